Context: an optimization exercise on an open-source flow, tuned for small area. The choices shown serve that exercise and are no tape-out recipe.
Where RTL was checked, it was by simulation tests only, not by an equivalence proof against the original.
Order is by start time. A run may have started before the one above it ended, and the first run may already hold edits.
Some runs may be left out. An edit can pass the tests and still lose a function that they never use.
Only the layout flow was run in runs 1 and 2; the RTL was not checked for function there.
Power is estimated from default activity; no workload was simulated.

<file path="flow/run.sh">
#!/bin/bash
# synth_recipe.tcl (not shown) runs the flow's synth.tcl, then flattens the netlist and writes it again
# the make line also repeats each setting of config.mk as NAME=value (left out here)
make -C /OpenROAD-flow-scripts/flow DESIGN_CONFIG=/design/flow/config.mk WORK_HOME=/design/flow/orfs CLKGATE_MAP_FILE= SYNTH_SCRIPT=/design/flow/synth_recipe.tcl finish
</file>
<file path="flow/config.mk">
export PLATFORM = sky130hd
export DESIGN_NAME = processor
export DESIGN_NICKNAME = processor
export VERILOG_FILES = /design/flow/design.v
export SDC_FILE = /design/flow/constraint.sdc
export NUM_CORES = 8
export LEC_CHECK = 0
export CAP_MARGIN = 20
export CORE_MARGIN = 2
export CORE_UTILIZATION = 30
export PLACE_DENSITY = 0.45
export SLEW_MARGIN = 20
</file>
<file path="flow/constraint.sdc">
create_clock -name core_clock -period 15.0 [get_ports {clk}]
set_input_delay 3.0000 -clock core_clock [delete_from_list [all_inputs] [get_ports {clk}]]
set_output_delay 3.0000 -clock core_clock [all_outputs]
set_load 0.01 [all_outputs]
</file>
<file path="flow/design.v">
module mux2(in0,in1,select,out);
input[31:0] in0,in1;
input select;
output[31:0] out;
reg[31:0] out;
always @(*)
		begin
case(select)
		0:out<=in0;
1:out<=in1;
endcase
end
endmodule
module mux4(in0,in1,in2,in3,select,out);
input[31:0] in0,in1,in2,in3;   
input[1:0] select;   
output[31:0] out;  
reg[31:0] out;
always@(*)
		begin
			case(select)
				0:out<=in0;
				1:out<=in1;
				2:out<=in2;
				3:out<=in3;
			endcase
		end
endmodule
module dff(in,clk,out,reset);
input reset;   
input[31:0] in;       
input clk;
output[31:0] out;   
reg[31:0] out;
	always @(posedge clk)
		begin
			if(reset==1'b1)           
				begin
					out<=0;
				end
			else
				begin
					out<=in;
				end
		end
endmodule
module dff2(in,clk,out,reset);
input reset;
input[5:0] in;
input clk;
output[5:0] out;
reg[5:0] out;
always @(posedge clk)
		begin
if(reset==1)
		begin
		out<=0;
		end
		else
		begin
		out<=in;
		end
		end
		endmodule
module dff3(in,clk,out,reset);
input reset;   
input in;       
input clk;
output out;   
reg out;
	always @(posedge clk)
		begin
			if(reset==1)           
				begin
					out<=0;
				end
			else
				begin
					out<=in;
				end
		end
endmodule
module adder(pc2,sext,branchaddress);
input[31:0] pc2,sext;   
output[31:0] branchaddress;  
reg[31:0] branchaddress;
always @(*)
		begin
		branchaddress <= pc2 + sext; 
		end
endmodule
module incby1(in,out,clear);
input clear;  
input[31:0] in;  
output[31:0] out;  
reg[31:0] out;
always @(in or clear)
	begin
		if(clear==1)
			begin
				out<=0;
			end
		else
			begin
				out<= in + 1;
			end
	end
endmodule
module sext(ir2,sext_select,sextended_value);
input[31:0] ir2;  
input[2:0] sext_select;  
output[31:0] sextended_value;  
reg[31:0] sextended_value; 	
always @(*)
		begin
			sextended_value<= {{21{ir2[31]}},ir2[30:25],ir2[24:21],ir2[20]};  
			case(sext_select)
				0: sextended_value<= {{21{ir2[31]}},ir2[30:25],ir2[24:21],ir2[20]};  
				1: sextended_value<= {{20{ir2[31]}},ir2[7],ir2[30:25],ir2[11:8],1'b0}; 
				2: sextended_value<= {ir2[31],ir2[30:20],ir2[19:12],{12{1'b0}}}; 
				3: sextended_value<= {{21{ir2[31]}},ir2[30:25],ir2[11:8],ir2[7]}; 
				4: sextended_value<= {{12{ir2[31]}},ir2[19:12],ir2[20],ir2[30:25],ir2[24:21],1'b0}; 
			endcase
		end
endmodule
module decoder(in,sext_select);
		input[6:0] in;
		output[2:0] sext_select;
		reg[2:0] sext_select;
always @(*)
		begin
sext_select<=0;  
case(in)
		19:sext_select<=0; 
		3:sext_select<=0; 
		99:sext_select<=1; 
		55:sext_select<=2; 
		23:sext_select<=2; 
		3:sext_select<=3;  
		111:sext_select<=4; 
endcase
end
endmodule
module alu_decode(ir2_output,alu_select);
input[31:0] ir2_output;
output[5:0] alu_select;
reg[5:0] alu_select;
always @(*)
		begin
		alu_select = 6'b000000;  
		if(ir2_output[6:0]==7'b0110011)
		begin
		if(ir2_output[31:25]==7'b0100000&&ir2_output[14:12]==3'b000)
		alu_select = 6'b000000; 
		if(ir2_output[31:25]==7'b0000000&&ir2_output[14:12]==3'b000)
		alu_select = 6'b000001; 
		if(ir2_output[31:25]==7'b0000000&&ir2_output[14:12]==3'b111)
		alu_select = 6'b000010; 
		if(ir2_output[31:25]==7'b0000000&&ir2_output[14:12]==3'b110)
		alu_select = 6'b000011; 
		if(ir2_output[31:25]==7'b0000000&&ir2_output[14:12]==3'b100)
		alu_select = 6'b000100; 
		if(ir2_output[31:25]==7'b0000000&&ir2_output[14:12]==3'b010)
		alu_select = 6'b000101; 
		if(ir2_output[31:25]==7'b0000000&&ir2_output[14:12]==3'b011)
		alu_select = 6'b000110; 
		if(ir2_output[31:25]==7'b0100000&&ir2_output[14:12]==3'b101)
		alu_select = 6'b000111; 
		if(ir2_output[31:25]==7'b0000000&&ir2_output[14:12]==3'b101)
		alu_select = 6'b001000; 
		if(ir2_output[31:25]==7'b0000000&&ir2_output[14:12]==3'b001)
		alu_select = 6'b001001; 
		if(ir2_output[31:25]==7'b0000001&&ir2_output[14:12]==3'b000)
		alu_select = 6'b001010; 
		end
		else if(ir2_output[6:0]==7'b0010011)
		begin
		if(ir2_output[14:12] == 3'b000)
		alu_select = 6'b001011; 
		if(ir2_output[14:12] == 3'b001)
		alu_select = 6'b001100; 
		if(ir2_output[14:12] == 3'b111)
		alu_select = 6'b001101; 
		if(ir2_output[14:12] == 3'b110)
		alu_select = 6'b001110; 
		if(ir2_output[14:12] == 3'b100)
		alu_select = 6'b001111; 
		if(ir2_output[14:12] == 3'b010)
		alu_select = 6'b010000; 
		if(ir2_output[14:12] == 3'b011)
		alu_select = 6'b010001; 
		if(ir2_output[14:12] == 3'b101&&ir2_output[31:25]==7'b0100000)
		alu_select = 6'b010010; 
		if(ir2_output[14:12] == 3'b101&&ir2_output[31:25]==7'b0000000)
		alu_select = 6'b010011; 
		if(ir2_output[14:12] == 3'b101&&ir2_output[31:25]==7'b0000001)
		alu_select = 6'b010100; 
		end
		else if(ir2_output[6:0]==7'b0110111)
		alu_select = 6'b010101; 
		else if(ir2_output[6:0]==7'b0010111)
		alu_select = 6'b010110; 
		else if(ir2_output[6:0]==7'b0000011&&ir2_output[14:12]==3'b010)
		alu_select = 6'b010111; 
		else if(ir2_output[6:0]==7'b0100011&&ir2_output[14:12]==3'b010)
		alu_select = 6'b011000; 
		else if(ir2_output[6:0]==7'b1101111)
		alu_select = 6'b011001; 
		else if(ir2_output[6:0]==7'b1100111)
		begin
		if (ir2_output[11:7]==5'b00000) 
		alu_select = 6'b011011;
		else
		alu_select = 6'b011010; 
		end
		else if(ir2_output[6:0]==7'b1100011)
		begin
		if(ir2_output[14:12]==3'b000)
		alu_select = 6'b011100; 
		if(ir2_output[14:12]==3'b001)
		alu_select = 6'b011101; 
		if(ir2_output[14:12]==3'b100)
		alu_select = 6'b011110; 
		if(ir2_output[14:12]==3'b101)
		alu_select = 6'b011111; 
		if(ir2_output[14:12]==3'b110)
		alu_select = 6'b100000; 
		if(ir2_output[14:12]==3'b111)
		alu_select = 6'b100001; 
		end
		else 
		alu_select = 6'b000000;  
		end
		endmodule
module alu(operand1,operand2,alu_select,z4_input);
input[31:0] operand1,operand2;
input[5:0] alu_select;
output[31:0] z4_input;
reg signed [31:0] z4_input;
always @(*)
				begin
				case(alu_select)
				0:	z4_input = operand1 + operand2;	 
1:	z4_input = operand1 - operand2;	 
2:	z4_input = operand1 & operand2;	 
3:	z4_input = operand1|operand2;  
4:	z4_input = operand1^operand2;	 
5:	begin 
if($signed(operand1)<$signed(operand2))
				z4_input = 1;
						else 
								z4_input = 0;
										end
												6:	begin
												if(operand1<operand2)
				z4_input =	1;
						else
								z4_input = 0; 
										end
												7:	z4_input = operand1>>>operand2[4:0]; 
8:	z4_input = operand1>>operand2[4:0];	 
9:	z4_input = operand1<<operand2[4:0]; 
10:	z4_input = operand1 * operand2 ;	 
11:	z4_input = operand1 + operand2 ;	 
12:	z4_input = operand1 - operand2 ;	 
13:	z4_input = operand1 & operand2 ;	 
14:	z4_input = operand1 | operand2 ;	 
15:	z4_input = operand1 ^ operand2 ;	 
16:	z4_input = 	operand1 << operand2 ; 
17:	begin
if(operand1<operand2)
				z4_input =	1;
						else
								z4_input = 0; 
										end
												18:	z4_input = 	operand1>>>operand2; 
19:	z4_input = 	operand1>>operand2;  
20:	z4_input = 	operand1<<operand2; 
21:	z4_input = 	operand2; 
22:	z4_input = 	operand1 + operand2; 
23:	z4_input = 	operand1 + operand2 ; 
24:	z4_input = 	operand1 + operand2; 
25:	z4_input = operand1 + operand2;	 
26:	z4_input = 	operand1 + operand2; 
27:	z4_input = 	operand1 + operand2; 
28:	z4_input = operand1 - operand2 ; 
29:	z4_input = 	operand1 - operand2 ; 
30:	z4_input = 	operand1 - operand2 ; 
31:	z4_input = 	operand1 - operand2 ; 
32:	z4_input = 	operand1 - operand2 ; 
33:	z4_input = 	operand1 - operand2 ; 
default:z4_input<=operand1 + operand2;
endcase
end
endmodule
module regfile(r1_add,r2_add,write_add,z5_output,write_enable,clk,reset,r1_value,r2_value);
reg[5:0] i;   
reg[31:0] registers[31:0];  
input[4:0] r1_add;
input [4:0] r2_add;
input[4:0] write_add;  
input[31:0] z5_output;   
input write_enable,reset,clk;
output[31:0] r1_value,r2_value;  
reg[31:0] r1_value,r2_value;
	always @(posedge clk)
		begin
			if(reset==1)
				begin
					for(i=0;i<32;i=i+1)
						begin
							registers[i] = 0;   
						end
				end
			else
				begin
					if(write_enable==1)    
						begin
							registers[write_add] <= z5_output;
						end
					r1_value <= registers[r1_add];   
					r2_value <= registers[r2_add];
				end
		end
endmodule
module fetch_stage(z4,clk,reset,select_pc,select_ir2,select_pc2,instruction,pc,branchaddress,ir2_input,pc2_input,ir2_output,pc2_output);
input clk,reset;
input[31:0] z4;  
input[1:0] select_pc,select_ir2;   
input select_pc2;  
input[31:0] instruction,branchaddress,ir2_output,pc2_output;   
output[31:0] pc;    
output[31:0] ir2_input,pc2_input;
wire[31:0] pcout,incrementedpc;
wire[31:0] nop = 32'b0;  
mux4 pcmux(.in0(z4),.in1(incrementedpc),.in2(pcout),.in3(branchaddress),.select(select_pc),.out(pc)); 
dff pcd(.in(pc),.clk(clk),.out(pcout),.reset(reset));   
incby1 inc(.in(pcout),.out(incrementedpc),.clear(reset));   
mux2 pc2mux(.in0(incrementedpc),.in1(pc2_output),.select(select_pc2),.out(pc2_input));  
mux4 ir2mux(.in0(instruction),.in1(nop),.in2(ir2_output),.in3(ir2_output),.select(select_ir2),.out(ir2_input));  
endmodule
module decode_stage(ir2_output,pc2_output,clk,r1_value,r2_value,z5_output,reset,ir3_output,pc3_output,x3_output,y3_output,md3_output,ir3_input,pc3_input,x3_input,y3_input,md3_input,branchaddress_input,select_ir3,select_pc3,select_x3,select_y3,select_md3,alu_select_input);
input[31:0] ir3_output,pc3_output,x3_output,y3_output,md3_output;  
input[31:0] ir2_output,pc2_output,r1_value,r2_value,z5_output;   
input reset,clk;     
input[1:0] select_ir3,select_x3,select_y3,select_md3; 
input select_pc3;
output[31:0] ir3_input,pc3_input,x3_input,y3_input,md3_input,branchaddress_input; 
output[5:0] alu_select_input;   
wire[31:0] ir2_output,pc2_output,r1_value,r2_value,z5_output,sextended_value;  
wire reset,clk;	
wire[5:0] alu_select_input;  
wire[1:0] select_ir3,select_x3,select_y3,select_md3;  
wire select_pc3;   
wire[31:0] nop = 32'b0;  
wire[2:0] sext_select;    
alu_decode decode(.ir2_output(ir2_output),.alu_select(alu_select_input));  
mux4 ir3mux(.in0(ir2_output),.in1(nop),.in2(ir3_output),.in3(ir3_output),.select(select_ir3),.out(ir3_input)); 
mux2 pc3mux(.in0(pc2_output),.in1(pc3_output),.select(select_pc3),.out(pc3_input));  
mux4 x3mux(.in0(r1_value),.in1(pc2_output),.in2(x3_output),.in3(z5_output),.select(select_x3),.out(x3_input));
mux4 y3mux(.in0(r2_value),.in1(sextended_value),.in2(y3_output),.in3(z5_output),.select(select_y3),.out(y3_input));
mux4 md3mux(.in0(r2_value),.in1(z5_output),.in2(md3_output),.in3(md3_output),.select(select_md3),.out(md3_input));  
decoder de(ir2_output[6:0],sext_select);   
sext ext(ir2_output,sext_select,sextended_value);  
adder branchadd(pc2_output,sextended_value,branchaddress_input);  
endmodule
module execute_stage(ir3_output,pc3_output,x3_output,y3_output,md3_output,pc4_output,z4_output,z5_output,select_ir4,select_pc4z4,select_operand1,select_operand2,select_md4,clk,reset,ir4_input,pc4_input,z4_input,md4_input,alu_select_output,branch_control_input,ir4_output,md4_output);
input[31:0] md4_output;
input [31:0] ir4_output;
input[5:0] alu_select_output;         
input[1:0] select_operand1,select_operand2,select_md4;   
input[1:0] select_ir4;
input select_pc4z4;    
input[31:0] ir3_output,pc3_output,x3_output,y3_output,md3_output,z4_output,z5_output,pc4_output;  
input clk,reset;     
output[31:0] ir4_input,pc4_input,z4_input,md4_input;  
wire[31:0] nop = 32'b0;  
wire[31:0] ir4_input,pc4_input,z4_input,md4_input;  
wire[31:0] operand1,operand2,mux_operand_in;  
wire[5:0] alu_select_output;     
output branch_control_input;
reg branch_control_input;
wire[31:0] md4_output;
		assign pc4_input = pc3_output;
		mux2 pc4z4mux(.in0(pc4_output),.in1(z4_output),.select(select_pc4z4),.out(mux_operand_in));
		mux4 operand1mux(.in0(x3_output),.in1(z5_output),.in2(z4_output),.in3(z4_output),.select(select_operand1),.out(operand1));
		mux4 operand2mux(.in0(y3_output),.in1(z5_output),.in2(z4_output),.in3(z4_output),.select(select_operand2),.out(operand2));
		mux4 ir4mux(.in0(ir3_output),.in1(nop),.in2(ir4_output),.in3(ir4_output),.select(select_ir4),.out(ir4_input));
		mux4 md4mux(.in0(md3_output),.in1(z5_output),.in2(z4_output),.in3(md4_output),.select(select_md4),.out(md4_input));
		alu al(.operand1(operand1),.operand2(operand2),.alu_select(alu_select_output),.z4_input(z4_input));
always @(*)
		begin
			if(ir3_output[6:0]==7'b1100011)
				begin
					if(ir3_output[14:12]==3'b000&&z4_input[31:0]==32'b0)
						branch_control_input = 1;
					else if(ir3_output[14:12]==3'b001&&z4_input[31:0]!=32'b0)
						branch_control_input = 1;
					else if(ir3_output[14:12]==3'b100&&z4_input[31]==1'b1)
						branch_control_input = 1;
					else if(ir3_output[14:12]==3'b101&&z4_input[31]==1'b0)
						branch_control_input = 1;
					else if(ir3_output[14:12]==3'b110&&z4_input[31]==1'b1)
						branch_control_input = 1;
					else if(ir3_output[14:12]==3'b111&&z4_input[31]==1'b0)
						branch_control_input = 1;
					else 
						branch_control_input = 0;
				end
			else
				begin
					branch_control_input = 0;
				end
		 end
endmodule
module memory_stage(clk,reset,ir4_output,pc4_output,z4_output,md4_output,z5_output,read_data,write_data,select_z5,select_writedata,ir5_input,z5_input,select_ir5);
input clk,reset,select_ir5;
input[31:0] ir4_output,pc4_output,z4_output,md4_output,z5_output,read_data;  
output[31:0] write_data,ir5_input,z5_input;   
input[1:0] select_z5;  
input select_writedata;          
wire[31:0] ir5_input;
wire[31:0] nop = 32'b0;  
mux2 writedatamux(.in0(z5_output),.in1(md4_output),.select(select_writedata),.out(write_data));
mux4 z5mux(.in0(read_data),.in1(z4_output),.in2(pc4_output),.in3(pc4_output),.select(select_z5),.out(z5_input));
mux2 ir5_mux(.in0(ir4_output),.in1(nop),.select(select_ir5),.out(ir5_input));
endmodule
module control(reset,ir2_output,ir3_output,ir4_output,ir5_output,branch_control_output,select_pc,select_pc2,select_ir2,select_ir3,select_ir4,select_pc3,select_x3,select_y3,select_md3,select_operand1,select_operand2,select_md4,select_datawrite,select_z5,reg_write_enable,data_write_signal,select_ir5,backpressureslave,a_ready,ir4_input);
input[31:0] ir4_input;
input a_ready;
input backpressureslave;
input branch_control_output;
input[31:0] ir2_output,ir3_output,ir4_output,ir5_output;  
output[1:0] select_pc,select_ir2,select_ir3,select_x3,select_y3,select_md3,select_operand1,select_operand2,select_md4,select_z5;
output select_pc2,select_pc3,select_datawrite,reg_write_enable,data_write_signal;
output[1:0] select_ir4;
output select_ir5;
reg[1:0] select_pc,select_ir2,select_ir3,select_x3,select_y3,select_md3,select_operand1,select_operand2,select_md4,select_z5;
reg select_pc2,select_pc3,select_datawrite,output_reg_enable,reg_write_enable,data_write_signal;
reg select_ir5;
reg[1:0] select_ir4;
reg backpressure;
input reset;
always @(*)
		begin
select_pc = 1; select_pc2 = 0; select_ir2 = 0; select_ir3 = 0; select_ir4 = 0;
select_pc3 = 0; select_x3 = 0; select_y3 = 0; select_md3 = 0;
select_operand1 = 0; select_operand2 = 0; select_md4 = 0; select_z5 = 1;
select_datawrite = 1; reg_write_enable = 0; data_write_signal = 0; select_ir5 = 0;
backpressure = 0;
if(reset==1)
		begin
		select_pc = 2;
		select_ir2 = 0;
		select_pc2 = 0;
		backpressure = 0;
		end
else
		begin
backpressure = 0;
if(backpressureslave==1||backpressure==1)
		begin
			select_pc = 2;
			select_pc2 = 1;
			select_ir2 = 2;
			select_ir3 = 2;
		end
else if((ir4_output[6:0]==7'b1100111)||(ir4_output[6:0]==7'b1101111))  
	begin
		select_pc = 0;   
		select_ir2 = 1;  
		select_ir3 = 1;  
		select_ir4 = 1;  
	end
else if(ir4_output[6:0] == 7'b1100011 && branch_control_output == 1 ) 
	begin
		select_pc = 3;   
		select_ir2 = 1;  
		select_ir3 = 1;  
		select_ir4 = 1;  
	end
else if(ir2_output[19:15] == ir3_output[11:7]&&(ir3_output[14:12] == 3'b010) && (ir3_output[6:0] == 7'b0000011) && (ir2_output[6:0] == 7'b1100111) && (ir2_output[14:12] == 3'b000))
	begin                                            
		select_pc = 2;  
		select_pc2 = 1;  
		select_ir2 = 2;  
		select_ir3 = 1;  
	end
else if((ir2_output[19:15] == ir3_output[11:7])&&(ir3_output[6:0] == 7'b0000011) && (ir2_output[6:0] == 7'b1100111) && (ir3_output[14:12] == 3'b010) && (ir3_output[14:12] == 3'b000))    
	begin
		select_pc = 2;  
		select_pc2 = 1;  
		select_ir2 = 2;  
		select_ir3 = 1;  
	end
else if(((ir3_output[11:7]== ir2_output[24:20])||(ir3_output[11:7]==ir2_output[19:15]))&&(ir2_output[6:0]==7'b0110011)&&(ir3_output[6:0]==7'b0000011)&&(ir3_output[14:12] == 3'b010))  
	begin
		select_pc = 2;  
		select_pc2 = 1;  
		select_ir2 = 2;  
		select_ir3 = 1;  
	end
else if((ir3_output[11:7]==ir2_output[19:15])&&(ir2_output[6:0]==7'b0010011)&&(ir3_output[6:0]==7'b0000011)&&(ir3_output[14:12] == 3'b010))  
	begin
		select_pc = 2;
		select_pc2 = 1;
		select_ir2 = 2;
		select_ir3 = 1;
	end
else if((ir3_output[14:12]==3'b010)&&(ir3_output[6:0]==7'b0000011)&&(ir2_output[6:0]==7'b1100011)&&((ir3_output[11:7]==ir2_output[24:20])||(ir3_output[11:7]==ir2_output[19:15])))  
	begin
		select_pc = 2;   
		select_pc2 = 1;	 
		select_ir2 = 2;  
		select_ir3 = 1;  
	end
else if((ir3_output[6:0]==7'b0000011)&&(ir2_output[6:0]==7'b0100011)&&(ir3_output[14:12]==3'b010)&&(ir2_output[14:12]==3'b010)&&(ir3_output[11:7]==ir2_output[19:15]))  
	begin
		select_pc = 2; 
		select_pc2 = 1;
		select_ir2 = 2;
		select_ir3 = 1;
	end 
else        
	begin
		select_pc = 1;
		select_pc2 = 0;
		select_ir2 = 0;
		select_ir3 = 0;
	end	
if(backpressureslave==1||backpressure==1)
		begin	
			select_x3 = 2;
		end
else if((ir2_output[6:0]==7'b0010111)||(ir2_output[6:0]==7'b1101111))  
	begin
		select_x3 = 1;
	end
else if((ir5_output[6:0] == 7'b0000011||ir5_output[6:0]==7'b0110011||ir5_output[6:0]==7'b0010011) && (ir2_output[6:0]==7'b1100011||ir2_output[6:0]==7'b0010011||ir2_output[6:0]==7'b0110011) && (ir5_output[11:7] == ir2_output[19:15])) 
	begin                     
		select_x3 = 3;																  
	end							 
else if(ir5_output[6:0]==7'b0000011&&ir5_output[14:12]==3'b010&&ir2_output[6:0]==7'b0100011&&ir2_output[14:12]==3'b010&&ir5_output[11:7]==ir2_output[19:15])
	begin  
		select_x3 = 3;
	end
else
	begin
		select_x3 = 0;
	end
if(backpressureslave==1||backpressure==1)			 
	begin
		select_y3 = 2;
	end
else if((ir2_output[6:0]==7'b0010011)||ir2_output[6:0]==7'b1100111||ir2_output[6:0]==7'b0110111||ir2_output[6:0]==7'b0010111||ir2_output[6:0]==7'b0000011)	 
	begin
		select_y3 = 1;
	end
else if((ir5_output[6:0]==7'b0000011||ir5_output[6:0]==7'b0110011||ir5_output[6:0]==7'b0010011)&&(ir2_output[6:0]==7'b0110011||ir2_output[6:0]==7'b0100011||ir2_output==7'b1100011)&&(ir2_output[24:20]==ir5_output[11:7])) 
	begin					 
		select_y3 = 3;       
	end
else
	begin
		select_y3 = 0;
	end
if(backpressureslave==0&&backpressure==0)
	begin
	select_pc3 = 0;
	end
else
	begin
	select_pc3 = 1;
	end
if(backpressureslave==1||backpressure==1)        
	begin
		select_md3 = 2;
	end
else if(ir2_output[24:20]==ir5_output[11:7]&&ir2_output[6:0]==7'b0100011&&ir5_output[6:0]==7'b0000011)
	begin	
		select_md3 = 1;
	end
else
	begin
		select_md3 = 0;
	end
if((ir5_output[6:0]==7'b0000011)&&(ir5_output[14:12]==3'b010)&&((ir3_output==7'b1100011)||(ir3_output[6:0]==7'b1100111)||(ir3_output[6:0]==7'b0110011)||(ir3_output[6:0]==7'b0010011))&&(ir5_output[11:7]==ir3_output[19:15]))  
	begin
		select_operand1 = 1;  
	end
else if((ir5_output[6:0]==7'b0000011)&&(ir5_output[14:12]==3'b010)&&(ir3_output[6:0]==7'b0100011)&&(ir3_output[14:12]==3'b010)&&(ir5_output[11:7]==ir3_output[19:15]))
	begin
		select_operand1 = 1;  
	end
else if((ir5_output[6:0]==7'b0110011||ir5_output==7'b0010011)&&(ir3_output[6:0]==7'b0110011||ir3_output==7'b0010011)&&(ir5_output[11:7]==ir3_output[19:15]));
else if((ir4_output[6:0]==7'b0110011||ir4_output[6:0]==7'b0010011||ir4_output[6:0]==7'b0110111||ir4_output[6:0]==7'b0010111)&&((ir3_output[6:0]==7'b0100011)||(ir3_output[6:0]==7'b1100111)||(ir3_output[6:0]==7'b0000011)&&(ir3_output[6:0]==7'b1100011)||(ir3_output[6:0]==7'b0010011)||(ir3_output[6:0]==7'b0010011)||(ir3_output[6:0]==7'b0110011))&&ir4_output[11:7]==ir3_output[19:15])  
	begin         
		select_operand1 = 2;
	end
else
	begin
		select_operand1 = 0;
	end
if((ir5_output[6:0]==7'b0000011||ir5_output[6:0]==7'b0110011||ir5_output[6:0]==7'b0010011)&&((ir3_output[6:0]==7'b1100011||ir3_output[6:0]==7'b0110011))&&(ir5_output[11:7]==ir3_output[24:20]))  
	begin  
		select_operand2 = 1;
	end
else if((ir4_output[6:0]==7'b0110011)&&((ir3_output[6:0]==7'b1100011))&&(ir4_output[11:7]==ir3_output[24:20]))
	begin  
		select_operand2 = 2;
	end
else if((ir4_output[6:0]==7'b0110011||ir4_output[6:0]==7'b0110111)&&(ir3_output[6:0]==7'b0110011)&&(ir4_output[11:7]==ir3_output[24:20]))  
	begin  
		select_operand2 = 2;
	end
else
	begin
		select_operand2 = 0;
	end
if(backpressureslave==1||backpressure==1)
		begin
		select_md4 = 3;
		end
else if((ir5_output[6:0]==7'b0000011)||(ir5_output[6:0]==7'b0110011)||(ir5_output[6:0]==7'b0010011)&&(ir3_output[6:0]==7'b0100011)&&(ir5_output[11:7]==ir3_output[24:20]))  
	begin
		select_md4 = 1;
	end
else if(((ir4_output[6:0]==7'b0110011)||(ir4_output[6:0]==7'b0010011))&&(ir3_output[6:0]==7'b0100011)&&(ir4_output[11:7]==ir3_output[24:20])) 
	begin
		select_md4 = 2;
	end
else 
	begin
		select_md4 = 0;
	end
	if(ir4_output[6:0] == 7'b1100011 && branch_control_output == 1)  
	begin
	select_ir4 = 1;
	end
	else if(backpressureslave==1||backpressure==1)
		begin
			select_ir4 = 2;
		end
	else
	begin
	select_ir4 = 0;
	end
if(ir4_output[6:0]==7'b0000011)   
	begin
		select_z5 = 0;
	end
else if(ir4_output[6:0]==7'b0110011||ir4_output[6:0]==7'b0010011||ir4_output[6:0]==7'b0110111||ir4_output[6:0]==7'b0010111)  
	begin
		select_z5 = 1;
	end
else if(((ir4_output[6:0]==7'b1101111)||(ir4_output[6:0]==7'b1100111))&&(ir4_output[11:7]!=5'b00000))  
	begin
		select_z5 = 2;
	end
if((ir5_output[6:0]==7'b0000011)&&(ir4_output[6:0]==7'b0100011)&&(ir5_output[11:7]==ir4_output[24:20])) 
	begin			
		select_datawrite = 0;     
	end
else
	begin
		select_datawrite = 1;
	end
if(ir4_output[6:0]==7'b0100011)  
	begin
		data_write_signal = 1;
	end
else
	begin
		data_write_signal = 0;
	end	
if(ir5_output[6:0]==7'b0110011||ir5_output[6:0]==7'b0010011||ir5_output[6:0]==7'b1101111||ir5_output[6:0]==7'b0000011||ir5_output[6:0]==7'b0110111||ir5_output[6:0]==7'b0010111)  
	begin	
		reg_write_enable = 1;
	end
else 
	begin
		reg_write_enable = 0;
	end
if(backpressureslave==0&&backpressure==0)
		begin
			select_ir5 = 0;
		end
else							 
	begin
			select_ir5 = 1;
	end
end
end
endmodule
module master(clk,reset,ir34,a_ready,a_valid,a_channel,d_channel,d_ready,backpressureslave,z4_input,md4_input,d_valid,d_error);
parameter a_channel_size = 53;
parameter d_channel_size = 43;
input[31:0] z4_input;
input[31:0] md4_input;
input clk,reset;
input[31:0] ir34;
input[d_channel_size-1:0] d_channel;
input backpressureslave;
input a_ready;
input d_ready;
input d_valid;
input d_error;
output[a_channel_size-1:0] a_channel;
output a_valid;
reg a_valid;
reg[a_channel_size-1:0] a_channel;
reg state;
always@(posedge clk)
		begin
			if(reset==1)
				begin
					a_valid <= 0;
					a_channel <= 0;
					state <= 0;
				end
			else
				begin
					case(state)
						0: 	begin
									if(ir34[6:0]==7'b0000011&&backpressureslave==0&&a_ready==1)            
										begin
											a_valid <= 1;
											state <=1;
											a_channel[52:50] <=   4;          
											a_channel[49:47] <=   0;          
											a_channel[46:44] <=   5;             
											a_channel[43:42] <=   0;             
											a_channel[41:32] <=   z4_input[9:0];            
											a_channel[31:0] <=    md4_input;            
										end
									else if(ir34[6:0]==7'b0100011&&backpressureslave==0&&a_ready==1)            
										begin
											a_valid <= 1;
											state <= 1;
											a_channel[52:50] <=  0;					 
											a_channel[49:47] <=	 0;			    
											a_channel[46:44] <=	 5;			    
											a_channel[43:42] <=	 0;			    
											a_channel[41:32] <=	 z4_input[9:0]; 				    
											a_channel[31:0] <=   md4_input;               
										end
							end
						1: begin
								if((d_valid!=1)&&backpressureslave==1)
									begin
											a_valid<=0;
									end
								else if(d_error==1&&d_valid==1)
									begin
											a_valid<=1;
									end
	 	 						else if((d_valid==1&&d_error!=1)&&(ir34[6:0]==7'b0000011||ir34[6:0]==7'b0100011)&&a_ready==1&&backpressureslave==0)
									begin
											a_valid <= 1;
											if(ir34[6:0]==7'b0000011)					 
												begin
													a_channel[52:50] <= 4;				 
													a_channel[49:47] <= 0;				 
													a_channel[46:44] <= 5;				 
													a_channel[43:42] <= 0;				 
													a_channel[41:32] <= z4_input[9:0];	 
													a_channel[31:0] <= md4_input;		 
												end
											else if(ir34[6:0]==7'b0100011)              	 
												begin
													a_channel[52:50] <= 0;					 
													a_channel[49:47] <= 0;					 
													a_channel[46:44] <= 5;					 
													a_channel[43:42] <= 0;					 
													a_channel[41:32] <= z4_input[9:0];		 
													a_channel[31:0] <= md4_input;			 
												end
									end
								else if(d_valid==1)
									begin
											a_valid <= 0;
											state <= 0;
									end
						   end
					endcase
				end
		end
endmodule
module processor(clk,reset,pc,instruction,backpressureslave,d_valid,d_data,a_valid,a_channel);
input[31:0] instruction;
output[31:0] pc;
input backpressureslave;  
input d_valid;            
input[31:0] d_data;       
output a_valid;           
output[52:0] a_channel;   
wire data_write_signal;  
input clk,reset;
wire clk,reset;
wire[31:0] z4_input,instruction,pc,branchaddress,z4_output;  
wire[1:0] select_pc,select_ir2;  
wire select_pc2;   
wire[31:0] ir2_input,pc2_input,ir2_output,pc2_output; 
wire[31:0] r1_value,r2_value;  
wire[31:0] ir3_output,pc3_output,x3_output,y3_output,md3_output,ir3_input,pc3_input,x3_input,y3_input,md3_input,branchaddress_input; 
wire[1:0] select_ir3,select_x3,select_y3,select_md3;  
wire select_pc3;   
wire[31:0] ir4_output,pc4_output,md4_output;
wire[31:0] ir4_input,pc4_input,md4_input;
wire[1:0] select_ir4;
wire select_pc4z4;  
wire[1:0] select_operand1,select_operand2,select_md4; 
wire[31:0] ir5_input,z5_input,z5_output,ir5_output;  
wire[31:0] read_data,write_data;  
wire[1:0] select_z5;	
wire select_writedata;
wire reg_write_enable;  
wire branch_control_output;  
wire[31:0] branchaddress3_input,branchaddress3_output;  
wire[5:0] alu_select_input,alu_select_output;  
wire branch_control_input;
wire backpressureslave;
wire a_ready = 1'b1;
wire d_ready = 1'b1;
wire select_ir5;
wire select_datawrite;
wire[42:0] d_channel = {11'b0,d_data};
fetch_stage fetch(.z4(z4_output),.clk(clk),.reset(reset),.select_pc(select_pc),.select_ir2(select_ir2),.select_pc2(select_pc2),.instruction(instruction),.pc(pc),.branchaddress(branchaddress),.ir2_input(ir2_input),.pc2_input(pc2_input),.ir2_output(ir2_output),.pc2_output(pc2_output));
dff ir2(.in(ir2_input),.clk(clk),.out(ir2_output),.reset(reset));
dff pc2(.in(pc2_input),.clk(clk),.out(pc2_output),.reset(reset));
decode_stage decode(.ir2_output(ir2_output),.pc2_output(pc2_output),.clk(clk),.r1_value(r1_value),.r2_value(r2_value),.z5_output(z5_output),.reset(reset),.ir3_output(ir3_output),.pc3_output(pc3_output),.x3_output(x3_output),.y3_output(y3_output),.md3_output(md3_output),.ir3_input(ir3_input),.pc3_input(pc3_input),.x3_input(x3_input),.y3_input(y3_input),.md3_input(md3_input),.branchaddress_input(branchaddress3_input),.select_ir3(select_ir3),.select_pc3(select_pc3),.select_x3(select_x3),.select_y3(select_y3),.select_md3(select_md3),.alu_select_input(alu_select_input));
dff ir3(.in(ir3_input),.clk(clk),.out(ir3_output),.reset(reset));
dff pc3(.in(pc3_input),.clk(clk),.out(pc3_output),.reset(reset));
dff x3(.in(x3_input),.clk(clk),.out(x3_output),.reset(reset));
dff y3(.in(y3_input),.clk(clk),.out(y3_output),.reset(reset));
dff branchadd(.in(branchaddress3_input),.clk(clk),.out(branchaddress3_output),.reset(reset));
dff md3(.in(md3_input),.clk(clk),.out(md3_output),.reset(reset));
dff2 aluselect(.in(alu_select_input),.clk(clk),.out(alu_select_output),.reset(reset));
execute_stage execute(.ir3_output(ir3_output),.pc3_output(pc3_output),.x3_output(x3_output),.y3_output(y3_output),.md3_output(md3_output),.pc4_output(pc4_output),.z4_output(z4_output),.z5_output(z5_output),.select_ir4(select_ir4),.select_pc4z4(select_pc4z4),.select_operand1(select_operand1),.select_operand2(select_operand2),.select_md4(select_md4),.clk(clk),.reset(reset),.ir4_input(ir4_input),.pc4_input(pc4_input),.z4_input(z4_input),.md4_input(md4_input),.alu_select_output(alu_select_output),.branch_control_input(branch_control_input),.ir4_output(ir4_output),.md4_output(md4_output));
dff ir4(.in(ir4_input),.clk(clk),.out(ir4_output),.reset(reset));
dff pc4(.in(pc4_input),.clk(clk),.out(pc4_output),.reset(reset));
dff z4(.in(z4_input),.clk(clk),.out(z4_output),.reset(reset));
dff md4(.in(md4_input),.clk(clk),.out(md4_output),.reset(reset));
dff branch4(.in(branchaddress3_output),.clk(clk),.out(branchaddress),.reset(reset));
dff3 controlbranch(.in(branch_control_input),.clk(clk),.out(branch_control_output),.reset(reset));
memory_stage mem(.clk(clk),.reset(reset),.ir4_output(ir4_output),.pc4_output(pc4_output),.z4_output(z4_output),.md4_output(md4_output),.z5_output(z5_output),.read_data(read_data),.write_data(write_data),.select_z5(select_z5),.select_writedata(select_writedata),.ir5_input(ir5_input),.z5_input(z5_input),.select_ir5(select_ir5));
dff ir5(.in(ir5_input),.clk(clk),.out(ir5_output),.reset(reset));
dff z5(.in(z5_input),.clk(clk),.out(z5_output),.reset(reset));
regfile registers(.r1_add(ir2_input[19:15]),.r2_add(ir2_input[24:20]),.write_add(ir5_output[11:7]),.z5_output(z5_output),.write_enable(reg_write_enable),.clk(clk),.reset(reset),.r1_value(r1_value),.r2_value(r2_value));
control control_part(.reset(reset),.ir2_output(ir2_output),.ir3_output(ir3_output),.ir4_output(ir4_output),.ir5_output(ir5_output),.select_pc(select_pc),.select_pc2(select_pc2),.select_ir2(select_ir2),.select_ir3(select_ir3),.select_ir4(select_ir4),.select_pc3(select_pc3),.select_x3(select_x3),.select_y3(select_y3),.select_md3(select_md3),.select_operand1(select_operand1),.select_operand2(select_operand2),.select_md4(select_md4),.select_datawrite(select_datawrite),.select_z5(select_z5),.reg_write_enable(reg_write_enable),.data_write_signal(data_write_signal),.branch_control_output(branch_control_output),.select_ir5(select_ir5),.backpressureslave(backpressureslave),.a_ready(a_ready),.ir4_input(ir4_input));
assign read_data = d_channel[31:0];
master m(.clk(clk),.reset(reset),.ir34(ir4_input),.a_ready(a_ready),.a_valid(a_valid),.a_channel(a_channel),.d_ready(d_ready),.d_channel(d_channel),.backpressureslave(backpressureslave),.z4_input(z4_input),.md4_input(md4_input),.d_valid(d_valid),.d_error(1'b0));
endmodule
</file>
==> metrics.md, run 1 <==
| Metric | Value |
|---|---|
| Outcome | no timing/DRC/antenna violations |
| Depth of the worst register-to-register path | 39 |
| Data arrival time of the critical path | 14.47 ns |
| RSZ-0062 raised after global routing | no |
| Average instance area after synthesis | 7.79 um2 |
| CP startpoint | reset |
| Worst slew margin | 13.7% |
| Synth unique cells | 110 |
| Worst path required time | 15.75 ns |
| Max-cap check violation count | 0 |
| Startpoint type of the worst setup path | primary input |
| Post-synthesis async set-or-reset flop share | 0% |
| Global-route total usage across every layer | 35.5% |
| Number of DRC markers in iteration 0 | 18.5k |
| Post-synthesis to final-layout area growth | 13.8% |
| Min cycle time layout | 13.72 ns |
| Die outline area | 0.333 mm2 |
| Total of fill cells in the finished design | 34.3k |
| Count of flip-flops with a built-in enable after synthesis | 64 |
| Count of buffers inserted at the top-level ports | 145 |
| Max clock buf depth | 4 |
| Critical path peak fanout | 32 |
| Worst vdd rail ir drop | 0.0855 mV |
| Worst setup slack after layout | 1.28 ns |
| Final hold slack | 0.427 ns |
| Sort of element at the end of the critical path | register |
| Pin slew with the least headroom to its limit | 1.29 ns |
| Number of nets still failing antenna checks after routing | 0 |
| Floorplan core area | 0.327 mm2 |
| Cts repair resizes | 0 |
| Largest register FFs | 1024 |
| Final-layout setup total negative slack | 0 ns |
| Total setup violations reported at the end of the flow | 0 |
| Most frequently used flop master after synthesis | sky130_fd_sc_hd__dfxtp_1 |
| Global-route wire length before repair | 833000 um |
| Later-pin clock latency in the skew report | 0.93 ns |
| Power per cell area | 99.4 mW/mm2 |
| Synthesized instance count | 12.7k |
| FMAX | 72.9 MHz |
| Cell row count | 210 |
| Slew Limit Fails | 0 |
| Final hold violations | 0 |
| Number of clock sinks seen by CTS | 1653 |
| Period utilization | 91.4% |
| Pin count of the biggest net entering global routing | 193 |
| Destination of the critical timing path | controlbranch.out |
| Tightest Hold Check Type | reg2reg |
| DRC errors left | 0 |
| Number of synthesis warnings | 16 |
| Detailed-route vias per instance | 6.33 |
| Via count of the routed design | 107k |
| Critical R2R Capture | controlbranch.out |
| Initial DRT Pass Iterations | 13 |
| R2r setup slk | 2.21 ns |
| Number of setup buffers added after CTS | 0 |
| Number of primary I/O pins | 154 |
| Die X | 577 um |
| Half-perimeter wire length of the detailed placement result | 395000 um |
| Share of final-layout standard cells stronger than drive strength 1 | 8.23% |
| Starting density of the core | 30.1% |
| Detailed Route WL | 613000 um |
| Register bank with the most flops | registers.registers |
| Average detailed-routed wire length per instance | 36.3 um |
| Type of the setup path with the least slack | in2reg |
| Clk slew on worst S/H paths | 0.06 ns |
| DIE HEIGHT | 577 um |
| Number of buffers created by CTS | 184 |
| Sequential element share of the synthesized area | 34.2% |
| Startpoint of the lowest-slack register-to-register path | ir5.out[10] |
| Post-synth design cell area | 0.0986 mm2 |
| #FFs+latches synth | 1653 |
| Global-route congestion overflow total | 0 |
| CTS root buffer | sky130_fd_sc_hd__clkbuf_16 |
| CTS Hold Bufs | 0 |
| Static Leakage | 40.6 nW |
| Final Net Count | 13.1k |
| CTS HTree Levels | 4 |
| Via count of the first global-routing pass | 99.1k |
| Antenna violations before repair | 45 |
| Standard cell with the maximum stage delay on the critical path | sky130_fd_sc_hd__or4_1 |
| Worst slack after detailed placement | 0.556 ns |
| Max incr delay on CP | 0.59 ns |
| Routability Congestion | 1.01 |
| Registers with the most flip-flops | registers.registers: 1024 flops, m.a_channel: 44 flops |
| Skew final | 0.0935 ns |
| Clock tree from TritonCTS | done |
logic make-up (layout without fill, tap and decap cells):
family	after synthesis	after routing	synth area share, %
and+or+nand+nor	4943	4943	21.1
AOI/OAI and AO/OA	3384	3384	23.2
DFF	1653	1653	34.2
buffers and inverters	1652	1491	6.44
adders and majority gates	665	665	11.6
xor gates and xnor gates	192	192	1.80
muxes	160	160	1.64
other	1	43	0.00380
cell type report:
cell class | instances | area, um2 | area share, %
tap | 4346 | 5440 | 4.84
multi-input combinational | 9352 | 59700 | 53.2
sequential | 1653 | 33800 | 30.1
antenna | 35 | 87.6 | 0.0780
inverter | 558 | 2100 | 1.87
clock inverter | 68 | 833 | 0.742
timing repair buffer | 608 | 5060 | 4.51
clock buffer | 257 | 5250 | 4.68
power by group:
part / total, mW / switching [mW] / internal (mW)
Sequential: 4.58 / 0.0944 / 4.48
Clock: 4.79 / 2.05 / 2.73
Combinational: 1.79 / 1.29 / 0.506
Total: 11.2 / 3.44 / 7.72
synthesized netlist by cell type (all sizes together), types with 20 or more instances:
| master | count | area share (%) |
|---|---|---|
| nand2 | 2724 | 10 |
| dfxtp | 1589 | 32 |
| a21oi | 1333 | 6.8 |
| nor2 | 1136 | 4.3 |
| clkbuf | 965 | 3.7 |
| a22oi | 577 | 4.4 |
| inv | 546 | 2.1 |
| fa | 411 | 8.3 |
| a221oi | 350 | 3.1 |
| nand3 | 323 | 1.6 |
| ha | 254 | 3.2 |
| o21ai | 189 | 0.98 |
| nor3 | 174 | 0.90 |
| a211oi | 166 | 1.3 |
| a22o | 161 | 1.4 |
| mux2i | 151 | 1.5 |
| nand4 | 133 | 0.84 |
| buf | 129 | 0.65 |
| xnor2 | 110 | 0.98 |
| nor2b | 92 | 0.58 |
| and2 | 91 | 0.58 |
| a222oi | 81 | 0.82 |
| and3 | 81 | 0.51 |
| a31oi | 78 | 0.50 |
| xor2 | 75 | 0.67 |
| edfxtp | 64 | 1.9 |
| nor4 | 64 | 0.42 |
| o211ai | 56 | 0.44 |
| o221ai | 40 | 0.36 |
| o22ai | 40 | 0.25 |
| o32ai | 40 | 0.39 |
| a21o | 36 | 0.27 |
| or3 | 29 | 0.19 |
| nand2b | 27 | 0.17 |
| o21bai | 24 | 0.18 |
| o31ai | 24 | 0.22 |
| o21a | 20 | 0.15 |
per-stage QoR:
stage	util (%)	total power, mW	cell area (um2)	instances
2_1_floorplan	-	5.56	98600	12700
3_3_place_gp	32.4	6.39	106000	16500
3_5_place_dp	32.4	6.39	106000	16500
4_1_cts	34.2	11.1	112000	16800
5_1_grt	34.3	11.4	112000	16800
6_report	34.3	11.2	112000	16900
critical path: cells and delay by family:
family | cells | cell delay [ns]
AO/OA/AOI/OAI | 9 | 2.62
buffers and inverters | 9 | 1.98
adder cells (fa/ha/maj) | 9 | 3.43
AND/OR/NAND/NOR | 12 | 2.94
XOR/XNOR | 1 | 0.44
placed cells by master, fill, tap and decap left out, types with 254 or more instances in the layout:
cell type,n
sky130_fd_sc_hd__buf_4,454
sky130_fd_sc_hd__inv_1,529
sky130_fd_sc_hd__nand2_1,2698
sky130_fd_sc_hd__a22oi_1,577
sky130_fd_sc_hd__ha_1,254
sky130_fd_sc_hd__nand3_1,307
sky130_fd_sc_hd__nor2_1,1040
sky130_fd_sc_hd__fa_1,411
sky130_fd_sc_hd__dfxtp_1,1574
sky130_fd_sc_hd__a221oi_1,350
sky130_fd_sc_hd__a21oi_1,1324
worst min-delay path by stage:
stage	depth (start not counted)	end	start
3_3_place_gp	1	branch4.out[22]	branchadd.out[22]
4_1_cts	1	branch4.out[1]	branchadd.out[1]
6_report	1	branch4.out[17]	branchadd.out[17]
5_1_grt	1	branch4.out[29]	branchadd.out[29]
3_5_place_dp	1	branch4.out[1]	branchadd.out[1]
2_1_floorplan	2	y3.out[12]	y3.out[12]
per-layer routing:
metal / up-vias / wire [um] / global-route usage, %
li1: 43600 / - / -
met1: 52200 / 234000 / 44.3
met5: - / 371 / 0.142
met4: 37 / 49900 / 23.9
met3: 2430 / 74300 / 11.1
met2: 8420 / 254000 / 52.1
==> run 2: too many edits to list; what changed since run 1 <==
flow/design.v: 853 -> 1068 lines; modules unchanged: 0
  lc_fa: new, 6 lines
  lc_ha: new, 6 lines
  lc_xor2: new, 5 lines
  lc_xnor2: new, 5 lines
  lc_xor3: new, 5 lines
  lc_o22ai: new, 5 lines
  lc_o21ai: new, 5 lines
  lc_a222oi: new, 5 lines
  lc_nand4: new, 5 lines
  lc_nand3: new, 5 lines
  lc_nand2: new, 5 lines
  lc_or3: new, 5 lines
  lc_mux2i: new, 5 lines
  lc_mux4: new, 6 lines
  lc_nor2: new, 5 lines
  lc_a22o: new, 5 lines
  lc_inv: new, 5 lines
  mul32: new, 597 lines, shown in part
  alu_unit: new, 46 lines
  rf_unit: new, 36 lines
  rdmux: new, 16 lines
  processor: edited, 65 -> 285 lines
  removed: mux2, mux4, dff, dff2, dff3, adder, incby1, sext, decoder, alu_decode, alu, regfile, fetch_stage, decode_stage, execute_stage, memory_stage, control, master
==> module lc_fa as of run 2 <==
module lc_fa(a, b, ci, s, co);
input a, b, ci;
output s, co;
assign s = a ^ b ^ ci;
assign co = (a & b) | (a & ci) | (b & ci);
endmodule
==> module lc_ha as of run 2 <==
module lc_ha(a, b, s, co);
input a, b;
output s, co;
assign s = a ^ b;
assign co = a & b;
endmodule
==> module lc_xor2 as of run 2 <==
module lc_xor2(a, b, y);
input a, b;
output y;
assign y = a ^ b;
endmodule
==> module lc_xnor2 as of run 2 <==
module lc_xnor2(a, b, y);
input a, b;
output y;
assign y = ~(a ^ b);
endmodule
==> module lc_xor3 as of run 2 <==
module lc_xor3(a, b, c, y);
input a, b, c;
output y;
assign y = a ^ b ^ c;
endmodule
==> module lc_o22ai as of run 2 <==
module lc_o22ai(a1, a2, b1, b2, y);
input a1, a2, b1, b2;
output y;
assign y = ~((a1 | a2) & (b1 | b2));
endmodule
==> module lc_o21ai as of run 2 <==
module lc_o21ai(a1, a2, b1, y);
input a1, a2, b1;
output y;
assign y = ~((a1 | a2) & b1);
endmodule
==> module lc_a222oi as of run 2 <==
module lc_a222oi(a1, a2, b1, b2, c1, c2, y);
input a1, a2, b1, b2, c1, c2;
output y;
assign y = ~((a1 & a2) | (b1 & b2) | (c1 & c2));
endmodule
==> module lc_nand4 as of run 2 <==
module lc_nand4(a, b, c, d, y);
input a, b, c, d;
output y;
assign y = ~(a & b & c & d);
endmodule
==> module lc_nand3 as of run 2 <==
module lc_nand3(a, b, c, y);
input a, b, c;
output y;
assign y = ~(a & b & c);
endmodule
==> module lc_nand2 as of run 2 <==
module lc_nand2(a, b, y);
input a, b;
output y;
assign y = ~(a & b);
endmodule
==> module lc_or3 as of run 2 <==
module lc_or3(a, b, c, y);
input a, b, c;
output y;
assign y = a | b | c;
endmodule
==> module lc_mux2i as of run 2 <==
module lc_mux2i(s, a, b, y);
input s, a, b;
output y;
assign y = ~(s ? b : a);
endmodule
==> module lc_mux4 as of run 2 <==
module lc_mux4(s1, s0, d, y);
input s1, s0;
input [3:0] d;
output y;
assign y = d[{s1, s0}];
endmodule
==> module lc_nor2 as of run 2 <==
module lc_nor2(a, b, y);
input a, b;
output y;
assign y = ~(a | b);
endmodule
==> module lc_a22o as of run 2 <==
module lc_a22o(a1, a2, b1, b2, y);
input a1, a2, b1, b2;
output y;
assign y = (a1 & a2) | (b1 & b2);
endmodule
==> module lc_inv as of run 2 <==
module lc_inv(a, y);
input a;
output y;
assign y = ~a;
endmodule
==> module mul32 as of run 2, first 18 of 597 lines <==
module mul32(an, bn, p);
input [31:0] an, bn;
output [31:0] p;
wire [31:0] b = ~bn;
wire neg0 = b[1];
wire none0 = ~(b[0] ^ 1'b0);
wire ntwo0 = ~((b[1] & ~b[0] & ~1'b0) | (~b[1] & b[0] & 1'b0));
wire pp0_0, pp0_0t; lc_nor2 upp0_0t(.a(none0), .b(an[0]), .y(pp0_0t)); lc_xor2 upp0_0(.a(pp0_0t), .b(neg0), .y(pp0_0));
wire pp0_1, pp0_1t; lc_o22ai upp0_1t(.a1(none0), .a2(an[1]), .b1(ntwo0), .b2(an[0]), .y(pp0_1t)); lc_xor2 upp0_1(.a(pp0_1t), .b(neg0), .y(pp0_1));
wire pp0_2, pp0_2t; lc_o22ai upp0_2t(.a1(none0), .a2(an[2]), .b1(ntwo0), .b2(an[1]), .y(pp0_2t)); lc_xor2 upp0_2(.a(pp0_2t), .b(neg0), .y(pp0_2));
wire pp0_3, pp0_3t; lc_o22ai upp0_3t(.a1(none0), .a2(an[3]), .b1(ntwo0), .b2(an[2]), .y(pp0_3t)); lc_xor2 upp0_3(.a(pp0_3t), .b(neg0), .y(pp0_3));
wire pp0_4, pp0_4t; lc_o22ai upp0_4t(.a1(none0), .a2(an[4]), .b1(ntwo0), .b2(an[3]), .y(pp0_4t)); lc_xor2 upp0_4(.a(pp0_4t), .b(neg0), .y(pp0_4));
wire pp0_5, pp0_5t; lc_o22ai upp0_5t(.a1(none0), .a2(an[5]), .b1(ntwo0), .b2(an[4]), .y(pp0_5t)); lc_xor2 upp0_5(.a(pp0_5t), .b(neg0), .y(pp0_5));
wire pp0_6, pp0_6t; lc_o22ai upp0_6t(.a1(none0), .a2(an[6]), .b1(ntwo0), .b2(an[5]), .y(pp0_6t)); lc_xor2 upp0_6(.a(pp0_6t), .b(neg0), .y(pp0_6));
wire pp0_7, pp0_7t; lc_o22ai upp0_7t(.a1(none0), .a2(an[7]), .b1(ntwo0), .b2(an[6]), .y(pp0_7t)); lc_xor2 upp0_7(.a(pp0_7t), .b(neg0), .y(pp0_7));
wire pp0_8, pp0_8t; lc_o22ai upp0_8t(.a1(none0), .a2(an[8]), .b1(ntwo0), .b2(an[7]), .y(pp0_8t)); lc_xor2 upp0_8(.a(pp0_8t), .b(neg0), .y(pp0_8));
wire pp0_9, pp0_9t; lc_o22ai upp0_9t(.a1(none0), .a2(an[9]), .b1(ntwo0), .b2(an[8]), .y(pp0_9t)); lc_xor2 upp0_9(.a(pp0_9t), .b(neg0), .y(pp0_9));
wire pp0_10, pp0_10t; lc_o22ai upp0_10t(.a1(none0), .a2(an[10]), .b1(ntwo0), .b2(an[9]), .y(pp0_10t)); lc_xor2 upp0_10(.a(pp0_10t), .b(neg0), .y(pp0_10));
==> module alu_unit as of run 2 <==
module alu_unit(a, b, op, z);
input [31:0] a, b;
input [3:0] op;
output [31:0] z;
wire sub   = (op == 4'd1) || (op == 4'd5) || (op == 4'd6);
wire rs    = (op == 4'd0) || (op == 4'd1) || (op >= 4'd13);
wire rm    = (op == 4'd8) || (op == 4'd9) || (op == 4'd10);
wire rr    = (op == 4'd7) || (op == 4'd11);
wire shift = (op == 4'd7) || (op == 4'd8) || (op == 4'd10) || (op == 4'd11);
wire full  = (op == 4'd10) || (op == 4'd11);
reg [3:0] nlut;
always @(*) begin
  case (op)
    4'd2: nlut = ~4'b1000;    
    4'd3: nlut = ~4'b1110;    
    4'd4: nlut = ~4'b0110;    
    4'd12: nlut = ~4'b1010;   
    default: nlut = 4'b1111;
  endcase
end
wire [31:0] bx, sum;
wire [32:0] c;
assign c[0] = sub;
genvar j;
generate for (j = 0; j < 32; j = j + 1) begin : add
  lc_xor2 ux(.a(b[j]), .b(sub), .y(bx[j]));
  lc_fa   ua(.a(a[j]), .b(bx[j]), .ci(c[j]), .s(sum[j]), .co(c[j+1]));
end endgenerate
wire slt  = (a[31] ^ b[31]) ? a[31] : sum[31];
wire sltu = !c[32];
wire [31:0] oh = (32'b1 << b[4:0]) & {32{!(full && (b[31:5] != 27'b0))}};
wire [31:0] an, bn, p;
generate for (j = 0; j < 32; j = j + 1) begin : mop
  lc_mux2i ua(.s(rr), .a(a[j]), .b(a[31-j]), .y(an[j]));
  lc_mux2i ub(.s(shift), .a(b[j]), .b(oh[j]), .y(bn[j]));
end endgenerate
mul32 mul(.an(an), .bn(bn), .p(p));
wire [31:0] nl, y;
generate for (j = 1; j < 32; j = j + 1) begin : res
  lc_mux4    ul(.s1(a[j]), .s0(b[j]), .d(nlut), .y(nl[j]));
  lc_a222oi  uy(.a1(sum[j]), .a2(rs), .b1(p[j]), .b2(rm), .c1(p[31-j]), .c2(rr), .y(y[j]));
  lc_nand2   uz(.a(y[j]), .b(nl[j]), .y(z[j]));
end endgenerate
assign z[0] = (sum[0] & rs) | (p[0] & rm) | (p[31] & rr) | !nlut[{a[0], b[0]}] |
              (slt & (op == 4'd5)) | (sltu & (op == 4'd6));
endmodule
==> module rf_unit as of run 2 <==
module rf_unit(clk, reset, ra1, ra2, wa, wd, we, r1, r2);
input clk, reset;
input [4:0] ra1, ra2, wa;
input [31:0] wd;
input we;
output reg [31:0] r1, r2;
wire [31:0] dec = we ? (32'b1 << wa) : 32'b0;
wire [31:0] ld = dec | {32{reset}};
wire [31:0] hd = ~ld;
wire [31:0] wdr = reset ? 32'b0 : wd;
wire [31:0] s1 = 32'b1 << ra1;
wire [31:0] s2 = 32'b1 << ra2;
wire [31:0] o1, o2;
wire [31:0] col [0:31];
genvar g, h;
generate for (h = 0; h < 32; h = h + 1) begin : w
  reg [31:0] q;
  wire [31:0] d;
  for (g = 0; g < 32; g = g + 1) begin : b
    lc_a22o u(.a1(q[g]), .a2(hd[h]), .b1(wdr[g]), .b2(ld[h]), .y(d[g]));
  end
  always @(posedge clk) q <= d;
end endgenerate
generate for (g = 0; g < 32; g = g + 1) begin : rd
  wire [31:0] c;
  for (h = 0; h < 32; h = h + 1) begin : r
    assign c[h] = w[h].q[g];
  end
  rdmux m1(.s(s1), .d(c), .y(o1[g]));
  rdmux m2(.s(s2), .d(c), .y(o2[g]));
end endgenerate
always @(posedge clk) begin
  r1 <= o1;
  r2 <= o2;
end
endmodule
==> module rdmux as of run 2 <==
module rdmux(s, d, y);
input [31:0] s, d;
output y;
wire [11:0] t;
genvar g;
generate for (g = 0; g < 10; g = g + 1) begin : l1
  lc_a222oi u(.a1(s[3*g]), .a2(d[3*g]), .b1(s[3*g+1]), .b2(d[3*g+1]), .c1(s[3*g+2]), .c2(d[3*g+2]), .y(t[g]));
end endgenerate
lc_nand2 u30(.a(s[30]), .b(d[30]), .y(t[10]));
lc_nand2 u31(.a(s[31]), .b(d[31]), .y(t[11]));
wire z0, z1, z2;
lc_nand4 n0(.a(t[0]), .b(t[1]), .c(t[2]), .d(t[3]), .y(z0));
lc_nand4 n1(.a(t[4]), .b(t[5]), .c(t[6]), .d(t[7]), .y(z1));
lc_nand4 n2(.a(t[8]), .b(t[9]), .c(t[10]), .d(t[11]), .y(z2));
lc_or3 o(.a(z0), .b(z1), .c(z2), .y(y));
endmodule
==> module processor as of run 2 <==
module processor(clk,reset,pc,instruction,backpressureslave,d_valid,d_data,a_valid,a_channel);
input clk, reset;
input [31:0] instruction;
output [31:0] pc;
input backpressureslave;
input d_valid;
input [31:0] d_data;
output a_valid;
output [52:0] a_channel;
localparam OP_R = 7'b0110011, OP_I = 7'b0010011, OP_L = 7'b0000011, OP_S = 7'b0100011,
           OP_B = 7'b1100011, OP_JALR = 7'b1100111, OP_JAL = 7'b1101111,
           OP_LUI = 7'b0110111, OP_AUIPC = 7'b0010111;
wire bp = backpressureslave;
reg [31:0] pcd;                  
reg [31:0] ir2, pc2;             
wire [31:0] r1_value, r2_value;  
reg [24:0] ir3;                  
reg        hi3;
reg [31:0] pc3, x3, y3, md3, bra3;
reg [3:0]  aluc3;                
reg [14:0] ir4;                  
reg        hi4;
reg [31:0] pc4, z4, md4, bra4;
reg        bco;                  
reg [14:0] ir5;
reg        hi5;
reg [31:0] z5;
reg        a_valid_r, mstate;
reg        ach_load, ach_size;
reg [9:0]  ach_addr;
reg [31:0] ach_data;
wire [6:0] op2 = ir2[6:0], op3 = ir3[6:0], op4 = ir4[6:0], op5 = ir5[6:0];
wire [2:0] f3_2 = ir2[14:12], f3_3 = ir3[14:12], f3_5 = ir5[14:12];
wire [4:0] rs1_2 = ir2[19:15], rs2_2 = ir2[24:20];
wire [4:0] rd3 = ir3[11:7], rs1_3 = ir3[19:15], rs2_3 = ir3[24:20];
wire [4:0] rd4 = ir4[11:7];
wire [4:0] rd5 = ir5[11:7];
wire lw3 = (op3 == OP_L) && (f3_3 == 3'b010);
wire lw5 = (op5 == OP_L) && (f3_5 == 3'b010);
wire jump4  = (op4 == OP_JALR) || (op4 == OP_JAL);
wire takebr = (op4 == OP_B) && bco;
wire c1 = (rs1_2 == rd3) && lw3 && (op2 == OP_JALR) && (f3_2 == 3'b000);
wire c3 = ((rd3 == rs2_2) || (rd3 == rs1_2)) && (op2 == OP_R) && lw3;
wire c4 = (rd3 == rs1_2) && (op2 == OP_I) && lw3;
wire c5 = lw3 && (op2 == OP_B) && ((rd3 == rs2_2) || (rd3 == rs1_2));
wire c6 = lw3 && (op2 == OP_S) && (f3_2 == 3'b010) && (rd3 == rs1_2);
wire stall = c1 | c3 | c4 | c5 | c6;
wire spc_z4  = !reset && !bp && jump4;
wire spc_br  = !reset && !bp && !jump4 && takebr;
wire spc_hld = reset || bp || (!jump4 && !takebr && stall);
wire spc_inc = !spc_z4 && !spc_br && !spc_hld;
wire hold2  = !reset && (bp || (!jump4 && !takebr && stall));    
wire nop2   = !reset && !bp && (jump4 || takebr);                
wire hold3  = !reset && bp;                                      
wire nop3   = !reset && !bp && (jump4 || takebr || stall);       
wire ld2    = !reset && !hold2 && !nop2;
wire ld3    = !reset && !hold3 && !nop3;
wire ir5_fwd = (op5 == OP_L) || (op5 == OP_R) || (op5 == OP_I);
reg [1:0] select_x3;
always @(*) begin
  if (bp) select_x3 = 2'd2;
  else if ((op2 == OP_AUIPC) || (op2 == OP_JAL)) select_x3 = 2'd1;
  else if (ir5_fwd && ((op2 == OP_B) || (op2 == OP_I) || (op2 == OP_R)) && (rd5 == rs1_2)) select_x3 = 2'd3;
  else if (lw5 && (op2 == OP_S) && (f3_2 == 3'b010) && (rd5 == rs1_2)) select_x3 = 2'd3;
  else select_x3 = 2'd0;
end
reg [1:0] select_y3;
always @(*) begin
  if (bp) select_y3 = 2'd2;
  else if ((op2 == OP_I) || (op2 == OP_JALR) || (op2 == OP_LUI) || (op2 == OP_AUIPC) || (op2 == OP_L)) select_y3 = 2'd1;
  else if (ir5_fwd && ((op2 == OP_R) || (op2 == OP_S) || (ir2 == 32'h63)) && (rs2_2 == rd5)) select_y3 = 2'd3;
  else select_y3 = 2'd0;
end
reg [1:0] select_md3;
always @(*) begin
  if (bp) select_md3 = 2'd2;
  else if ((rs2_2 == rd5) && (op2 == OP_S) && (op5 == OP_L)) select_md3 = 2'd1;
  else select_md3 = 2'd0;
end
wire ir3_63 = hi3 && (ir3[24:7] == 18'b0) && (op3 == 7'h63);
wire ir3_13 = hi3 && (ir3[24:7] == 18'b0) && (op3 == 7'h13);
wire ir5_13 = hi5 && (ir5[14:7] == 8'b0) && (op5 == 7'h13);
reg [1:0] select_op1;
always @(*) begin
  if (lw5 && (ir3_63 || (op3 == OP_JALR) || (op3 == OP_R) || (op3 == OP_I)) && (rd5 == rs1_3)) select_op1 = 2'd1;
  else if (lw5 && (op3 == OP_S) && (f3_3 == 3'b010) && (rd5 == rs1_3)) select_op1 = 2'd1;
  else if (((op5 == OP_R) || ir5_13) && ((op3 == OP_R) || ir3_13) && (rd5 == rs1_3)) select_op1 = 2'd0;
  else if (((op4 == OP_R) || (op4 == OP_I) || (op4 == OP_LUI) || (op4 == OP_AUIPC)) &&
           ((op3 == OP_S) || (op3 == OP_JALR) || (op3 == OP_I) || (op3 == OP_R)) && (rd4 == rs1_3)) select_op1 = 2'd2;
  else select_op1 = 2'd0;
end
reg [1:0] select_op2;
always @(*) begin
  if (ir5_fwd && ((op3 == OP_B) || (op3 == OP_R)) && (rd5 == rs2_3)) select_op2 = 2'd1;
  else if ((op4 == OP_R) && (op3 == OP_B) && (rd4 == rs2_3)) select_op2 = 2'd2;
  else if (((op4 == OP_R) || (op4 == OP_LUI)) && (op3 == OP_R) && (rd4 == rs2_3)) select_op2 = 2'd2;
  else select_op2 = 2'd0;
end
reg [1:0] select_md4;
always @(*) begin
  if (bp) select_md4 = 2'd3;
  else if ((op5 == OP_L) || (op5 == OP_R) || ((op5 == OP_I) && (op3 == OP_S) && (rd5 == rs2_3))) select_md4 = 2'd1;
  else if (((op4 == OP_R) || (op4 == OP_I)) && (op3 == OP_S) && (rd4 == rs2_3)) select_md4 = 2'd2;
  else select_md4 = 2'd0;
end
reg [1:0] select_z5;
always @(*) begin
  if (op4 == OP_L) select_z5 = 2'd0;
  else if ((op4 == OP_R) || (op4 == OP_I) || (op4 == OP_LUI) || (op4 == OP_AUIPC)) select_z5 = 2'd1;
  else if (jump4 && (rd4 != 5'd0)) select_z5 = 2'd2;
  else select_z5 = 2'd1;
end
wire reg_we = (op5 == OP_R) || (op5 == OP_I) || (op5 == OP_JAL) || (op5 == OP_L) || (op5 == OP_LUI) || (op5 == OP_AUIPC);
wire nop4  = !reset && takebr;
wire hold4 = !reset && !takebr && bp;
wire [14:0] ir4_in = nop4 ? 15'b0 : (hold4 ? ir4 : ir3[14:0]);
wire        hi4_in = nop4 ? 1'b1 : (hold4 ? hi4 : (hi3 && ir3[24:15] == 10'b0));
wire memop = (ir4_in[6:0] == OP_L) || (ir4_in[6:0] == OP_S);
wire req = memop && !bp && (!mstate || d_valid);
wire ach_ld = req && !reset;
wire ach_hd = !req && !reset;
reg [31:0] imm2;
always @(*) begin
  case (op2)
    OP_B: imm2 = {{20{ir2[31]}}, ir2[7], ir2[30:25], ir2[11:8], 1'b0};
    OP_LUI, OP_AUIPC: imm2 = {ir2[31:12], 12'b0};
    OP_JAL: imm2 = {{12{ir2[31]}}, ir2[19:12], ir2[20], ir2[30:21], 1'b0};
    default: imm2 = {{21{ir2[31]}}, ir2[30:20]};
  endcase
end
localparam A_ADD = 4'd0, A_SUB = 4'd1, A_AND = 4'd2, A_OR = 4'd3, A_XOR = 4'd4, A_SLT = 4'd5,
           A_SLTU = 4'd6, A_SRL = 4'd7, A_SLL = 4'd8, A_MUL = 4'd9, A_SLLW = 4'd10,
           A_SRLW = 4'd11, A_LUI = 4'd12;
reg [3:0] aluc2;
wire [6:0] f7_2 = ir2[31:25];
always @(*) begin
  aluc2 = A_ADD;
  if (op2 == OP_R) begin
    case ({f7_2, f3_2})
      {7'b0100000, 3'b000}: aluc2 = A_ADD;
      {7'b0000000, 3'b000}: aluc2 = A_SUB;
      {7'b0000000, 3'b111}: aluc2 = A_AND;
      {7'b0000000, 3'b110}: aluc2 = A_OR;
      {7'b0000000, 3'b100}: aluc2 = A_XOR;
      {7'b0000000, 3'b010}: aluc2 = A_SLT;
      {7'b0000000, 3'b011}: aluc2 = A_SLTU;
      {7'b0100000, 3'b101}: aluc2 = A_SRL;
      {7'b0000000, 3'b101}: aluc2 = A_SRL;
      {7'b0000000, 3'b001}: aluc2 = A_SLL;
      {7'b0000001, 3'b000}: aluc2 = A_MUL;
      default: aluc2 = A_ADD;
    endcase
  end else if (op2 == OP_I) begin
    case (f3_2)
      3'b000: aluc2 = A_ADD;
      3'b001: aluc2 = A_SUB;
      3'b111: aluc2 = A_AND;
      3'b110: aluc2 = A_OR;
      3'b100: aluc2 = A_XOR;
      3'b010: aluc2 = A_SLLW;
      3'b011: aluc2 = A_SLTU;
      3'b101: aluc2 = (f7_2 == 7'b0100000 || f7_2 == 7'b0000000) ? A_SRLW :
                      (f7_2 == 7'b0000001) ? A_SLLW : A_ADD;
      default: aluc2 = A_ADD;
    endcase
  end else if (op2 == OP_LUI) aluc2 = A_LUI;
  else if (op2 == OP_B) aluc2 = (f3_2 == 3'b010 || f3_2 == 3'b011) ? A_ADD : A_SUB;
  else aluc2 = A_ADD;
end
wire sx_r = (select_x3 == 2'd0), sx_p = (select_x3 == 2'd1), sx_h = (select_x3 == 2'd2), sx_z = (select_x3 == 2'd3);
wire sy_r = (select_y3 == 2'd0), sy_i = (select_y3 == 2'd1), sy_h = (select_y3 == 2'd2), sy_z = (select_y3 == 2'd3);
wire sm_r = (select_md3 == 2'd0), sm_z = (select_md3 == 2'd1), sm_h = (select_md3 == 2'd2);
wire s1_x = (select_op1 == 2'd0), s1_5 = (select_op1 == 2'd1), s1_4 = select_op1[1];
wire s2_y = (select_op2 == 2'd0), s2_5 = (select_op2 == 2'd1), s2_4 = select_op2[1];
wire s4_m = (select_md4 == 2'd0), s4_5 = (select_md4 == 2'd1), s4_4 = (select_md4 == 2'd2), s4_h = (select_md4 == 2'd3);
wire s5_d = (select_z5 == 2'd0), s5_4 = (select_z5 == 2'd1), s5_p = select_z5[1];
wire nhold2 = !hold2, nhold3 = !hold3, nrst = !reset;
wire [31:0] pc_n, pcinc, ir2_d, pc2_d, x3_d, y3_d, md3_d, bra3_d, ir3_d, pc3_d;
wire [31:0] operand1, operand2, md4_d, z5_d, ach_data_d;
wire [9:0]  ach_addr_d;
wire [31:0] z4_in;
wire [32:0] bc;
assign bc[0] = 1'b0;
lc_inv inc0(.a(pcd[0]), .y(pcinc[0]));
wire [31:0] ic;
assign ic[1] = pcd[0];
genvar j;
generate for (j = 1; j < 31; j = j + 1) begin : inc
  lc_ha u(.a(pcd[j]), .b(ic[j]), .s(pcinc[j]), .co(ic[j+1]));
end endgenerate
lc_xor2 inc31(.a(pcd[31]), .b(ic[31]), .y(pcinc[31]));
generate for (j = 0; j < 32; j = j + 1) begin : dp
  wire t1, t2, t3, t4, t5, t6, t7, t8, t9, t10, t11, t12;
  lc_a222oi upc(.a1(z4[j]), .a2(spc_z4), .b1(pcinc[j]), .b2(spc_inc), .c1(pcd[j]), .c2(spc_hld), .y(t1));
  lc_nand2 upb(.a(bra4[j]), .b(spc_br), .y(t2));
  lc_nand2 upo(.a(t1), .b(t2), .y(pc_n[j]));
  lc_a22o uir2(.a1(ir2[j]), .a2(hold2), .b1(instruction[j]), .b2(ld2), .y(ir2_d[j]));
  lc_a22o upc2(.a1(pc2[j]), .a2(hold2), .b1(pcinc[j]), .b2(nhold2), .y(pc2_d[j]));
  lc_a222oi ux3(.a1(r1_value[j]), .a2(sx_r), .b1(pc2[j]), .b2(sx_p), .c1(x3[j]), .c2(sx_h), .y(t3));
  lc_nand2 ux3z(.a(z5[j]), .b(sx_z), .y(t4));
  lc_nand2 ux3o(.a(t3), .b(t4), .y(x3_d[j]));
  lc_a222oi uy3(.a1(r2_value[j]), .a2(sy_r), .b1(imm2[j]), .b2(sy_i), .c1(y3[j]), .c2(sy_h), .y(t5));
  lc_nand2 uy3z(.a(z5[j]), .b(sy_z), .y(t6));
  lc_nand2 uy3o(.a(t5), .b(t6), .y(y3_d[j]));
  lc_a222oi umd3(.a1(r2_value[j]), .a2(sm_r), .b1(z5[j]), .b2(sm_z), .c1(md3[j]), .c2(sm_h), .y(t7));
  lc_inv umd3o(.a(t7), .y(md3_d[j]));
  lc_fa uba(.a(pc2[j]), .b(imm2[j]), .ci(bc[j]), .s(bra3_d[j]), .co(bc[j+1]));
  lc_a22o upc3(.a1(pc3[j]), .a2(hold3), .b1(pc2[j]), .b2(nhold3), .y(pc3_d[j]));
  lc_a222oi uo1(.a1(x3[j]), .a2(s1_x), .b1(z5[j]), .b2(s1_5), .c1(z4[j]), .c2(s1_4), .y(t8));
  lc_inv uo1o(.a(t8), .y(operand1[j]));
  lc_a222oi uo2(.a1(y3[j]), .a2(s2_y), .b1(z5[j]), .b2(s2_5), .c1(z4[j]), .c2(s2_4), .y(t9));
  lc_inv uo2o(.a(t9), .y(operand2[j]));
  lc_a222oi um4(.a1(md3[j]), .a2(s4_m), .b1(z5[j]), .b2(s4_5), .c1(z4[j]), .c2(s4_4), .y(t10));
  lc_nand2 um4h(.a(md4[j]), .b(s4_h), .y(t11));
  lc_nand2 um4o(.a(t10), .b(t11), .y(md4_d[j]));
  lc_a222oi uz5(.a1(d_data[j]), .a2(s5_d), .b1(z4[j]), .b2(s5_4), .c1(pc4[j]), .c2(s5_p), .y(t12));
  lc_inv uz5o(.a(t12), .y(z5_d[j]));
  lc_a22o uad(.a1(ach_data[j]), .a2(ach_hd), .b1(md4_d[j]), .b2(ach_ld), .y(ach_data_d[j]));
end endgenerate
generate for (j = 0; j < 25; j = j + 1) begin : dp3
  lc_a22o uir3(.a1(ir3[j]), .a2(hold3), .b1(ir2[j]), .b2(ld3), .y(ir3_d[j]));
end endgenerate
generate for (j = 0; j < 10; j = j + 1) begin : dpa
  lc_a22o uaa(.a1(ach_addr[j]), .a2(ach_hd), .b1(z4_in[j]), .b2(ach_ld), .y(ach_addr_d[j]));
end endgenerate
assign pc = pc_n;
rf_unit rf(.clk(clk), .reset(reset), .ra1(ir2_d[19:15]), .ra2(ir2_d[24:20]), .wa(rd5), .wd(z5), .we(reg_we),
           .r1(r1_value), .r2(r2_value));
alu_unit alu(.a(operand1), .b(operand2), .op(aluc3), .z(z4_in));
reg bci;
always @(*) begin
  bci = 1'b0;
  if (op3 == OP_B) begin
    case (f3_3)
      3'b000: bci = (z4_in == 32'b0);
      3'b001: bci = (z4_in != 32'b0);
      3'b100, 3'b110: bci = z4_in[31];
      3'b101, 3'b111: bci = !z4_in[31];
      default: bci = 1'b0;
    endcase
  end
end
assign a_valid = a_valid_r;
assign a_channel = {ach_load, 2'b00, 3'b000, ach_size, 1'b0, ach_size, 2'b00, ach_addr, ach_data};
always @(posedge clk) begin
  pcd <= pc_n & {32{nrst}};
  ir2 <= ir2_d;
  ir3 <= ir3_d;
  ach_data <= ach_data_d;
  ach_addr <= ach_addr_d;
  if (reset) begin
    hi3 <= 1'b1;
    ir4 <= 15'b0; hi4 <= 1'b1;
    ir5 <= 15'b0; hi5 <= 1'b1;
    a_valid_r <= 1'b0; mstate <= 1'b0;
    ach_load <= 1'b0; ach_size <= 1'b0;
  end else begin
    if (!hold3) hi3 <= nop3 ? 1'b1 : (ir2[31:25] == 7'b0);
    ir4 <= ir4_in; hi4 <= hi4_in;
    ir5 <= bp ? 15'b0 : ir4;
    hi5 <= bp ? 1'b1 : hi4;
    a_valid_r <= req | (a_valid_r & !d_valid & !bp);
    mstate <= req | (mstate & !d_valid);
    if (req) begin
      ach_load <= (ir4_in[6:0] == OP_L);
      ach_size <= 1'b1;
    end
  end
end
always @(posedge clk) begin
  pc2 <= pc2_d;
  pc3 <= pc3_d;
  x3 <= x3_d;
  y3 <= y3_d;
  md3 <= md3_d;
  bra3 <= bra3_d;
  aluc3 <= aluc2;
  pc4 <= pc3;
  z4 <= z4_in;
  md4 <= md4_d;
  bra4 <= bra3;
  bco <= bci;
  z5 <= z5_d;
end
endmodule
--- a/flow/config.mk
+++ b/flow/config.mk
@@ -12 +12,2 @@
 export SLEW_MARGIN = 20
+export SYNTH_HIERARCHICAL = 1
==> metrics.md, run 2 <==
| Metric | Value |
|---|---|
| Outcome | failed layout checks |
| Layout check fault list | setup timing |
| Data arrival time of the critical path | 17.57 ns (+3.10 ns) |
| Later-pin clock latency in the skew report | 0.86 ns (-0.07 ns) |
| Die X | 499 um (-14%) |
| Via count of the routed design | 70.0k (-34%) |
| Standard cell with the maximum stage delay on the critical path | sky130_fd_sc_hd__or4_4 |
| Die outline area | 0.249 mm2 (-25%) |
| Total of fill cells in the finished design | 23.9k (-30%) |
| Number of primary I/O pins | 154 (unchanged) |
| Global-route congestion overflow total | 0 (unchanged) |
| Number of nets still failing antenna checks after routing | 0 (unchanged) |
| Placed standard-cell area | 0.0849 mm2 (-20%) |
| Global-route wire length before repair | 535000 um (-36%) |
| Post-synth design cell area | 0.0734 mm2 (-26%) |
| Family of cells with the greatest summed delay on the critical path | adder cells |
| Clock tree from TritonCTS | done |
| Clk slew on worst S/H paths | 0.08 ns (+0.02 ns) |
| Final-layout setup total negative slack | -6.61 ns (-6.61 ns) |
| Max clock buf depth | 3 (-1) |
| Via count of the first global-routing pass | 66.4k (-33%) |
| DIE HEIGHT | 499 um (-14%) |
| Skew final | 0.0468 ns (-0.0467 ns) |
| Area of combinational cells with multiple inputs | 0.0419 mm2 (-30%) |
| Cell row count | 181 (-14%) |
| Commonest non-fill, non-tap cell in the layout | sky130_fd_sc_hd__dfxtp_1 |
| Number of buffers created by CTS | 168 (-8.7%) |
| Leading post-synthesis cells by instance count | 1613 x sky130_fd_sc_hd__dfxtp_1, 1191 x sky130_fd_sc_hd__a22o_1, 927 x sky130_fd_sc_hd__a222oi_1 |
| Sort of element at the end of the critical path | register |
| Most frequently used flop master after synthesis | sky130_fd_sc_hd__dfxtp_1 |
| Final hold violations | 0 (unchanged) |
| Sequential element share of the synthesized area | 44.0% (+9.8 points) |
| #FFs+latches synth | 1613 (-2.4%) |
| Final Cell Area | 0.0910 mm2 (-19%) |
| Critical path peak fanout | 19 (-41%) |
| Register bank with the most flops | rf.w.q |
| Share of final-layout standard cells stronger than drive strength 1 | 16.4% (+8.1 points) |
| Slew Limit Fails | 0 (unchanged) |
| Top-count cell post-synth | sky130_fd_sc_hd__dfxtp_1 |
| Average detailed-routed wire length per instance | 36.2 um (-0.38%) |
| Number of DRC markers in iteration 0 | 14.8k (-20%) |
| Synthesized instance count | 6424 (-49%) |
| Startpoint type of the worst setup path | register |
| DRC errors left | 0 (unchanged) |
| Commonest non-fill, non-tap cells in the layout | 1612 x sky130_fd_sc_hd__dfxtp_1, 1191 x sky130_fd_sc_hd__a22o_1, 927 x sky130_fd_sc_hd__a222oi_1 |
| Number of synthesis warnings | 9 (-7) |
| Routability Congestion | 0.964 (-4.4%) |
| Worst slew margin | 19.9% (+6.1 points) |
| Post-synthesis to final-layout area growth | 24.0% |
| Cell taking the most area after synthesis | sky130_fd_sc_hd__dfxtp_1 |
| Core utilization of the finished layout | 37.4% (+3.1 points) |
| CTS HTree Levels | 4 (unchanged) |
| Number of clock sinks seen by CTS | 1613 (-2.4%) |
| Detailed Route WL | 387000 um (-37%) |
| Count of buffer and inverter cells on the critical path | 7 (-2) |
| Cell repeated most along the worst path | sky130_fd_sc_hd__fa_2 |
| Average instance area after synthesis | 11.4 um2 (+47%) |
| Starting density of the core | 30.2% (about the same) |
| Max incr delay on CP | 0.53 ns (-0.06 ns) |
| Half-perimeter wire length of the detailed placement result | 250000 um (-37%) |
| Worst setup slack after layout | -1.77 ns (-3.05 ns) |
| Period utilization | 112% (+20 points) |
| Max-cap check violation count | 0 (unchanged) |
| Count of buffers inserted at the top-level ports | 145 (unchanged) |
| Ranking of synthesized cells by area | sky130_fd_sc_hd__dfxtp_1 44%, sky130_fd_sc_hd__a22o_1 14%, sky130_fd_sc_hd__a222oi_1 13% |
| Detailed-route vias per instance | 6.55 (+3.6%) |
| Pin count of the biggest net entering global routing | 81 (-58%) |
| FMAX | 59.6 MHz (-18%) |
| Floorplan core area | 0.243 mm2 (-26%) |
| Footprint of the flip-flops and latches | 0.0323 mm2 (-4.3%) |
| Share of the synthesized area in the top cell type | 44.0% (+12 points) |
| Antenna violations before repair | 34 (-24%) |
| Final Net Count | 7772 (-41%) |
| Final hold slack | 0.309 ns (-0.118 ns) |
| RSZ-0062 raised after global routing | yes |
| Post-synthesis async set-or-reset flop share | 0% (unchanged) |
| Tightest Hold Check Type | reg2reg |
| Largest register FFs | 1024 (unchanged) |
| Type of the setup path with the least slack | reg2reg |
| Initial DRT Pass Iterations | 13 (unchanged) |
| Pin slew with the least headroom to its limit | 1.20 ns (-0.0916 ns) |
| Global-route total usage across every layer | 29.7% (-5.8 points) |
| CTS root buffer | sky130_fd_sc_hd__clkbuf_16 |
| Count of flip-flops with a built-in enable after synthesis | 0 (-100%) |
| Synth unique cells | 91 (-17%) |
| Worst path required time | 15.80 ns (+0.05 ns) |
| Total setup violations reported at the end of the flow | 10 (+10) |
| Min cycle time layout | 16.77 ns (+3.05 ns) |
[run 2: per-layer routing]
layer | routed length (um) | global-route usage [%]
met1 | 157000 | 40.0
met2 | 170000 | 45.5
met3 | 40400 | 6.61
met4 | 19100 | 12.8
met5 | 122 | 0
[run 2: metrics by stage]
| step | worst slack, ns | cells |
|---|---|---|
| 6_report | -1.77 | 10700 |
| 3_3_place_gp | -2.30 | 10300 |
| 3_5_place_dp | -2.37 | 10400 |
| 2_1_floorplan | -2.71 | 6462 |
| 5_1_grt | -2.24 | 10700 |
| 4_1_cts | -1.88 | 10700 |
[run 2: cell type report]
cell class | instances | area share (%)
antenna | 12 | 0.0330
multi-input combinational | 4614 | 46.1
sequential | 1613 | 35.5
tap | 3202 | 4.40
clock inverter | 53 | 0.737
timing repair buffer | 789 | 7.10
inverter | 153 | 0.636
clock buffer | 251 | 5.50
[run 2: per-module statistics from Yosys, one instance, submodules excluded, excerpt]
| module | cells | area (um2) |
|---|---|---|
| alu_unit | 108 | 679 |
| lc_a22o | 1 | 8.76 |
| lc_fa | 1 | 20.0 |
| lc_ha | 1 | 12.5 |
| lc_inv | 1 | 3.75 |
| lc_mux2i | 1 | 10.0 |
| lc_mux4 | 1 | 22.5 |
| lc_nand4 | 1 | 6.26 |
| lc_o22ai | 1 | 6.26 |
| processor | 972 | 13300 |
[run 2: worst paths after layout]
path,startpoint,to,slack (ns),depth (start not counted)
worst max-delay path,ir5[6],bco,-1.77,58
worst min-delay path,bra3[18],bra4[18],0.31,0
worst max register to register,ir5[6],bco,-1.77,58
worst min register to register,bra3[18],bra4[18],0.31,0
[run 2: logic make-up after synthesis]
family	after synthesis	share of synthesized area, %
AOI/OAI and AO/OA	2563	30.8
xor gates and xnor gates	365	4.36
adders and majority gates	365	9.33
buffers and inverters	235	1.32
DFF	1613	44.0
muxes	98	1.87
other	2	0.0102
and+or+nand+nor	1183	8.29
[run 2: repair_timing]
| item | CTS | global route |
|---|---|---|
| buffers inserted | 12 | 10 |
| pin swaps | 26 | 23 |
| endpoints found under the setup margin | 13 | 15 |
| resized for setup | 34 | 26 |
| cloned | 0 | 1 |
| hold buffers | 0 | 0 |
Power of run 2 is not shown: the default activity estimate is doubtful for this run.
==> inputs of run 3 (changes only) <==
--- a/flow/design.v
+++ b/flow/design.v
@@ -88,2 +88,7 @@
 endmodule
+module lc_or2(a, b, y);
+input a, b;
+output y;
+assign y = a | b;
+endmodule
 module mul32(an, bn, p);
@@ -672,14 +677,39 @@
 wire t520; lc_fa ut519(.a(t455), .b(t454), .ci(t518), .s(p[19]), .co(t520));
-wire t522; lc_fa ut521(.a(t457), .b(t456), .ci(t520), .s(p[20]), .co(t522));
-wire t524; lc_fa ut523(.a(t459), .b(t458), .ci(t522), .s(p[21]), .co(t524));
-wire t526; lc_fa ut525(.a(t461), .b(t460), .ci(t524), .s(p[22]), .co(t526));
-wire t528; lc_fa ut527(.a(t463), .b(t462), .ci(t526), .s(p[23]), .co(t528));
-wire t530; lc_fa ut529(.a(t465), .b(t464), .ci(t528), .s(p[24]), .co(t530));
-wire t532; lc_fa ut531(.a(t467), .b(t466), .ci(t530), .s(p[25]), .co(t532));
-wire t534; lc_fa ut533(.a(t469), .b(t468), .ci(t532), .s(p[26]), .co(t534));
-wire t536; lc_fa ut535(.a(t471), .b(t470), .ci(t534), .s(p[27]), .co(t536));
-wire t538; lc_fa ut537(.a(t473), .b(t472), .ci(t536), .s(p[28]), .co(t538));
-wire t540; lc_fa ut539(.a(t475), .b(t474), .ci(t538), .s(p[29]), .co(t540));
-wire t542; lc_fa ut541(.a(t477), .b(t476), .ci(t540), .s(p[30]), .co(t542));
-wire t544; lc_fa ut543(.a(t479), .b(t478), .ci(t542), .s(p[31]), .co(t544));
+wire nsel; lc_inv usel(.a(t520), .y(nsel));
+wire t521, t523; lc_ha ut521(.a(t457), .b(t456), .s(t521), .co(t523));
+wire t522, t524; lc_xnor2 ut522(.a(t457), .b(t456), .y(t522)); lc_or2 ut524(.a(t457), .b(t456), .y(t524));
+lc_a22o um20(.a1(t522), .a2(t520), .b1(t521), .b2(nsel), .y(p[20]));
+wire t525, t527; lc_fa ut525(.a(t459), .b(t458), .ci(t523), .s(t525), .co(t527));
+wire t526, t528; lc_fa ut526(.a(t459), .b(t458), .ci(t524), .s(t526), .co(t528));
+lc_a22o um21(.a1(t526), .a2(t520), .b1(t525), .b2(nsel), .y(p[21]));
+wire t529, t531; lc_fa ut529(.a(t461), .b(t460), .ci(t527), .s(t529), .co(t531));
+wire t530, t532; lc_fa ut530(.a(t461), .b(t460), .ci(t528), .s(t530), .co(t532));
+lc_a22o um22(.a1(t530), .a2(t520), .b1(t529), .b2(nsel), .y(p[22]));
+wire t533, t535; lc_fa ut533(.a(t463), .b(t462), .ci(t531), .s(t533), .co(t535));
+wire t534, t536; lc_fa ut534(.a(t463), .b(t462), .ci(t532), .s(t534), .co(t536));
+lc_a22o um23(.a1(t534), .a2(t520), .b1(t533), .b2(nsel), .y(p[23]));
+wire t537, t539; lc_fa ut537(.a(t465), .b(t464), .ci(t535), .s(t537), .co(t539));
+wire t538, t540; lc_fa ut538(.a(t465), .b(t464), .ci(t536), .s(t538), .co(t540));
+lc_a22o um24(.a1(t538), .a2(t520), .b1(t537), .b2(nsel), .y(p[24]));
+wire t541, t543; lc_fa ut541(.a(t467), .b(t466), .ci(t539), .s(t541), .co(t543));
+wire t542, t544; lc_fa ut542(.a(t467), .b(t466), .ci(t540), .s(t542), .co(t544));
+lc_a22o um25(.a1(t542), .a2(t520), .b1(t541), .b2(nsel), .y(p[25]));
+wire t545, t547; lc_fa ut545(.a(t469), .b(t468), .ci(t543), .s(t545), .co(t547));
+wire t546, t548; lc_fa ut546(.a(t469), .b(t468), .ci(t544), .s(t546), .co(t548));
+lc_a22o um26(.a1(t546), .a2(t520), .b1(t545), .b2(nsel), .y(p[26]));
+wire t549, t551; lc_fa ut549(.a(t471), .b(t470), .ci(t547), .s(t549), .co(t551));
+wire t550, t552; lc_fa ut550(.a(t471), .b(t470), .ci(t548), .s(t550), .co(t552));
+lc_a22o um27(.a1(t550), .a2(t520), .b1(t549), .b2(nsel), .y(p[27]));
+wire t553, t555; lc_fa ut553(.a(t473), .b(t472), .ci(t551), .s(t553), .co(t555));
+wire t554, t556; lc_fa ut554(.a(t473), .b(t472), .ci(t552), .s(t554), .co(t556));
+lc_a22o um28(.a1(t554), .a2(t520), .b1(t553), .b2(nsel), .y(p[28]));
+wire t557, t559; lc_fa ut557(.a(t475), .b(t474), .ci(t555), .s(t557), .co(t559));
+wire t558, t560; lc_fa ut558(.a(t475), .b(t474), .ci(t556), .s(t558), .co(t560));
+lc_a22o um29(.a1(t558), .a2(t520), .b1(t557), .b2(nsel), .y(p[29]));
+wire t561, t563; lc_fa ut561(.a(t477), .b(t476), .ci(t559), .s(t561), .co(t563));
+wire t562, t564; lc_fa ut562(.a(t477), .b(t476), .ci(t560), .s(t562), .co(t564));
+lc_a22o um30(.a1(t562), .a2(t520), .b1(t561), .b2(nsel), .y(p[30]));
+wire t565, t567; lc_fa ut565(.a(t479), .b(t478), .ci(t563), .s(t565), .co(t567));
+wire t566, t568; lc_fa ut566(.a(t479), .b(t478), .ci(t564), .s(t566), .co(t568));
+lc_a22o um31(.a1(t566), .a2(t520), .b1(t565), .b2(nsel), .y(p[31]));
 endmodule
@@ -691,6 +721,8 @@
 wire rs    = (op == 4'd0) || (op == 4'd1) || (op >= 4'd13);
-wire rm    = (op == 4'd8) || (op == 4'd9) || (op == 4'd10);
-wire rr    = (op == 4'd7) || (op == 4'd11);
-wire shift = (op == 4'd7) || (op == 4'd8) || (op == 4'd10) || (op == 4'd11);
 wire full  = (op == 4'd10) || (op == 4'd11);
+wire tl    = full && (b[31:5] != 27'b0);
+wire rm    = ((op == 4'd8) || (op == 4'd9) || (op == 4'd10)) && !tl;
+wire rev   = (op == 4'd7) || (op == 4'd11);
+wire rr    = rev && !tl;
+wire shift = (op == 4'd7) || (op == 4'd8) || (op == 4'd10) || (op == 4'd11);
 reg [3:0] nlut;
@@ -706,3 +738,3 @@
 wire [31:0] bx, sum;
-wire [32:0] c;
+wire [16:0] c;
 assign c[0] = sub;
@@ -711,10 +743,27 @@
   lc_xor2 ux(.a(b[j]), .b(sub), .y(bx[j]));
-  lc_fa   ua(.a(a[j]), .b(bx[j]), .ci(c[j]), .s(sum[j]), .co(c[j+1]));
 end endgenerate
+generate for (j = 0; j < 16; j = j + 1) begin : addl
+  lc_fa ua(.a(a[j]), .b(bx[j]), .ci(c[j]), .s(sum[j]), .co(c[j+1]));
+end endgenerate
+wire [32:16] c0, c1;
+wire [31:16] s0, s1;
+lc_ha  uh0(.a(a[16]), .b(bx[16]), .s(s0[16]), .co(c0[17]));
+lc_xnor2 uh1(.a(a[16]), .b(bx[16]), .y(s1[16]));
+lc_or2 uh1c(.a(a[16]), .b(bx[16]), .y(c1[17]));
+generate for (j = 17; j < 32; j = j + 1) begin : addh
+  lc_fa ua0(.a(a[j]), .b(bx[j]), .ci(c0[j]), .s(s0[j]), .co(c0[j+1]));
+  lc_fa ua1(.a(a[j]), .b(bx[j]), .ci(c1[j]), .s(s1[j]), .co(c1[j+1]));
+end endgenerate
+wire nc16;
+lc_inv uc16(.a(c[16]), .y(nc16));
+generate for (j = 16; j < 32; j = j + 1) begin : addm
+  lc_a22o um(.a1(s1[j]), .a2(c[16]), .b1(s0[j]), .b2(nc16), .y(sum[j]));
+end endgenerate
+wire cout = c[16] ? c1[32] : c0[32];
 wire slt  = (a[31] ^ b[31]) ? a[31] : sum[31];
-wire sltu = !c[32];
-wire [31:0] oh = (32'b1 << b[4:0]) & {32{!(full && (b[31:5] != 27'b0))}};
+wire sltu = !cout;
+wire [31:0] oh = 32'b1 << b[4:0];
 wire [31:0] an, bn, p;
 generate for (j = 0; j < 32; j = j + 1) begin : mop
-  lc_mux2i ua(.s(rr), .a(a[j]), .b(a[31-j]), .y(an[j]));
+  lc_mux2i ua(.s(rev), .a(a[j]), .b(a[31-j]), .y(an[j]));
   lc_mux2i ub(.s(shift), .a(b[j]), .b(oh[j]), .y(bn[j]));
@@ -862,21 +911,27 @@
 end
-wire ir3_63 = hi3 && (ir3[24:7] == 18'b0) && (op3 == 7'h63);
-wire ir3_13 = hi3 && (ir3[24:7] == 18'b0) && (op3 == 7'h13);
-wire ir5_13 = hi5 && (ir5[14:7] == 8'b0) && (op5 == 7'h13);
-reg [1:0] select_op1;
-always @(*) begin
-  if (lw5 && (ir3_63 || (op3 == OP_JALR) || (op3 == OP_R) || (op3 == OP_I)) && (rd5 == rs1_3)) select_op1 = 2'd1;
-  else if (lw5 && (op3 == OP_S) && (f3_3 == 3'b010) && (rd5 == rs1_3)) select_op1 = 2'd1;
-  else if (((op5 == OP_R) || ir5_13) && ((op3 == OP_R) || ir3_13) && (rd5 == rs1_3)) select_op1 = 2'd0;
-  else if (((op4 == OP_R) || (op4 == OP_I) || (op4 == OP_LUI) || (op4 == OP_AUIPC)) &&
-           ((op3 == OP_S) || (op3 == OP_JALR) || (op3 == OP_I) || (op3 == OP_R)) && (rd4 == rs1_3)) select_op1 = 2'd2;
-  else select_op1 = 2'd0;
-end
-reg [1:0] select_op2;
-always @(*) begin
-  if (ir5_fwd && ((op3 == OP_B) || (op3 == OP_R)) && (rd5 == rs2_3)) select_op2 = 2'd1;
-  else if ((op4 == OP_R) && (op3 == OP_B) && (rd4 == rs2_3)) select_op2 = 2'd2;
-  else if (((op4 == OP_R) || (op4 == OP_LUI)) && (op3 == OP_R) && (rd4 == rs2_3)) select_op2 = 2'd2;
-  else select_op2 = 2'd0;
-end
+function [1:0] f_sel_op1(input [24:0] i3, input h3, input [14:0] i4, input [14:0] i5, input h5);
+  reg i3_63, i3_13, i5_13, l5;
+  begin
+    i3_63 = h3 && (i3[24:7] == 18'b0) && (i3[6:0] == 7'h63);
+    i3_13 = h3 && (i3[24:7] == 18'b0) && (i3[6:0] == 7'h13);
+    i5_13 = h5 && (i5[14:7] == 8'b0) && (i5[6:0] == 7'h13);
+    l5 = (i5[6:0] == OP_L) && (i5[14:12] == 3'b010);
+    if (l5 && (i3_63 || (i3[6:0] == OP_JALR) || (i3[6:0] == OP_R) || (i3[6:0] == OP_I)) && (i5[11:7] == i3[19:15])) f_sel_op1 = 2'd1;
+    else if (l5 && (i3[6:0] == OP_S) && (i3[14:12] == 3'b010) && (i5[11:7] == i3[19:15])) f_sel_op1 = 2'd1;
+    else if (((i5[6:0] == OP_R) || i5_13) && ((i3[6:0] == OP_R) || i3_13) && (i5[11:7] == i3[19:15])) f_sel_op1 = 2'd0;
+    else if (((i4[6:0] == OP_R) || (i4[6:0] == OP_I) || (i4[6:0] == OP_LUI) || (i4[6:0] == OP_AUIPC)) &&
+             ((i3[6:0] == OP_S) || (i3[6:0] == OP_JALR) || (i3[6:0] == OP_I) || (i3[6:0] == OP_R)) && (i4[11:7] == i3[19:15])) f_sel_op1 = 2'd2;
+    else f_sel_op1 = 2'd0;
+  end
+endfunction
+function [1:0] f_sel_op2(input [24:0] i3, input [14:0] i4, input [14:0] i5);
+  reg f5;
+  begin
+    f5 = (i5[6:0] == OP_L) || (i5[6:0] == OP_R) || (i5[6:0] == OP_I);
+    if (f5 && ((i3[6:0] == OP_B) || (i3[6:0] == OP_R)) && (i5[11:7] == i3[24:20])) f_sel_op2 = 2'd1;
+    else if ((i4[6:0] == OP_R) && (i3[6:0] == OP_B) && (i4[11:7] == i3[24:20])) f_sel_op2 = 2'd2;
+    else if (((i4[6:0] == OP_R) || (i4[6:0] == OP_LUI)) && (i3[6:0] == OP_R) && (i4[11:7] == i3[24:20])) f_sel_op2 = 2'd2;
+    else f_sel_op2 = 2'd0;
+  end
+endfunction
 reg [1:0] select_md4;
@@ -900,2 +955,11 @@
 wire        hi4_in = nop4 ? 1'b1 : (hold4 ? hi4 : (hi3 && ir3[24:15] == 10'b0));
+wire [24:0] ir3n;
+wire        hi3n = reset ? 1'b1 : (hold3 ? hi3 : (nop3 ? 1'b1 : (ir2[31:25] == 7'b0)));
+wire [14:0] ir4n = reset ? 15'b0 : ir4_in;
+wire        hi4n = reset ? 1'b1 : hi4_in;
+wire [14:0] ir5n = (reset || bp) ? 15'b0 : ir4;
+wire        hi5n = (reset || bp) ? 1'b1 : hi4;
+wire [1:0]  sel_op1n = f_sel_op1(ir3n, hi3n, ir4n, ir5n, hi5n);
+wire [1:0]  sel_op2n = f_sel_op2(ir3n, ir4n, ir5n);
+reg s1_x, s1_5, s1_4, s2_y, s2_5, s2_4;
 wire memop = (ir4_in[6:0] == OP_L) || (ir4_in[6:0] == OP_S);
@@ -955,4 +1019,2 @@
 wire sm_r = (select_md3 == 2'd0), sm_z = (select_md3 == 2'd1), sm_h = (select_md3 == 2'd2);
-wire s1_x = (select_op1 == 2'd0), s1_5 = (select_op1 == 2'd1), s1_4 = select_op1[1];
-wire s2_y = (select_op2 == 2'd0), s2_5 = (select_op2 == 2'd1), s2_4 = select_op2[1];
 wire s4_m = (select_md4 == 2'd0), s4_5 = (select_md4 == 2'd1), s4_4 = (select_md4 == 2'd2), s4_h = (select_md4 == 2'd3);
@@ -960,3 +1022,3 @@
 wire nhold2 = !hold2, nhold3 = !hold3, nrst = !reset;
-wire [31:0] pc_n, pcinc, ir2_d, pc2_d, x3_d, y3_d, md3_d, bra3_d, ir3_d, pc3_d;
+wire [31:0] pc_n, pcinc, ir2_d, pc2_d, x3_d, y3_d, md3_d, bra3_d, pc3_d;
 wire [31:0] operand1, operand2, md4_d, z5_d, ach_data_d;
@@ -1003,3 +1065,3 @@
 generate for (j = 0; j < 25; j = j + 1) begin : dp3
-  lc_a22o uir3(.a1(ir3[j]), .a2(hold3), .b1(ir2[j]), .b2(ld3), .y(ir3_d[j]));
+  lc_a22o uir3(.a1(ir3[j]), .a2(hold3), .b1(ir2[j]), .b2(ld3), .y(ir3n[j]));
 end endgenerate
@@ -1030,3 +1092,7 @@
   ir2 <= ir2_d;
-  ir3 <= ir3_d;
+  ir3 <= ir3n; hi3 <= hi3n;
+  ir4 <= ir4n; hi4 <= hi4n;
+  ir5 <= ir5n; hi5 <= hi5n;
+  s1_x <= (sel_op1n == 2'd0); s1_5 <= (sel_op1n == 2'd1); s1_4 <= sel_op1n[1];
+  s2_y <= (sel_op2n == 2'd0); s2_5 <= (sel_op2n == 2'd1); s2_4 <= sel_op2n[1];
   ach_data <= ach_data_d;
@@ -1034,5 +1100,2 @@
   if (reset) begin
-    hi3 <= 1'b1;
-    ir4 <= 15'b0; hi4 <= 1'b1;
-    ir5 <= 15'b0; hi5 <= 1'b1;
     a_valid_r <= 1'b0; mstate <= 1'b0;
@@ -1040,6 +1103,2 @@
   end else begin
-    if (!hold3) hi3 <= nop3 ? 1'b1 : (ir2[31:25] == 7'b0);
-    ir4 <= ir4_in; hi4 <= hi4_in;
-    ir5 <= bp ? 15'b0 : ir4;
-    hi5 <= bp ? 1'b1 : hi4;
     a_valid_r <= req | (a_valid_r & !d_valid & !bp);
--- a/flow/config.mk
+++ b/flow/config.mk
@@ -10,2 +10,4 @@
 export CORE_UTILIZATION = 30
+export CTS_CLUSTER_DIAMETER = 150
+export CTS_CLUSTER_SIZE = 20
 export PLACE_DENSITY = 0.45
==> metrics.md, run 3 <==
| Metric | Value |
|---|---|
| Number of buffers created by CTS | 90 (-46%) |
| Floorplan core area | 0.246 mm2 (+1.2%) |
| Number of nets still failing antenna checks after routing | 0 (unchanged) |
| Met2 GRT Util | 44.5% (-1.0 points) |
| Via count of the first global-routing pass | 64.7k (-2.6%) |
| DRC errors left | 0 (unchanged) |
| Half-perimeter wire length of the detailed placement result | 240000 um (-4.0%) |
| Depth of the worst register-to-register path | 37 (-36%) |
| Data arrival time of the critical path | 15.00 ns (-2.57 ns) |
| Top-count cell post-synth | sky130_fd_sc_hd__dfxtp_1 |
| Worst slew margin | 20.1% (+0.29 points) |
| Total of fill cells in the finished design | 24.4k (+2.3%) |
| Number of instances in the placed design | 10.2k (-1.3%) |
| Number of setup buffers added after CTS | 0 (-12) |
| Cell repeated most along the worst path | sky130_fd_sc_hd__fa_1 |
| Cell taking the most area after synthesis | sky130_fd_sc_hd__dfxtp_1 |
| Via count of the routed design | 68.8k (-1.8%) |
| R2r setup slk | 0.66 ns (+2.43 ns) |
| Pin count of the biggest net entering global routing | 93 (+15%) |
| CTS Hold Bufs | 0 (unchanged) |
| Startpoint of the lowest-slack register-to-register path | ir2[4] |
| Commonest non-fill, non-tap cells in the layout | 1618 x sky130_fd_sc_hd__dfxtp_1, 1216 x sky130_fd_sc_hd__a22o_1, 927 x sky130_fd_sc_hd__a222oi_1 |
| Synthesized instance count | 6514 (+1.4%) |
| Period utilization | 95.6% (-16 points) |
| Final Net Count | 7462 (-4.0%) |
| Detailed-route vias per instance | 6.65 (+1.6%) |
| Startpoint type of the worst setup path | register |
| Worst path required time | 15.66 ns (-0.14 ns) |
| Worst slack after detailed placement | 0.758 ns (+3.13 ns) |
| Average instance area after synthesis | 11.4 um2 (about the same) |
| Total number of cells along the worst setup path | 37 (-36%) |
| Number of DRC markers in iteration 0 | 15.0k (+1.7%) |
| Starting density of the core | 30.2% (+0.042 points) |
| Post-synth design cell area | 0.0744 mm2 (+1.3%) |
| Slew Limit Fails | 0 (unchanged) |
| CP startpoint | ir2[4] |
| Clk slew on worst S/H paths | 0.10 ns (+0.02 ns) |
| Commonest non-fill, non-tap cell in the layout | sky130_fd_sc_hd__dfxtp_1 |
| Die X | 502 um (+0.67%) |
| FMAX | 69.7 MHz (+17%) |
| Share of the synthesized area in the top cell type | 43.6% (-0.45 points) |
| Final hold violations | 0 (unchanged) |
| CTS root buffer | sky130_fd_sc_hd__clkbuf_16 |
| Antenna violations before repair | 35 (+2.9%) |
| Count of buffers inserted at the top-level ports | 145 (unchanged) |
| Most frequently used flop master after synthesis | sky130_fd_sc_hd__dfxtp_1 |
| Count of buffer and inverter cells on the critical path | 1 (-6) |
| Share of final-layout standard cells stronger than drive strength 1 | 8.98% (-7.4 points) |
| Max incr delay on CP | 0.45 ns (-0.08 ns) |
| Global-route total usage across every layer | 28.9% (-0.81 points) |
| Standard cell with the maximum stage delay on the critical path | sky130_fd_sc_hd__dfxtp_1 |
| Max clock buf depth | 3 (unchanged) |
| Skew final | 0.0482 ns (+0.00137 ns) |
| Post-synthesis async set-or-reset flop share | 0% (unchanged) |
| Initial DRT Pass Iterations | 19 (+6) |
| Number of synthesis warnings | 9 (unchanged) |
| Family of cells with the greatest summed delay on the critical path | adder cells |
| Average detailed-routed wire length per instance | 36.8 um (+1.8%) |
| Global routing usage on met1 | 38.4% (-1.5 points) |
| Later-pin clock latency in the skew report | 0.79 ns (-0.07 ns) |
| Final hold slack | 0.317 ns (+0.00748 ns) |
| Max-cap check violation count | 0 (unchanged) |
| Die outline area | 0.252 mm2 (+1.3%) |
| Sequential element share of the synthesized area | 43.6% (-0.45 points) |
| Tightest Hold Check Type | reg2reg |
| Routability Congestion | 0.942 (-2.3%) |
| Global-route congestion overflow total | 0 (unchanged) |
| Critical R2R Capture | bra3[31] |
| #FFs+latches synth | 1618 (+0.31%) |
| Ranking of synthesized cells by area | sky130_fd_sc_hd__dfxtp_1 44%, sky130_fd_sc_hd__a22o_1 14%, sky130_fd_sc_hd__a222oi_1 12% |
| Count of flip-flops with a built-in enable after synthesis | 0 (unchanged) |
| Final-layout setup total negative slack | 0 ns (+6.61 ns) |
| Total setup violations reported at the end of the flow | 0 (-10) |
| Worst setup slack after layout | 0.660 ns (+2.43 ns) |
| Leading post-synthesis cells by instance count | 1618 x sky130_fd_sc_hd__dfxtp_1, 1216 x sky130_fd_sc_hd__a22o_1, 927 x sky130_fd_sc_hd__a222oi_1 |
| Number of clock sinks seen by CTS | 1618 (+0.31%) |
| Clock tree from TritonCTS | done |
| Destination of the critical timing path | bra3[31] |
| Register bank with the most flops | rf.w.q |
| Critical path peak fanout | 7 (-12) |
| Type of the setup path with the least slack | reg2reg |
| Met3 usage | 6.48% (-0.13 points) |
| Cts repair resizes | 0 (-100%) |
| Number of primary I/O pins | 154 (unchanged) |
| Pin slew with the least headroom to its limit | 1.20 ns (-0.00689 ns) |
| Cell row count | 182 (+0.55%) |
| Global-route wire length before repair | 525000 um (-1.8%) |
| Synth unique cells | 86 (-5.5%) |
| CTS HTree Levels | 3 (-1) |
| Post-synthesis to final-layout area growth | 15.5% |
| Detailed Route WL | 381000 um (-1.6%) |
| Min cycle time layout | 14.34 ns (-2.43 ns) |
| RSZ-0062 raised after global routing | no |
| Busiest layer in global routing | met2 |
| Sort of element at the end of the critical path | register |
| Number of non-filler instances in the completed layout | 10.3k (-3.3%) |
| Outcome | no timing/DRC/antenna violations |
| DIE HEIGHT | 502 um (+0.67%) |
| Largest register FFs | 1024 (unchanged) |
## run 3: cells by family after synthesis
family          count (synthesis)  share of synthesized area (%)
buf+inv                       239                           1.36
simple gates                 1193                           8.14
compound gates               2588                           30.7
other cells                     2                         0.0101
mux                           108                           1.98
xor+xnor                      375                           4.42
fa+ha+maj                     391                           9.89
flops                        1618                           43.6
## run 3: metal layers
layer  wire (um)  up-vias
li1            -    28300
met1      153000    35300
met2      167000     4449
met3       40500      695
met4       19800        8
met5          49        -
## run 3: final cells by class
type                            instances  area, um2  area share (%)
Antenna cell                           14       35.0          0.0408
Clock buffer                           92       2290            2.67
Clock inverter                          5       73.8          0.0859
Inverter                              161        604           0.703
Multi-Input combinational cell       4695      42500            49.5
Sequential cell                      1618      32400            37.7
Tap cell                             3312       4140            4.82
Timing Repair Buffer                  437       3830            4.46
## run 3: worst min path at each step
stage,start,end,slack (ns),cells after the start
after detailed placement,bra3[3],bra4[3],0.31,0
final,bra3[27],bra4[27],0.32,0
after global placement,bra3[20],bra4[20],0.31,0
after CTS,bra3[20],bra4[20],0.31,0
after floorplan,bra3[0],bra4[0],0.31,0
after global routing,bra3[27],bra4[27],0.32,0
## run 3: worst reg2reg max path, delay by kind of cell, from the launching register on
| kind | cells | cell delay, ns |
|---|---|---|
| AND/OR/NAND/NOR | 4 | 0.74 |
| flip-flops | 1 | 0.45 |
| adder cells (fa/ha/maj) | 32 | 12.84 |
| buffers and inverters | 1 | 0.19 |
## run 3: through the flow
step / area, um2 / util (%)
final: 85900 / 34.9
after global routing: 85900 / 34.9
after CTS: 85600 / 34.8
after detailed placement: 83300 / 33.8
after global placement: 83200 / 33.8
after floorplan: 74500 / -
## run 3: Yosys stat by module, one instance, submodules excluded, excerpt
module	area [um2]	flops+latches	times used	cells
lc_inv	3.75	0	131	1
mul32	474	0	1	77
lc_fa	20.0	0	328	1
processor	13700	530	1	1015
lc_mux2i	10.0	0	64	1
rf_unit	23100	1088	1	1315
lc_ha	12.5	0	63	1
alu_unit	537	0	1	95
lc_a222oi	10.0	0	927	1
lc_xnor2	8.76	0	2	1
lc_nand4	6.26	0	192	1
Power of run 3 is not shown: default switching activity piles up to over one toggle a cycle in this logic, so the estimate is an artifact.
==> inputs of run 4 (changes only) <==
--- a/flow/config.mk
+++ b/flow/config.mk
@@ -10,4 +10,2 @@
 export CORE_UTILIZATION = 30
-export CTS_CLUSTER_DIAMETER = 150
-export CTS_CLUSTER_SIZE = 20
 export PLACE_DENSITY = 0.45
==> metrics.md, run 4 <==
| Metric | Value |
|---|---|
| DRC errors left | 0 (unchanged) |
| Synthesized-area fraction occupied by ao, oa, aoi and oai cells | 30.7% (unchanged) |
| Largest register FFs | 1024 (unchanged) |
| Skew final | 0.0428 ns (-0.00542 ns) |
| DIE HEIGHT | 502 um (unchanged) |
| Share of the synthesized area in the top cell type | 43.6% (unchanged) |
| Detailed Route WL | 383000 um (+0.53%) |
| Total setup violations reported at the end of the flow | 0 (unchanged) |
| Antenna violations before repair | 34 (-2.9%) |
| Initial DRT Pass Iterations | 14 (-5) |
| #FFs+latches synth | 1618 (unchanged) |
| Share of final-layout standard cells stronger than drive strength 1 | 10.9% (+1.9 points) |
| Sort of element at the end of the critical path | register |
| Worst path required time | 15.70 ns (+0.04 ns) |
| Via count of the first global-routing pass | 65.8k (+1.6%) |
| Worst slew margin | 20.3% (+0.16 points) |
| Post-synthesis async set-or-reset flop share | 0% (unchanged) |
| Cell taking the most area after synthesis | sky130_fd_sc_hd__dfxtp_1 |
| Cell repeated most along the worst path | sky130_fd_sc_hd__fa_1 |
| Global-route congestion overflow total | 0 (unchanged) |
| Xor and xnor area share after synthesis | 4.42% (unchanged) |
| Starting density of the core | 30.2% (unchanged) |
| Via count of the routed design | 69.6k (+1.2%) |
| Number of buffers created by CTS | 169 (+88%) |
| Standard cell with the maximum stage delay on the critical path | sky130_fd_sc_hd__fa_1 |
| Die X | 502 um (unchanged) |
| RSZ-0062 raised after global routing | no |
| Count of flip-flops with a built-in enable after synthesis | 0 (unchanged) |
| Ranking of synthesized cells by area | sky130_fd_sc_hd__dfxtp_1 44%, sky130_fd_sc_hd__a22o_1 14%, sky130_fd_sc_hd__a222oi_1 12% |
| Final hold violations | 0 (unchanged) |
| Critical path peak fanout | 7 (unchanged) |
| CTS root buffer | sky130_fd_sc_hd__clkbuf_16 |
| Half-perimeter wire length of the detailed placement result | 240000 um (unchanged) |
| Synthesized instance count | 6514 (unchanged) |
| Share of cell area taken by muxes after synthesis | 1.98% (unchanged) |
| Startpoint type of the worst setup path | register |
| Post-synthesis to final-layout area growth | 19.8% |
| Number of primary I/O pins | 154 (unchanged) |
| Sequential element share of the synthesized area | 43.6% (unchanged) |
| Commonest non-fill, non-tap cell in the layout | sky130_fd_sc_hd__dfxtp_1 |
| Later-pin clock latency in the skew report | 0.83 ns (+0.04 ns) |
| Number of synthesis warnings | 9 (unchanged) |
| Total of fill cells in the finished design | 24.3k (-0.68%) |
| Leading post-synthesis cells by instance count | 1618 x sky130_fd_sc_hd__dfxtp_1, 1216 x sky130_fd_sc_hd__a22o_1, 927 x sky130_fd_sc_hd__a222oi_1 |
| Die outline area | 0.252 mm2 (unchanged) |
| CTS HTree Levels | 4 (+1) |
| Max clock buf depth | 3 (unchanged) |
| Final-layout setup total negative slack | 0 ns (unchanged) |
| Data arrival time of the critical path | 15.03 ns (+0.03 ns) |
| Clk slew on worst S/H paths | 0.07 ns (-0.03 ns) |
| Synthesized-area fraction occupied by adder cells | 9.89% (unchanged) |
| Type of the setup path with the least slack | reg2reg |
| Global-route wire length before repair | 528000 um (+0.58%) |
| Period utilization | 95.5% (about the same) |
| Count of buffers inserted at the top-level ports | 145 (unchanged) |
| Cts repair resizes | 0 (unchanged) |
| Slew Limit Fails | 0 (unchanged) |
| Cell row count | 182 (unchanged) |
| FMAX | 69.8 MHz (about the same) |
| Number of non-filler instances in the completed layout | 10.5k (+1.9%) |
| Global-route total usage across every layer | 29.1% (+0.20 points) |
| Post-Synth Simple-Gate Area | 8.14% (unchanged) |
| Min cycle time layout | 14.33 ns (-0.0121 ns) |
| Floorplan core area | 0.246 mm2 (unchanged) |
| Average instance area after synthesis | 11.4 um2 (unchanged) |
| Outcome | no timing/DRC/antenna violations |
| Number of DRC markers in iteration 0 | 15.0k (-0.040%) |
| Post-synth design cell area | 0.0744 mm2 (unchanged) |
| Top-count cell post-synth | sky130_fd_sc_hd__dfxtp_1 |
| Tightest Hold Check Type | reg2reg |
| Pin count of the biggest net entering global routing | 93 (unchanged) |
| Register bank with the most flops | rf.w.q |
| Average detailed-routed wire length per instance | 36.3 um (-1.4%) |
| Clock tree from TritonCTS | done |
| Routability Congestion | 0.942 (unchanged) |
| Main combinational cell family by area after synthesis | compound AO/OA/AOI/OAI gates |
| Number of setup buffers added after CTS | 0 (unchanged) |
| Max incr delay on CP | 0.45 ns (about the same) |
| Number of clock sinks seen by CTS | 1618 (unchanged) |
| Number of nets still failing antenna checks after routing | 0 (unchanged) |
| Most frequently used flop master after synthesis | sky130_fd_sc_hd__dfxtp_1 |
| Number of instances in the placed design | 10.2k (unchanged) |
| Detailed-route vias per instance | 6.61 (-0.71%) |
| Final Net Count | 7540 (+1.0%) |
| Max-cap check violation count | 0 (unchanged) |
| Commonest non-fill, non-tap cells in the layout | 1618 x sky130_fd_sc_hd__dfxtp_1, 1216 x sky130_fd_sc_hd__a22o_1, 927 x sky130_fd_sc_hd__a222oi_1 |
| Pin slew with the least headroom to its limit | 1.19 ns (-0.00239 ns) |
| CTS Hold Bufs | 0 (unchanged) |
| Synth unique cells | 86 (unchanged) |
-- run 4: changes by cell type in the layout (fill, tap and decap cells not counted), sizes merged --
cell | previous run | this run
clkbuf | 92 | 252
inv | 161 | 166
bufinv | 0 | 9
buf | 294 | 293
diode | 14 | 17
clkinv | 5 | 26
clkinvlp | 0 | 3
-- run 4: per-module statistics from Yosys, one instance, submodules excluded, excerpt --
| module | flip-flops and latches | times used | cells inside |
|---|---|---|---|
| lc_fa | 0 | 328 | 1 |
| lc_mux4 | 0 | 31 | 1 |
| lc_or2 | 0 | 2 | 1 |
| lc_a22o | 0 | 1215 | 1 |
| lc_o22ai | 0 | 256 | 1 |
| lc_nand4 | 0 | 192 | 1 |
| processor | 530 | 1 | 1015 |
| lc_xnor2 | 0 | 2 | 1 |
| lc_or3 | 0 | 64 | 1 |
-- run 4: metrics by stage --
step | cell area (um2) | hold WS, ns | util [%] | setup slack [ns]
2_1_floorplan | 74500 | 0.310 | - | 0.557
6_report | 89100 | 0.319 | 36.2 | 0.672
5_1_grt | 89000 | 0.322 | 36.2 | 0.245
4_1_cts | 88800 | 0.314 | 36.1 | 0.710
3_3_place_gp | 83200 | 0.310 | 33.8 | 0.806
3_5_place_dp | 83300 | 0.312 | 33.8 | 0.758
-- run 4: layout make-up --
| cell class | count | area [um2] | share of cell area (%) |
|---|---|---|---|
| antenna | 17 | 42.5 | 0.0478 |
| clock buffer | 252 | 5030 | 5.64 |
| clock inverter | 43 | 526 | 0.590 |
| inverter | 161 | 604 | 0.678 |
| multi-input combinational | 4695 | 42500 | 47.7 |
| sequential | 1618 | 32400 | 36.4 |
| tap | 3312 | 4140 | 4.65 |
| timing repair buffer | 436 | 3810 | 4.28 |
-- run 4: logic make-up after synthesis --
group | count (synthesis)
AO/OA/AOI/OAI | 2588
flip-flops | 1618
AND/OR/NAND/NOR | 1193
adder cells (fa/ha/maj) | 391
XOR/XNOR | 375
buffers and inverters | 239
multiplexers | 108
other | 2
-- run 4: routing by layer --
metal	track usage [%]	up-vias	routed length [um]
met4	13.4	12	19300
met5	0	-	87
met3	7.07	778	42200
met1	38.5	35600	154000
met2	44.5	4632	168000
li1	-	28600	-
-- run 4: critical path: cells and delay by family (launching register included) --
| kind | cells | cell delay, ns |
|---|---|---|
| buffers and inverters | 1 | 0.19 |
| DFF | 1 | 0.44 |
| adders and majority gates | 32 | 12.87 |
| and+or+nand+nor | 4 | 0.72 |
-- run 4: path summary, 6_finish.rpt --
path             from  endpoint  slack, ns  cells after the start
max            ir2[4]  bra3[31]       0.67                     37
min          bra3[24]  bra4[24]       0.32                      0
max reg2reg    ir2[4]  bra3[31]       0.67                     37
min reg2reg  bra3[24]  bra4[24]       0.32                      0
Power of run 4 is left out for the same reason.
==> inputs of run 5 (changes only) <==
--- a/flow/design.v
+++ b/flow/design.v
@@ -785,11 +785,17 @@
 input we;
-output reg [31:0] r1, r2;
-wire [31:0] dec = we ? (32'b1 << wa) : 32'b0;
+output [31:0] r1, r2;
+reg [4:0]  wb_a;
+reg [31:0] wb_d;
+reg        wb_e;
+always @(posedge clk) begin
+  wb_a <= wa;
+  wb_d <= wd;
+  wb_e <= we && !reset;
+end
+wire [31:0] dec = wb_e ? (32'b1 << wb_a) : 32'b0;
 wire [31:0] ld = dec | {32{reset}};
 wire [31:0] hd = ~ld;
-wire [31:0] wdr = reset ? 32'b0 : wd;
+wire [31:0] wdr = reset ? 32'b0 : wb_d;
 wire [31:0] s1 = 32'b1 << ra1;
 wire [31:0] s2 = 32'b1 << ra2;
-wire [31:0] o1, o2;
-wire [31:0] col [0:31];
 genvar g, h;
@@ -808,9 +814,5 @@
   end
-  rdmux m1(.s(s1), .d(c), .y(o1[g]));
-  rdmux m2(.s(s2), .d(c), .y(o2[g]));
+  rdmux m1(.s(s1), .d(c), .y(r1[g]));
+  rdmux m2(.s(s2), .d(c), .y(r2[g]));
 end endgenerate
-always @(posedge clk) begin
-  r1 <= o1;
-  r2 <= o2;
-end
 endmodule
@@ -846,3 +848,3 @@
 reg [31:0] pcd;                  
-reg [31:0] ir2, pc2;             
+reg [31:0] ir2;                  
 wire [31:0] r1_value, r2_value;  
@@ -854,3 +856,3 @@
 reg        hi4;
-reg [31:0] pc4, z4, md4, bra4;
+reg [31:0] pc4, z4, bra4;
 reg        bco;                  
@@ -938,4 +940,3 @@
 always @(*) begin
-  if (bp) select_md4 = 2'd3;
-  else if ((op5 == OP_L) || (op5 == OP_R) || ((op5 == OP_I) && (op3 == OP_S) && (rd5 == rs2_3))) select_md4 = 2'd1;
+  if ((op5 == OP_L) || (op5 == OP_R) || ((op5 == OP_I) && (op3 == OP_S) && (rd5 == rs2_3))) select_md4 = 2'd1;
   else if (((op4 == OP_R) || (op4 == OP_I)) && (op3 == OP_S) && (rd4 == rs2_3)) select_md4 = 2'd2;
@@ -1019,6 +1020,6 @@
 wire sm_r = (select_md3 == 2'd0), sm_z = (select_md3 == 2'd1), sm_h = (select_md3 == 2'd2);
-wire s4_m = (select_md4 == 2'd0), s4_5 = (select_md4 == 2'd1), s4_4 = (select_md4 == 2'd2), s4_h = (select_md4 == 2'd3);
+wire s4_m = (select_md4 == 2'd0), s4_5 = (select_md4 == 2'd1), s4_4 = (select_md4 == 2'd2);
 wire s5_d = (select_z5 == 2'd0), s5_4 = (select_z5 == 2'd1), s5_p = select_z5[1];
 wire nhold2 = !hold2, nhold3 = !hold3, nrst = !reset;
-wire [31:0] pc_n, pcinc, ir2_d, pc2_d, x3_d, y3_d, md3_d, bra3_d, pc3_d;
+wire [31:0] pc_n, pcinc, ir2_d, x3_d, y3_d, md3_d, bra3_d, pc3_d;
 wire [31:0] operand1, operand2, md4_d, z5_d, ach_data_d;
@@ -1042,4 +1043,3 @@
   lc_a22o uir2(.a1(ir2[j]), .a2(hold2), .b1(instruction[j]), .b2(ld2), .y(ir2_d[j]));
-  lc_a22o upc2(.a1(pc2[j]), .a2(hold2), .b1(pcinc[j]), .b2(nhold2), .y(pc2_d[j]));
-  lc_a222oi ux3(.a1(r1_value[j]), .a2(sx_r), .b1(pc2[j]), .b2(sx_p), .c1(x3[j]), .c2(sx_h), .y(t3));
+  lc_a222oi ux3(.a1(r1_value[j]), .a2(sx_r), .b1(pcd[j]), .b2(sx_p), .c1(x3[j]), .c2(sx_h), .y(t3));
   lc_nand2 ux3z(.a(z5[j]), .b(sx_z), .y(t4));
@@ -1051,4 +1051,4 @@
   lc_inv umd3o(.a(t7), .y(md3_d[j]));
-  lc_fa uba(.a(pc2[j]), .b(imm2[j]), .ci(bc[j]), .s(bra3_d[j]), .co(bc[j+1]));
-  lc_a22o upc3(.a1(pc3[j]), .a2(hold3), .b1(pc2[j]), .b2(nhold3), .y(pc3_d[j]));
+  lc_fa uba(.a(pcd[j]), .b(imm2[j]), .ci(bc[j]), .s(bra3_d[j]), .co(bc[j+1]));
+  lc_a22o upc3(.a1(pc3[j]), .a2(hold3), .b1(pcd[j]), .b2(nhold3), .y(pc3_d[j]));
   lc_a222oi uo1(.a1(x3[j]), .a2(s1_x), .b1(z5[j]), .b2(s1_5), .c1(z4[j]), .c2(s1_4), .y(t8));
@@ -1058,4 +1058,3 @@
   lc_a222oi um4(.a1(md3[j]), .a2(s4_m), .b1(z5[j]), .b2(s4_5), .c1(z4[j]), .c2(s4_4), .y(t10));
-  lc_nand2 um4h(.a(md4[j]), .b(s4_h), .y(t11));
-  lc_nand2 um4o(.a(t10), .b(t11), .y(md4_d[j]));
+  lc_inv um4o(.a(t10), .y(md4_d[j]));
   lc_a222oi uz5(.a1(d_data[j]), .a2(s5_d), .b1(z4[j]), .b2(s5_4), .c1(pc4[j]), .c2(s5_p), .y(t12));
@@ -1071,3 +1070,3 @@
 assign pc = pc_n;
-rf_unit rf(.clk(clk), .reset(reset), .ra1(ir2_d[19:15]), .ra2(ir2_d[24:20]), .wa(rd5), .wd(z5), .we(reg_we),
+rf_unit rf(.clk(clk), .reset(reset), .ra1(ir2[19:15]), .ra2(ir2[24:20]), .wa(rd5), .wd(z5), .we(reg_we),
            .r1(r1_value), .r2(r2_value));
@@ -1112,3 +1111,2 @@
 always @(posedge clk) begin
-  pc2 <= pc2_d;
   pc3 <= pc3_d;
@@ -1121,3 +1119,2 @@
   z4 <= z4_in;
-  md4 <= md4_d;
   bra4 <= bra3;
--- a/flow/config.mk
+++ b/flow/config.mk
@@ -10,2 +10,4 @@
 export CORE_UTILIZATION = 30
+export CTS_CLUSTER_DIAMETER = 150
+export CTS_CLUSTER_SIZE = 20
 export PLACE_DENSITY = 0.45
==> metrics.md, run 5 <==
| Metric | Value |
|---|---|
| Outcome | no timing/DRC/antenna violations |
| Sort of element at the end of the critical path | register |
| CTS HTree Levels | 3 (-1) |
| Total setup violations reported at the end of the flow | 0 (unchanged) |
| Global-route wire length before repair | 514000 um (-2.8%) |
| Post-synthesis async set-or-reset flop share | 0% (unchanged) |
| Number of buffers created by CTS | 86 (-49%) |
| Clock tree from TritonCTS | done |
| Half-perimeter wire length of the detailed placement result | 236000 um (-1.7%) |
| Count of buffers inserted at the top-level ports | 145 (unchanged) |
| Commonest non-fill, non-tap cell in the layout | sky130_fd_sc_hd__dfxtp_1 |
| Max-cap check violation count | 0 (unchanged) |
| Most frequently used flop master after synthesis | sky130_fd_sc_hd__dfxtp_1 |
| Via count of the first global-routing pass | 64.0k (-2.7%) |
| Startpoint type of the worst setup path | register |
| Depth of the worst register-to-register path | 35 (-5.4%) |
| Average detailed-routed wire length per instance | 37.1 um (+2.2%) |
| Total of fill cells in the finished design | 23.8k (-1.7%) |
| Count of flip-flops with a built-in enable after synthesis | 0 (unchanged) |
| Synthesized instance count | 6361 (-2.3%) |
| Routability Congestion | 0.955 (+1.4%) |
| Cell repeated most along the worst path | sky130_fd_sc_hd__fa_1 |
| Max clock buf depth | 3 (unchanged) |
| Number of nets still failing antenna checks after routing | 0 (unchanged) |
| Number of clock sinks seen by CTS | 1528 (-5.6%) |
| Min cycle time layout | 14.27 ns (-0.0630 ns) |
| Largest register FFs | 1024 (unchanged) |
| Final hold violations | 0 (unchanged) |
| CTS Hold Bufs | 0 (unchanged) |
| Data arrival time of the critical path | 14.93 ns (-0.10 ns) |
| Pin slew with the least headroom to its limit | 1.21 ns (+0.0150 ns) |
| DRC errors left | 0 (unchanged) |
| Final Net Count | 7308 (-3.1%) |
| Placed standard-cell area | 0.0809 mm2 (-2.8%) |
| Number of non-filler instances in the completed layout | 10.1k (-4.5%) |
| Worst slew margin | 19.5% (-0.83 points) |
| RSZ-0062 raised after global routing | no |
| Pin count of the biggest net entering global routing | 87 (-6.5%) |
| R2r setup slk | 0.73 ns (+0.06 ns) |
| Die outline area | 0.245 mm2 (-2.9%) |
| Cell row count | 180 (-1.1%) |
| Global-route total usage across every layer | 29.2% (+0.093 points) |
| Initial DRT Pass Iterations | 19 (+5) |
| #FFs+latches synth | 1528 (-5.6%) |
| Synth unique cells | 84 (-2.3%) |
| Average instance area after synthesis | 11.3 um2 (-0.60%) |
| Final-layout setup total negative slack | 0 ns (unchanged) |
| CTS root buffer | sky130_fd_sc_hd__clkbuf_16 |
| Period utilization | 95.1% (-0.42 points) |
| DIE HEIGHT | 495 um (-1.5%) |
| Standard cell with the maximum stage delay on the critical path | sky130_fd_sc_hd__dfxtp_1 |
| Footprint of the flip-flops and latches | 0.0306 mm2 (-5.6%) |
| Max incr delay on CP | 0.48 ns (+0.03 ns) |
| Number of instances in the placed design | 9943 (-2.6%) |
| Later-pin clock latency in the skew report | 0.79 ns (-0.04 ns) |
| Cell taking the most area after synthesis | sky130_fd_sc_hd__dfxtp_1 |
| Leading post-synthesis cells by instance count | 1528 x sky130_fd_sc_hd__dfxtp_1, 1188 x sky130_fd_sc_hd__a22o_1, 927 x sky130_fd_sc_hd__a222oi_1 |
| Number of synthesis warnings | 9 (unchanged) |
| Critical path peak fanout | 8 (+1) |
| Commonest non-fill, non-tap cells in the layout | 1528 x sky130_fd_sc_hd__dfxtp_1, 1188 x sky130_fd_sc_hd__a22o_1, 927 x sky130_fd_sc_hd__a222oi_1 |
| Sequential element share of the synthesized area | 42.4% (-1.2 points) |
| FMAX | 70.1 MHz (+0.44%) |
| Slew Limit Fails | 0 (unchanged) |
| Skew final | 0.0866 ns (+0.0439 ns) |
| Clk slew on worst S/H paths | 0.09 ns (+0.02 ns) |
| Register bank with the most flops | rf.w.q |
| Post-synthesis to final-layout area growth | 15.5% |
| Number of primary I/O pins | 154 (unchanged) |
| Floorplan core area | 0.240 mm2 (-2.6%) |
| Share of final-layout standard cells stronger than drive strength 1 | 9.25% (-1.7 points) |
| Detailed Route WL | 374000 um (-2.4%) |
| Global-route congestion overflow total | 0 (unchanged) |
| Starting density of the core | 30.1% (-0.12 points) |
| Top-count cell post-synth | sky130_fd_sc_hd__dfxtp_1 |
| Worst path required time | 15.66 ns (-0.04 ns) |
| Antenna violations before repair | 28 (-18%) |
| Tightest Hold Check Type | reg2reg |
| Cell depth of the worst min-delay path | 0 (unchanged) |
| Cts repair resizes | 0 (unchanged) |
| Final Cell Area | 0.0834 mm2 (-6.4%) |
| Type of the setup path with the least slack | reg2reg |
| Number of setup buffers added after CTS | 0 (unchanged) |
| Number of DRC markers in iteration 0 | 14.0k (-7.0%) |
| Area of combinational cells with multiple inputs | 0.0419 mm2 (-1.5%) |
| Detailed-route vias per instance | 6.69 (+1.3%) |
| Die X | 495 um (-1.5%) |
| Via count of the routed design | 67.3k (-3.3%) |
| Post-synth design cell area | 0.0722 mm2 (-2.9%) |
| Ranking of synthesized cells by area | sky130_fd_sc_hd__dfxtp_1 42%, sky130_fd_sc_hd__a22o_1 14%, sky130_fd_sc_hd__a222oi_1 13% |
| Share of the synthesized area in the top cell type | 42.4% (-1.2 points) |
[run 5: worst max-delay path: cells and delay by family (launching register included)]
family / cells / cell delay (ns)
fa+ha+maj: 32 / 13.03
flops: 1 / 0.48
simple gates: 3 / 0.62
[run 5: logic make-up after synthesis]
logic type / synth area share, %
buf+inv: 1.59
mux: 2.04
compound gates: 31.2
other cells: 0.0104
flops: 42.4
fa+ha+maj: 10.2
xor+xnor: 4.54
simple gates: 8.04
[run 5: cell type report]
class | instances | share of cell area, %
multi-input cells | 4596 | 50.3
flip-flops and latches | 1528 | 36.7
well taps | 3185 | 4.78
repair buffers | 447 | 4.53
clock buffers | 86 | 2.58
inverters | 190 | 0.856
clock inverters | 8 | 0.218
diodes | 16 | 0.0480
[run 5: final timing paths]
kind,startpoint,end
hold / removal,bra3[2],bra4[2]
hold reg to reg,bra3[2],bra4[2]
setup reg to reg,ir2[6],bra3[31]
setup / recovery,ir2[6],bra3[31]
[run 5: stage by stage]
stage | setup WS, ns | hold WS (ns) | util, %
3_5_place_dp | 0.763 | 0.312 | 33.7
4_1_cts | 0.764 | 0.326 | 34.7
6_report | 0.735 | 0.326 | 34.8
5_1_grt | 0.344 | 0.336 | 34.7
2_1_floorplan | 0.341 | 0.310 | -
3_3_place_gp | 0.935 | 0.311 | 33.7
[run 5: per-module statistics from Yosys (local to each module, per instance), excerpt]
| module | cells inside | copies in the design | cell area [um2] | flip-flops and latches |
|---|---|---|---|---|
| lc_nor2 | 1 | 16 | 3.75 | 0 |
| rf_unit | 1290 | 1 | 22500 | 1062 |
| lc_nand2 | 1 | 351 | 3.75 | 0 |
| lc_a222oi | 1 | 927 | 10.0 | 0 |
| processor | 951 | 1 | 12400 | 466 |
| lc_or3 | 1 | 64 | 6.26 | 0 |
| alu_unit | 95 | 1 | 537 | 0 |
| lc_a22o | 1 | 1183 | 8.76 | 0 |
| lc_ha | 1 | 63 | 12.5 | 0 |
[run 5: routing by layer]
metal | GRT usage (%) | up-vias | wire length (um)
li1 | - | 27700 | -
met5 | 0 | - | 69
met1 | 38.6 | 34300 | 149000
met3 | 5.94 | 758 | 37400
met4 | 16.2 | 10 | 22800
met2 | 44.3 | 4523 | 164000
Power of run 5 is left out for the same reason.
==> inputs of run 6 (changes only) <==
==> flow/flow/run.sh (new file) <==
#!/bin/bash
# The standard layout (standard.sh, unchanged synthesis and steps) with two settings
# changed through ORFS variables: the port buffers are the small sky130_fd_sc_hd__buf_2 instead of
# the delay cell buffer_ports picks by default, and clock tree synthesis clusters at most 20 sinks
# within 150 um per leaf buffer. Each make run's full output goes to its own log file here.
set -euo pipefail
export BUFFER_PORTS_ARGS="-buffer_cell sky130_fd_sc_hd__buf_2"
export CTS_ARGS="-sink_clustering_enable -repair_clock_nets -sink_clustering_size 20 -sink_clustering_max_diameter 150"
bash standard.sh synth > synth.log 2>&1
bash standard.sh > layout.log 2>&1
==> flow/standard.sh (new file) <==
#!/bin/bash
# synth_recipe.tcl (not shown) runs the flow's synth.tcl, then flattens the netlist and writes it again
# the make line also repeats each setting of config.mk as NAME=value (left out here)
make -C /OpenROAD-flow-scripts/flow DESIGN_CONFIG=/design/flow/config.mk WORK_HOME=/design/flow/orfs CLKGATE_MAP_FILE= SYNTH_SCRIPT=/design/flow/synth_recipe.tcl "${@:-finish}"
removed: flow/run.sh
==> metrics.md, run 6 <==
| Metric | Value |
|---|---|
| Post-synthesis to final-layout area growth | 14.5% |
| Floorplan core area | 0.240 mm2 (unchanged) |
| RSZ-0062 raised after global routing | no |
| Number of DRC markers in iteration 0 | 14.2k (+1.8%) |
| Average instance area after synthesis | 11.3 um2 (unchanged) |
| Number of buffers created by CTS | 86 (unchanged) |
| Skew final | 0.0622 ns (-0.0244 ns) |
| Pin count of the biggest net entering global routing | 62 (-29%) |
| Antenna violations before repair | 36 (+29%) |
| Data arrival time of the critical path | 15.07 ns (+0.14 ns) |
| Number of setup buffers added after CTS | 0 (unchanged) |
| Commonest non-fill, non-tap cells in the layout | 1528 x sky130_fd_sc_hd__dfxtp_1, 1188 x sky130_fd_sc_hd__a22o_1, 927 x sky130_fd_sc_hd__a222oi_1 |
| #FFs+latches synth | 1528 (unchanged) |
| Final-layout setup total negative slack | 0 ns (unchanged) |
| Clk slew on worst S/H paths | 0.10 ns (about the same) |
| Worst path required time | 15.66 ns (about the same) |
| Commonest non-fill, non-tap cell in the layout | sky130_fd_sc_hd__dfxtp_1 |
| Critical path peak fanout | 8 (unchanged) |
| CTS Hold Bufs | 0 (unchanged) |
| Count of buffers inserted at the top-level ports | 145 (unchanged) |
| Leading post-synthesis cells by instance count | 1528 x sky130_fd_sc_hd__dfxtp_1, 1188 x sky130_fd_sc_hd__a22o_1, 927 x sky130_fd_sc_hd__a222oi_1 |
| Max clock buf depth | 3 (unchanged) |
| Average detailed-routed wire length per instance | 37.1 um (-0.21%) |
| Worst slew margin | 15.1% (-4.4 points) |
| Pin slew with the least headroom to its limit | 1.27 ns (+0.0624 ns) |
| Share of final-layout standard cells stronger than drive strength 1 | 11.4% (+2.2 points) |
| Number of instances in the placed design | 9946 (+0.030%) |
| Register bank with the most flops | rf.w.q |
| Cell depth of the worst min-delay path | 0 (unchanged) |
| Startpoint type of the worst setup path | register |
| Starting density of the core | 30.1% (unchanged) |
| Cell row count | 180 (unchanged) |
| Max-cap check violation count | 0 (unchanged) |
| Tightest Hold Check Type | reg2reg |
| Routability Congestion | 0.912 (-4.5%) |
| Later-pin clock latency in the skew report | 0.79 ns (about the same) |
| Number of nets still failing antenna checks after routing | 0 (unchanged) |
| Post-synth design cell area | 0.0722 mm2 (unchanged) |
| Post-synthesis async set-or-reset flop share | 0% (unchanged) |
| Standard cell with the maximum stage delay on the critical path | sky130_fd_sc_hd__dfxtp_1 |
| Number of synthesis warnings | 9 (unchanged) |
| Final hold violations | 0 (unchanged) |
| Final Cell Area | 0.0826 mm2 (-0.84%) |
| Cell repeated most along the worst path | sky130_fd_sc_hd__fa_1 |
| Final Net Count | 7310 (+0.027%) |
| Most frequently used flop master after synthesis | sky130_fd_sc_hd__dfxtp_1 |
| CTS HTree Levels | 3 (unchanged) |
| Global-route wire length before repair | 515000 um (+0.19%) |
| Synth unique cells | 84 (unchanged) |
| Cts repair resizes | 0 (unchanged) |
| Global-route congestion overflow total | 0 (unchanged) |
| Largest register FFs | 1024 (unchanged) |
| Clock tree from TritonCTS | done |
| Via count of the first global-routing pass | 64.3k (+0.51%) |
| Cell taking the most area after synthesis | sky130_fd_sc_hd__dfxtp_1 |
| Number of primary I/O pins | 154 (unchanged) |
| Type of the setup path with the least slack | reg2reg |
| Count of flip-flops with a built-in enable after synthesis | 0 (unchanged) |
| Ranking of synthesized cells by area | sky130_fd_sc_hd__dfxtp_1 42%, sky130_fd_sc_hd__a22o_1 14%, sky130_fd_sc_hd__a222oi_1 13% |
| Die X | 495 um (unchanged) |
| Outcome | no timing/DRC/antenna violations |
| Placed standard-cell area | 0.0803 mm2 (-0.79%) |
| Synthesized instance count | 6361 (unchanged) |
| Total setup violations reported at the end of the flow | 0 (unchanged) |
| Depth of the worst register-to-register path | 35 (unchanged) |
| Period utilization | 96.1% (+0.97 points) |
| Number of clock sinks seen by CTS | 1528 (unchanged) |
| Initial DRT Pass Iterations | 14 (-5) |
| Top-count cell post-synth | sky130_fd_sc_hd__dfxtp_1 |
| FMAX | 69.4 MHz (-1.0%) |
| Share of the synthesized area in the top cell type | 42.4% (unchanged) |
| Sequential element share of the synthesized area | 42.4% (unchanged) |
| Die outline area | 0.245 mm2 (unchanged) |
| Final hold slack | 0.307 ns (-0.0191 ns) |
| CTS root buffer | sky130_fd_sc_hd__clkbuf_16 |
| Sort of element at the end of the critical path | register |
| Detailed Route WL | 373000 um (-0.24%) |
| Min cycle time layout | 14.41 ns (+0.145 ns) |
| Half-perimeter wire length of the detailed placement result | 234000 um (-0.93%) |
| Number of non-filler instances in the completed layout | 10.1k (-0.030%) |
| DIE HEIGHT | 495 um (unchanged) |
| Via count of the routed design | 67.4k (+0.18%) |
| DRC errors left | 0 (unchanged) |
| Detailed-route vias per instance | 6.71 (+0.21%) |
| Global-route total usage across every layer | 29.1% (-0.044 points) |
| Slew Limit Fails | 0 (unchanged) |
| Max incr delay on CP | 0.50 ns (+0.02 ns) |
[run 6: cell types whose count changed in the layout (fill, tap and decap cells not counted), sizes merged]
cell and delta:
buf +145, clkdlybuf4s50 -143, diode -6, inv +2, bufinv -1, clkbuf +1, clkinv -1
[run 6: cell type report]
type,instances,area (um2)
clock inverters,8,144
clock buffers,87,2180
inverters,190,713
well taps,3185,3990
fillers,23900,157000
flip-flops and latches,1528,30600
repair buffers,449,3090
multi-input cells,4596,41900
diodes,10,25.0
[run 6: path summary, 6_finish.rpt]
path | start | endpoint | slack (ns)
setup / recovery | ir2[6] | bra3[31] | 0.59
hold / removal | pc3[11] | pc4[11] | 0.31
setup reg to reg | ir2[6] | bra3[31] | 0.59
hold reg to reg | pc3[11] | pc4[11] | 0.31
[run 6: critical path: cells and delay by family, from the launching register on]
family	cells	cell delay, ns
flops	1	0.50
simple gates	3	0.63
fa+ha+maj	32	13.15
[run 6: cell families after synthesis]
logic type      synth area share [%]
xor+xnor                        4.54
buf+inv                         1.59
simple gates                    8.04
other cells                   0.0104
fa+ha+maj                       10.2
flops                           42.4
compound gates                  31.2
mux                             2.04
[run 6: through the flow]
step                      utilization [%]  setup slack, ns
after global placement               33.4            0.787
after CTS                            34.4            0.648
after detailed placement             33.5            0.690
final                                34.5            0.590
after global routing                 34.5            0.240
after floorplan                         -            0.341
[run 6: Yosys stat by module (local to each module, per instance), a selection]
module,cell area (um2),cells,copies in the design,flops+latches
rf_unit,22500,1290,1,1062
lc_mux4,22.5,1,31,0
lc_fa,20.0,1,328,0
lc_ha,12.5,1,63,0
lc_o22ai,6.26,1,256,0
lc_nand4,6.26,1,192,0
lc_or3,6.26,1,64,0
lc_inv,3.75,1,163,0
[run 6: layer usage]
metal	share of wire, %	track usage, %	wire length [um]
met1	40	38.2	148000
met2	44	45.2	165000
met3	10	6.06	38000
met4	5.8	15.0	21700
met5	0.026	0	97
Power of run 6 is left out for the same reason.
==> inputs of run 7 (changes only) <==
--- a/flow/design.v
+++ b/flow/design.v
@@ -93,9 +93,21 @@
 endmodule
-module mul32(an, bn, p);
-input [31:0] an, bn;
+module lc_a21o(a1, a2, b1, y);
+input a1, a2, b1;
+output y;
+assign y = (a1 & a2) | b1;
+endmodule
+module lc_and2(a, b, y);
+input a, b;
+output y;
+assign y = a & b;
+endmodule
+module mul32(an, bn, ad, ga, gb, ci, p, co);
+input [31:0] an, bn, ga, gb;
+input ad, ci;
 output [31:0] p;
+output co;
 wire [31:0] b = ~bn;
-wire neg0 = b[1];
-wire none0 = ~(b[0] ^ 1'b0);
-wire ntwo0 = ~((b[1] & ~b[0] & ~1'b0) | (~b[1] & b[0] & 1'b0));
+wire neg0 = b[1] & ~ad;
+wire none0 = ~(b[0] ^ 1'b0) | ad;
+wire ntwo0 = ~((b[1] & ~b[0] & ~1'b0) | (~b[1] & b[0] & 1'b0)) | ad;
 wire pp0_0, pp0_0t; lc_nor2 upp0_0t(.a(none0), .b(an[0]), .y(pp0_0t)); lc_xor2 upp0_0(.a(pp0_0t), .b(neg0), .y(pp0_0));
@@ -132,5 +144,5 @@
 wire pp0_31, pp0_31t; lc_o22ai upp0_31t(.a1(none0), .a2(an[31]), .b1(ntwo0), .b2(an[30]), .y(pp0_31t)); lc_xor2 upp0_31(.a(pp0_31t), .b(neg0), .y(pp0_31));
-wire neg1 = b[3];
-wire none1 = ~(b[2] ^ b[1]);
-wire ntwo1 = ~((b[3] & ~b[2] & ~b[1]) | (~b[3] & b[2] & b[1]));
+wire neg1 = b[3] & ~ad;
+wire none1 = ~(b[2] ^ b[1]) | ad;
+wire ntwo1 = ~((b[3] & ~b[2] & ~b[1]) | (~b[3] & b[2] & b[1])) | ad;
 wire pp1_0, pp1_0t; lc_nor2 upp1_0t(.a(none1), .b(an[0]), .y(pp1_0t)); lc_xor2 upp1_0(.a(pp1_0t), .b(neg1), .y(pp1_0));
@@ -165,5 +177,5 @@
 wire pp1_29, pp1_29t; lc_o22ai upp1_29t(.a1(none1), .a2(an[29]), .b1(ntwo1), .b2(an[28]), .y(pp1_29t)); lc_xor2 upp1_29(.a(pp1_29t), .b(neg1), .y(pp1_29));
-wire neg2 = b[5];
-wire none2 = ~(b[4] ^ b[3]);
-wire ntwo2 = ~((b[5] & ~b[4] & ~b[3]) | (~b[5] & b[4] & b[3]));
+wire neg2 = b[5] & ~ad;
+wire none2 = ~(b[4] ^ b[3]) | ad;
+wire ntwo2 = ~((b[5] & ~b[4] & ~b[3]) | (~b[5] & b[4] & b[3])) | ad;
 wire pp2_0, pp2_0t; lc_nor2 upp2_0t(.a(none2), .b(an[0]), .y(pp2_0t)); lc_xor2 upp2_0(.a(pp2_0t), .b(neg2), .y(pp2_0));
@@ -196,5 +208,5 @@
 wire pp2_27, pp2_27t; lc_o22ai upp2_27t(.a1(none2), .a2(an[27]), .b1(ntwo2), .b2(an[26]), .y(pp2_27t)); lc_xor2 upp2_27(.a(pp2_27t), .b(neg2), .y(pp2_27));
-wire neg3 = b[7];
-wire none3 = ~(b[6] ^ b[5]);
-wire ntwo3 = ~((b[7] & ~b[6] & ~b[5]) | (~b[7] & b[6] & b[5]));
+wire neg3 = b[7] & ~ad;
+wire none3 = ~(b[6] ^ b[5]) | ad;
+wire ntwo3 = ~((b[7] & ~b[6] & ~b[5]) | (~b[7] & b[6] & b[5])) | ad;
 wire pp3_0, pp3_0t; lc_nor2 upp3_0t(.a(none3), .b(an[0]), .y(pp3_0t)); lc_xor2 upp3_0(.a(pp3_0t), .b(neg3), .y(pp3_0));
@@ -225,5 +237,5 @@
 wire pp3_25, pp3_25t; lc_o22ai upp3_25t(.a1(none3), .a2(an[25]), .b1(ntwo3), .b2(an[24]), .y(pp3_25t)); lc_xor2 upp3_25(.a(pp3_25t), .b(neg3), .y(pp3_25));
-wire neg4 = b[9];
-wire none4 = ~(b[8] ^ b[7]);
-wire ntwo4 = ~((b[9] & ~b[8] & ~b[7]) | (~b[9] & b[8] & b[7]));
+wire neg4 = b[9] & ~ad;
+wire none4 = ~(b[8] ^ b[7]) | ad;
+wire ntwo4 = ~((b[9] & ~b[8] & ~b[7]) | (~b[9] & b[8] & b[7])) | ad;
 wire pp4_0, pp4_0t; lc_nor2 upp4_0t(.a(none4), .b(an[0]), .y(pp4_0t)); lc_xor2 upp4_0(.a(pp4_0t), .b(neg4), .y(pp4_0));
@@ -252,5 +264,5 @@
 wire pp4_23, pp4_23t; lc_o22ai upp4_23t(.a1(none4), .a2(an[23]), .b1(ntwo4), .b2(an[22]), .y(pp4_23t)); lc_xor2 upp4_23(.a(pp4_23t), .b(neg4), .y(pp4_23));
-wire neg5 = b[11];
-wire none5 = ~(b[10] ^ b[9]);
-wire ntwo5 = ~((b[11] & ~b[10] & ~b[9]) | (~b[11] & b[10] & b[9]));
+wire neg5 = b[11] & ~ad;
+wire none5 = ~(b[10] ^ b[9]) | ad;
+wire ntwo5 = ~((b[11] & ~b[10] & ~b[9]) | (~b[11] & b[10] & b[9])) | ad;
 wire pp5_0, pp5_0t; lc_nor2 upp5_0t(.a(none5), .b(an[0]), .y(pp5_0t)); lc_xor2 upp5_0(.a(pp5_0t), .b(neg5), .y(pp5_0));
@@ -277,5 +289,5 @@
 wire pp5_21, pp5_21t; lc_o22ai upp5_21t(.a1(none5), .a2(an[21]), .b1(ntwo5), .b2(an[20]), .y(pp5_21t)); lc_xor2 upp5_21(.a(pp5_21t), .b(neg5), .y(pp5_21));
-wire neg6 = b[13];
-wire none6 = ~(b[12] ^ b[11]);
-wire ntwo6 = ~((b[13] & ~b[12] & ~b[11]) | (~b[13] & b[12] & b[11]));
+wire neg6 = b[13] & ~ad;
+wire none6 = ~(b[12] ^ b[11]) | ad;
+wire ntwo6 = ~((b[13] & ~b[12] & ~b[11]) | (~b[13] & b[12] & b[11])) | ad;
 wire pp6_0, pp6_0t; lc_nor2 upp6_0t(.a(none6), .b(an[0]), .y(pp6_0t)); lc_xor2 upp6_0(.a(pp6_0t), .b(neg6), .y(pp6_0));
@@ -300,5 +312,5 @@
 wire pp6_19, pp6_19t; lc_o22ai upp6_19t(.a1(none6), .a2(an[19]), .b1(ntwo6), .b2(an[18]), .y(pp6_19t)); lc_xor2 upp6_19(.a(pp6_19t), .b(neg6), .y(pp6_19));
-wire neg7 = b[15];
-wire none7 = ~(b[14] ^ b[13]);
-wire ntwo7 = ~((b[15] & ~b[14] & ~b[13]) | (~b[15] & b[14] & b[13]));
+wire neg7 = b[15] & ~ad;
+wire none7 = ~(b[14] ^ b[13]) | ad;
+wire ntwo7 = ~((b[15] & ~b[14] & ~b[13]) | (~b[15] & b[14] & b[13])) | ad;
 wire pp7_0, pp7_0t; lc_nor2 upp7_0t(.a(none7), .b(an[0]), .y(pp7_0t)); lc_xor2 upp7_0(.a(pp7_0t), .b(neg7), .y(pp7_0));
@@ -321,5 +333,5 @@
 wire pp7_17, pp7_17t; lc_o22ai upp7_17t(.a1(none7), .a2(an[17]), .b1(ntwo7), .b2(an[16]), .y(pp7_17t)); lc_xor2 upp7_17(.a(pp7_17t), .b(neg7), .y(pp7_17));
-wire neg8 = b[17];
-wire none8 = ~(b[16] ^ b[15]);
-wire ntwo8 = ~((b[17] & ~b[16] & ~b[15]) | (~b[17] & b[16] & b[15]));
+wire neg8 = b[17] & ~ad;
+wire none8 = ~(b[16] ^ b[15]) | ad;
+wire ntwo8 = ~((b[17] & ~b[16] & ~b[15]) | (~b[17] & b[16] & b[15])) | ad;
 wire pp8_0, pp8_0t; lc_nor2 upp8_0t(.a(none8), .b(an[0]), .y(pp8_0t)); lc_xor2 upp8_0(.a(pp8_0t), .b(neg8), .y(pp8_0));
@@ -340,5 +352,5 @@
 wire pp8_15, pp8_15t; lc_o22ai upp8_15t(.a1(none8), .a2(an[15]), .b1(ntwo8), .b2(an[14]), .y(pp8_15t)); lc_xor2 upp8_15(.a(pp8_15t), .b(neg8), .y(pp8_15));
-wire neg9 = b[19];
-wire none9 = ~(b[18] ^ b[17]);
-wire ntwo9 = ~((b[19] & ~b[18] & ~b[17]) | (~b[19] & b[18] & b[17]));
+wire neg9 = b[19] & ~ad;
+wire none9 = ~(b[18] ^ b[17]) | ad;
+wire ntwo9 = ~((b[19] & ~b[18] & ~b[17]) | (~b[19] & b[18] & b[17])) | ad;
 wire pp9_0, pp9_0t; lc_nor2 upp9_0t(.a(none9), .b(an[0]), .y(pp9_0t)); lc_xor2 upp9_0(.a(pp9_0t), .b(neg9), .y(pp9_0));
@@ -357,5 +369,5 @@
 wire pp9_13, pp9_13t; lc_o22ai upp9_13t(.a1(none9), .a2(an[13]), .b1(ntwo9), .b2(an[12]), .y(pp9_13t)); lc_xor2 upp9_13(.a(pp9_13t), .b(neg9), .y(pp9_13));
-wire neg10 = b[21];
-wire none10 = ~(b[20] ^ b[19]);
-wire ntwo10 = ~((b[21] & ~b[20] & ~b[19]) | (~b[21] & b[20] & b[19]));
+wire neg10 = b[21] & ~ad;
+wire none10 = ~(b[20] ^ b[19]) | ad;
+wire ntwo10 = ~((b[21] & ~b[20] & ~b[19]) | (~b[21] & b[20] & b[19])) | ad;
 wire pp10_0, pp10_0t; lc_nor2 upp10_0t(.a(none10), .b(an[0]), .y(pp10_0t)); lc_xor2 upp10_0(.a(pp10_0t), .b(neg10), .y(pp10_0));
@@ -372,5 +384,5 @@
 wire pp10_11, pp10_11t; lc_o22ai upp10_11t(.a1(none10), .a2(an[11]), .b1(ntwo10), .b2(an[10]), .y(pp10_11t)); lc_xor2 upp10_11(.a(pp10_11t), .b(neg10), .y(pp10_11));
-wire neg11 = b[23];
-wire none11 = ~(b[22] ^ b[21]);
-wire ntwo11 = ~((b[23] & ~b[22] & ~b[21]) | (~b[23] & b[22] & b[21]));
+wire neg11 = b[23] & ~ad;
+wire none11 = ~(b[22] ^ b[21]) | ad;
+wire ntwo11 = ~((b[23] & ~b[22] & ~b[21]) | (~b[23] & b[22] & b[21])) | ad;
 wire pp11_0, pp11_0t; lc_nor2 upp11_0t(.a(none11), .b(an[0]), .y(pp11_0t)); lc_xor2 upp11_0(.a(pp11_0t), .b(neg11), .y(pp11_0));
@@ -385,5 +397,5 @@
 wire pp11_9, pp11_9t; lc_o22ai upp11_9t(.a1(none11), .a2(an[9]), .b1(ntwo11), .b2(an[8]), .y(pp11_9t)); lc_xor2 upp11_9(.a(pp11_9t), .b(neg11), .y(pp11_9));
-wire neg12 = b[25];
-wire none12 = ~(b[24] ^ b[23]);
-wire ntwo12 = ~((b[25] & ~b[24] & ~b[23]) | (~b[25] & b[24] & b[23]));
+wire neg12 = b[25] & ~ad;
+wire none12 = ~(b[24] ^ b[23]) | ad;
+wire ntwo12 = ~((b[25] & ~b[24] & ~b[23]) | (~b[25] & b[24] & b[23])) | ad;
 wire pp12_0, pp12_0t; lc_nor2 upp12_0t(.a(none12), .b(an[0]), .y(pp12_0t)); lc_xor2 upp12_0(.a(pp12_0t), .b(neg12), .y(pp12_0));
@@ -396,5 +408,5 @@
 wire pp12_7, pp12_7t; lc_o22ai upp12_7t(.a1(none12), .a2(an[7]), .b1(ntwo12), .b2(an[6]), .y(pp12_7t)); lc_xor2 upp12_7(.a(pp12_7t), .b(neg12), .y(pp12_7));
-wire neg13 = b[27];
-wire none13 = ~(b[26] ^ b[25]);
-wire ntwo13 = ~((b[27] & ~b[26] & ~b[25]) | (~b[27] & b[26] & b[25]));
+wire neg13 = b[27] & ~ad;
+wire none13 = ~(b[26] ^ b[25]) | ad;
+wire ntwo13 = ~((b[27] & ~b[26] & ~b[25]) | (~b[27] & b[26] & b[25])) | ad;
 wire pp13_0, pp13_0t; lc_nor2 upp13_0t(.a(none13), .b(an[0]), .y(pp13_0t)); lc_xor2 upp13_0(.a(pp13_0t), .b(neg13), .y(pp13_0));
@@ -405,5 +417,5 @@
 wire pp13_5, pp13_5t; lc_o22ai upp13_5t(.a1(none13), .a2(an[5]), .b1(ntwo13), .b2(an[4]), .y(pp13_5t)); lc_xor2 upp13_5(.a(pp13_5t), .b(neg13), .y(pp13_5));
-wire neg14 = b[29];
-wire none14 = ~(b[28] ^ b[27]);
-wire ntwo14 = ~((b[29] & ~b[28] & ~b[27]) | (~b[29] & b[28] & b[27]));
+wire neg14 = b[29] & ~ad;
+wire none14 = ~(b[28] ^ b[27]) | ad;
+wire ntwo14 = ~((b[29] & ~b[28] & ~b[27]) | (~b[29] & b[28] & b[27])) | ad;
 wire pp14_0, pp14_0t; lc_nor2 upp14_0t(.a(none14), .b(an[0]), .y(pp14_0t)); lc_xor2 upp14_0(.a(pp14_0t), .b(neg14), .y(pp14_0));
@@ -412,5 +424,5 @@
 wire pp14_3, pp14_3t; lc_o22ai upp14_3t(.a1(none14), .a2(an[3]), .b1(ntwo14), .b2(an[2]), .y(pp14_3t)); lc_xor2 upp14_3(.a(pp14_3t), .b(neg14), .y(pp14_3));
-wire neg15 = b[31];
-wire none15 = ~(b[30] ^ b[29]);
-wire ntwo15 = ~((b[31] & ~b[30] & ~b[29]) | (~b[31] & b[30] & b[29]));
+wire neg15 = b[31] & ~ad;
+wire none15 = ~(b[30] ^ b[29]) | ad;
+wire ntwo15 = ~((b[31] & ~b[30] & ~b[29]) | (~b[31] & b[30] & b[29])) | ad;
 wire pp15_0, pp15_0t; lc_nor2 upp15_0t(.a(none15), .b(an[0]), .y(pp15_0t)); lc_xor2 upp15_0(.a(pp15_0t), .b(neg15), .y(pp15_0));
@@ -657,59 +669,124 @@
 wire t479, t480; lc_fa ut479(.a(t360), .b(t419), .ci(t418), .s(t479), .co(t480));
-wire t482; lc_ha ut481(.a(pp0_0), .b(neg0), .s(p[0]), .co(t482));
-wire t484; lc_ha ut483(.a(pp0_1), .b(t482), .s(p[1]), .co(t484));
-wire t486; lc_fa ut485(.a(neg1), .b(t421), .ci(t484), .s(p[2]), .co(t486));
-wire t488; lc_fa ut487(.a(t423), .b(t422), .ci(t486), .s(p[3]), .co(t488));
-wire t490; lc_fa ut489(.a(t425), .b(t424), .ci(t488), .s(p[4]), .co(t490));
-wire t492; lc_fa ut491(.a(t427), .b(t426), .ci(t490), .s(p[5]), .co(t492));
-wire t494; lc_fa ut493(.a(t429), .b(t428), .ci(t492), .s(p[6]), .co(t494));
-wire t496; lc_fa ut495(.a(t431), .b(t430), .ci(t494), .s(p[7]), .co(t496));
-wire t498; lc_fa ut497(.a(t433), .b(t432), .ci(t496), .s(p[8]), .co(t498));
-wire t500; lc_fa ut499(.a(t435), .b(t434), .ci(t498), .s(p[9]), .co(t500));
-wire t502; lc_fa ut501(.a(t437), .b(t436), .ci(t500), .s(p[10]), .co(t502));
-wire t504; lc_fa ut503(.a(t439), .b(t438), .ci(t502), .s(p[11]), .co(t504));
-wire t506; lc_fa ut505(.a(t441), .b(t440), .ci(t504), .s(p[12]), .co(t506));
-wire t508; lc_fa ut507(.a(t443), .b(t442), .ci(t506), .s(p[13]), .co(t508));
-wire t510; lc_fa ut509(.a(t445), .b(t444), .ci(t508), .s(p[14]), .co(t510));
-wire t512; lc_fa ut511(.a(t447), .b(t446), .ci(t510), .s(p[15]), .co(t512));
-wire t514; lc_fa ut513(.a(t449), .b(t448), .ci(t512), .s(p[16]), .co(t514));
-wire t516; lc_fa ut515(.a(t451), .b(t450), .ci(t514), .s(p[17]), .co(t516));
-wire t518; lc_fa ut517(.a(t453), .b(t452), .ci(t516), .s(p[18]), .co(t518));
-wire t520; lc_fa ut519(.a(t455), .b(t454), .ci(t518), .s(p[19]), .co(t520));
-wire nsel; lc_inv usel(.a(t520), .y(nsel));
-wire t521, t523; lc_ha ut521(.a(t457), .b(t456), .s(t521), .co(t523));
-wire t522, t524; lc_xnor2 ut522(.a(t457), .b(t456), .y(t522)); lc_or2 ut524(.a(t457), .b(t456), .y(t524));
-lc_a22o um20(.a1(t522), .a2(t520), .b1(t521), .b2(nsel), .y(p[20]));
-wire t525, t527; lc_fa ut525(.a(t459), .b(t458), .ci(t523), .s(t525), .co(t527));
-wire t526, t528; lc_fa ut526(.a(t459), .b(t458), .ci(t524), .s(t526), .co(t528));
-lc_a22o um21(.a1(t526), .a2(t520), .b1(t525), .b2(nsel), .y(p[21]));
-wire t529, t531; lc_fa ut529(.a(t461), .b(t460), .ci(t527), .s(t529), .co(t531));
-wire t530, t532; lc_fa ut530(.a(t461), .b(t460), .ci(t528), .s(t530), .co(t532));
-lc_a22o um22(.a1(t530), .a2(t520), .b1(t529), .b2(nsel), .y(p[22]));
-wire t533, t535; lc_fa ut533(.a(t463), .b(t462), .ci(t531), .s(t533), .co(t535));
-wire t534, t536; lc_fa ut534(.a(t463), .b(t462), .ci(t532), .s(t534), .co(t536));
-lc_a22o um23(.a1(t534), .a2(t520), .b1(t533), .b2(nsel), .y(p[23]));
-wire t537, t539; lc_fa ut537(.a(t465), .b(t464), .ci(t535), .s(t537), .co(t539));
-wire t538, t540; lc_fa ut538(.a(t465), .b(t464), .ci(t536), .s(t538), .co(t540));
-lc_a22o um24(.a1(t538), .a2(t520), .b1(t537), .b2(nsel), .y(p[24]));
-wire t541, t543; lc_fa ut541(.a(t467), .b(t466), .ci(t539), .s(t541), .co(t543));
-wire t542, t544; lc_fa ut542(.a(t467), .b(t466), .ci(t540), .s(t542), .co(t544));
-lc_a22o um25(.a1(t542), .a2(t520), .b1(t541), .b2(nsel), .y(p[25]));
-wire t545, t547; lc_fa ut545(.a(t469), .b(t468), .ci(t543), .s(t545), .co(t547));
-wire t546, t548; lc_fa ut546(.a(t469), .b(t468), .ci(t544), .s(t546), .co(t548));
-lc_a22o um26(.a1(t546), .a2(t520), .b1(t545), .b2(nsel), .y(p[26]));
-wire t549, t551; lc_fa ut549(.a(t471), .b(t470), .ci(t547), .s(t549), .co(t551));
-wire t550, t552; lc_fa ut550(.a(t471), .b(t470), .ci(t548), .s(t550), .co(t552));
-lc_a22o um27(.a1(t550), .a2(t520), .b1(t549), .b2(nsel), .y(p[27]));
-wire t553, t555; lc_fa ut553(.a(t473), .b(t472), .ci(t551), .s(t553), .co(t555));
-wire t554, t556; lc_fa ut554(.a(t473), .b(t472), .ci(t552), .s(t554), .co(t556));
-lc_a22o um28(.a1(t554), .a2(t520), .b1(t553), .b2(nsel), .y(p[28]));
-wire t557, t559; lc_fa ut557(.a(t475), .b(t474), .ci(t555), .s(t557), .co(t559));
-wire t558, t560; lc_fa ut558(.a(t475), .b(t474), .ci(t556), .s(t558), .co(t560));
-lc_a22o um29(.a1(t558), .a2(t520), .b1(t557), .b2(nsel), .y(p[29]));
-wire t561, t563; lc_fa ut561(.a(t477), .b(t476), .ci(t559), .s(t561), .co(t563));
-wire t562, t564; lc_fa ut562(.a(t477), .b(t476), .ci(t560), .s(t562), .co(t564));
-lc_a22o um30(.a1(t562), .a2(t520), .b1(t561), .b2(nsel), .y(p[30]));
-wire t565, t567; lc_fa ut565(.a(t479), .b(t478), .ci(t563), .s(t565), .co(t567));
-wire t566, t568; lc_fa ut566(.a(t479), .b(t478), .ci(t564), .s(t566), .co(t568));
-lc_a22o um31(.a1(t566), .a2(t520), .b1(t565), .b2(nsel), .y(p[31]));
+wire t481; lc_a21o ut481(.a1(ga[0]), .a2(ad), .b1(pp0_0), .y(t481));
+wire t482; lc_a21o ut482(.a1(gb[0]), .a2(ad), .b1(neg0), .y(t482));
+wire t483; lc_a21o ut483(.a1(ga[1]), .a2(ad), .b1(pp0_1), .y(t483));
+wire t484; lc_and2 ut484(.a(gb[1]), .b(ad), .y(t484));
+wire t485; lc_a21o ut485(.a1(ga[2]), .a2(ad), .b1(neg1), .y(t485));
+wire t486; lc_a21o ut486(.a1(gb[2]), .a2(ad), .b1(t421), .y(t486));
+wire t487; lc_a21o ut487(.a1(ga[3]), .a2(ad), .b1(t423), .y(t487));
+wire t488; lc_a21o ut488(.a1(gb[3]), .a2(ad), .b1(t422), .y(t488));
+wire t489; lc_a21o ut489(.a1(ga[4]), .a2(ad), .b1(t425), .y(t489));
+wire t490; lc_a21o ut490(.a1(gb[4]), .a2(ad), .b1(t424), .y(t490));
+wire t491; lc_a21o ut491(.a1(ga[5]), .a2(ad), .b1(t427), .y(t491));
+wire t492; lc_a21o ut492(.a1(gb[5]), .a2(ad), .b1(t426), .y(t492));
+wire t493; lc_a21o ut493(.a1(ga[6]), .a2(ad), .b1(t429), .y(t493));
+wire t494; lc_a21o ut494(.a1(gb[6]), .a2(ad), .b1(t428), .y(t494));
+wire t495; lc_a21o ut495(.a1(ga[7]), .a2(ad), .b1(t431), .y(t495));
+wire t496; lc_a21o ut496(.a1(gb[7]), .a2(ad), .b1(t430), .y(t496));
+wire t497; lc_a21o ut497(.a1(ga[8]), .a2(ad), .b1(t433), .y(t497));
+wire t498; lc_a21o ut498(.a1(gb[8]), .a2(ad), .b1(t432), .y(t498));
+wire t499; lc_a21o ut499(.a1(ga[9]), .a2(ad), .b1(t435), .y(t499));
+wire t500; lc_a21o ut500(.a1(gb[9]), .a2(ad), .b1(t434), .y(t500));
+wire t501; lc_a21o ut501(.a1(ga[10]), .a2(ad), .b1(t437), .y(t501));
+wire t502; lc_a21o ut502(.a1(gb[10]), .a2(ad), .b1(t436), .y(t502));
+wire t503; lc_a21o ut503(.a1(ga[11]), .a2(ad), .b1(t439), .y(t503));
+wire t504; lc_a21o ut504(.a1(gb[11]), .a2(ad), .b1(t438), .y(t504));
+wire t505; lc_a21o ut505(.a1(ga[12]), .a2(ad), .b1(t441), .y(t505));
+wire t506; lc_a21o ut506(.a1(gb[12]), .a2(ad), .b1(t440), .y(t506));
+wire t507; lc_a21o ut507(.a1(ga[13]), .a2(ad), .b1(t443), .y(t507));
+wire t508; lc_a21o ut508(.a1(gb[13]), .a2(ad), .b1(t442), .y(t508));
+wire t509; lc_a21o ut509(.a1(ga[14]), .a2(ad), .b1(t445), .y(t509));
+wire t510; lc_a21o ut510(.a1(gb[14]), .a2(ad), .b1(t444), .y(t510));
+wire t511; lc_a21o ut511(.a1(ga[15]), .a2(ad), .b1(t447), .y(t511));
+wire t512; lc_a21o ut512(.a1(gb[15]), .a2(ad), .b1(t446), .y(t512));
+wire t513; lc_a21o ut513(.a1(ga[16]), .a2(ad), .b1(t449), .y(t513));
+wire t514; lc_a21o ut514(.a1(gb[16]), .a2(ad), .b1(t448), .y(t514));
+wire t515; lc_a21o ut515(.a1(ga[17]), .a2(ad), .b1(t451), .y(t515));
+wire t516; lc_a21o ut516(.a1(gb[17]), .a2(ad), .b1(t450), .y(t516));
+wire t517; lc_a21o ut517(.a1(ga[18]), .a2(ad), .b1(t453), .y(t517));
+wire t518; lc_a21o ut518(.a1(gb[18]), .a2(ad), .b1(t452), .y(t518));
+wire t519; lc_a21o ut519(.a1(ga[19]), .a2(ad), .b1(t455), .y(t519));
+wire t520; lc_a21o ut520(.a1(gb[19]), .a2(ad), .b1(t454), .y(t520));
+wire t521; lc_a21o ut521(.a1(ga[20]), .a2(ad), .b1(t457), .y(t521));
+wire t522; lc_a21o ut522(.a1(gb[20]), .a2(ad), .b1(t456), .y(t522));
+wire t523; lc_a21o ut523(.a1(ga[21]), .a2(ad), .b1(t459), .y(t523));
+wire t524; lc_a21o ut524(.a1(gb[21]), .a2(ad), .b1(t458), .y(t524));
+wire t525; lc_a21o ut525(.a1(ga[22]), .a2(ad), .b1(t461), .y(t525));
+wire t526; lc_a21o ut526(.a1(gb[22]), .a2(ad), .b1(t460), .y(t526));
+wire t527; lc_a21o ut527(.a1(ga[23]), .a2(ad), .b1(t463), .y(t527));
+wire t528; lc_a21o ut528(.a1(gb[23]), .a2(ad), .b1(t462), .y(t528));
+wire t529; lc_a21o ut529(.a1(ga[24]), .a2(ad), .b1(t465), .y(t529));
+wire t530; lc_a21o ut530(.a1(gb[24]), .a2(ad), .b1(t464), .y(t530));
+wire t531; lc_a21o ut531(.a1(ga[25]), .a2(ad), .b1(t467), .y(t531));
+wire t532; lc_a21o ut532(.a1(gb[25]), .a2(ad), .b1(t466), .y(t532));
+wire t533; lc_a21o ut533(.a1(ga[26]), .a2(ad), .b1(t469), .y(t533));
+wire t534; lc_a21o ut534(.a1(gb[26]), .a2(ad), .b1(t468), .y(t534));
+wire t535; lc_a21o ut535(.a1(ga[27]), .a2(ad), .b1(t471), .y(t535));
+wire t536; lc_a21o ut536(.a1(gb[27]), .a2(ad), .b1(t470), .y(t536));
+wire t537; lc_a21o ut537(.a1(ga[28]), .a2(ad), .b1(t473), .y(t537));
+wire t538; lc_a21o ut538(.a1(gb[28]), .a2(ad), .b1(t472), .y(t538));
+wire t539; lc_a21o ut539(.a1(ga[29]), .a2(ad), .b1(t475), .y(t539));
+wire t540; lc_a21o ut540(.a1(gb[29]), .a2(ad), .b1(t474), .y(t540));
+wire t541; lc_a21o ut541(.a1(ga[30]), .a2(ad), .b1(t477), .y(t541));
+wire t542; lc_a21o ut542(.a1(gb[30]), .a2(ad), .b1(t476), .y(t542));
+wire t543; lc_a21o ut543(.a1(ga[31]), .a2(ad), .b1(t479), .y(t543));
+wire t544; lc_a21o ut544(.a1(gb[31]), .a2(ad), .b1(t478), .y(t544));
+wire t545; lc_fa ua0(.a(t481), .b(t482), .ci(ci), .s(p[0]), .co(t545));
+wire t546; lc_fa ua1(.a(t483), .b(t484), .ci(t545), .s(p[1]), .co(t546));
+wire t547; lc_fa ua2(.a(t485), .b(t486), .ci(t546), .s(p[2]), .co(t547));
+wire t548; lc_fa ua3(.a(t487), .b(t488), .ci(t547), .s(p[3]), .co(t548));
+wire t549; lc_fa ua4(.a(t489), .b(t490), .ci(t548), .s(p[4]), .co(t549));
+wire t550; lc_fa ua5(.a(t491), .b(t492), .ci(t549), .s(p[5]), .co(t550));
+wire t551; lc_fa ua6(.a(t493), .b(t494), .ci(t550), .s(p[6]), .co(t551));
+wire t552; lc_fa ua7(.a(t495), .b(t496), .ci(t551), .s(p[7]), .co(t552));
+wire t553; lc_fa ua8(.a(t497), .b(t498), .ci(t552), .s(p[8]), .co(t553));
+wire t554; lc_fa ua9(.a(t499), .b(t500), .ci(t553), .s(p[9]), .co(t554));
+wire t555; lc_fa ua10(.a(t501), .b(t502), .ci(t554), .s(p[10]), .co(t555));
+wire t556; lc_fa ua11(.a(t503), .b(t504), .ci(t555), .s(p[11]), .co(t556));
+wire t557; lc_fa ua12(.a(t505), .b(t506), .ci(t556), .s(p[12]), .co(t557));
+wire t558; lc_fa ua13(.a(t507), .b(t508), .ci(t557), .s(p[13]), .co(t558));
+wire t559; lc_fa ua14(.a(t509), .b(t510), .ci(t558), .s(p[14]), .co(t559));
+wire t560; lc_fa ua15(.a(t511), .b(t512), .ci(t559), .s(p[15]), .co(t560));
+wire t561; lc_fa ua16(.a(t513), .b(t514), .ci(t560), .s(p[16]), .co(t561));
+wire t562; lc_fa ua17(.a(t515), .b(t516), .ci(t561), .s(p[17]), .co(t562));
+wire t563; lc_fa ua18(.a(t517), .b(t518), .ci(t562), .s(p[18]), .co(t563));
+wire t564; lc_fa ua19(.a(t519), .b(t520), .ci(t563), .s(p[19]), .co(t564));
+wire nsel; lc_inv usel(.a(t564), .y(nsel));
+wire t565, t567; lc_ha ut565(.a(t521), .b(t522), .s(t565), .co(t567));
+wire t566, t568; lc_xnor2 ut566(.a(t521), .b(t522), .y(t566)); lc_or2 ut568(.a(t521), .b(t522), .y(t568));
+lc_a22o um20(.a1(t566), .a2(t564), .b1(t565), .b2(nsel), .y(p[20]));
+wire t569, t571; lc_fa ut569(.a(t523), .b(t524), .ci(t567), .s(t569), .co(t571));
+wire t570, t572; lc_fa ut570(.a(t523), .b(t524), .ci(t568), .s(t570), .co(t572));
+lc_a22o um21(.a1(t570), .a2(t564), .b1(t569), .b2(nsel), .y(p[21]));
+wire t573, t575; lc_fa ut573(.a(t525), .b(t526), .ci(t571), .s(t573), .co(t575));
+wire t574, t576; lc_fa ut574(.a(t525), .b(t526), .ci(t572), .s(t574), .co(t576));
+lc_a22o um22(.a1(t574), .a2(t564), .b1(t573), .b2(nsel), .y(p[22]));
+wire t577, t579; lc_fa ut577(.a(t527), .b(t528), .ci(t575), .s(t577), .co(t579));
+wire t578, t580; lc_fa ut578(.a(t527), .b(t528), .ci(t576), .s(t578), .co(t580));
+lc_a22o um23(.a1(t578), .a2(t564), .b1(t577), .b2(nsel), .y(p[23]));
+wire t581, t583; lc_fa ut581(.a(t529), .b(t530), .ci(t579), .s(t581), .co(t583));
+wire t582, t584; lc_fa ut582(.a(t529), .b(t530), .ci(t580), .s(t582), .co(t584));
+lc_a22o um24(.a1(t582), .a2(t564), .b1(t581), .b2(nsel), .y(p[24]));
+wire t585, t587; lc_fa ut585(.a(t531), .b(t532), .ci(t583), .s(t585), .co(t587));
+wire t586, t588; lc_fa ut586(.a(t531), .b(t532), .ci(t584), .s(t586), .co(t588));
+lc_a22o um25(.a1(t586), .a2(t564), .b1(t585), .b2(nsel), .y(p[25]));
+wire t589, t591; lc_fa ut589(.a(t533), .b(t534), .ci(t587), .s(t589), .co(t591));
+wire t590, t592; lc_fa ut590(.a(t533), .b(t534), .ci(t588), .s(t590), .co(t592));
+lc_a22o um26(.a1(t590), .a2(t564), .b1(t589), .b2(nsel), .y(p[26]));
+wire t593, t595; lc_fa ut593(.a(t535), .b(t536), .ci(t591), .s(t593), .co(t595));
+wire t594, t596; lc_fa ut594(.a(t535), .b(t536), .ci(t592), .s(t594), .co(t596));
+lc_a22o um27(.a1(t594), .a2(t564), .b1(t593), .b2(nsel), .y(p[27]));
+wire t597, t599; lc_fa ut597(.a(t537), .b(t538), .ci(t595), .s(t597), .co(t599));
+wire t598, t600; lc_fa ut598(.a(t537), .b(t538), .ci(t596), .s(t598), .co(t600));
+lc_a22o um28(.a1(t598), .a2(t564), .b1(t597), .b2(nsel), .y(p[28]));
+wire t601, t603; lc_fa ut601(.a(t539), .b(t540), .ci(t599), .s(t601), .co(t603));
+wire t602, t604; lc_fa ut602(.a(t539), .b(t540), .ci(t600), .s(t602), .co(t604));
+lc_a22o um29(.a1(t602), .a2(t564), .b1(t601), .b2(nsel), .y(p[29]));
+wire t605, t607; lc_fa ut605(.a(t541), .b(t542), .ci(t603), .s(t605), .co(t607));
+wire t606, t608; lc_fa ut606(.a(t541), .b(t542), .ci(t604), .s(t606), .co(t608));
+lc_a22o um30(.a1(t606), .a2(t564), .b1(t605), .b2(nsel), .y(p[30]));
+wire t609, t611; lc_fa ut609(.a(t543), .b(t544), .ci(t607), .s(t609), .co(t611));
+wire t610, t612; lc_fa ut610(.a(t543), .b(t544), .ci(t608), .s(t610), .co(t612));
+lc_a22o um31(.a1(t610), .a2(t564), .b1(t609), .b2(nsel), .y(p[31]));
+lc_a22o umc(.a1(t612), .a2(t564), .b1(t611), .b2(nsel), .y(co));
 endmodule
@@ -720,2 +797,3 @@
 wire sub   = (op == 4'd1) || (op == 4'd5) || (op == 4'd6);
+wire ad    = (op == 4'd0) || sub || (op >= 4'd13);
 wire rs    = (op == 4'd0) || (op == 4'd1) || (op >= 4'd13);
@@ -723,3 +801,3 @@
 wire tl    = full && (b[31:5] != 27'b0);
-wire rm    = ((op == 4'd8) || (op == 4'd9) || (op == 4'd10)) && !tl;
+wire rm    = (((op == 4'd8) || (op == 4'd9) || (op == 4'd10)) && !tl) || rs;
 wire rev   = (op == 4'd7) || (op == 4'd11);
@@ -737,31 +815,6 @@
 end
-wire [31:0] bx, sum;
-wire [16:0] c;
-assign c[0] = sub;
-genvar j;
-generate for (j = 0; j < 32; j = j + 1) begin : add
-  lc_xor2 ux(.a(b[j]), .b(sub), .y(bx[j]));
-end endgenerate
-generate for (j = 0; j < 16; j = j + 1) begin : addl
-  lc_fa ua(.a(a[j]), .b(bx[j]), .ci(c[j]), .s(sum[j]), .co(c[j+1]));
-end endgenerate
-wire [32:16] c0, c1;
-wire [31:16] s0, s1;
-lc_ha  uh0(.a(a[16]), .b(bx[16]), .s(s0[16]), .co(c0[17]));
-lc_xnor2 uh1(.a(a[16]), .b(bx[16]), .y(s1[16]));
-lc_or2 uh1c(.a(a[16]), .b(bx[16]), .y(c1[17]));
-generate for (j = 17; j < 32; j = j + 1) begin : addh
-  lc_fa ua0(.a(a[j]), .b(bx[j]), .ci(c0[j]), .s(s0[j]), .co(c0[j+1]));
-  lc_fa ua1(.a(a[j]), .b(bx[j]), .ci(c1[j]), .s(s1[j]), .co(c1[j+1]));
-end endgenerate
-wire nc16;
-lc_inv uc16(.a(c[16]), .y(nc16));
-generate for (j = 16; j < 32; j = j + 1) begin : addm
-  lc_a22o um(.a1(s1[j]), .a2(c[16]), .b1(s0[j]), .b2(nc16), .y(sum[j]));
-end endgenerate
-wire cout = c[16] ? c1[32] : c0[32];
-wire slt  = (a[31] ^ b[31]) ? a[31] : sum[31];
-wire sltu = !cout;
 wire [31:0] oh = 32'b1 << b[4:0];
-wire [31:0] an, bn, p;
+wire [31:0] an, bn, bx, p;
+wire cout;
+genvar j;
 generate for (j = 0; j < 32; j = j + 1) begin : mop
@@ -769,4 +822,7 @@
   lc_mux2i ub(.s(shift), .a(b[j]), .b(oh[j]), .y(bn[j]));
+  lc_xor2  ux(.a(b[j]), .b(sub), .y(bx[j]));
 end endgenerate
-mul32 mul(.an(an), .bn(bn), .p(p));
+mul32 mul(.an(an), .bn(bn), .ad(ad), .ga(a), .gb(bx), .ci(sub), .p(p), .co(cout));
+wire slt  = (a[31] ^ b[31]) ? a[31] : p[31];
+wire sltu = !cout;
 wire [31:0] nl, y;
@@ -774,6 +830,6 @@
   lc_mux4    ul(.s1(a[j]), .s0(b[j]), .d(nlut), .y(nl[j]));
-  lc_a222oi  uy(.a1(sum[j]), .a2(rs), .b1(p[j]), .b2(rm), .c1(p[31-j]), .c2(rr), .y(y[j]));
+  lc_a222oi  uy(.a1(p[j]), .a2(rm), .b1(p[31-j]), .b2(rr), .c1(p[j]), .c2(rm), .y(y[j]));
   lc_nand2   uz(.a(y[j]), .b(nl[j]), .y(z[j]));
 end endgenerate
-assign z[0] = (sum[0] & rs) | (p[0] & rm) | (p[31] & rr) | !nlut[{a[0], b[0]}] |
+assign z[0] = (p[0] & rm) | (p[31] & rr) | !nlut[{a[0], b[0]}] |
               (slt & (op == 4'd5)) | (sltu & (op == 4'd6));
==> metrics.md, run 7 <==
| Metric | Value |
|---|---|
| Outcome | no timing/DRC/antenna violations |
| Final hold violations | 0 (unchanged) |
| CTS Hold Bufs | 0 (unchanged) |
| Largest register FFs | 1024 (unchanged) |
| Via count of the routed design | 67.4k (-0.064%) |
| Worst vdd rail ir drop | 0.0978 mV |
| Antenna violations before repair | 32 (-11%) |
| Total of fill cells in the finished design | 23.8k (-0.28%) |
| Most frequently used flop master after synthesis | sky130_fd_sc_hd__dfxtp_1 |
| Number of synthesis warnings | 9 (unchanged) |
| Period utilization | 95.8% (-0.28 points) |
| Number of instances in the placed design | 9948 (+0.020%) |
| Ranking of synthesized cells by area | sky130_fd_sc_hd__dfxtp_1 43%, sky130_fd_sc_hd__a22o_1 14%, sky130_fd_sc_hd__a222oi_1 13% |
| Post-synthesis async set-or-reset flop share | 0% (unchanged) |
| Final Net Count | 7284 (-0.36%) |
| Data arrival time of the critical path | 15.01 ns (-0.06 ns) |
| RSZ-0062 raised after global routing | no |
| Number of DRC markers in iteration 0 | 14.1k (-0.81%) |
| Die X | 493 um (-0.31%) |
| Count of flip-flops with a built-in enable after synthesis | 0 (unchanged) |
| Static Leakage | 35.3 nW |
| Sequential element share of the synthesized area | 42.6% (+0.27 points) |
| Min cycle time layout | 14.37 ns (-0.0414 ns) |
| Cts repair resizes | 0 (unchanged) |
| Skew final | 0.0529 ns (-0.00926 ns) |
| Max-cap check violation count | 0 (unchanged) |
| Startpoint type of the worst setup path | register |
| Detailed Route WL | 370000 um (-0.60%) |
| Number of non-filler instances in the completed layout | 10.1k (+0.070%) |
| Critical path peak fanout | 11 (+3) |
| Sequential Power Share | 50.4% |
| CTS root buffer | sky130_fd_sc_hd__clkbuf_16 |
| Switching power share of the total | 37.2% |
| Type of the setup path with the least slack | reg2reg |
| Half-perimeter wire length of the detailed placement result | 234000 um (+0.12%) |
| Total setup violations reported at the end of the flow | 0 (unchanged) |
| Share of the synthesized area in the top cell type | 42.6% (+0.27 points) |
| Pin slew with the least headroom to its limit | 1.21 ns (-0.0633 ns) |
| Cell row count | 179 (-0.56%) |
| Sort of element at the end of the critical path | register |
| #FFs+latches synth | 1528 (unchanged) |
| DRC errors left | 0 (unchanged) |
| Via count of the first global-routing pass | 63.8k (-0.76%) |
| Number of buffers created by CTS | 86 (unchanged) |
| Commonest non-fill, non-tap cells in the layout | 1528 x sky130_fd_sc_hd__dfxtp_1, 1173 x sky130_fd_sc_hd__a22o_1, 927 x sky130_fd_sc_hd__a222oi_1 |
| Pin count of the biggest net entering global routing | 111 (+79%) |
| Die outline area | 0.243 mm2 (-0.62%) |
| Floorplan core area | 0.238 mm2 (-0.84%) |
| Later-pin clock latency in the skew report | 0.80 ns (about the same) |
| Worst path required time | 15.64 ns (-0.02 ns) |
| Global-route wire length before repair | 512000 um (-0.59%) |
| Clock tree from TritonCTS | done |
| Synth unique cells | 81 (-3.6%) |
| Count of buffers inserted at the top-level ports | 145 (unchanged) |
| Routability Congestion | 0.910 (-0.23%) |
| Cell taking the most area after synthesis | sky130_fd_sc_hd__dfxtp_1 |
| Post-synth design cell area | 0.0717 mm2 (-0.63%) |
| CTS HTree Levels | 3 (unchanged) |
| Final-layout setup total negative slack | 0 ns (unchanged) |
| Commonest non-fill, non-tap cell in the layout | sky130_fd_sc_hd__dfxtp_1 |
| Starting density of the core | 30.2% (+0.064 points) |
| Average detailed-routed wire length per instance | 36.8 um (-0.67%) |
| Synthesized instance count | 6384 (+0.36%) |
| Detailed-route vias per instance | 6.70 (-0.13%) |
| Power per cell area | 138 mW/mm2 |
| Global-route total usage across every layer | 29.1% (-0.083 points) |
| Post-synthesis to final-layout area growth | 14.6% (about the same) |
| Max incr delay on CP | 0.50 ns (about the same) |
| Standard cell with the maximum stage delay on the critical path | sky130_fd_sc_hd__dfxtp_1 |
| Number of primary I/O pins | 154 (unchanged) |
| Share of final-layout standard cells stronger than drive strength 1 | 11.4% (-0.062 points) |
| Worst slew margin | 19.5% (+4.4 points) |
| Number of nets still failing antenna checks after routing | 0 (unchanged) |
| FMAX | 69.6 MHz (+0.29%) |
| Internal power contribution | 7.14 mW |
| Tightest Hold Check Type | reg2reg |
| Initial DRT Pass Iterations | 17 (+3) |
| Number of clock sinks seen by CTS | 1528 (unchanged) |
| Top-count cell post-synth | sky130_fd_sc_hd__dfxtp_1 |
| Part of the total power dissipated in the clock network | 22.5% |
| Clk slew on worst S/H paths | 0.09 ns (about the same) |
| Global-route congestion overflow total | 0 (unchanged) |
| Leading post-synthesis cells by instance count | 1528 x sky130_fd_sc_hd__dfxtp_1, 1173 x sky130_fd_sc_hd__a22o_1, 927 x sky130_fd_sc_hd__a222oi_1 |
| Slew Limit Fails | 0 (unchanged) |
| DIE HEIGHT | 493 um (-0.31%) |
| Max clock buf depth | 3 (unchanged) |
| Average instance area after synthesis | 11.2 um2 (-0.98%) |
| Number of setup buffers added after CTS | 0 (unchanged) |
| Cell repeated most along the worst path | sky130_fd_sc_hd__fa_1 |
| Part of the total power dissipated in combinational logic | 27.1% |
| Register bank with the most flops | rf.w.q |
| Switching power of the nets | 4.23 mW |
-- run 7: power groups by stage --
stage	Sequential, mW	Clock [mW]	Combinational, mW
after floorplan	5.48	0	1.77
after global placement	5.73	0	2.95
after detailed placement	5.76	0	2.99
after CTS	5.68	2.59	2.99
after global routing	5.81	2.73	3.20
final	5.74	2.55	3.09
-- run 7: worst paths after layout --
check / startpoint / endpoint / slack (ns) / depth (start not counted)
min reg2reg: bra3[14] / bra4[14] / 0.33 / 0
max reg2reg: ir2[6] / bra3[31] / 0.63 / 36
max: ir2[6] / bra3[31] / 0.63 / 36
min: bra3[14] / bra4[14] / 0.33 / 0
-- run 7: cells by family after synthesis --
kind of cell | after synthesis | share of synthesized area, %
AO/OA/AOI/OAI | 2612 | 31.9
XOR/XNOR | 373 | 4.55
adder cells (fa/ha/maj) | 344 | 8.97
buffers and inverters | 274 | 1.60
flip-flops | 1528 | 42.6
multiplexers | 106 | 2.02
other | 2 | 0.0105
AND/OR/NAND/NOR | 1145 | 8.29
-- run 7: critical path, delay by kind of cell (launching register included) --
family / cells / cell delay, ns
fa+ha+maj: 32 / 13.00
simple gates: 3 / 0.55
flops: 1 / 0.50
buf+inv: 1 / 0.18
-- run 7: through the flow --
stage	hold slack [ns]	utilization [%]	cell area (um2)	setup WS [ns]	power (mW)
6_report	0.329	34.6	82200	0.632	11.4
3_5_place_dp	0.312	33.5	79800	0.645	8.75
2_1_floorplan	0.310	-	71900	0.173	7.25
4_1_cts	0.332	34.5	82100	0.641	11.3
5_1_grt	0.337	34.5	82200	0.305	11.7
3_3_place_gp	0.311	33.5	79700	0.726	8.69
-- run 7: Yosys stat by module, one instance, submodules excluded, excerpt --
module	times used	flip-flops and latches
lc_or2	1	0
lc_a222oi	927	0
lc_nand4	192	0
lc_a21o	63	0
rf_unit	1	1062
alu_unit	1	0
lc_ha	60	0
lc_mux2i	64	0
lc_or3	64	0
-- run 7: routing by layer --
metal,track usage [%],share of wire (%),vias up
li1,-,-,27800
met1,38.9,40,34100
met2,43.5,43,4644
met3,6.61,11,750
met4,15.2,6.1,8
met5,0.0783,0.013,-
-- run 7: layout make-up --
class                      count  area, um2  share of cell area, %
timing repair buffer         451       3110                   3.78
clock buffer                  87       2180                   2.65
inverter                     185        694                  0.845
antenna                       15       37.5                 0.0457
sequential                  1528      30600                   37.2
clock inverter                 7        163                  0.198
multi-input combinational   4620      41500                   50.4
tap                         3167       3960                   4.82
==> inputs of run 8 (changes only) <==
--- a/flow/config.mk
+++ b/flow/config.mk
@@ -7,3 +7,3 @@
 export LEC_CHECK = 0
-export CAP_MARGIN = 20
+export CAP_MARGIN = 0
 export CORE_MARGIN = 2
@@ -13,3 +13,3 @@
 export PLACE_DENSITY = 0.45
-export SLEW_MARGIN = 20
+export SLEW_MARGIN = 0
 export SYNTH_HIERARCHICAL = 1
==> metrics.md, run 8 <==
| Metric | Value |
|---|---|
| Standard cell with the maximum stage delay on the critical path | sky130_fd_sc_hd__dfxtp_1 |
| Period utilization | 95.6% (-0.17 points) |
| DIE HEIGHT | 493 um (unchanged) |
| Largest register FFs | 1024 (unchanged) |
| Pin slew with the least headroom to its limit | 1.39 ns (+0.181 ns) |
| Number of DRC markers in iteration 0 | 14.1k (-0.17%) |
| Share of the synthesized area in the top cell type | 42.6% (unchanged) |
| Critical path peak fanout | 11 (unchanged) |
| Type of the setup path with the least slack | reg2reg |
| Cell row count | 179 (unchanged) |
| Internal power contribution | 7.13 mW (-0.21%) |
| Routability Congestion | 0.910 (unchanged) |
| Tightest Hold Check Type | reg2reg |
| Ranking of synthesized cells by area | sky130_fd_sc_hd__dfxtp_1 43%, sky130_fd_sc_hd__a22o_1 14%, sky130_fd_sc_hd__a222oi_1 13% |
| Total Power Consumption | 11.4 mW (about the same) |
| RSZ-0062 raised after global routing | no |
| Most frequently used flop master after synthesis | sky130_fd_sc_hd__dfxtp_1 |
| Global-route wire length before repair | 513000 um (+0.21%) |
| Antenna violations before repair | 32 (unchanged) |
| Post-synthesis async set-or-reset flop share | 0% (unchanged) |
| Part of the total power dissipated in combinational logic | 27.1% (about the same) |
| Final-layout setup total negative slack | 0 ns (unchanged) |
| Detailed-route vias per instance | 6.71 (+0.14%) |
| Global-route congestion overflow total | 0 (unchanged) |
| Max clock buf depth | 3 (unchanged) |
| Family of cells with the greatest summed delay on the critical path | adder cells |
| Initial DRT Pass Iterations | 17 (unchanged) |
| Detailed Route WL | 372000 um (+0.36%) |
| Pin count of the biggest net entering global routing | 111 (unchanged) |
| Worst vdd rail ir drop | 0.0903 mV (-7.7%) |
| Slew Limit Fails | 0 (unchanged) |
| Clock tree from TritonCTS | done |
| Half-perimeter wire length of the detailed placement result | 234000 um (-0.11%) |
| Number of setup buffers added after CTS | 0 (unchanged) |
| #FFs+latches synth | 1528 (unchanged) |
| Power per cell area | 139 mW/mm2 (+0.13%) |
| Max incr delay on CP | 0.59 ns (+0.09 ns) |
| Number of nets still failing antenna checks after routing | 0 (unchanged) |
| Register bank with the most flops | rf.w.q |
| Via count of the first global-routing pass | 63.8k (+0.0078%) |
| CTS HTree Levels | 3 (unchanged) |
| Count of flip-flops with a built-in enable after synthesis | 0 (unchanged) |
| Share of final-layout standard cells stronger than drive strength 1 | 11.3% (-0.066 points) |
| Part of the total power dissipated in the clock network | 22.5% (about the same) |
| Floorplan core area | 0.238 mm2 (unchanged) |
| Worst slew margin | 7.46% (-12 points) |
| Global-route total usage across every layer | 29.1% (+0.049 points) |
| Leading post-synthesis cells by instance count | 1528 x sky130_fd_sc_hd__dfxtp_1, 1173 x sky130_fd_sc_hd__a22o_1, 927 x sky130_fd_sc_hd__a222oi_1 |
| Synthesized instance count | 6384 (unchanged) |
| Startpoint type of the worst setup path | register |
| Average detailed-routed wire length per instance | 37.0 um (+0.41%) |
| Number of buffers created by CTS | 86 (unchanged) |
| Final hold violations | 0 (unchanged) |
| Cell repeated most along the worst path | sky130_fd_sc_hd__fa_1 |
| Number of clock sinks seen by CTS | 1528 (unchanged) |
| Outcome | no timing/DRC/antenna violations |
| Total setup violations reported at the end of the flow | 0 (unchanged) |
| Commonest non-fill, non-tap cell in the layout | sky130_fd_sc_hd__dfxtp_1 |
| Worst path required time | 15.67 ns (+0.03 ns) |
| Total of fill cells in the finished design | 23.8k (+0.017%) |
| Cell taking the most area after synthesis | sky130_fd_sc_hd__dfxtp_1 |
| Max-cap check violation count | 0 (unchanged) |
| Static Leakage | 35.3 nW (-0.15%) |
| Sequential Power Share | 50.4% (about the same) |
| Core utilization of the finished layout | 34.5% (-0.051 points) |
| Min cycle time layout | 14.34 ns (-0.0252 ns) |
| Count of buffers inserted at the top-level ports | 145 (unchanged) |
| Post-synth design cell area | 0.0717 mm2 (unchanged) |
| Switching power share of the total | 37.3% (+0.12 points) |
| Sort of element at the end of the critical path | register |
| Cts repair resizes | 0 (unchanged) |
| Clk slew on worst S/H paths | 0.09 ns (about the same) |
| FMAX | 69.7 MHz (+0.18%) |
| Post-synthesis to final-layout area growth | 14.4% |
| Sequential element share of the synthesized area | 42.6% (unchanged) |
| Starting density of the core | 30.2% (unchanged) |
| Average instance area after synthesis | 11.2 um2 (unchanged) |
| Later-pin clock latency in the skew report | 0.80 ns (about the same) |
| Final Net Count | 7279 (-0.069%) |
| Die X | 493 um (unchanged) |
| Top-count cell post-synth | sky130_fd_sc_hd__dfxtp_1 |
| Skew final | 0.0394 ns (-0.0135 ns) |
| Number of synthesis warnings | 9 (unchanged) |
| Switching power of the nets | 4.25 mW (+0.29%) |
| Data arrival time of the critical path | 15.01 ns (about the same) |
| DRC errors left | 0 (unchanged) |
| Synth unique cells | 81 (unchanged) |
| Via count of the routed design | 67.4k (+0.089%) |
| Count of buffer and inverter cells on the critical path | 1 (unchanged) |
| Number of primary I/O pins | 154 (unchanged) |
| Commonest non-fill, non-tap cells in the layout | 1528 x sky130_fd_sc_hd__dfxtp_1, 1173 x sky130_fd_sc_hd__a22o_1, 927 x sky130_fd_sc_hd__a222oi_1 |
| Die outline area | 0.243 mm2 (unchanged) |
| CTS Hold Bufs | 0 (unchanged) |
| CTS root buffer | sky130_fd_sc_hd__clkbuf_16 |
run 8: routing by layer:
| metal | global-route usage (%) | wire length (um) | vias to the layer above |
|---|---|---|---|
| met5 | 0 | 13 | - |
| met4 | 14.8 | 22000 | 2 |
| met3 | 5.96 | 39100 | 765 |
| met2 | 44.1 | 160000 | 4556 |
| met1 | 39.2 | 150000 | 34300 |
| li1 | - | - | 27800 |
run 8: area by class of cell:
class | instances | area [um2] | share of cell area, %
multi-input combinational | 4620 | 41500 | 50.5
clock buffer | 87 | 2160 | 2.63
timing repair buffer | 446 | 3010 | 3.67
inverter | 185 | 694 | 0.846
clock inverter | 8 | 164 | 0.200
antenna | 14 | 35.0 | 0.0427
tap | 3167 | 3960 | 4.83
sequential | 1528 | 30600 | 37.3
run 8: per-module statistics from Yosys, one instance, submodules excluded, a selection:
module | times used | flops+latches | area (um2)
lc_a21o | 63 | 0 | 7.51
lc_ha | 60 | 0 | 12.5
lc_fa | 284 | 0 | 20.0
lc_nand4 | 192 | 0 | 6.26
lc_a22o | 1168 | 0 | 8.76
lc_or2 | 1 | 0 | 6.26
lc_xor2 | 306 | 0 | 8.76
lc_xnor2 | 1 | 0 | 8.76
lc_a222oi | 927 | 0 | 10.0
lc_o22ai | 256 | 0 | 6.26
lc_and2 | 1 | 0 | 6.26
lc_mux4 | 31 | 0 | 22.5
mul32 | 1 | 0 | 629
lc_mux2i | 64 | 0 | 10.0
run 8: power groups by stage:
| stage | Clock [mW] | Combinational [mW] | Sequential [mW] |
|---|---|---|---|
| 3_3_place_gp | 0 | 2.95 | 5.73 |
| 2_1_floorplan | 0 | 1.77 | 5.48 |
| 6_report | 2.56 | 3.09 | 5.73 |
| 4_1_cts | 2.59 | 2.99 | 5.68 |
| 5_1_grt | 2.71 | 3.19 | 5.81 |
| 3_5_place_dp | 0 | 2.99 | 5.76 |
run 8: path summary, 6_finish.rpt:
kind | startpoint | end | slack [ns] | cells after the start
setup reg to reg | ir2[2] | bra3[31] | 0.66 | 36
hold / removal | bra3[18] | bra4[18] | 0.31 | 0
setup / recovery | ir2[2] | bra3[31] | 0.66 | 36
hold reg to reg | bra3[18] | bra4[18] | 0.31 | 0
run 8: kinds of logic after synthesis:
logic type / share of synthesized area [%]
compound gates: 31.9
flops: 42.6
simple gates: 8.29
xor+xnor: 4.55
fa+ha+maj: 8.97
buf+inv: 1.60
mux: 2.02
other cells: 0.0105
run 8: through the flow:
| step | std cells | instance area, um2 | setup slack [ns] | hold WS, ns |
|---|---|---|---|---|
| after floorplan | 6422 | 71900 | 0.173 | 0.310 |
| after global placement | 9946 | 79700 | 0.726 | 0.311 |
| after detailed placement | 9946 | 79700 | 0.652 | 0.312 |
| after CTS | 10000 | 82000 | 0.664 | 0.315 |
| after global routing | 10000 | 82000 | 0.309 | 0.325 |
| final | 10100 | 82100 | 0.657 | 0.315 |
==> inputs of run 9 (changes only) <==
==> flow/flow/run.sh (replaced) <==
#!/bin/bash
# The standard layout (standard.sh: unchanged synthesis and steps) with these changes,
# made through ORFS variables:
#  - the port buffers are sky130_fd_sc_hd__buf_2 instead of the delay cell buffer_ports picks;
#  - clock tree synthesis clusters at most 20 sinks within 150 um per leaf buffer, without
#    dummy loads.
# Each make run's full output goes to its own log file in this folder.
set -euo pipefail
export BUFFER_PORTS_ARGS="-buffer_cell sky130_fd_sc_hd__buf_2"
export CTS_ARGS="-sink_clustering_enable -repair_clock_nets -sink_clustering_size 20 -sink_clustering_max_diameter 150 -dont_use_dummy_load"
bash standard.sh synth > synth.log 2>&1
bash standard.sh > layout.log 2>&1
--- a/flow/config.mk
+++ b/flow/config.mk
@@ -9,6 +9,4 @@
 export CORE_MARGIN = 2
-export CORE_UTILIZATION = 30
-export CTS_CLUSTER_DIAMETER = 150
-export CTS_CLUSTER_SIZE = 20
-export PLACE_DENSITY = 0.45
+export CORE_UTILIZATION = 45
+export PLACE_DENSITY = 0.6
 export SLEW_MARGIN = 0
==> metrics.md, run 9 <==
| Metric | Value |
|---|---|
| Outcome | no timing/DRC/antenna violations |
| Die outline area | 0.163 mm2 (-33%) |
| Number of instances in the placed design | 8813 (-11%) |
| R2r setup slk | 0.42 ns (-0.23 ns) |
| Commonest non-fill, non-tap cell in the layout | sky130_fd_sc_hd__dfxtp_1 |
| Type of the setup path with the least slack | reg2reg |
| Tightest Hold Check Type | reg2reg |
| DRC errors left | 0 (unchanged) |
| Number of buffers created by CTS | 86 (unchanged) |
| Register bank with the most flops | rf.w.q |
| Routability Congestion | 1.04 (+14%) |
| CTS Hold Bufs | 0 (unchanged) |
| Slew Limit Fails | 0 (unchanged) |
| Number of clock sinks seen by CTS | 1528 (unchanged) |
| Post-synthesis to final-layout area growth | 11.6% |
| Detailed-route vias per instance | 7.63 (+14%) |
| Xor and xnor area share after synthesis | 4.55% (unchanged) |
| Total setup violations reported at the end of the flow | 0 (unchanged) |
| Main combinational cell family by area after synthesis | compound AO/OA/AOI/OAI gates |
| Post-synth design cell area | 0.0717 mm2 (unchanged) |
| Ranking of synthesized cells by area | sky130_fd_sc_hd__dfxtp_1 43%, sky130_fd_sc_hd__a22o_1 14%, sky130_fd_sc_hd__a222oi_1 13% |
| Synth unique cells | 81 (unchanged) |
| Half-perimeter wire length of the detailed placement result | 208000 um (-11%) |
| Synthesized-area fraction occupied by adder cells | 8.97% (unchanged) |
| Number of non-filler instances in the completed layout | 8908 (-11%) |
| Synthesized-area fraction occupied by ao, oa, aoi and oai cells | 31.9% (unchanged) |
| Pin slew with the least headroom to its limit | 1.32 ns (-0.0703 ns) |
| Post-Synth Simple-Gate Area | 8.29% (unchanged) |
| Final-layout setup total negative slack | 0 ns (unchanged) |
| Worst slew margin | 11.9% (+4.5 points) |
| Data arrival time of the critical path | 15.21 ns (+0.20 ns) |
| Commonest non-fill, non-tap cells in the layout | 1528 x sky130_fd_sc_hd__dfxtp_1, 1173 x sky130_fd_sc_hd__a22o_1, 927 x sky130_fd_sc_hd__a222oi_1 |
| Number of primary I/O pins | 154 (unchanged) |
| Pin count of the biggest net entering global routing | 84 (-24%) |
| Share of final-layout standard cells stronger than drive strength 1 | 10.7% (-0.61 points) |
| Cell row count | 146 (-18%) |
| DIE HEIGHT | 403 um (-18%) |
| Cell taking the most area after synthesis | sky130_fd_sc_hd__dfxtp_1 |
| Number of synthesis warnings | 9 (unchanged) |
| Top-count cell post-synth | sky130_fd_sc_hd__dfxtp_1 |
| Global-route wire length before repair | 471000 um (-8.1%) |
| Min cycle time layout | 14.58 ns (+0.234 ns) |
| Clock tree from TritonCTS | done |
| Share of cell area taken by muxes after synthesis | 2.02% (unchanged) |
| RSZ-0062 raised after global routing | no |
| Die X | 403 um (-18%) |
| Count of buffers inserted at the top-level ports | 145 (unchanged) |
| Sort of element at the end of the critical path | register |
| Number of DRC markers in iteration 0 | 16.9k (+20%) |
| Final hold violations | 0 (unchanged) |
| Worst slack after detailed placement | 0.562 ns (-0.0906 ns) |
| Area of combinational cells with multiple inputs | 0.0413 mm2 (-0.30%) |
| CTS root buffer | sky130_fd_sc_hd__clkbuf_16 |
| Count of flip-flops with a built-in enable after synthesis | 0 (unchanged) |
| Cts repair resizes | 0 (unchanged) |
| Share of the synthesized area in the top cell type | 42.6% (unchanged) |
| Detailed Route WL | 335000 um (-9.8%) |
| Total Power Consumption | 11.1 mW (-2.2%) |
| Max incr delay on CP | 0.50 ns (-0.09 ns) |
| Global-route congestion overflow total | 0 (unchanged) |
| Antenna violations before repair | 12 (-63%) |
| Placed standard-cell area | 0.0779 mm2 (-2.3%) |
| Starting density of the core | 45.3% (+15 points) |
| Sequential element share of the synthesized area | 42.6% (unchanged) |
| Worst vdd rail ir drop | 0.0925 mV (+2.4%) |
| Total of fill cells in the finished design | 14.3k (-40%) |
| Number of setup buffers added after CTS | 0 (unchanged) |
| Power per cell area | 139 mW/mm2 (+0.21%) |
| Startpoint type of the worst setup path | register |
| Later-pin clock latency in the skew report | 0.76 ns (-0.04 ns) |
| Skew final | 0.101 ns (+0.0616 ns) |
| Leading post-synthesis cells by instance count | 1528 x sky130_fd_sc_hd__dfxtp_1, 1173 x sky130_fd_sc_hd__a22o_1, 927 x sky130_fd_sc_hd__a222oi_1 |
| Synthesized instance count | 6384 (unchanged) |
| Average detailed-routed wire length per instance | 37.6 um (+1.8%) |
| Core utilization of the finished layout | 50.6% (+16 points) |
| #FFs+latches synth | 1528 (unchanged) |
| Clk slew on worst S/H paths | 0.09 ns (about the same) |
| Number of nets still failing antenna checks after routing | 0 (unchanged) |
| Final Net Count | 7241 (-0.52%) |
| Footprint of the flip-flops and latches | 0.0306 mm2 (unchanged) |
| Max-cap check violation count | 0 (unchanged) |
| Worst setup slack after layout | 0.423 ns (-0.234 ns) |
| Most frequently used flop master after synthesis | sky130_fd_sc_hd__dfxtp_1 |
| Final Cell Area | 0.0801 mm2 (-2.4%) |
| Max clock buf depth | 3 (unchanged) |
| Cell repeated most along the worst path | sky130_fd_sc_hd__fa_1 |
| FMAX | 68.6 MHz (-1.6%) |
| Standard cell with the maximum stage delay on the critical path | sky130_fd_sc_hd__dfxtp_1 |
| Critical path peak fanout | 10 (-1) |
| Average instance area after synthesis | 11.2 um2 (unchanged) |
| Via count of the first global-routing pass | 64.0k (+0.28%) |
| Initial DRT Pass Iterations | 17 (unchanged) |
| Worst path required time | 15.63 ns (-0.04 ns) |
| CTS HTree Levels | 3 (unchanged) |
| Floorplan core area | 0.158 mm2 (-33%) |
| Final hold slack | 0.265 ns (-0.0495 ns) |
| Static Leakage | 35.0 nW (-0.91%) |
| Post-synthesis async set-or-reset flop share | 0% (unchanged) |
| Via count of the routed design | 67.9k (+0.75%) |
| Period utilization | 97.2% (+1.6 points) |
| Global-route total usage across every layer | 39.4% (+10 points) |
| Largest register FFs | 1024 (unchanged) |
[run 9: cell counts after synthesis]
No cell type changed its count.
[run 9: cells by family (layout without fill, tap and decap cells)]
| logic type | Yosys count | count (layout) |
|---|---|---|
| compound gates | 2612 | 2612 |
| flops | 1528 | 1528 |
| simple gates | 1145 | 1145 |
| xor+xnor | 373 | 373 |
| fa+ha+maj | 344 | 344 |
| buf+inv | 274 | 679 |
| mux | 106 | 106 |
| other cells | 2 | 49 |
[run 9: final timing paths]
check	from	to	cells after the start
worst max register to register	ir2[6]	bra3[31]	35
worst max-delay path	ir2[6]	bra3[31]	35
worst min-delay path	bra3[18]	bra4[18]	0
worst min register to register	bra3[18]	bra4[18]	0
[run 9: area by class of cell]
type                    instances  share of cell area (%)
repair buffers                408                    3.39
well taps                    2072                    3.24
diodes                          9                  0.0281
inverters                     185                   0.867
multi-input cells            4620                    51.6
flip-flops and latches       1528                    38.2
clock buffers                  86                    2.69
[run 9: metal layers]
layer,routed length (um),vias to the layer above,GRT usage [%]
met5,103,-,0
met4,26900,14,25.8
met3,46100,1062,11.5
met2,139000,5604,57.2
met1,123000,33500,51.0
li1,-,27700,-
[run 9: power by group]
part	switching, mW	internal [mW]
sequential	0.799	4.92
combinational	1.85	1.14
clock	1.39	1.02
[run 9: critical path: cells and delay by family (launching register included)]
family | cells | cell delay (ns)
fa+ha+maj | 32 | 13.09
simple gates | 3 | 0.88
flops | 1 | 0.50
[run 9: Yosys stat by module (local to each module, per instance), a selection]
| module | cells | copies in the design | cell area [um2] | flops+latches |
|---|---|---|---|---|
| lc_a21o | 1 | 63 | 7.51 | 0 |
| lc_a222oi | 1 | 927 | 10.0 | 0 |
| lc_a22o | 1 | 1168 | 8.76 | 0 |
| lc_inv | 1 | 162 | 3.75 | 0 |
| lc_mux2i | 1 | 64 | 10.0 | 0 |
| lc_mux4 | 1 | 31 | 22.5 | 0 |
| lc_nor2 | 1 | 16 | 3.75 | 0 |
| lc_or3 | 1 | 64 | 6.26 | 0 |
| lc_xnor2 | 1 | 1 | 8.76 | 0 |
| rf_unit | 1290 | 1 | 22500 | 1062 |
==> inputs of run 10 (changes only) <==
==> flow/flow/run.sh (replaced) <==
#!/bin/bash
# The standard layout (standard.sh: unchanged synthesis and steps) with these changes,
# made through ORFS variables:
#  - the port buffers are sky130_fd_sc_hd__buf_1 instead of the delay cell buffer_ports picks;
#  - clock tree synthesis clusters at most 22 sinks within 120 um per leaf buffer, without
#    dummy loads.
# Each make run's full output goes to its own log file in this folder.
set -euo pipefail
export BUFFER_PORTS_ARGS="-buffer_cell sky130_fd_sc_hd__buf_1"
export CTS_ARGS="-sink_clustering_enable -repair_clock_nets -sink_clustering_size 22 -sink_clustering_max_diameter 120 -dont_use_dummy_load"
bash standard.sh synth > synth.log 2>&1
bash standard.sh > layout.log 2>&1
==> metrics.md, run 10 <==
| Metric | Value |
|---|---|
| Outcome | no timing/DRC/antenna violations |
| Max clock buf depth | 3 (unchanged) |
| Cell row count | 146 (unchanged) |
| Register bank with the most flops | rf.w.q |
| Sequential element share of the synthesized area | 42.6% (unchanged) |
| Footprint of the flip-flops and latches | 0.0306 mm2 (unchanged) |
| Pin slew with the least headroom to its limit | 1.31 ns (-0.00985 ns) |
| Number of clock sinks seen by CTS | 1528 (unchanged) |
| Average instance area after synthesis | 11.2 um2 (unchanged) |
| Total Power Consumption | 11.1 mW (-0.62%) |
| Tightest Hold Check Type | reg2reg |
| Via count of the first global-routing pass | 63.6k (-0.60%) |
| Sort of element at the end of the critical path | register |
| Final-layout setup total negative slack | 0 ns (unchanged) |
| Worst slew margin | 12.6% (+0.66 points) |
| Die X | 403 um (unchanged) |
| Top-count cell post-synth | sky130_fd_sc_hd__dfxtp_1 |
| Power per cell area | 139 mW/mm2 (-0.22%) |
| Global-route total usage across every layer | 39.5% (+0.11 points) |
| Static Leakage | 34.4 nW (-1.7%) |
| Data arrival time of the critical path | 15.23 ns (+0.02 ns) |
| Number of DRC markers in iteration 0 | 16.4k (-2.9%) |
| Startpoint type of the worst setup path | register |
| Post-synthesis to final-layout area growth | 11.2% |
| Floorplan core area | 0.158 mm2 (unchanged) |
| Number of setup buffers added after CTS | 0 (unchanged) |
| Die outline area | 0.163 mm2 (unchanged) |
| Cell taking the most area after synthesis | sky130_fd_sc_hd__dfxtp_1 |
| Slew Limit Fails | 0 (unchanged) |
| Placed standard-cell area | 0.0777 mm2 (-0.22%) |
| Half-perimeter wire length of the detailed placement result | 208000 um (about the same) |
| Post-synthesis async set-or-reset flop share | 0% (unchanged) |
| Worst setup slack after layout | 0.416 ns (-0.00685 ns) |
| Detailed-route vias per instance | 7.64 (+0.21%) |
| Most frequently used flop master after synthesis | sky130_fd_sc_hd__dfxtp_1 |
| Count of flip-flops with a built-in enable after synthesis | 0 (unchanged) |
| Share of the synthesized area in the top cell type | 42.6% (unchanged) |
| Number of nets still failing antenna checks after routing | 0 (unchanged) |
| Commonest non-fill, non-tap cells in the layout | 1528 x sky130_fd_sc_hd__dfxtp_1, 1173 x sky130_fd_sc_hd__a22o_1, 927 x sky130_fd_sc_hd__a222oi_1 |
| Max-cap check violation count | 0 (unchanged) |
| Pin count of the biggest net entering global routing | 123 (+46%) |
| Detailed Route WL | 337000 um (+0.43%) |
| FMAX | 68.6 MHz (about the same) |
| Cell depth of the worst min-delay path | 0 (unchanged) |
| Number of primary I/O pins | 154 (unchanged) |
| #FFs+latches synth | 1528 (unchanged) |
| Area of combinational cells with multiple inputs | 0.0413 mm2 (about the same) |
| Type of the setup path with the least slack | reg2reg |
| Max incr delay on CP | 0.54 ns (+0.04 ns) |
| RSZ-0062 raised after global routing | no |
| Routability Congestion | 1.01 (-2.0%) |
| CTS root buffer | sky130_fd_sc_hd__clkbuf_16 |
| CTS HTree Levels | 3 (unchanged) |
| Cts repair resizes | 0 (unchanged) |
| Final Net Count | 7236 (-0.069%) |
| CTS Hold Bufs | 0 (unchanged) |
| Clock tree from TritonCTS | done |
| Initial DRT Pass Iterations | 17 (unchanged) |
| Commonest non-fill, non-tap cell in the layout | sky130_fd_sc_hd__dfxtp_1 |
| DIE HEIGHT | 403 um (unchanged) |
| Number of buffers created by CTS | 80 (-7.0%) |
| Min cycle time layout | 14.58 ns (+0.00685 ns) |
| Synthesized instance count | 6384 (unchanged) |
| Leading post-synthesis cells by instance count | 1528 x sky130_fd_sc_hd__dfxtp_1, 1173 x sky130_fd_sc_hd__a22o_1, 927 x sky130_fd_sc_hd__a222oi_1 |
| Ranking of synthesized cells by area | sky130_fd_sc_hd__dfxtp_1 43%, sky130_fd_sc_hd__a22o_1 14%, sky130_fd_sc_hd__a222oi_1 13% |
| Global-route congestion overflow total | 0 (unchanged) |
| Synth unique cells | 81 (unchanged) |
| Worst path required time | 15.65 ns (+0.02 ns) |
| Via count of the routed design | 68.0k (+0.16%) |
| Period utilization | 97.2% (about the same) |
| Standard cell with the maximum stage delay on the critical path | sky130_fd_sc_hd__dfxtp_1 |
| Share of final-layout standard cells stronger than drive strength 1 | 8.50% (-2.2 points) |
| Worst slack after detailed placement | 0.496 ns (-0.0659 ns) |
| Post-synth design cell area | 0.0717 mm2 (unchanged) |
| Average detailed-routed wire length per instance | 37.8 um (+0.47%) |
| Worst vdd rail ir drop | 0.0910 mV (-1.5%) |
| Largest register FFs | 1024 (unchanged) |
| Skew final | 0.0968 ns (-0.00419 ns) |
| Global-route wire length before repair | 471000 um (about the same) |
| DRC errors left | 0 (unchanged) |
| Count of buffers inserted at the top-level ports | 145 (unchanged) |
| Final Cell Area | 0.0798 mm2 (-0.40%) |
| Total setup violations reported at the end of the flow | 0 (unchanged) |
| Later-pin clock latency in the skew report | 0.77 ns (about the same) |
| Starting density of the core | 45.3% (unchanged) |
| Depth of the worst register-to-register path | 35 (unchanged) |
| Number of synthesis warnings | 9 (unchanged) |
| Clk slew on worst S/H paths | 0.10 ns (about the same) |
| Critical path peak fanout | 10 (unchanged) |
| Antenna violations before repair | 18 (+6) |
| Final hold violations | 0 (unchanged) |
| Total of fill cells in the finished design | 14.3k (+0.21%) |
| Cell repeated most along the worst path | sky130_fd_sc_hd__fa_1 |
## run 10: cell counts after synthesis
No cell type changed its count.
## run 10: final timing paths
kind	startpoint	end	slack, ns
min	bra3[10]	bra4[10]	0.28
min reg2reg	bra3[10]	bra4[10]	0.28
max	ir2[5]	bra3[31]	0.42
max reg2reg	ir2[5]	bra3[31]	0.42
## run 10: layer usage
metal	share of wire (%)	GRT usage, %	vias up
li1	-	-	27700
met3	14	12.7	1100
met5	0.040	0	-
met2	41	57.1	5644
met1	36	50.5	33600
met4	8.1	26.2	12
## run 10: per-stage QoR
step,cells,utilization [%],hold slack (ns)
floorplan,6422,-,0.310
global placement,8814,49.1,0.310
detailed placement,8814,49.1,0.312
CTS,8894,50.3,0.262
global route,8894,50.3,0.289
finish,8904,50.4,0.282
## run 10: critical path: cells and delay by family, from the launching register on
family        cells  cell delay (ns)
simple gates      3             0.87
fa+ha+maj        32            13.01
flops             1             0.54
## run 10: final cells by class
class	count	share of cell area, %
multi-input cells	4620	51.8
flip-flops and latches	1528	38.3
repair buffers	409	3.19
inverters	185	0.871
clock buffers	80	2.51
well taps	2072	3.25
diodes	10	0.0314
## run 10: kinds of logic after synthesis
logic type               share of synthesized area [%]
buffers and inverters                             1.60
other                                           0.0105
XOR/XNOR                                          4.55
flip-flops                                        42.6
adder cells (fa/ha/maj)                           8.97
AO/OA/AOI/OAI                                     31.9
multiplexers                                      2.02
AND/OR/NAND/NOR                                   8.29
## run 10: modules after synthesis, one instance, submodules excluded, excerpt
| module | cell area [um2] | flip-flops and latches | cells | times used |
|---|---|---|---|---|
| lc_fa | 20.0 | 0 | 1 | 284 |
| processor | 12400 | 466 | 951 | 1 |
| lc_nand4 | 6.26 | 0 | 1 | 192 |
| lc_mux4 | 22.5 | 0 | 1 | 31 |
| mul32 | 629 | 0 | 96 | 1 |
| lc_a222oi | 10.0 | 0 | 1 | 927 |
| lc_nand2 | 3.75 | 0 | 1 | 351 |
| lc_and2 | 6.26 | 0 | 1 | 1 |
| lc_xor2 | 8.76 | 0 | 1 | 306 |
| lc_o22ai | 6.26 | 0 | 1 | 256 |
| lc_ha | 12.5 | 0 | 1 | 60 |
| alu_unit | 519 | 0 | 100 | 1 |
## run 10: power by group
group	leakage (nW)	internal, mW	switching [mW]	total [mW]
sequential	12.7	4.92	0.797	5.71
combinational	20.7	1.14	1.86	3.00
clock	0.986	0.954	1.38	2.34
total	34.4	7.02	4.04	11.1
==> inputs of run 11 (changes only) <==
--- a/flow/design.v
+++ b/flow/design.v
@@ -792,6 +792,7 @@
 endmodule
-module alu_unit(a, b, op, z);
-input [31:0] a, b;
+module alu_unit(an_in, bn_in, op, z);
+input [31:0] an_in, bn_in;
 input [3:0] op;
 output [31:0] z;
+wire [31:0] b = ~bn_in;
 wire sub   = (op == 4'd1) || (op == 4'd5) || (op == 4'd6);
@@ -805,2 +806,3 @@
 wire shift = (op == 4'd7) || (op == 4'd8) || (op == 4'd10) || (op == 4'd11);
+wire nrev = !rev, nshift = !shift;
 reg [3:0] nlut;
@@ -808,6 +810,6 @@
   case (op)
-    4'd2: nlut = ~4'b1000;    
-    4'd3: nlut = ~4'b1110;    
+    4'd2: nlut = ~4'b0001;    
+    4'd3: nlut = ~4'b0111;    
     4'd4: nlut = ~4'b0110;    
-    4'd12: nlut = ~4'b1010;   
+    4'd12: nlut = ~4'b0101;   
     default: nlut = 4'b1111;
@@ -815,4 +817,4 @@
 end
-wire [31:0] oh = 32'b1 << b[4:0];
-wire [31:0] an, bn, bx, p;
+wire [31:0] noh = ~(32'b1 << b[4:0]);
+wire [31:0] an, bn, bx, ga, p;
 wire cout;
@@ -820,8 +822,9 @@
 generate for (j = 0; j < 32; j = j + 1) begin : mop
-  lc_mux2i ua(.s(rev), .a(a[j]), .b(a[31-j]), .y(an[j]));
-  lc_mux2i ub(.s(shift), .a(b[j]), .b(oh[j]), .y(bn[j]));
-  lc_xor2  ux(.a(b[j]), .b(sub), .y(bx[j]));
+  lc_a22o  ua(.a1(an_in[j]), .a2(nrev), .b1(an_in[31-j]), .b2(rev), .y(an[j]));
+  lc_a22o  ub(.a1(bn_in[j]), .a2(nshift), .b1(noh[j]), .b2(shift), .y(bn[j]));
+  lc_xnor2 ux(.a(bn_in[j]), .b(sub), .y(bx[j]));
+  lc_inv   ui(.a(an_in[j]), .y(ga[j]));
 end endgenerate
-mul32 mul(.an(an), .bn(bn), .ad(ad), .ga(a), .gb(bx), .ci(sub), .p(p), .co(cout));
-wire slt  = (a[31] ^ b[31]) ? a[31] : p[31];
+mul32 mul(.an(an), .bn(bn), .ad(ad), .ga(ga), .gb(bx), .ci(sub), .p(p), .co(cout));
+wire slt  = (ga[31] ^ b[31]) ? ga[31] : p[31];
 wire sltu = !cout;
@@ -829,3 +832,3 @@
 generate for (j = 1; j < 32; j = j + 1) begin : res
-  lc_mux4    ul(.s1(a[j]), .s0(b[j]), .d(nlut), .y(nl[j]));
+  lc_mux4    ul(.s1(an_in[j]), .s0(bn_in[j]), .d(nlut), .y(nl[j]));
   lc_a222oi  uy(.a1(p[j]), .a2(rm), .b1(p[31-j]), .b2(rr), .c1(p[j]), .c2(rm), .y(y[j]));
@@ -833,3 +836,3 @@
 end endgenerate
-assign z[0] = (p[0] & rm) | (p[31] & rr) | !nlut[{a[0], b[0]}] |
+assign z[0] = (p[0] & rm) | (p[31] & rr) | !nlut[{an_in[0], bn_in[0]}] |
               (slt & (op == 4'd5)) | (sltu & (op == 4'd6));
@@ -1079,8 +1082,7 @@
 wire nhold2 = !hold2, nhold3 = !hold3, nrst = !reset;
-wire [31:0] pc_n, pcinc, ir2_d, x3_d, y3_d, md3_d, bra3_d, pc3_d;
-wire [31:0] operand1, operand2, md4_d, z5_d, ach_data_d;
+wire [31:0] pc_n, pcd_d, pcinc, ir2_d, x3_d, y3_d, md3_d, bra3_d, pc3_d;
+wire [31:0] operand1_n, operand2_n, md4_d, z5_d, ach_data_d;    
 wire [9:0]  ach_addr_d;
 wire [31:0] z4_in;
-wire [32:0] bc;
-assign bc[0] = 1'b0;
+wire [32:1] bc;
 lc_inv inc0(.a(pcd[0]), .y(pcinc[0]));
@@ -1098,2 +1100,3 @@
   lc_nand2 upo(.a(t1), .b(t2), .y(pc_n[j]));
+  assign pcd_d[j] = !((t1 & t2) | reset);
   lc_a22o uir2(.a1(ir2[j]), .a2(hold2), .b1(instruction[j]), .b2(ld2), .y(ir2_d[j]));
@@ -1107,8 +1110,5 @@
   lc_inv umd3o(.a(t7), .y(md3_d[j]));
-  lc_fa uba(.a(pcd[j]), .b(imm2[j]), .ci(bc[j]), .s(bra3_d[j]), .co(bc[j+1]));
   lc_a22o upc3(.a1(pc3[j]), .a2(hold3), .b1(pcd[j]), .b2(nhold3), .y(pc3_d[j]));
-  lc_a222oi uo1(.a1(x3[j]), .a2(s1_x), .b1(z5[j]), .b2(s1_5), .c1(z4[j]), .c2(s1_4), .y(t8));
-  lc_inv uo1o(.a(t8), .y(operand1[j]));
-  lc_a222oi uo2(.a1(y3[j]), .a2(s2_y), .b1(z5[j]), .b2(s2_5), .c1(z4[j]), .c2(s2_4), .y(t9));
-  lc_inv uo2o(.a(t9), .y(operand2[j]));
+  lc_a222oi uo1(.a1(x3[j]), .a2(s1_x), .b1(z5[j]), .b2(s1_5), .c1(z4[j]), .c2(s1_4), .y(operand1_n[j]));
+  lc_a222oi uo2(.a1(y3[j]), .a2(s2_y), .b1(z5[j]), .b2(s2_5), .c1(z4[j]), .c2(s2_4), .y(operand2_n[j]));
   lc_a222oi um4(.a1(md3[j]), .a2(s4_m), .b1(z5[j]), .b2(s4_5), .c1(z4[j]), .c2(s4_4), .y(t10));
@@ -1119,2 +1119,6 @@
 end endgenerate
+lc_ha uba0(.a(pcd[0]), .b(imm2[0]), .s(bra3_d[0]), .co(bc[1]));
+generate for (j = 1; j < 32; j = j + 1) begin : dpb
+  lc_fa uba(.a(pcd[j]), .b(imm2[j]), .ci(bc[j]), .s(bra3_d[j]), .co(bc[j+1]));
+end endgenerate
 generate for (j = 0; j < 25; j = j + 1) begin : dp3
@@ -1128,3 +1132,3 @@
            .r1(r1_value), .r2(r2_value));
-alu_unit alu(.a(operand1), .b(operand2), .op(aluc3), .z(z4_in));
+alu_unit alu(.an_in(operand1_n), .bn_in(operand2_n), .op(aluc3), .z(z4_in));
 reg bci;
@@ -1145,3 +1149,3 @@
 always @(posedge clk) begin
-  pcd <= pc_n & {32{nrst}};
+  pcd <= pcd_d;
   ir2 <= ir2_d;
==> metrics.md, run 11 <==
| Metric | Value |
|---|---|
| Standard cell with the maximum stage delay on the critical path | sky130_fd_sc_hd__a222oi_1 |
| Via count of the routed design | 68.5k (+0.69%) |
| Startpoint type of the worst setup path | register |
| Number of synthesis warnings | 9 (unchanged) |
| Most frequently used flop master after synthesis | sky130_fd_sc_hd__dfxtp_1 |
| Initial DRT Pass Iterations | 17 (unchanged) |
| Max clock buf depth | 3 (unchanged) |
| Pin slew with the least headroom to its limit | 1.31 ns (+0.00663 ns) |
| CTS root buffer | sky130_fd_sc_hd__clkbuf_16 |
| DIE HEIGHT | 403 um (about the same) |
| Detailed Route WL | 340000 um (+1.1%) |
| Register bank with the most flops | rf.w.q |
| #FFs+latches synth | 1528 (unchanged) |
| Floorplan core area | 0.158 mm2 (-0.11%) |
| Largest register FFs | 1024 (unchanged) |
| Number of buffers created by CTS | 79 (-1.3%) |
| R2r setup slk | 0.74 ns (+0.33 ns) |
| DRC errors left | 0 (unchanged) |
| Post-synth design cell area | 0.0716 mm2 (-0.15%) |
| Worst slew margin | 12.2% (-0.44 points) |
| Half-perimeter wire length of the detailed placement result | 214000 um (+2.7%) |
| Slew Limit Fails | 0 (unchanged) |
| Number of DRC markers in iteration 0 | 16.2k (-1.2%) |
| Starting density of the core | 45.3% (about the same) |
| Clock tree from TritonCTS | done |
| Synth unique cells | 89 (+9.9%) |
| Number of nets still failing antenna checks after routing | 0 (unchanged) |
| Worst vdd rail ir drop | 0.0954 mV (+4.8%) |
| Later-pin clock latency in the skew report | 0.77 ns (about the same) |
| Number of non-filler instances in the completed layout | 8927 (+0.26%) |
| Cell row count | 146 (unchanged) |
| Global-route total usage across every layer | 40.1% (+0.59 points) |
| Sequential element share of the synthesized area | 42.7% (+0.065 points) |
| Detailed-route vias per instance | 7.68 (+0.43%) |
| Core utilization of the finished layout | 50.5% (+0.12 points) |
| Via count of the first global-routing pass | 64.2k (+0.92%) |
| Static Leakage | 34.3 nW (-0.23%) |
| Sort of element at the end of the critical path | register |
| CTS HTree Levels | 3 (unchanged) |
| Final Net Count | 7258 (+0.30%) |
| Cell repeated most along the worst path | sky130_fd_sc_hd__fa_1 |
| Pin count of the biggest net entering global routing | 68 (-45%) |
| Count of buffers inserted at the top-level ports | 145 (unchanged) |
| Number of primary I/O pins | 154 (unchanged) |
| Final hold violations | 0 (unchanged) |
| Synthesized instance count | 6361 (-0.36%) |
| Tightest Hold Check Type | reg2reg |
| Min cycle time layout | 14.26 ns (-0.328 ns) |
| Max incr delay on CP | 1.05 ns (+0.51 ns) |
| Commonest non-fill, non-tap cells in the layout | 1528 x sky130_fd_sc_hd__dfxtp_1, 1232 x sky130_fd_sc_hd__a22o_1, 927 x sky130_fd_sc_hd__a222oi_1 |
| Number of setup buffers added after CTS | 0 (unchanged) |
| Critical path peak fanout | 14 (+4) |
| Period utilization | 95.0% (-2.2 points) |
| FMAX | 70.1 MHz (+2.3%) |
| RSZ-0062 raised after global routing | no |
| Total setup violations reported at the end of the flow | 0 (unchanged) |
| Number of clock sinks seen by CTS | 1528 (unchanged) |
| Outcome | no timing/DRC/antenna violations |
| Number of instances in the placed design | 8836 (+0.25%) |
| Worst path required time | 15.62 ns (-0.03 ns) |
| Count of flip-flops with a built-in enable after synthesis | 0 (unchanged) |
| Final-layout setup total negative slack | 0 ns (unchanged) |
| Power per cell area | 140 mW/mm2 (+1.1%) |
| Antenna violations before repair | 27 (+9) |
| Leading post-synthesis cells by instance count | 1528 x sky130_fd_sc_hd__dfxtp_1, 1232 x sky130_fd_sc_hd__a22o_1, 927 x sky130_fd_sc_hd__a222oi_1 |
| Clk slew on worst S/H paths | 0.09 ns (about the same) |
| Share of the synthesized area in the top cell type | 42.7% (+0.065 points) |
| Top-count cell post-synth | sky130_fd_sc_hd__dfxtp_1 |
| Average detailed-routed wire length per instance | 38.1 um (+0.84%) |
| Type of the setup path with the least slack | reg2reg |
| Share of final-layout standard cells stronger than drive strength 1 | 9.19% (+0.69 points) |
| Cell taking the most area after synthesis | sky130_fd_sc_hd__dfxtp_1 |
| Routability Congestion | 0.962 (-5.2%) |
| Die X | 403 um (about the same) |
| Skew final | 0.0880 ns (-0.00883 ns) |
| Post-synthesis to final-layout area growth | 11.5% |
| Ranking of synthesized cells by area | sky130_fd_sc_hd__dfxtp_1 43%, sky130_fd_sc_hd__a22o_1 15%, sky130_fd_sc_hd__a222oi_1 13% |
| Global-route wire length before repair | 477000 um (+1.2%) |
| CTS Hold Bufs | 0 (unchanged) |
| Max-cap check violation count | 0 (unchanged) |
| Data arrival time of the critical path | 14.87 ns (-0.36 ns) |
| Die outline area | 0.162 mm2 (-0.15%) |
| Commonest non-fill, non-tap cell in the layout | sky130_fd_sc_hd__dfxtp_1 |
| Global-route congestion overflow total | 0 (unchanged) |
| Post-synthesis async set-or-reset flop share | 0% (unchanged) |
| Average instance area after synthesis | 11.3 um2 (+0.21%) |
==> run 11: path summary, 6_finish.rpt <==
check	start	endpoint	depth (start not counted)
hold / removal	bra3[20]	bra4[20]	0
setup reg to reg	z4[0]	bco	41
setup / recovery	z4[0]	bco	41
hold reg to reg	bra3[20]	bra4[20]	0
==> run 11: final cells by class <==
type                    instances  area [um2]
multi-input cells            4617       41100
flip-flops and latches       1528       30600
clock buffers                  79        1980
fillers                     14300       78300
diodes                         11        27.5
repair buffers                461        2940
inverters                     159         597
well taps                    2072        2590
==> run 11: cell families (layout without fill, tap and decap cells) <==
logic type	Yosys count	after routing	synth area share, %
compound gates	2707	2707	33.0
flops	1528	1528	42.7
simple gates	1107	1107	7.93
xor+xnor	374	374	4.57
fa+ha+maj	345	345	8.99
buf+inv	253	699	1.60
mux	45	45	1.18
other cells	2	50	0.0105
==> run 11: Yosys stat by module, one instance, submodules excluded, excerpt <==
module	times used	cells inside
lc_ha	61	1
lc_o22ai	256	1
lc_or2	1	1
lc_nor2	16	1
lc_a222oi	927	1
rf_unit	1	1290
lc_nand2	351	1
lc_or3	64	1
lc_and2	1	1
lc_a21o	63	1
lc_mux4	31	1
lc_xnor2	33	1
lc_nand4	192	1
==> run 11: per-layer routing <==
| layer | part of all wire (%) | up-vias | routed length [um] | GRT usage [%] |
|---|---|---|---|---|
| met4 | 8.3 | 16 | 28100 | 27.0 |
| met5 | 0.031 | - | 104 | 0.0297 |
| met1 | 36 | 33900 | 123000 | 50.6 |
| li1 | - | 27900 | - | - |
| met3 | 14 | 1204 | 46200 | 12.0 |
| met2 | 42 | 5524 | 143000 | 59.1 |
==> run 11: metrics by stage <==
| stage | hold slack (ns) | total power [mW] | cell area (um2) | worst slack [ns] |
|---|---|---|---|---|
| after detailed placement | 0.312 | 8.75 | 77800 | 0.890 |
| after CTS | 0.284 | 11.0 | 79800 | 0.908 |
| final | 0.290 | 11.2 | 79900 | 0.744 |
| after global routing | 0.299 | 11.5 | 79800 | 0.164 |
| after floorplan | 0.310 | 7.32 | 71800 | 0.0676 |
| after global placement | 0.310 | 8.68 | 77800 | 0.958 |
==> run 11: critical path: cells and delay by family, from the launching register on <==
kind	cells	cell delay [ns]
compound gates	9	2.92
xor+xnor	1	0.08
fa+ha+maj	21	8.42
buf+inv	1	0.20
flops	1	0.38
simple gates	9	2.13
==> run 11: report_power, final <==
part | switching, mW | internal (mW) | leakage [nW]
Combinational | 1.91 | 1.22 | 20.6
Sequential | 0.809 | 4.93 | 12.7
Clock | 1.37 | 0.943 | 0.974
==> run 11: what timing repair did <==
| action | 4_1_cts | 5_1_grt |
|---|---|---|
| gates resized for setup | 0 | 1 |
| endpoints found under the setup margin | 0 | 1 |
| hold endpoints to repair | 0 | 0 |

## port drivers added, routing unchanged
Ports are ideal in the flow. The routed layouts listed here were re-timed in OpenROAD. Step 1, drivers: a clkbuf_16 drives clk and a buf_2 each remaining input, both assumed. Step 2 adds t to the input delays and takes it off the output delays; t is the mean of the earliest and latest rising clock arrival at the registers after step 1. Input paths then give back, and output paths get back, about the clock's delay inside the block. Slacks: ideal / step 1 / step 2; pairs: ideal / step 1.
run	t, ns	setup WS [ns]	worst data-port slew with drivers (ns)
run 1	0.986	1.283 / 1.345 / 0.359	0.06
run 2	0.926	-1.765 / -1.765 / -1.765	0.09
run 3	0.863	0.660 / 0.660 / 0.660	0.08
run 4	0.899	0.672 / 0.672 / 0.672	0.08
run 5	0.851	0.735 / 0.735 / 0.735	0.06
run 6	0.850	0.590 / 0.590 / 0.590	0.06
run 7	0.874	0.632 / 0.632 / 0.632	0.05
run 8	0.864	0.657 / 0.657 / 0.657	0.06
run 9	0.792	0.423 / 0.423 / 0.423	0.05
run 10	0.808	0.416 / 0.416 / 0.416	0.05
run 11	0.800	0.744 / 0.744 / 0.744	0.05
For run 1, which loses most, drivers alone change the setup slack by +0.062 ns; drivers and shift together by -0.924 ns.
